This design comes from an exercise in tuning for small area on the open sky130 flow, not from production work. Where RTL was checked, it was by simulation tests only, not by an equivalence proof against the original. Order is by start time. A run may have started before the one above it ended, and the first run may already hold edits. Not every run is shown, and edits may drop behaviour that the tests do not exercise. For runs 7 to 11, only the layout was checked, not whether the RTL still works. Power figures rest on the tool's default switching activity, not on a simulated workload. The flow treats the clock pin as an ideal source, which a real chip does not have.

--- design.v ---
`default_nettype none
module hub75 #(
    parameter FIFO_WIDTH = 64,
    parameter OUT_REG = 6,
    parameter CLK_SPEED = 40_000_000
) (
    input wire clk,
    input wire s_axi_valid,
    output logic s_axi_ready,
    input wire reset_n,
    input wire [FIFO_WIDTH - 1 : 0] r0_in,
    input wire [FIFO_WIDTH - 1 : 0] g0_in,
    input wire [FIFO_WIDTH - 1 : 0] b0_in,
    input wire [FIFO_WIDTH - 1 : 0] r1_in,
    input wire [FIFO_WIDTH - 1 : 0] g1_in,
    input wire [FIFO_WIDTH - 1 : 0] b1_in,
    output logic r0_out,
    output logic g0_out,
    output logic b0_out,
    output logic r1_out,
    output logic g1_out,
    output logic b1_out,
    output logic [5 - 1 : 0] addr_out,
    output logic blank,
    output logic latch_out,
    output logic clk_out
);
  logic [FIFO_WIDTH - 1 : 0] piso [6];  
  logic [2 : 0 ] addr_cnt;
  int shift_cnt; 
  int timer;
  logic valid_data;
  int bcm_val;  
  typedef enum {
    S0,  
    S1,  
    S2,  
    S3,  
    S4,  
    S5,  
    S6,  
    S7,
    RST
  } state_t;
  state_t c_state, n_state;
  always_comb begin
    case (addr_cnt)
      3'b000 : bcm_val = 10418;
      3'b001 : bcm_val = 5210;
      3'b010 : bcm_val = 2604;
      3'b011 : bcm_val = 1302;
      3'b100 : bcm_val = 651;
      3'b101 : bcm_val = 325;
      3'b110 : bcm_val = 163;
      default : bcm_val = 82;
    endcase
  end
  always_comb begin
    case (c_state)
      S0: begin
        if (s_axi_valid == 1'b1) begin
          n_state = S1;
        end else begin
          n_state = S0;
        end
      end
      S1: n_state = S2;
      S2: begin
        if (shift_cnt < 63) begin
          n_state = S1;
        end else begin
          n_state = S3;
        end
      end
      S3: begin
        if (timer > 0) begin
          n_state = S3;
        end else begin
          n_state = S4;
        end
      end
      S4: n_state = S5;
      S5: n_state = S6;
      S6: n_state = S0;
      RST: begin
        if (reset_n == 1'b0) begin
          n_state = RST;
        end else begin
          n_state = S0;
        end
      end
      default: n_state = RST;
    endcase
  end
  always_ff @(posedge clk) begin
    if (reset_n == 0) begin
      c_state <= RST;
      clk_out <= 1'b0;
      latch_out <= 1'b0;
      blank <= 1'b1;
      s_axi_ready <= 1'b0;
      addr_cnt <= '0;
      addr_out <= '0;
      valid_data <= 1'b0;
      shift_cnt <= 0;
      timer <= 0;
    end else begin
      c_state <= n_state;
      clk_out <= 1'b0;
      latch_out <= 1'b0;
      blank <= 1'b1;
      s_axi_ready <= (n_state == S0);
      if (timer > 0) begin
        timer <= timer - 1;
      end
      if (c_state == S0) begin
        if (valid_data) begin
          blank <= 1'b0; 
        end
        if (s_axi_valid == 1'b1) begin
          shift_cnt <= 0;
        end
      end
      if (c_state == S1) begin
        clk_out <= 1'b1;
        if (valid_data) begin
          blank <= 1'b0;
        end
      end
      if (c_state == S2) begin
        if (valid_data) begin
          blank <= 1'b0;
        end
        shift_cnt <= shift_cnt + 1;
      end
      if (c_state == S3) begin
        if (valid_data) begin
          blank <= 1'b0;
        end
      end
      if (c_state == S5) begin
        if (valid_data && (addr_cnt == 0)) begin
          addr_out <= addr_out + 1;
        end
      end
      if (c_state == S6) begin
        latch_out <= 1'b1;
        valid_data <= 1'b1;
        addr_cnt <= addr_cnt + 1;
        timer <= bcm_val;
      end
    end
  end
  always_ff @(posedge clk) begin
    if (c_state == S0) begin
      if (s_axi_valid == 1'b1) begin
        piso[0] <= r0_in;
        piso[1] <= g0_in;
        piso[2] <= b0_in;
        piso[3] <= r1_in;
        piso[4] <= g1_in;
        piso[5] <= b1_in;
      end
    end
    if (c_state == S2) begin
      for (int i = 0; i < 6; i++) begin
        for (int k = 0; k < 63; k++) begin
          piso[i][k] <= piso[i][k + 1];
        end
        piso[i][63] <= 1'b0;
      end
    end
  end
  always_comb begin
    r0_out = piso[0][0];
    g0_out = piso[1][0];
    b0_out = piso[2][0];
    r1_out = piso[3][0];
    g1_out = piso[4][0];
    b1_out = piso[5][0];
  end
endmodule
--- run.sh ---
#!/bin/bash
# synth_recipe.tcl (not shown) runs the flow's synth.tcl, then flattens the netlist and writes it again
# the make line also repeats each setting of config.mk as NAME=value (left out here)
make -C /OpenROAD-flow-scripts/flow DESIGN_CONFIG=/design/flow/config.mk WORK_HOME=/design/flow/orfs CLKGATE_MAP_FILE= SYNTH_SCRIPT=/design/flow/synth_recipe.tcl finish
--- config.mk ---
export PLATFORM = sky130hd
export DESIGN_NAME = hub75
export DESIGN_NICKNAME = hub75
export VERILOG_FILES = /design/flow/design.v
export SDC_FILE = /design/flow/constraint.sdc
export NUM_CORES = 4
export LEC_CHECK = 0
export CAP_MARGIN = 20
export CORE_MARGIN = 2
export CORE_UTILIZATION = 40
export SLEW_MARGIN = 20
--- constraint.sdc ---
create_clock -name core_clock -period 10.0 [get_ports {clk}]
set_input_delay 2.0000 -clock core_clock [delete_from_list [all_inputs] [get_ports {clk}]]
set_output_delay 2.0000 -clock core_clock [all_outputs]
set_load 0.01 [all_outputs]
==> results.yml, run 1 <==
global_routing:
  groute.layer.met2.usage: 0.309
  gr-total-overflow: 0
  met1_usage: 0.271
  grt_max_degree: 235
  grt_util_all_layers: 0.197
  grt_pass1_vias: 15327
  grt_antenna_before_repair: 11
  grt.met3_usage: 0.0570
  grt_pass1_wl_um: 83400
  grt-busiest-layer: "met2"
clock_network:
  htreeDepth: 2
  root_buffer: "clkbuf_16"
  cts_hold_buf: 0
  cts_tree: "built"
  clk_latency_ns: 0.59
  cts_sinks: 465
  cts.clk_slew.worst_paths_ns: 0.06
  cts_buffers: 51
  cts_resized: 0
  cts_setup_buffers: 0
  cts_buffer_depth: 3
synthesis:
  yosysWarningCount: 2
  ys_ff_latch: 465
  synthDistinctLibCells: 65
  syn_inst: 2154
  synth-seq-area-share: 0.639
  synth_edf_count: 378
  avgSynthCellArea_sq_um: 9.51
  ys.flop_type: "edfxtp_1"
  syn_area_sq_mm: 0.0205
  async_reset_ff_frac: 0
  synth_nets: 2550
placement:
  place_ws_ns: 4.51
  place.detailed.hpwl_um: 34600
  place_inst: 3125
  place.gp.congestion: 0.817
  io_buffers: 401
sta:
  finalWorstSetupSlack_ns: 5.02
  setup_viol: 0
  fmax_mhz: 201
  tns_ns: 0
  fin_crit_ns: 4.98
  rsz0062_at_grt: "no"
  max_slew_margin: 0.258
  slew_violations: 0
  worstMarginPinSlew_ns: 1.11
  fin_crit_sh: 0.498
  hold_viol: 0
  timing.hold.ws_ns: 0.431
  skew_ns: 0.0181
setup_path:
  path_max_fanout: 165
  start_kind: "primary input"
  arrival_ns: 5.19
  crit_type: "in2reg"
  worstSetupEndpointType: "flop"
  critPathRequiredTime_ns: 10.20
power:
  p_per_area_mw_per_mm2: 188
  leakage_nw: 10.7
  vdd_drop_max_v: 0.000136
finish:
  fillCellCount: 4616
  final_common_cell: "nand2_1"
  layout_common_cells: "1,185 x nand2_1, 401 x clkdlybuf4s50_1, 378 x edfxtp_1, 87 x dfxtp_1, 53 x clkbuf_16"
  nets: 2903
  final_util: 0.529
  syn_to_final_growth_pct: 30.1
  instances_no_fill: 3219
  layout-drive-gt1-share: 0.0425
outcome:
  status: "no timing/DRC/antenna violations"
floorplanning:
  pin_count: 402
  initial_core_util: 0.407
  chipHeight_um: 230
  dieArea_sq_mm: 0.0530
  fp.coreArea_sq_mm: 0.0504
  rows: 82
  chipWidth_um: 230
detailed_routing:
  viasPerCell: 4.93
  wire_per_inst_um: 16.6
  drtIter0Drc: 1256
  via_count: 15870
  ant_nets: 0
  routed_wl_um: 53300
  drc: 0
  dr.pass1.iters: 6
worst_hold_path:
  hold_path_class: "reg2reg"
job:
  cap_violations: 0
-- synth_stat cells (2+ instances only) --
cell	count	area [sq um]
nor3_1	15	75.1
or2_2	7	43.8
a21oi_1	47	235
inv_1	11	41.3
and2_1	6	37.5
nand2_1	1186	4450
a31o_2	2	17.5
nand2b_1	5	31.3
mux2_2	4	45.0
dfxtp_1	87	1740
nand4_1	19	119
and4_1	3	26.3
o21a_1	3	22.5
a211oi_1	4	30.0
and3_1	13	81.3
nor4_1	15	93.8
xor2_1	6	52.6
mux2i_1	4	40.0
a31oi_1	4	25.0
o21ai_0	19	95.1
buf_2	4	20.0
nor2_1	48	180
nand3b_1	6	45.0
o311ai_0	7	61.3
nor3b_1	3	22.5
or3_4	2	22.5
xnor2_1	5	43.8
o211ai_1	11	82.6
buf_1	2	7.51
ha_1	9	113
o221ai_1	2	17.5
or3_1	23	144
o31ai_1	8	60.1
edfxtp_1	378	11400
o211a_1	3	30.0
o2111a_1	2	22.5
or4_1	14	105
clkbuf_1	106	398
nand3_1	30	150
nor2b_1	5	31.3
or4_4	2	22.5
-- logic make-up after synthesis --
family,after synthesis,share of synthesized area
compound gates,123,0.0398
xor+xnor,11,0.00470
fa+ha+maj,9,0.00550
buf+inv,126,0.0239
flops,465,0.639
mux,8,0.00415
simple gates,1412,0.283
-- per-layer routing --
metal	part of all wire	wire, um
met1	0.45	24100
met3	0.076	4030
met5	0.0014	74
met2	0.45	24200
met4	0.016	864
-- worst paths after layout --
| check | startpoint | endpoint | slack, ns | depth (start not counted) |
|---|---|---|---|---|
| worst max-delay path | s_axi_valid | piso[4][42] | 5.02 | 7 |
| worst min-delay path | valid_data | blank | 0.43 | 1 |
| worst max register to register | c_state[1] | piso[4][42] | 5.82 | 7 |
| worst min register to register | valid_data | blank | 0.43 | 1 |
-- final cells by class --
class,instances,area (sq um),share of cell area
Antenna cell,5,12.5,0.000469
Clock buffer,71,1440,0.0539
Clock inverter,17,116,0.00437
Inverter,12,48.8,0.00183
Multi-Input combinational cell,1563,6930,0.260
Sequential cell,465,13100,0.491
Tap cell,672,841,0.0315
Timing Repair Buffer,414,4170,0.156
-- per-stage QoR --
stage	instance area (sq um)	power, mW
2_1_floorplan	20500	2.98
3_3_place_gp	25000	3.23
3_5_place_dp	25100	3.26
4_1_cts	26600	5.06
5_1_grt	26600	5.25
6_report	26700	5.00
-- sequential cells by signal, indices dropped and copies added (netlist names) --
signal / count
piso: 384
shift_cnt: 32
timer: 32
addr_out: 5
c_state: 4
addr_cnt: 3
blank: 1
clk_out: 1
latch_out: 1
s_axi_ready: 1
valid_data: 1
-- report_power, final --
| group | internal (mW) | switching, mW | leakage (nW) | total (mW) |
|---|---|---|---|---|
| clock network | 1.02 | 0.758 | 0.757 | 1.78 |
| logic | 0.371 | 0.460 | 5.69 | 0.831 |
| registers | 2.30 | 0.0911 | 4.24 | 2.39 |
-- critical path, stage by stage --
cell and delay, ns:
clkdlybuf4s50_1 0.53, and2_1 0.44, nor2_1 0.22, clkinvlp_4 0.17, buf_12 0.32, buf_16 0.51, buf_12 0.62
==> inputs of run 2 (changes only) <==
==> design.v (replaced) <==
`default_nettype none
module hub75 #(
    parameter FIFO_WIDTH = 64,
    parameter OUT_REG = 6,
    parameter CLK_SPEED = 40_000_000
) (
    input wire clk,
    input wire s_axi_valid,
    output logic s_axi_ready,
    input wire reset_n,
    input wire [FIFO_WIDTH - 1 : 0] r0_in,
    input wire [FIFO_WIDTH - 1 : 0] g0_in,
    input wire [FIFO_WIDTH - 1 : 0] b0_in,
    input wire [FIFO_WIDTH - 1 : 0] r1_in,
    input wire [FIFO_WIDTH - 1 : 0] g1_in,
    input wire [FIFO_WIDTH - 1 : 0] b1_in,
    output logic r0_out,
    output logic g0_out,
    output logic b0_out,
    output logic r1_out,
    output logic g1_out,
    output logic b1_out,
    output logic [5 - 1 : 0] addr_out,
    output logic blank,
    output logic latch_out,
    output logic clk_out
);
  logic ld_n;             
  logic sh, s3, s4, s5, s6, vd;
  logic [2:0] addr_cnt;
  logic [13:0] tmr;      
  logic tz;               
  logic [6:0] cnt;      
  logic [13:0] tload;
  logic done, rst_st, tterm, ldv;
  logic [5:0] head, col_q;
  logic [62:0] ring [6];
  logic [63:0] din [6];
  assign din[0] = r0_in;
  assign din[1] = g0_in;
  assign din[2] = b0_in;
  assign din[3] = r1_in;
  assign din[4] = g1_in;
  assign din[5] = b1_in;
  always_comb begin
    case (addr_cnt)
      3'd0: tload = 14'd0;
      3'd1: tload = 14'd13990;
      3'd2: tload = 14'd3472;
      3'd3: tload = 14'd10367;
      3'd4: tload = 14'd640;
      3'd5: tload = 14'd14945;
      3'd6: tload = 14'd851;
      3'd7: tload = 14'd10089;
      default: tload = 'x;
    endcase
  end
  assign done = (cnt == 7'd0);
  assign tterm = (tmr == 14'd5077);
  assign rst_st = ~(s_axi_ready | sh | s3 | s4 | s5 | s6);
  assign ldv = s_axi_ready & s_axi_valid;
  always_ff @(posedge clk) begin
    if (reset_n == 1'b0) begin
      s_axi_ready <= 1'b0;
      ld_n <= 1'b1;
      sh <= 1'b0;
      clk_out <= 1'b0;
      s3 <= 1'b0;
      s4 <= 1'b0;
      s5 <= 1'b0;
      s6 <= 1'b0;
      latch_out <= 1'b0;
      blank <= 1'b1;
      vd <= 1'b0;
      addr_cnt <= '0;
      addr_out <= '0;
      tz <= 1'b1;
    end else begin
      s_axi_ready <= s6 | rst_st | (s_axi_ready & ~s_axi_valid);
      ld_n <= ~(s6 | rst_st | (s_axi_ready & ~s_axi_valid));
      sh <= ldv | (sh & ~(clk_out & done));
      clk_out <= sh & ~clk_out;
      s3 <= (clk_out & done) | (s3 & ~tz);
      s4 <= s3 & tz;
      s5 <= s4;
      s6 <= s5;
      latch_out <= s6;
      blank <= ~(vd & (s_axi_ready | sh | s3));
      if (s6) vd <= 1'b1;
      if (s6) addr_cnt <= addr_cnt + 3'd1;
      if (s5 && vd && addr_cnt == 3'd0) addr_out <= addr_out + 5'd1;
      tz <= ~s6 & (tz | tterm);
    end
  end
  always_ff @(posedge clk) begin
    if (s6) tmr <= tload;
    else tmr <= {tmr[12:0], ~(^{tmr[13], tmr[12], tmr[11], tmr[1]})};
    if (s_axi_ready) cnt <= 7'd0;
    else cnt <= {cnt[5:0], ~(^{cnt[6], cnt[5]})};
  end
  always_ff @(posedge clk) begin
    ring[0][1] <= ~((ld_n | din[0][1]) & (s_axi_ready | ring[0][2]));
    ring[0][3] <= ~((ld_n | din[0][2]) & (s_axi_ready | ring[0][4]));
    ring[0][5] <= ~((ld_n | din[0][3]) & (s_axi_ready | ring[0][6]));
    ring[0][7] <= ~((ld_n | din[0][4]) & (s_axi_ready | ring[0][8]));
    ring[0][9] <= ~((ld_n | din[0][5]) & (s_axi_ready | ring[0][10]));
    ring[0][11] <= ~((ld_n | din[0][6]) & (s_axi_ready | ring[0][12]));
    ring[0][13] <= ~((ld_n | din[0][7]) & (s_axi_ready | ring[0][14]));
    ring[0][15] <= ~((ld_n | din[0][8]) & (s_axi_ready | ring[0][16]));
    ring[0][17] <= ~((ld_n | din[0][9]) & (s_axi_ready | ring[0][18]));
    ring[0][19] <= ~((ld_n | din[0][10]) & (s_axi_ready | ring[0][20]));
    ring[0][21] <= ~((ld_n | din[0][11]) & (s_axi_ready | ring[0][22]));
    ring[0][23] <= ~((ld_n | din[0][12]) & (s_axi_ready | ring[0][24]));
    ring[0][25] <= ~((ld_n | din[0][13]) & (s_axi_ready | ring[0][26]));
    ring[0][27] <= ~((ld_n | din[0][14]) & (s_axi_ready | ring[0][28]));
    ring[0][29] <= ~((ld_n | din[0][15]) & (s_axi_ready | ring[0][30]));
    ring[0][31] <= ~((ld_n | din[0][16]) & (s_axi_ready | ring[0][32]));
    ring[0][33] <= ~((ld_n | din[0][17]) & (s_axi_ready | ring[0][34]));
    ring[0][35] <= ~((ld_n | din[0][18]) & (s_axi_ready | ring[0][36]));
    ring[0][37] <= ~((ld_n | din[0][19]) & (s_axi_ready | ring[0][38]));
    ring[0][39] <= ~((ld_n | din[0][20]) & (s_axi_ready | ring[0][40]));
    ring[0][41] <= ~((ld_n | din[0][21]) & (s_axi_ready | ring[0][42]));
    ring[0][43] <= ~((ld_n | din[0][22]) & (s_axi_ready | ring[0][44]));
    ring[0][45] <= ~((ld_n | din[0][23]) & (s_axi_ready | ring[0][46]));
    ring[0][47] <= ~((ld_n | din[0][24]) & (s_axi_ready | ring[0][48]));
    ring[0][49] <= ~((ld_n | din[0][25]) & (s_axi_ready | ring[0][50]));
    ring[0][51] <= ~((ld_n | din[0][26]) & (s_axi_ready | ring[0][52]));
    ring[0][53] <= ~((ld_n | din[0][27]) & (s_axi_ready | ring[0][54]));
    ring[0][55] <= ~((ld_n | din[0][28]) & (s_axi_ready | ring[0][56]));
    ring[0][57] <= ~((ld_n | din[0][29]) & (s_axi_ready | ring[0][58]));
    ring[0][59] <= ~((ld_n | din[0][30]) & (s_axi_ready | ring[0][60]));
    ring[0][61] <= ~((ld_n | din[0][31]) & (s_axi_ready | ring[0][62]));
    ring[0][0] <= ~((ld_n | din[0][32]) & (s_axi_ready | ring[0][1]));
    ring[0][2] <= ~((ld_n | din[0][33]) & (s_axi_ready | ring[0][3]));
    ring[0][4] <= ~((ld_n | din[0][34]) & (s_axi_ready | ring[0][5]));
    ring[0][6] <= ~((ld_n | din[0][35]) & (s_axi_ready | ring[0][7]));
    ring[0][8] <= ~((ld_n | din[0][36]) & (s_axi_ready | ring[0][9]));
    ring[0][10] <= ~((ld_n | din[0][37]) & (s_axi_ready | ring[0][11]));
    ring[0][12] <= ~((ld_n | din[0][38]) & (s_axi_ready | ring[0][13]));
    ring[0][14] <= ~((ld_n | din[0][39]) & (s_axi_ready | ring[0][15]));
    ring[0][16] <= ~((ld_n | din[0][40]) & (s_axi_ready | ring[0][17]));
    ring[0][18] <= ~((ld_n | din[0][41]) & (s_axi_ready | ring[0][19]));
    ring[0][20] <= ~((ld_n | din[0][42]) & (s_axi_ready | ring[0][21]));
    ring[0][22] <= ~((ld_n | din[0][43]) & (s_axi_ready | ring[0][23]));
    ring[0][24] <= ~((ld_n | din[0][44]) & (s_axi_ready | ring[0][25]));
    ring[0][26] <= ~((ld_n | din[0][45]) & (s_axi_ready | ring[0][27]));
    ring[0][28] <= ~((ld_n | din[0][46]) & (s_axi_ready | ring[0][29]));
    ring[0][30] <= ~((ld_n | din[0][47]) & (s_axi_ready | ring[0][31]));
    ring[0][32] <= ~((ld_n | din[0][48]) & (s_axi_ready | ring[0][33]));
    ring[0][34] <= ~((ld_n | din[0][49]) & (s_axi_ready | ring[0][35]));
    ring[0][36] <= ~((ld_n | din[0][50]) & (s_axi_ready | ring[0][37]));
    ring[0][38] <= ~((ld_n | din[0][51]) & (s_axi_ready | ring[0][39]));
    ring[0][40] <= ~((ld_n | din[0][52]) & (s_axi_ready | ring[0][41]));
    ring[0][42] <= ~((ld_n | din[0][53]) & (s_axi_ready | ring[0][43]));
    ring[0][44] <= ~((ld_n | din[0][54]) & (s_axi_ready | ring[0][45]));
    ring[0][46] <= ~((ld_n | din[0][55]) & (s_axi_ready | ring[0][47]));
    ring[0][48] <= ~((ld_n | din[0][56]) & (s_axi_ready | ring[0][49]));
    ring[0][50] <= ~((ld_n | din[0][57]) & (s_axi_ready | ring[0][51]));
    ring[0][52] <= ~((ld_n | din[0][58]) & (s_axi_ready | ring[0][53]));
    ring[0][54] <= ~((ld_n | din[0][59]) & (s_axi_ready | ring[0][55]));
    ring[0][56] <= ~((ld_n | din[0][60]) & (s_axi_ready | ring[0][57]));
    ring[0][58] <= ~((ld_n | din[0][61]) & (s_axi_ready | ring[0][59]));
    ring[0][60] <= ~((ld_n | din[0][62]) & (s_axi_ready | ring[0][61]));
    ring[0][62] <= ~((ld_n | din[0][63]) & (s_axi_ready | ring[0][0]));
    ring[1][1] <= ~((ld_n | din[1][1]) & (s_axi_ready | ring[1][2]));
    ring[1][3] <= ~((ld_n | din[1][2]) & (s_axi_ready | ring[1][4]));
    ring[1][5] <= ~((ld_n | din[1][3]) & (s_axi_ready | ring[1][6]));
    ring[1][7] <= ~((ld_n | din[1][4]) & (s_axi_ready | ring[1][8]));
    ring[1][9] <= ~((ld_n | din[1][5]) & (s_axi_ready | ring[1][10]));
    ring[1][11] <= ~((ld_n | din[1][6]) & (s_axi_ready | ring[1][12]));
    ring[1][13] <= ~((ld_n | din[1][7]) & (s_axi_ready | ring[1][14]));
    ring[1][15] <= ~((ld_n | din[1][8]) & (s_axi_ready | ring[1][16]));
    ring[1][17] <= ~((ld_n | din[1][9]) & (s_axi_ready | ring[1][18]));
    ring[1][19] <= ~((ld_n | din[1][10]) & (s_axi_ready | ring[1][20]));
    ring[1][21] <= ~((ld_n | din[1][11]) & (s_axi_ready | ring[1][22]));
    ring[1][23] <= ~((ld_n | din[1][12]) & (s_axi_ready | ring[1][24]));
    ring[1][25] <= ~((ld_n | din[1][13]) & (s_axi_ready | ring[1][26]));
    ring[1][27] <= ~((ld_n | din[1][14]) & (s_axi_ready | ring[1][28]));
    ring[1][29] <= ~((ld_n | din[1][15]) & (s_axi_ready | ring[1][30]));
    ring[1][31] <= ~((ld_n | din[1][16]) & (s_axi_ready | ring[1][32]));
    ring[1][33] <= ~((ld_n | din[1][17]) & (s_axi_ready | ring[1][34]));
    ring[1][35] <= ~((ld_n | din[1][18]) & (s_axi_ready | ring[1][36]));
    ring[1][37] <= ~((ld_n | din[1][19]) & (s_axi_ready | ring[1][38]));
    ring[1][39] <= ~((ld_n | din[1][20]) & (s_axi_ready | ring[1][40]));
    ring[1][41] <= ~((ld_n | din[1][21]) & (s_axi_ready | ring[1][42]));
    ring[1][43] <= ~((ld_n | din[1][22]) & (s_axi_ready | ring[1][44]));
    ring[1][45] <= ~((ld_n | din[1][23]) & (s_axi_ready | ring[1][46]));
    ring[1][47] <= ~((ld_n | din[1][24]) & (s_axi_ready | ring[1][48]));
    ring[1][49] <= ~((ld_n | din[1][25]) & (s_axi_ready | ring[1][50]));
    ring[1][51] <= ~((ld_n | din[1][26]) & (s_axi_ready | ring[1][52]));
    ring[1][53] <= ~((ld_n | din[1][27]) & (s_axi_ready | ring[1][54]));
    ring[1][55] <= ~((ld_n | din[1][28]) & (s_axi_ready | ring[1][56]));
    ring[1][57] <= ~((ld_n | din[1][29]) & (s_axi_ready | ring[1][58]));
    ring[1][59] <= ~((ld_n | din[1][30]) & (s_axi_ready | ring[1][60]));
    ring[1][61] <= ~((ld_n | din[1][31]) & (s_axi_ready | ring[1][62]));
    ring[1][0] <= ~((ld_n | din[1][32]) & (s_axi_ready | ring[1][1]));
    ring[1][2] <= ~((ld_n | din[1][33]) & (s_axi_ready | ring[1][3]));
    ring[1][4] <= ~((ld_n | din[1][34]) & (s_axi_ready | ring[1][5]));
    ring[1][6] <= ~((ld_n | din[1][35]) & (s_axi_ready | ring[1][7]));
    ring[1][8] <= ~((ld_n | din[1][36]) & (s_axi_ready | ring[1][9]));
    ring[1][10] <= ~((ld_n | din[1][37]) & (s_axi_ready | ring[1][11]));
    ring[1][12] <= ~((ld_n | din[1][38]) & (s_axi_ready | ring[1][13]));
    ring[1][14] <= ~((ld_n | din[1][39]) & (s_axi_ready | ring[1][15]));
    ring[1][16] <= ~((ld_n | din[1][40]) & (s_axi_ready | ring[1][17]));
    ring[1][18] <= ~((ld_n | din[1][41]) & (s_axi_ready | ring[1][19]));
    ring[1][20] <= ~((ld_n | din[1][42]) & (s_axi_ready | ring[1][21]));
    ring[1][22] <= ~((ld_n | din[1][43]) & (s_axi_ready | ring[1][23]));
    ring[1][24] <= ~((ld_n | din[1][44]) & (s_axi_ready | ring[1][25]));
    ring[1][26] <= ~((ld_n | din[1][45]) & (s_axi_ready | ring[1][27]));
    ring[1][28] <= ~((ld_n | din[1][46]) & (s_axi_ready | ring[1][29]));
    ring[1][30] <= ~((ld_n | din[1][47]) & (s_axi_ready | ring[1][31]));
    ring[1][32] <= ~((ld_n | din[1][48]) & (s_axi_ready | ring[1][33]));
    ring[1][34] <= ~((ld_n | din[1][49]) & (s_axi_ready | ring[1][35]));
    ring[1][36] <= ~((ld_n | din[1][50]) & (s_axi_ready | ring[1][37]));
    ring[1][38] <= ~((ld_n | din[1][51]) & (s_axi_ready | ring[1][39]));
    ring[1][40] <= ~((ld_n | din[1][52]) & (s_axi_ready | ring[1][41]));
    ring[1][42] <= ~((ld_n | din[1][53]) & (s_axi_ready | ring[1][43]));
    ring[1][44] <= ~((ld_n | din[1][54]) & (s_axi_ready | ring[1][45]));
    ring[1][46] <= ~((ld_n | din[1][55]) & (s_axi_ready | ring[1][47]));
    ring[1][48] <= ~((ld_n | din[1][56]) & (s_axi_ready | ring[1][49]));
    ring[1][50] <= ~((ld_n | din[1][57]) & (s_axi_ready | ring[1][51]));
    ring[1][52] <= ~((ld_n | din[1][58]) & (s_axi_ready | ring[1][53]));
    ring[1][54] <= ~((ld_n | din[1][59]) & (s_axi_ready | ring[1][55]));
    ring[1][56] <= ~((ld_n | din[1][60]) & (s_axi_ready | ring[1][57]));
    ring[1][58] <= ~((ld_n | din[1][61]) & (s_axi_ready | ring[1][59]));
    ring[1][60] <= ~((ld_n | din[1][62]) & (s_axi_ready | ring[1][61]));
    ring[1][62] <= ~((ld_n | din[1][63]) & (s_axi_ready | ring[1][0]));
    ring[2][1] <= ~((ld_n | din[2][1]) & (s_axi_ready | ring[2][2]));
    ring[2][3] <= ~((ld_n | din[2][2]) & (s_axi_ready | ring[2][4]));
    ring[2][5] <= ~((ld_n | din[2][3]) & (s_axi_ready | ring[2][6]));
    ring[2][7] <= ~((ld_n | din[2][4]) & (s_axi_ready | ring[2][8]));
    ring[2][9] <= ~((ld_n | din[2][5]) & (s_axi_ready | ring[2][10]));
    ring[2][11] <= ~((ld_n | din[2][6]) & (s_axi_ready | ring[2][12]));
    ring[2][13] <= ~((ld_n | din[2][7]) & (s_axi_ready | ring[2][14]));
    ring[2][15] <= ~((ld_n | din[2][8]) & (s_axi_ready | ring[2][16]));
    ring[2][17] <= ~((ld_n | din[2][9]) & (s_axi_ready | ring[2][18]));
    ring[2][19] <= ~((ld_n | din[2][10]) & (s_axi_ready | ring[2][20]));
    ring[2][21] <= ~((ld_n | din[2][11]) & (s_axi_ready | ring[2][22]));
    ring[2][23] <= ~((ld_n | din[2][12]) & (s_axi_ready | ring[2][24]));
    ring[2][25] <= ~((ld_n | din[2][13]) & (s_axi_ready | ring[2][26]));
    ring[2][27] <= ~((ld_n | din[2][14]) & (s_axi_ready | ring[2][28]));
    ring[2][29] <= ~((ld_n | din[2][15]) & (s_axi_ready | ring[2][30]));
    ring[2][31] <= ~((ld_n | din[2][16]) & (s_axi_ready | ring[2][32]));
    ring[2][33] <= ~((ld_n | din[2][17]) & (s_axi_ready | ring[2][34]));
    ring[2][35] <= ~((ld_n | din[2][18]) & (s_axi_ready | ring[2][36]));
    ring[2][37] <= ~((ld_n | din[2][19]) & (s_axi_ready | ring[2][38]));
    ring[2][39] <= ~((ld_n | din[2][20]) & (s_axi_ready | ring[2][40]));
    ring[2][41] <= ~((ld_n | din[2][21]) & (s_axi_ready | ring[2][42]));
    ring[2][43] <= ~((ld_n | din[2][22]) & (s_axi_ready | ring[2][44]));
    ring[2][45] <= ~((ld_n | din[2][23]) & (s_axi_ready | ring[2][46]));
    ring[2][47] <= ~((ld_n | din[2][24]) & (s_axi_ready | ring[2][48]));
    ring[2][49] <= ~((ld_n | din[2][25]) & (s_axi_ready | ring[2][50]));
    ring[2][51] <= ~((ld_n | din[2][26]) & (s_axi_ready | ring[2][52]));
    ring[2][53] <= ~((ld_n | din[2][27]) & (s_axi_ready | ring[2][54]));
    ring[2][55] <= ~((ld_n | din[2][28]) & (s_axi_ready | ring[2][56]));
    ring[2][57] <= ~((ld_n | din[2][29]) & (s_axi_ready | ring[2][58]));
    ring[2][59] <= ~((ld_n | din[2][30]) & (s_axi_ready | ring[2][60]));
    ring[2][61] <= ~((ld_n | din[2][31]) & (s_axi_ready | ring[2][62]));
    ring[2][0] <= ~((ld_n | din[2][32]) & (s_axi_ready | ring[2][1]));
    ring[2][2] <= ~((ld_n | din[2][33]) & (s_axi_ready | ring[2][3]));
    ring[2][4] <= ~((ld_n | din[2][34]) & (s_axi_ready | ring[2][5]));
    ring[2][6] <= ~((ld_n | din[2][35]) & (s_axi_ready | ring[2][7]));
    ring[2][8] <= ~((ld_n | din[2][36]) & (s_axi_ready | ring[2][9]));
    ring[2][10] <= ~((ld_n | din[2][37]) & (s_axi_ready | ring[2][11]));
    ring[2][12] <= ~((ld_n | din[2][38]) & (s_axi_ready | ring[2][13]));
    ring[2][14] <= ~((ld_n | din[2][39]) & (s_axi_ready | ring[2][15]));
    ring[2][16] <= ~((ld_n | din[2][40]) & (s_axi_ready | ring[2][17]));
    ring[2][18] <= ~((ld_n | din[2][41]) & (s_axi_ready | ring[2][19]));
    ring[2][20] <= ~((ld_n | din[2][42]) & (s_axi_ready | ring[2][21]));
    ring[2][22] <= ~((ld_n | din[2][43]) & (s_axi_ready | ring[2][23]));
    ring[2][24] <= ~((ld_n | din[2][44]) & (s_axi_ready | ring[2][25]));
    ring[2][26] <= ~((ld_n | din[2][45]) & (s_axi_ready | ring[2][27]));
    ring[2][28] <= ~((ld_n | din[2][46]) & (s_axi_ready | ring[2][29]));
    ring[2][30] <= ~((ld_n | din[2][47]) & (s_axi_ready | ring[2][31]));
    ring[2][32] <= ~((ld_n | din[2][48]) & (s_axi_ready | ring[2][33]));
    ring[2][34] <= ~((ld_n | din[2][49]) & (s_axi_ready | ring[2][35]));
    ring[2][36] <= ~((ld_n | din[2][50]) & (s_axi_ready | ring[2][37]));
    ring[2][38] <= ~((ld_n | din[2][51]) & (s_axi_ready | ring[2][39]));
    ring[2][40] <= ~((ld_n | din[2][52]) & (s_axi_ready | ring[2][41]));
    ring[2][42] <= ~((ld_n | din[2][53]) & (s_axi_ready | ring[2][43]));
    ring[2][44] <= ~((ld_n | din[2][54]) & (s_axi_ready | ring[2][45]));
    ring[2][46] <= ~((ld_n | din[2][55]) & (s_axi_ready | ring[2][47]));
    ring[2][48] <= ~((ld_n | din[2][56]) & (s_axi_ready | ring[2][49]));
    ring[2][50] <= ~((ld_n | din[2][57]) & (s_axi_ready | ring[2][51]));
    ring[2][52] <= ~((ld_n | din[2][58]) & (s_axi_ready | ring[2][53]));
    ring[2][54] <= ~((ld_n | din[2][59]) & (s_axi_ready | ring[2][55]));
    ring[2][56] <= ~((ld_n | din[2][60]) & (s_axi_ready | ring[2][57]));
    ring[2][58] <= ~((ld_n | din[2][61]) & (s_axi_ready | ring[2][59]));
    ring[2][60] <= ~((ld_n | din[2][62]) & (s_axi_ready | ring[2][61]));
    ring[2][62] <= ~((ld_n | din[2][63]) & (s_axi_ready | ring[2][0]));
    ring[3][1] <= ~((ld_n | din[3][1]) & (s_axi_ready | ring[3][2]));
    ring[3][3] <= ~((ld_n | din[3][2]) & (s_axi_ready | ring[3][4]));
    ring[3][5] <= ~((ld_n | din[3][3]) & (s_axi_ready | ring[3][6]));
    ring[3][7] <= ~((ld_n | din[3][4]) & (s_axi_ready | ring[3][8]));
    ring[3][9] <= ~((ld_n | din[3][5]) & (s_axi_ready | ring[3][10]));
    ring[3][11] <= ~((ld_n | din[3][6]) & (s_axi_ready | ring[3][12]));
    ring[3][13] <= ~((ld_n | din[3][7]) & (s_axi_ready | ring[3][14]));
    ring[3][15] <= ~((ld_n | din[3][8]) & (s_axi_ready | ring[3][16]));
    ring[3][17] <= ~((ld_n | din[3][9]) & (s_axi_ready | ring[3][18]));
    ring[3][19] <= ~((ld_n | din[3][10]) & (s_axi_ready | ring[3][20]));
    ring[3][21] <= ~((ld_n | din[3][11]) & (s_axi_ready | ring[3][22]));
    ring[3][23] <= ~((ld_n | din[3][12]) & (s_axi_ready | ring[3][24]));
    ring[3][25] <= ~((ld_n | din[3][13]) & (s_axi_ready | ring[3][26]));
    ring[3][27] <= ~((ld_n | din[3][14]) & (s_axi_ready | ring[3][28]));
    ring[3][29] <= ~((ld_n | din[3][15]) & (s_axi_ready | ring[3][30]));
    ring[3][31] <= ~((ld_n | din[3][16]) & (s_axi_ready | ring[3][32]));
    ring[3][33] <= ~((ld_n | din[3][17]) & (s_axi_ready | ring[3][34]));
    ring[3][35] <= ~((ld_n | din[3][18]) & (s_axi_ready | ring[3][36]));
    ring[3][37] <= ~((ld_n | din[3][19]) & (s_axi_ready | ring[3][38]));
    ring[3][39] <= ~((ld_n | din[3][20]) & (s_axi_ready | ring[3][40]));
    ring[3][41] <= ~((ld_n | din[3][21]) & (s_axi_ready | ring[3][42]));
    ring[3][43] <= ~((ld_n | din[3][22]) & (s_axi_ready | ring[3][44]));
    ring[3][45] <= ~((ld_n | din[3][23]) & (s_axi_ready | ring[3][46]));
    ring[3][47] <= ~((ld_n | din[3][24]) & (s_axi_ready | ring[3][48]));
    ring[3][49] <= ~((ld_n | din[3][25]) & (s_axi_ready | ring[3][50]));
    ring[3][51] <= ~((ld_n | din[3][26]) & (s_axi_ready | ring[3][52]));
    ring[3][53] <= ~((ld_n | din[3][27]) & (s_axi_ready | ring[3][54]));
    ring[3][55] <= ~((ld_n | din[3][28]) & (s_axi_ready | ring[3][56]));
    ring[3][57] <= ~((ld_n | din[3][29]) & (s_axi_ready | ring[3][58]));
    ring[3][59] <= ~((ld_n | din[3][30]) & (s_axi_ready | ring[3][60]));
    ring[3][61] <= ~((ld_n | din[3][31]) & (s_axi_ready | ring[3][62]));
    ring[3][0] <= ~((ld_n | din[3][32]) & (s_axi_ready | ring[3][1]));
    ring[3][2] <= ~((ld_n | din[3][33]) & (s_axi_ready | ring[3][3]));
    ring[3][4] <= ~((ld_n | din[3][34]) & (s_axi_ready | ring[3][5]));
    ring[3][6] <= ~((ld_n | din[3][35]) & (s_axi_ready | ring[3][7]));
    ring[3][8] <= ~((ld_n | din[3][36]) & (s_axi_ready | ring[3][9]));
    ring[3][10] <= ~((ld_n | din[3][37]) & (s_axi_ready | ring[3][11]));
    ring[3][12] <= ~((ld_n | din[3][38]) & (s_axi_ready | ring[3][13]));
    ring[3][14] <= ~((ld_n | din[3][39]) & (s_axi_ready | ring[3][15]));
    ring[3][16] <= ~((ld_n | din[3][40]) & (s_axi_ready | ring[3][17]));
    ring[3][18] <= ~((ld_n | din[3][41]) & (s_axi_ready | ring[3][19]));
    ring[3][20] <= ~((ld_n | din[3][42]) & (s_axi_ready | ring[3][21]));
    ring[3][22] <= ~((ld_n | din[3][43]) & (s_axi_ready | ring[3][23]));
    ring[3][24] <= ~((ld_n | din[3][44]) & (s_axi_ready | ring[3][25]));
    ring[3][26] <= ~((ld_n | din[3][45]) & (s_axi_ready | ring[3][27]));
    ring[3][28] <= ~((ld_n | din[3][46]) & (s_axi_ready | ring[3][29]));
    ring[3][30] <= ~((ld_n | din[3][47]) & (s_axi_ready | ring[3][31]));
    ring[3][32] <= ~((ld_n | din[3][48]) & (s_axi_ready | ring[3][33]));
    ring[3][34] <= ~((ld_n | din[3][49]) & (s_axi_ready | ring[3][35]));
    ring[3][36] <= ~((ld_n | din[3][50]) & (s_axi_ready | ring[3][37]));
    ring[3][38] <= ~((ld_n | din[3][51]) & (s_axi_ready | ring[3][39]));
    ring[3][40] <= ~((ld_n | din[3][52]) & (s_axi_ready | ring[3][41]));
    ring[3][42] <= ~((ld_n | din[3][53]) & (s_axi_ready | ring[3][43]));
    ring[3][44] <= ~((ld_n | din[3][54]) & (s_axi_ready | ring[3][45]));
    ring[3][46] <= ~((ld_n | din[3][55]) & (s_axi_ready | ring[3][47]));
    ring[3][48] <= ~((ld_n | din[3][56]) & (s_axi_ready | ring[3][49]));
    ring[3][50] <= ~((ld_n | din[3][57]) & (s_axi_ready | ring[3][51]));
    ring[3][52] <= ~((ld_n | din[3][58]) & (s_axi_ready | ring[3][53]));
    ring[3][54] <= ~((ld_n | din[3][59]) & (s_axi_ready | ring[3][55]));
    ring[3][56] <= ~((ld_n | din[3][60]) & (s_axi_ready | ring[3][57]));
    ring[3][58] <= ~((ld_n | din[3][61]) & (s_axi_ready | ring[3][59]));
    ring[3][60] <= ~((ld_n | din[3][62]) & (s_axi_ready | ring[3][61]));
    ring[3][62] <= ~((ld_n | din[3][63]) & (s_axi_ready | ring[3][0]));
    ring[4][1] <= ~((ld_n | din[4][1]) & (s_axi_ready | ring[4][2]));
    ring[4][3] <= ~((ld_n | din[4][2]) & (s_axi_ready | ring[4][4]));
    ring[4][5] <= ~((ld_n | din[4][3]) & (s_axi_ready | ring[4][6]));
    ring[4][7] <= ~((ld_n | din[4][4]) & (s_axi_ready | ring[4][8]));
    ring[4][9] <= ~((ld_n | din[4][5]) & (s_axi_ready | ring[4][10]));
    ring[4][11] <= ~((ld_n | din[4][6]) & (s_axi_ready | ring[4][12]));
    ring[4][13] <= ~((ld_n | din[4][7]) & (s_axi_ready | ring[4][14]));
    ring[4][15] <= ~((ld_n | din[4][8]) & (s_axi_ready | ring[4][16]));
    ring[4][17] <= ~((ld_n | din[4][9]) & (s_axi_ready | ring[4][18]));
    ring[4][19] <= ~((ld_n | din[4][10]) & (s_axi_ready | ring[4][20]));
    ring[4][21] <= ~((ld_n | din[4][11]) & (s_axi_ready | ring[4][22]));
    ring[4][23] <= ~((ld_n | din[4][12]) & (s_axi_ready | ring[4][24]));
    ring[4][25] <= ~((ld_n | din[4][13]) & (s_axi_ready | ring[4][26]));
    ring[4][27] <= ~((ld_n | din[4][14]) & (s_axi_ready | ring[4][28]));
    ring[4][29] <= ~((ld_n | din[4][15]) & (s_axi_ready | ring[4][30]));
    ring[4][31] <= ~((ld_n | din[4][16]) & (s_axi_ready | ring[4][32]));
    ring[4][33] <= ~((ld_n | din[4][17]) & (s_axi_ready | ring[4][34]));
    ring[4][35] <= ~((ld_n | din[4][18]) & (s_axi_ready | ring[4][36]));
    ring[4][37] <= ~((ld_n | din[4][19]) & (s_axi_ready | ring[4][38]));
    ring[4][39] <= ~((ld_n | din[4][20]) & (s_axi_ready | ring[4][40]));
    ring[4][41] <= ~((ld_n | din[4][21]) & (s_axi_ready | ring[4][42]));
    ring[4][43] <= ~((ld_n | din[4][22]) & (s_axi_ready | ring[4][44]));
    ring[4][45] <= ~((ld_n | din[4][23]) & (s_axi_ready | ring[4][46]));
    ring[4][47] <= ~((ld_n | din[4][24]) & (s_axi_ready | ring[4][48]));
    ring[4][49] <= ~((ld_n | din[4][25]) & (s_axi_ready | ring[4][50]));
    ring[4][51] <= ~((ld_n | din[4][26]) & (s_axi_ready | ring[4][52]));
    ring[4][53] <= ~((ld_n | din[4][27]) & (s_axi_ready | ring[4][54]));
    ring[4][55] <= ~((ld_n | din[4][28]) & (s_axi_ready | ring[4][56]));
    ring[4][57] <= ~((ld_n | din[4][29]) & (s_axi_ready | ring[4][58]));
    ring[4][59] <= ~((ld_n | din[4][30]) & (s_axi_ready | ring[4][60]));
    ring[4][61] <= ~((ld_n | din[4][31]) & (s_axi_ready | ring[4][62]));
    ring[4][0] <= ~((ld_n | din[4][32]) & (s_axi_ready | ring[4][1]));
    ring[4][2] <= ~((ld_n | din[4][33]) & (s_axi_ready | ring[4][3]));
    ring[4][4] <= ~((ld_n | din[4][34]) & (s_axi_ready | ring[4][5]));
    ring[4][6] <= ~((ld_n | din[4][35]) & (s_axi_ready | ring[4][7]));
    ring[4][8] <= ~((ld_n | din[4][36]) & (s_axi_ready | ring[4][9]));
    ring[4][10] <= ~((ld_n | din[4][37]) & (s_axi_ready | ring[4][11]));
    ring[4][12] <= ~((ld_n | din[4][38]) & (s_axi_ready | ring[4][13]));
    ring[4][14] <= ~((ld_n | din[4][39]) & (s_axi_ready | ring[4][15]));
    ring[4][16] <= ~((ld_n | din[4][40]) & (s_axi_ready | ring[4][17]));
    ring[4][18] <= ~((ld_n | din[4][41]) & (s_axi_ready | ring[4][19]));
    ring[4][20] <= ~((ld_n | din[4][42]) & (s_axi_ready | ring[4][21]));
    ring[4][22] <= ~((ld_n | din[4][43]) & (s_axi_ready | ring[4][23]));
    ring[4][24] <= ~((ld_n | din[4][44]) & (s_axi_ready | ring[4][25]));
    ring[4][26] <= ~((ld_n | din[4][45]) & (s_axi_ready | ring[4][27]));
    ring[4][28] <= ~((ld_n | din[4][46]) & (s_axi_ready | ring[4][29]));
    ring[4][30] <= ~((ld_n | din[4][47]) & (s_axi_ready | ring[4][31]));
    ring[4][32] <= ~((ld_n | din[4][48]) & (s_axi_ready | ring[4][33]));
    ring[4][34] <= ~((ld_n | din[4][49]) & (s_axi_ready | ring[4][35]));
    ring[4][36] <= ~((ld_n | din[4][50]) & (s_axi_ready | ring[4][37]));
    ring[4][38] <= ~((ld_n | din[4][51]) & (s_axi_ready | ring[4][39]));
    ring[4][40] <= ~((ld_n | din[4][52]) & (s_axi_ready | ring[4][41]));
    ring[4][42] <= ~((ld_n | din[4][53]) & (s_axi_ready | ring[4][43]));
    ring[4][44] <= ~((ld_n | din[4][54]) & (s_axi_ready | ring[4][45]));
    ring[4][46] <= ~((ld_n | din[4][55]) & (s_axi_ready | ring[4][47]));
    ring[4][48] <= ~((ld_n | din[4][56]) & (s_axi_ready | ring[4][49]));
    ring[4][50] <= ~((ld_n | din[4][57]) & (s_axi_ready | ring[4][51]));
    ring[4][52] <= ~((ld_n | din[4][58]) & (s_axi_ready | ring[4][53]));
    ring[4][54] <= ~((ld_n | din[4][59]) & (s_axi_ready | ring[4][55]));
    ring[4][56] <= ~((ld_n | din[4][60]) & (s_axi_ready | ring[4][57]));
    ring[4][58] <= ~((ld_n | din[4][61]) & (s_axi_ready | ring[4][59]));
    ring[4][60] <= ~((ld_n | din[4][62]) & (s_axi_ready | ring[4][61]));
    ring[4][62] <= ~((ld_n | din[4][63]) & (s_axi_ready | ring[4][0]));
    ring[5][1] <= ~((ld_n | din[5][1]) & (s_axi_ready | ring[5][2]));
    ring[5][3] <= ~((ld_n | din[5][2]) & (s_axi_ready | ring[5][4]));
    ring[5][5] <= ~((ld_n | din[5][3]) & (s_axi_ready | ring[5][6]));
    ring[5][7] <= ~((ld_n | din[5][4]) & (s_axi_ready | ring[5][8]));
    ring[5][9] <= ~((ld_n | din[5][5]) & (s_axi_ready | ring[5][10]));
    ring[5][11] <= ~((ld_n | din[5][6]) & (s_axi_ready | ring[5][12]));
    ring[5][13] <= ~((ld_n | din[5][7]) & (s_axi_ready | ring[5][14]));
    ring[5][15] <= ~((ld_n | din[5][8]) & (s_axi_ready | ring[5][16]));
    ring[5][17] <= ~((ld_n | din[5][9]) & (s_axi_ready | ring[5][18]));
    ring[5][19] <= ~((ld_n | din[5][10]) & (s_axi_ready | ring[5][20]));
    ring[5][21] <= ~((ld_n | din[5][11]) & (s_axi_ready | ring[5][22]));
    ring[5][23] <= ~((ld_n | din[5][12]) & (s_axi_ready | ring[5][24]));
    ring[5][25] <= ~((ld_n | din[5][13]) & (s_axi_ready | ring[5][26]));
    ring[5][27] <= ~((ld_n | din[5][14]) & (s_axi_ready | ring[5][28]));
    ring[5][29] <= ~((ld_n | din[5][15]) & (s_axi_ready | ring[5][30]));
    ring[5][31] <= ~((ld_n | din[5][16]) & (s_axi_ready | ring[5][32]));
    ring[5][33] <= ~((ld_n | din[5][17]) & (s_axi_ready | ring[5][34]));
    ring[5][35] <= ~((ld_n | din[5][18]) & (s_axi_ready | ring[5][36]));
    ring[5][37] <= ~((ld_n | din[5][19]) & (s_axi_ready | ring[5][38]));
    ring[5][39] <= ~((ld_n | din[5][20]) & (s_axi_ready | ring[5][40]));
    ring[5][41] <= ~((ld_n | din[5][21]) & (s_axi_ready | ring[5][42]));
    ring[5][43] <= ~((ld_n | din[5][22]) & (s_axi_ready | ring[5][44]));
    ring[5][45] <= ~((ld_n | din[5][23]) & (s_axi_ready | ring[5][46]));
    ring[5][47] <= ~((ld_n | din[5][24]) & (s_axi_ready | ring[5][48]));
    ring[5][49] <= ~((ld_n | din[5][25]) & (s_axi_ready | ring[5][50]));
    ring[5][51] <= ~((ld_n | din[5][26]) & (s_axi_ready | ring[5][52]));
    ring[5][53] <= ~((ld_n | din[5][27]) & (s_axi_ready | ring[5][54]));
    ring[5][55] <= ~((ld_n | din[5][28]) & (s_axi_ready | ring[5][56]));
    ring[5][57] <= ~((ld_n | din[5][29]) & (s_axi_ready | ring[5][58]));
    ring[5][59] <= ~((ld_n | din[5][30]) & (s_axi_ready | ring[5][60]));
    ring[5][61] <= ~((ld_n | din[5][31]) & (s_axi_ready | ring[5][62]));
    ring[5][0] <= ~((ld_n | din[5][32]) & (s_axi_ready | ring[5][1]));
    ring[5][2] <= ~((ld_n | din[5][33]) & (s_axi_ready | ring[5][3]));
    ring[5][4] <= ~((ld_n | din[5][34]) & (s_axi_ready | ring[5][5]));
    ring[5][6] <= ~((ld_n | din[5][35]) & (s_axi_ready | ring[5][7]));
    ring[5][8] <= ~((ld_n | din[5][36]) & (s_axi_ready | ring[5][9]));
    ring[5][10] <= ~((ld_n | din[5][37]) & (s_axi_ready | ring[5][11]));
    ring[5][12] <= ~((ld_n | din[5][38]) & (s_axi_ready | ring[5][13]));
    ring[5][14] <= ~((ld_n | din[5][39]) & (s_axi_ready | ring[5][15]));
    ring[5][16] <= ~((ld_n | din[5][40]) & (s_axi_ready | ring[5][17]));
    ring[5][18] <= ~((ld_n | din[5][41]) & (s_axi_ready | ring[5][19]));
    ring[5][20] <= ~((ld_n | din[5][42]) & (s_axi_ready | ring[5][21]));
    ring[5][22] <= ~((ld_n | din[5][43]) & (s_axi_ready | ring[5][23]));
    ring[5][24] <= ~((ld_n | din[5][44]) & (s_axi_ready | ring[5][25]));
    ring[5][26] <= ~((ld_n | din[5][45]) & (s_axi_ready | ring[5][27]));
    ring[5][28] <= ~((ld_n | din[5][46]) & (s_axi_ready | ring[5][29]));
    ring[5][30] <= ~((ld_n | din[5][47]) & (s_axi_ready | ring[5][31]));
    ring[5][32] <= ~((ld_n | din[5][48]) & (s_axi_ready | ring[5][33]));
    ring[5][34] <= ~((ld_n | din[5][49]) & (s_axi_ready | ring[5][35]));
    ring[5][36] <= ~((ld_n | din[5][50]) & (s_axi_ready | ring[5][37]));
    ring[5][38] <= ~((ld_n | din[5][51]) & (s_axi_ready | ring[5][39]));
    ring[5][40] <= ~((ld_n | din[5][52]) & (s_axi_ready | ring[5][41]));
    ring[5][42] <= ~((ld_n | din[5][53]) & (s_axi_ready | ring[5][43]));
    ring[5][44] <= ~((ld_n | din[5][54]) & (s_axi_ready | ring[5][45]));
    ring[5][46] <= ~((ld_n | din[5][55]) & (s_axi_ready | ring[5][47]));
    ring[5][48] <= ~((ld_n | din[5][56]) & (s_axi_ready | ring[5][49]));
    ring[5][50] <= ~((ld_n | din[5][57]) & (s_axi_ready | ring[5][51]));
    ring[5][52] <= ~((ld_n | din[5][58]) & (s_axi_ready | ring[5][53]));
    ring[5][54] <= ~((ld_n | din[5][59]) & (s_axi_ready | ring[5][55]));
    ring[5][56] <= ~((ld_n | din[5][60]) & (s_axi_ready | ring[5][57]));
    ring[5][58] <= ~((ld_n | din[5][61]) & (s_axi_ready | ring[5][59]));
    ring[5][60] <= ~((ld_n | din[5][62]) & (s_axi_ready | ring[5][61]));
    ring[5][62] <= ~((ld_n | din[5][63]) & (s_axi_ready | ring[5][0]));
  end
  always_ff @(posedge clk) begin
    for (int c = 0; c < 6; c++) begin
      if (s_axi_ready) col_q[c] <= din[c][0];
      else if (clk_out) col_q[c] <= ring[c][0];
    end
  end
  always_comb begin
    r0_out = col_q[0];
    g0_out = col_q[1];
    b0_out = col_q[2];
    r1_out = col_q[3];
    g1_out = col_q[4];
    b1_out = col_q[5];
  end
endmodule
==> run 2 against run 1 <==
  * Sequential cell count decreased by 28
  * Clock power decreased by 9.6%
  * Design area decreased by 32%
  * Fmax increased by 26%
  * Still clean on timing, DRC and antenna
  * Global-route usage increased by 0.14 points
  * Critical endpoint is now s_axi_ready
  * Highest routed layer is now met4
  * Sequential power decreased by 3%
  * Register-to-register slack improved by 0.99 ns
  * Clock skew decreased by 0.0029 ns
==> results.yml, run 2 <==
outcome:
  status: "no timing/DRC/antenna violations"
setup_path:
  crit_buf_inv: 1
  crit_type: "reg2out"
  path_max_fanout: 61
  r2r_setup_slack_ns: 6.81
  slowest_stage: "dfxtp_4"
  path_cells: "clkdlybuf4s50_1"
  worstSetupEndpointType: "output port"
  start_kind: "flop"
  crit_path_max_incr_delay_ns: 0.75
  arrival_ns: 1.95
  cp_top_family: "flip-flops"
  critPathRequiredTime_ns: 8.00
clock_network:
  clk_latency_ns: 0.53
  cts_resized: 0
  cts_sinks: 437
  cts_tree: "built"
  cts_hold_buf: 0
  cts_buffers: 45
  root_buffer: "clkbuf_16"
  cts_buffer_depth: 3
  cts.clk_slew.worst_paths_ns: 0.06
  cts_setup_buffers: 0
  htreeDepth: 2
sta:
  max_slew_margin: 0.312
  slew_violations: 0
  fmax_mhz: 253
  hold_viol: 0
  setup_viol: 0
  fin_crit_ns: 3.95
  finalWorstSetupSlack_ns: 6.05
  skew_ns: 0.0152
  fin_crit_sh: 0.395
  rsz0062_at_grt: "no"
  worstMarginPinSlew_ns: 1.03
  tns_ns: 0
detailed_routing:
  viasPerCell: 5.07
  drc: 0
  routed_wl_um: 33900
  drtIter0Drc: 495
  dr_wl_met2_um: 15700
  wl_met3_um: 2590
  dr.pass1.iters: 4
  met1_length_um: 14700
  top_layer: "met4"
  ant_nets: 0
  wire_per_inst_um: 18.7
  via_count: 9195
synthesis:
  yosys-top-cells-area: "dfxtp_1 69%, o22ai_1 19%, mux2_2 2.0%"
  yosysWarningCount: 3
  async_reset_ff_frac: 0
  syn_inst: 1019
  avgSynthCellArea_sq_um: 12.2
  synth_edf_count: 6
  synth_area_leader_cell: "dfxtp_1"
  ys.flop_type: "dfxtp_1"
  synth_nets: 1415
  synth_common_cells: "431 x dfxtp_1, 378 x o22ai_1, 40 x buf_2, 32 x clkbuf_1, 22 x mux2_2"
  synth-seq-area-share: 0.707
  synth_top_area_share: 0.693
  yosysMostFrequentCell: "dfxtp_1"
  syn_area_sq_mm: 0.0125
  synthDistinctLibCells: 40
  ys_ff_latch: 437
finish:
  final_common_cell: "dfxtp_1"
  syn_to_final_growth_pct: 45.2
  layout_common_cells: "429 x dfxtp_1, 401 x clkdlybuf4s50_1, 378 x o22ai_1, 47 x clkbuf_16, 22 x mux2_2"
  top_register: "ring"
  nets: 1778
  fillCellCount: 2575
  largest_reg_flops: 378
  layout-drive-gt1-share: 0.0742
power:
  p_per_area_mw_per_mm2: 250
  power_mw: 4.52
  leakage_nw: 6.92
  vdd_drop_max_v: 0.000162
floorplanning:
  rows: 64
  dieArea_sq_mm: 0.0326
  fp.coreArea_sq_mm: 0.0306
  chipWidth_um: 180
  pin_count: 402
  initial_core_util: 0.407
  chipHeight_um: 180
global_routing:
  grt_util_all_layers: 0.198
  grt_max_degree: 231
  grt_antenna_before_repair: 3
  gr-total-overflow: 0
  grt_pass1_vias: 9238
  grt_pass1_wl_um: 51700
placement:
  io_buffers: 401
  place.detailed.hpwl_um: 22800
  place.gp.congestion: 0.756
  place_ws_ns: 5.82
job:
  cap_violations: 0
worst_hold_path:
  hold_path_class: "reg2reg"
## run 2: routing by layer
layer / vias up / global-route usage
met3: 54 / 0.0643
met5: - / 0
met1: 4245 / 0.249
met2: 319 / 0.325
met4: 0 / 0.0623
li1: 4577 / -
## run 2: area by class of cell
class	instances	area, sq um	area share
Inverter	12	45.0	0.00249
Sequential cell	437	8820	0.487
Clock buffer	69	1370	0.0757
Tap cell	396	495	0.0274
Multi-Input combinational cell	479	3200	0.177
Clock inverter	11	83.8	0.00463
Antenna cell	3	7.51	0.000415
Timing Repair Buffer	407	4070	0.225
## run 2: worst paths after layout
path / cells past startpoint / startpoint / to
worst max-delay path: 1 / s_axi_ready / s_axi_ready
worst min-delay path: 1 / ring[1][60] / ring[1][59]
worst max register to register: 3 / s_axi_ready / col_q[3]
worst min register to register: 1 / ring[1][60] / ring[1][59]
## run 2: metrics by stage
stage / hold slack (ns) / utilization / instances / cell area (sq um)
after global placement: 0.400 / 0.544 / 1731 / 16600
final: 0.397 / 0.591 / 1814 / 18100
after floorplan: 0.393 / - / 1019 / 12500
after detailed placement: 0.404 / 0.544 / 1731 / 16600
after CTS: 0.398 / 0.591 / 1811 / 18100
after global routing: 0.419 / 0.591 / 1814 / 18100
## run 2: cell families (layout without fill, tap and decap cells)
kind of cell / count (synthesis) / count (layout) / share of synthesized area
AO/OA/AOI/OAI: 395 / 395 / 0.199
XOR/XNOR: 5 / 5 / 0.00352
adder cells (fa/ha/maj): 9 / 9 / 0.00904
buffers and inverters: 103 / 499 / 0.0357
flip-flops: 437 / 437 / 0.707
multiplexers: 26 / 26 / 0.0241
other: 0 / 3 / 0
AND/OR/NAND/NOR: 44 / 44 / 0.0217
## run 2: power by group
group / switching [mW] / internal, mW / leakage (nW)
clock: 0.647 / 0.965 / 0.725
combinational: 0.237 / 0.347 / 2.51
sequential: 0.147 / 2.17 / 3.68
==> inputs of run 3 (changes only) <==
==> flow/run.sh (new file) <==
#!/bin/bash
# Standard layout, but with the smallest buffer on the ports.
set -euo pipefail
bash standard.sh "BUFFER_PORTS_ARGS=-buffer_cell sky130_fd_sc_hd__buf_1" finish > standard_flow.log 2>&1
==> standard.sh (new file) <==
#!/bin/bash
# synth_recipe.tcl (not shown) runs the flow's synth.tcl, then flattens the netlist and writes it again
# the make line also repeats each setting of config.mk as NAME=value (left out here)
make -C /OpenROAD-flow-scripts/flow DESIGN_CONFIG=/design/flow/config.mk WORK_HOME=/design/flow/orfs CLKGATE_MAP_FILE= SYNTH_SCRIPT=/design/flow/synth_recipe.tcl "${@:-finish}"
--- a/config.mk
+++ b/config.mk
@@ -8,4 +8,6 @@
 export CAP_MARGIN = 20
 export CORE_MARGIN = 2
 export CORE_UTILIZATION = 40
+export CTS_BUF_LIST = sky130_fd_sc_hd__clkbuf_4
+export CTS_CLUSTER_SIZE = 20
 export SLEW_MARGIN = 20
removed: run.sh
==> run 3 against run 2 <==
  * Highest routed layer unchanged
  * Worst hold slack worse by 0.011 ns
  * Clock power is 16% lower
  * Critical endpoint unchanged
  * First-iteration DRC count fell by 19%
  * Still clean
  * Sequential cell count unchanged
  * Fmax grew 2.8%
  * Via count rose by 3.0%
  * Synthesized cell count unchanged
  * Sequential power about the same
  * Combinational power decreased by 18%
  * Core utilization fell by 8.8 points
==> results.yml, run 3 <==
outcome:
  status: "no timing/DRC/antenna violations"
clock_network:
  cts_tree: "built"
  cts_setup_buffers: 0
  cts_buffers: 107
  root_buffer: "clkbuf_4"
  cts_hold_buf: 0
  cts_resized: 0
  cts.clk_slew.worst_paths_ns: 0.07
  clk_latency_ns: 0.71
  cts_sinks: 437
  htreeDepth: 3
  cts_buffer_depth: 3
floorplanning:
  chipWidth_um: 180
  dieArea_sq_mm: 0.0326
  rows: 64
  fp.coreArea_sq_mm: 0.0306
  chipHeight_um: 180
  pin_count: 402
  initial_core_util: 0.407
synthesis:
  synth_area_leader_cell: "dfxtp_1"
  synth-seq-area-share: 0.707
  async_reset_ff_frac: 0
  ys_ff_latch: 437
  yosys-top-cells-area: "dfxtp_1 69%, o22ai_1 19%, mux2_2 2.0%"
  yosysMostFrequentCell: "dfxtp_1"
  synth_edf_count: 6
  synth_nets: 1415
  avgSynthCellArea_sq_um: 12.2
  synth_top_area_share: 0.693
  synthDistinctLibCells: 40
  syn_inst: 1019
  yosysWarningCount: 3
  synth_common_cells: "431 x dfxtp_1, 378 x o22ai_1, 40 x buf_2, 32 x clkbuf_1, 22 x mux2_2"
  ys.flop_type: "dfxtp_1"
  syn_area_sq_mm: 0.0125
placement:
  place.gp.congestion: 0.792
  place.detailed.hpwl_um: 20500
  dpl_cell_area_sq_mm: 0.0141
  io_buffers: 401
  place_inst: 1729
  place_ws_ns: 6.13
finish:
  layout-drive-gt1-share: 0.126
  top_register: "ring"
  final_common_cell: "dfxtp_1"
  nets: 1838
  final_util: 0.503
  instances_no_fill: 1910
  layout_common_cells: "429 x dfxtp_1, 401 x buf_1, 378 x o22ai_1, 151 x clkbuf_4"
  largest_reg_flops: 378
  syn_to_final_growth_pct: 23.6
  final_area_sq_mm: 0.0154
setup_path:
  path_max_fanout: 83
  crit_path_max_incr_delay_ns: 0.89
  worstSetupEndpointType: "output port"
  arrival_ns: 1.84
  start_kind: "flop"
  slowest_stage: "dfxtp_4"
  crit_type: "reg2out"
  cp_top_family: "flip-flops"
  path_cells: "buf_1"
  crit_buf_inv: 1
  critPathRequiredTime_ns: 8.00
detailed_routing:
  viasPerCell: 4.96
  drtIter0Drc: 399
  wire_per_inst_um: 16.4
  via_count: 9472
  dr.pass1.iters: 4
  drc: 0
  routed_wl_um: 31400
  ant_nets: 0
sta:
  finalWorstSetupSlack_ns: 6.16
  worstMarginPinSlew_ns: 1.15
  rsz0062_at_grt: "no"
  fmax_mhz: 260
  setup_viol: 0
  fin_crit_sh: 0.384
  slew_violations: 0
  skew_ns: 0.0326
  hold_viol: 0
  max_slew_margin: 0.235
  tns_ns: 0
  fin_crit_ns: 3.84
  timing.hold.ws_ns: 0.386
job:
  cap_violations: 0
worst_hold_path:
  hold_path_class: "reg2reg"
global_routing:
  gr-total-overflow: 0
  grt_util_all_layers: 0.185
  grt_antenna_before_repair: 1
  grt_pass1_wl_um: 48900
  grt_max_degree: 232
  grt_pass1_vias: 9530
power:
  vdd_drop_max_v: 0.000140
  p_per_area_mw_per_mm2: 271
  power_mw: 4.17
  leakage_nw: 5.85
## run 3: cell count changes in the layout (fill, tap and decap cells not counted), sizes merged
| cell | previous run | this run |
|---|---|---|
| clkinv | 9 | 23 |
| buf | 6 | 405 |
| clkinvlp | 0 | 2 |
| clkdlybuf4s50 | 401 | 0 |
| clkbuf | 69 | 151 |
## run 3: layout make-up
type | count | area (sq um)
clock inverter | 27 | 136
clock buffer | 151 | 1130
sequential | 437 | 8820
multi-input combinational | 479 | 3200
fill | 2909 | 15200
antenna | 3 | 7.51
tap | 396 | 495
timing repair buffer | 405 | 1560
inverter | 12 | 45.0
## run 3: power by group
part	total [mW]	switching, mW	internal (mW)
Combinational	0.478	0.232	0.245
Clock	1.36	0.650	0.714
Sequential	2.33	0.155	2.17
## run 3: cell families (layout without fill, tap and decap cells)
family                   after synthesis  in the layout  share of synthesized area
adder cells (fa/ha/maj)                9              9                    0.00904
AND/OR/NAND/NOR                       44             44                     0.0217
AO/OA/AOI/OAI                        395            395                      0.199
buffers and inverters                103            595                     0.0357
XOR/XNOR                               5              5                    0.00352
flip-flops                           437            437                      0.707
other                                  0              3                          0
multiplexers                          26             26                     0.0241
## run 3: final timing paths
kind	start	endpoint	slack, ns	depth (start not counted)
setup / recovery	s_axi_ready	s_axi_ready	6.16	1
hold / removal	ring[2][2]	ring[2][1]	0.39	1
setup reg to reg	s_axi_ready	col_q[3]	7.44	2
hold reg to reg	ring[2][2]	ring[2][1]	0.39	1
## run 3: metal layers
metal,vias to the layer above,global-route usage,wire (um)
met2,372,0.290,14500
met4,0,0.0913,865
met5,-,0,0
li1,4753,-,-
met1,4286,0.225,13400
met3,61,0.0697,2610
==> inputs of run 4 (changes only) <==
==> run.sh (new file) <==
#!/bin/bash
# synth_recipe.tcl (not shown) runs the flow's synth.tcl, then flattens the netlist and writes it again
# the make line also repeats each setting of config.mk as NAME=value (left out here)
make -C /OpenROAD-flow-scripts/flow DESIGN_CONFIG=/design/flow/config.mk WORK_HOME=/design/flow/orfs CLKGATE_MAP_FILE= SYNTH_SCRIPT=/design/flow/synth_recipe.tcl finish
removed: flow/run.sh
removed: standard.sh
==> run 4 against run 3 <==
  * Still clean
  * Final cell count grew 0.26%
  * Routed wire length grew 9.4%
  * Critical path depth is the same
  * Via count grew 1.0%
  * Register-to-register slack lost 0.58 ns
  * Critical endpoint unchanged
  * Highest routed layer unchanged
==> results.yml, run 4 <==
outcome:
  status: "no timing/DRC/antenna violations"
synthesis:
  synth_nets: 1415
  syn_inst: 1019
  synth-seq-area-share: 0.707
  ys.flop_type: "dfxtp_1"
  avgSynthCellArea_sq_um: 12.2
  yosys-top-cells-area: "dfxtp_1 69%, o22ai_1 19%, mux2_2 2.0%"
  async_reset_ff_frac: 0
  yosysMostFrequentCell: "dfxtp_1"
  synthDistinctLibCells: 40
  synth_top_area_share: 0.693
  syn_area_sq_mm: 0.0125
  synth_edf_count: 6
  ys_ff_latch: 437
  synth_common_cells: "431 x dfxtp_1, 378 x o22ai_1, 40 x buf_2, 32 x clkbuf_1, 22 x mux2_2"
  yosysWarningCount: 3
  synth_area_leader_cell: "dfxtp_1"
power:
  p_per_area_mw_per_mm2: 239
  power_frac_comb: 0.136
  power_mw: 4.29
  power.switching_fraction: 0.245
  leakage_nw: 6.97
  p_int_mw: 3.24
  pwr-share-seq: 0.541
  p_clk_frac: 0.323
  vdd_drop_max_v: 0.000138
  p_sw_mw: 1.05
floorplanning:
  chipWidth_um: 180
  chipHeight_um: 180
  pin_count: 402
  dieArea_sq_mm: 0.0326
  initial_core_util: 0.407
  fp.coreArea_sq_mm: 0.0306
  rows: 64
sta:
  tns_ns: 0
  skew_ns: 0.0472
  fmax_mhz: 244
  fin_crit_ns: 4.11
  slew_violations: 0
  hold_viol: 0
  fin_crit_sh: 0.411
  worstMarginPinSlew_ns: 1.09
  setup_viol: 0
  max_slew_margin: 0.276
  rsz0062_at_grt: "no"
  timing.hold.ws_ns: 0.380
finish:
  top_register: "ring"
  layout-drive-gt1-share: 0.133
  fillCellCount: 2642
  layout_common_cells: "429 x dfxtp_1, 401 x clkdlybuf4s50_1, 378 x o22ai_1, 158 x clkbuf_4, 22 x mux2_2"
  largest_reg_flops: 378
  final_common_cell: "dfxtp_1"
  instances_no_fill: 1915
  nets: 1841
  syn_to_final_growth_pct: 44.0
detailed_routing:
  routed_wl_um: 34400
  dr.pass1.iters: 5
  ant_nets: 0
  drtIter0Drc: 484
  via_count: 9568
  viasPerCell: 5.00
  wire_per_inst_um: 17.9
  drc: 0
clock_network:
  htreeDepth: 3
  cts_sinks: 437
  cts_hold_buf: 0
  root_buffer: "clkbuf_4"
  cts_buffer_depth: 3
  cts.clk_slew.worst_paths_ns: 0.06
  clk_latency_ns: 0.72
  cts_tree: "built"
  cts_setup_buffers: 0
  cts_resized: 0
  cts_buffers: 108
setup_path:
  crit_buf_inv: 1
  crit_path_max_incr_delay_ns: 0.76
  startpoint: "s_axi_ready"
  arrival_ns: 2.11
  path_max_fanout: 61
  path_cells: "clkdlybuf4s50_1"
  start_kind: "flop"
  critPathRequiredTime_ns: 8.00
  cp_top_family: "flip-flops"
  r2r-start: "s_axi_ready"
  slowest_stage: "dfxtp_4"
  crit_type: "reg2out"
  worstSetupEndpointType: "output port"
global_routing:
  grt_pass1_wl_um: 52700
  grt_antenna_before_repair: 4
  grt_util_all_layers: 0.202
  gr-total-overflow: 0
  grt_pass1_vias: 9701
  grt_max_degree: 231
placement:
  place_inst: 1731
  place.gp.congestion: 0.756
  place.detailed.hpwl_um: 22800
  io_buffers: 401
worst_hold_path:
  hold_path_class: "reg2reg"
  holdCritStartpoint: "ring[4][51]"
job:
  cap_violations: 0
run 4: cell counts after synthesis:
No cell type changed its count.
run 4: logic make-up (layout without fill, tap and decap cells):
family	count (synthesis)	in the layout	share of synthesized area
compound gates	395	395	0.199
simple gates	44	44	0.0217
flops	437	437	0.707
mux	26	26	0.0241
other cells	0	4	0
fa+ha+maj	9	9	0.00904
xor+xnor	5	5	0.00352
buf+inv	103	599	0.0357
run 4: layer usage:
metal / GRT usage / share of wire / up-vias
li1: - / - / 4766
met1: 0.246 / 0.43 / 4386
met2: 0.326 / 0.47 / 358
met3: 0.0762 / 0.080 / 58
met4: 0.0765 / 0.022 / 0
met5: 0 / 0 / -
run 4: layout make-up:
cell class,instances,area (sq um),area share
Tap cell,396,495,0.0276
Multi-Input combinational cell,479,3200,0.179
Clock inverter,22,104,0.00579
Antenna cell,4,10.0,0.000558
Clock buffer,158,1190,0.0662
Inverter,12,45.0,0.00251
Timing Repair Buffer,407,4070,0.227
Sequential cell,437,8820,0.492
run 4: power groups by stage:
| stage | clock network (mW) | logic, mW | registers (mW) |
|---|---|---|---|
| final | 1.38 | 0.585 | 2.32 |
| after global routing | 1.53 | 0.646 | 2.36 |
| after detailed placement | 0 | 0.586 | 2.35 |
| after global placement | 0 | 0.572 | 2.35 |
| after floorplan | 0 | 0.370 | 2.30 |
| after CTS | 1.44 | 0.589 | 2.32 |
run 4: worst paths after layout:
check | end | slack [ns] | cells after the start
worst max-delay path | s_axi_ready | 5.89 | 1
worst min-delay path | ring[4][50] | 0.38 | 1
worst max register to register | col_q[3] | 6.86 | 3
worst min register to register | ring[4][50] | 0.38 | 1
run 4: through the flow:
step | area, sq um | setup WS, ns | util
3_3_place_gp | 16600 | 5.87 | 0.544
3_5_place_dp | 16600 | 5.82 | 0.544
2_1_floorplan | 12500 | 6.81 | -
4_1_cts | 17900 | 5.84 | 0.586
5_1_grt | 17900 | 5.78 | 0.586
6_report | 17900 | 5.89 | 0.586
==> inputs of run 5 (changes only) <==
--- a/design.v
+++ b/design.v
@@ -42,19 +42,20 @@
   assign din[3] = r1_in;
   assign din[4] = g1_in;
   assign din[5] = b1_in;
-  always_comb begin
-    case (addr_cnt)
-      3'd0: tload = 14'd0;
-      3'd1: tload = 14'd13990;
-      3'd2: tload = 14'd3472;
-      3'd3: tload = 14'd10367;
-      3'd4: tload = 14'd640;
-      3'd5: tload = 14'd14945;
-      3'd6: tload = 14'd851;
-      3'd7: tload = 14'd10089;
-      default: tload = 'x;
-    endcase
-  end
+  assign tload[0] = 8'b11101000 >> addr_cnt;
+  assign tload[1] = 8'b01001010 >> addr_cnt;
+  assign tload[2] = 8'b00001010 >> addr_cnt;
+  assign tload[3] = 8'b10001000 >> addr_cnt;
+  assign tload[4] = 8'b01001100 >> addr_cnt;
+  assign tload[5] = 8'b10101010 >> addr_cnt;
+  assign tload[6] = 8'b11101000 >> addr_cnt;
+  assign tload[7] = 8'b00010110 >> addr_cnt;
+  assign tload[8] = 8'b11000100 >> addr_cnt;
+  assign tload[9] = 8'b11110010 >> addr_cnt;
+  assign tload[10] = 8'b10000110 >> addr_cnt;
+  assign tload[11] = 8'b00101100 >> addr_cnt;
+  assign tload[12] = 8'b00100010 >> addr_cnt;
+  assign tload[13] = 8'b10101010 >> addr_cnt;
   assign done = (cnt == 7'd0);
   assign tterm = (tmr == 14'd5077);
   assign rst_st = ~(s_axi_ready | sh | s3 | s4 | s5 | s6);
==> flow/run.sh (new file) <==
#!/bin/bash
# Standard layout, with the smallest buffer on the ports and a leaner clock tree.
set -euo pipefail
bash standard.sh "BUFFER_PORTS_ARGS=-buffer_cell sky130_fd_sc_hd__buf_1" \
  "CTS_ARGS=-sink_clustering_enable -repair_clock_nets -buf_list {sky130_fd_sc_hd__clkbuf_8 sky130_fd_sc_hd__clkbuf_16} -sink_clustering_size 30 -sink_clustering_max_diameter 100 -dont_use_dummy_load" \
  finish > standard_flow.log 2>&1
==> standard.sh (new file) <==
#!/bin/bash
# synth_recipe.tcl (not shown) runs the flow's synth.tcl, then flattens the netlist and writes it again
# the make line also repeats each setting of config.mk as NAME=value (left out here)
make -C /OpenROAD-flow-scripts/flow DESIGN_CONFIG=/design/flow/config.mk WORK_HOME=/design/flow/orfs CLKGATE_MAP_FILE= SYNTH_SCRIPT=/design/flow/synth_recipe.tcl "${@:-finish}"
--- a/config.mk
+++ b/config.mk
@@ -7,7 +7,6 @@
 export LEC_CHECK = 0
 export CAP_MARGIN = 20
 export CORE_MARGIN = 2
-export CORE_UTILIZATION = 40
-export CTS_BUF_LIST = sky130_fd_sc_hd__clkbuf_4
-export CTS_CLUSTER_SIZE = 20
+export CORE_UTILIZATION = 65
+export PLACE_DENSITY = 0.75
 export SLEW_MARGIN = 20
removed: run.sh
==> run 5 against run 4 <==
  * Still clean
  * Die area shrank 39%
  * Synthesized area shrank 2.0%
  * Routed wire length shrank 12%
  * Total power shrank 17%
  * Core utilization grew 17 points
  * Critical path type unchanged
==> results.yml, run 5 <==
detailed_routing:
  drc: 0
  drtIter0Drc: 575
  wire_per_inst_um: 19.0
  ant_nets: 0
  dr.pass1.iters: 4
  viasPerCell: 5.59
  via_count: 8870
  routed_wl_um: 30100
floorplanning:
  initial_core_util: 0.657
  rows: 50
  dieArea_sq_mm: 0.0199
  chipHeight_um: 141
  pin_count: 402
  chipWidth_um: 141
  fp.coreArea_sq_mm: 0.0186
power:
  leakage_nw: 5.17
  vdd_drop_max_v: 0.000152
  p_sw_uw: 868
  pwr-share-seq: 0.641
  power.switching_fraction: 0.244
  power_frac_comb: 0.133
  p_int_mw: 2.69
  p_per_area_mw_per_mm2: 252
  p_clk_frac: 0.226
synthesis:
  yosysWarningCount: 3
  synth_common_cells: "419 x dfxtp_1, 378 x o22ai_1, 76 x buf_2, 17 x clkbuf_1, 15 x a21oi_1"
  synth-seq-area-share: 0.702
  synth_area_leader_cell: "dfxtp_1"
  yosysMostFrequentCell: "dfxtp_1"
  avgSynthCellArea_sq_um: 12.1
  ys.flop_type: "dfxtp_1"
  synth_edf_count: 6
  async_reset_ff_frac: 0
  yosys-top-cells-area: "dfxtp_1 69%, o22ai_1 19%, buf_2 3.1%"
  syn_inst: 1013
  syn_area_sq_mm: 0.0122
  synth_nets: 1409
  ys_ff_latch: 425
  synthDistinctLibCells: 38
  synth_top_area_share: 0.687
clock_network:
  htreeDepth: 1
  cts_hold_buf: 0
  cts_setup_buffers: 0
  cts_buffer_depth: 3
  cts_buffers: 18
  cts.clk_slew.worst_paths_ns: 0.11
  cts_resized: 0
  cts_tree: "built"
  root_buffer: "clkbuf_16"
  cts_sinks: 425
  clk_latency_ns: 0.52
worst_hold_path:
  hold_path_class: "reg2reg"
  holdCritStartpoint: "ring[0][39]"
setup_path:
  worstSetupEndpointType: "output port"
  crit_buf_inv: 1
  r2r-start: "s_axi_ready"
  cp_top_family: "flip-flops"
  path_max_fanout: 51
  start_kind: "flop"
  crit_type: "reg2out"
  arrival_ns: 1.45
  slowest_stage: "dfxtp_4"
  startpoint: "s_axi_ready"
  critPathRequiredTime_ns: 8.00
  crit_path_max_incr_delay_ns: 0.68
  path_cells: "buf_1"
placement:
  place_inst: 1562
  place.detailed.hpwl_um: 21200
  io_buffers: 401
  dpl_cell_area_sq_mm: 0.0136
  place.gp.congestion: 0.835
sta:
  hold_viol: 0
  fin_crit_ns: 3.45
  worstMarginPinSlew_ns: 1.10
  timing.hold.ws_ns: 0.355
  slew_violations: 0
  tns_ns: 0
  rsz0062_at_grt: "no"
  max_slew_margin: 0.269
  fin_crit_sh: 0.345
  skew_ns: 0.0603
  setup_viol: 0
  fmax_mhz: 290
finish:
  layout_common_cells: "416 x dfxtp_1, 401 x buf_1, 378 x o22ai_1, 18 x clkbuf_16, 15 x a21oi_1"
  nets: 1744
  final_area_sq_mm: 0.0141
  final_common_cell: "dfxtp_1"
  final_util: 0.758
  top_register: "ring"
  layout-drive-gt1-share: 0.0305
  syn_to_final_growth_pct: 15.4
  largest_reg_flops: 378
  instances_no_fill: 1586
global_routing:
  grt_antenna_before_repair: 4
  grt_pass1_wl_um: 44200
  grt_pass1_vias: 8295
  gr-total-overflow: 0
  grt_util_all_layers: 0.282
  grt_max_degree: 113
job:
  cap_violations: 0
outcome:
  status: "no timing/DRC/antenna violations"
## run 5: cell types whose count changed in the layout (fill, tap and decap cells not counted), moves of 9 or more
| cell | delta |
|---|---|
| a21oi_1 | +14 |
| buf_1 | +401 |
| clkbuf_16 | +18 |
| clkbuf_4 | -158 |
| clkdlybuf4s50_1 | -401 |
| clkinv_1 | -15 |
| dfxtp_1 | -13 |
| mux2_2 | -14 |
| nor2_1 | +9 |
## run 5: stage by stage
stage,total power [mW],setup WS [ns]
2_1_floorplan,2.62,7.50
3_3_place_gp,2.76,6.87
3_5_place_dp,2.78,6.85
4_1_cts,3.57,6.53
5_1_grt,3.71,6.46
6_report,3.55,6.55
## run 5: layout make-up
cell class	instances	area, sq um
Multi-Input combinational cell	488	3170
Clock buffer	18	450
Inverter	7	26.3
Sequential cell	425	8580
Timing Repair Buffer	408	1560
Tap cell	234	293
Antenna cell	6	15.0
Fill cell	1382	4490
## run 5: cell families after synthesis
logic type	after synthesis	synth area share
xor gates and xnor gates	5	0.00359
buffers and inverters	100	0.0385
DFF	425	0.702
AOI/OAI and AO/OA	406	0.207
muxes	14	0.0123
adders and majority gates	9	0.00923
and+or+nand+nor	54	0.0272
## run 5: layer usage
layer	routed length (um)	global-route usage
met5	0	0
met2	14200	0.460
met4	1080	0.112
met3	2280	0.0761
met1	12500	0.360
## run 5: path summary, 6_finish.rpt
kind | end | cells past startpoint | slack, ns
max | s_axi_ready | 1 | 6.55
min | ring[0][38] | 1 | 0.36
max reg2reg | col_q[4] | 3 | 6.79
min reg2reg | ring[0][38] | 1 | 0.36
## run 5: power groups by stage
| stage | logic [mW] | clock network (mW) | registers [mW] |
|---|---|---|---|
| finish | 0.473 | 0.804 | 2.28 |
| global placement | 0.449 | 0 | 2.31 |
| floorplan | 0.374 | 0 | 2.25 |
| CTS | 0.473 | 0.814 | 2.28 |
| detailed placement | 0.471 | 0 | 2.31 |
| global route | 0.527 | 0.868 | 2.32 |
==> inputs of run 6 (changes only) <==
--- a/config.mk
+++ b/config.mk
@@ -7,6 +7,5 @@
 export LEC_CHECK = 0
 export CAP_MARGIN = 20
 export CORE_MARGIN = 2
-export CORE_UTILIZATION = 65
-export PLACE_DENSITY = 0.75
+export CORE_UTILIZATION = 40
 export SLEW_MARGIN = 20
==> run 6 against run 5 <==
  * Clock skew decreased by 0.0090 ns
  * Via count decreased by 0.74%
  * Sequential power about the same
  * Sequential cell count unchanged
  * Worst hold slack improved by 0.040 ns
  * Global-route usage decreased by 11 points
  * Synthesized cell count unchanged
  * Setup slack got worse by 0.31 ns
  * Non-clock buffer count decreased by 2
  * Total power increased by 0.32%
  * Register-to-register slack improved by 0.25 ns
  * Final cell count increased by 9.4%
  * Critical endpoint unchanged
==> results.yml, run 6 <==
outcome:
  status: "no timing/DRC/antenna violations"
synthesis:
  syn_area_sq_mm: 0.0122
  synth_nets: 1409
  avgSynthCellArea_sq_um: 12.1
  syn_inst: 1013
  yosysWarningCount: 3
  yosys-top-cells-area: "dfxtp_1 69%, o22ai_1 19%, buf_2 3.1%"
  async_reset_ff_frac: 0
  ys_ff_latch: 425
  synth-seq-area-share: 0.702
  yosysMostFrequentCell: "dfxtp_1"
  synthDistinctLibCells: 38
  synth_area_leader_cell: "dfxtp_1"
  synth_edf_count: 6
  synth_common_cells: "419 x dfxtp_1, 378 x o22ai_1, 76 x buf_2, 17 x clkbuf_1, 15 x a21oi_1"
  synth_top_area_share: 0.687
  ys.flop_type: "dfxtp_1"
setup_path:
  startpoint: "s_axi_ready"
  worstSetupEndpointType: "output port"
  crit_path_max_incr_delay_ns: 1.01
  r2r_setup_slack_ns: 7.04
  start_kind: "flop"
  cp_top_family: "flip-flops"
  critPathRequiredTime_ns: 8.00
  r2r-start: "ld_n"
  endpoint: "s_axi_ready"
  cp.depth: 1
  path_max_fanout: 96
  r2r_cells: 3
  slowest_stage: "dfxtp_4"
  arrival_ns: 1.76
  crit_buf_inv: 1
  path_cells: "buf_1"
  regToRegEndpoint: "ring[3][33]"
  crit_type: "reg2out"
detailed_routing:
  via_count: 8804
  viasPerCell: 5.07
  drtIter0Drc: 594
  dr.pass1.iters: 4
  wire_per_inst_um: 17.4
  drc: 0
  routed_wl_um: 30100
  ant_nets: 0
finish:
  largest_reg_flops: 378
  layout-drive-gt1-share: 0.0290
  nets: 1742
  fillCellCount: 2849
  top_register: "ring"
  layout_common_cells: "416 x dfxtp_1, 401 x buf_1, 378 x o22ai_1, 18 x clkbuf_16, 15 x a21oi_1"
  instances_no_fill: 1735
  final_common_cell: "dfxtp_1"
  syn_to_final_growth_pct: 16.9
  final_util: 0.478
placement:
  place_inst: 1716
  io_buffers: 401
  place.gp.congestion: 0.796
  place.detailed.hpwl_um: 20300
power:
  p_int_mw: 2.69
  power_frac_comb: 0.131
  p_sw_uw: 878
  pwr-share-seq: 0.639
  p_clk_frac: 0.229
  p_per_area_mw_per_mm2: 250
  vdd_drop_max_v: 0.000183
  leakage_nw: 5.16
  power_mw: 3.57
  power.switching_fraction: 0.246
global_routing:
  grt-busiest-layer: "met2"
  grt_antenna_before_repair: 1
  grt_util_all_layers: 0.172
  met1_usage: 0.225
  grt.met3_usage: 0.0536
  grt_pass1_vias: 8283
  grt_pass1_wl_um: 43500
  grt_max_degree: 201
  gr-total-overflow: 0
  groute.layer.met2.usage: 0.276
floorplanning:
  rows: 63
  chipWidth_um: 179
  initial_core_util: 0.409
  fp.coreArea_sq_mm: 0.0299
  dieArea_sq_mm: 0.0319
  chipHeight_um: 179
  pin_count: 402
clock_network:
  cts_buffer_depth: 3
  cts_setup_buffers: 0
  clk_latency_ns: 0.52
  cts_buffers: 18
  htreeDepth: 1
  cts_resized: 0
  cts.clk_slew.worst_paths_ns: 0.11
  root_buffer: "clkbuf_16"
  cts_tree: "built"
  cts_sinks: 425
  cts_hold_buf: 0
sta:
  slew_violations: 0
  skew_ns: 0.0513
  setup_viol: 0
  worstMarginPinSlew_ns: 1.04
  tns_ns: 0
  fin_crit_sh: 0.376
  max_slew_margin: 0.308
  fmax_mhz: 266
  rsz0062_at_grt: "no"
  fin_crit_ns: 3.76
  hold_viol: 0
worst_hold_path:
  hold_path_class: "reg2reg"
job:
  cap_violations: 0
==> run 6: per-layer routing <==
| metal | vias up | routed length [um] |
|---|---|---|
| li1 | 4458 | - |
| met1 | 4027 | 12900 |
| met2 | 282 | 13700 |
| met3 | 37 | 2740 |
| met4 | 0 | 799 |
| met5 | - | 0 |
==> run 6: area by class of cell <==
class                      instances  area, sq um  share of cell area
clock buffer                      18          450              0.0316
multi-input combinational        488         3170               0.222
tap                              390          488              0.0342
sequential                       425         8580               0.601
timing repair buffer             406         1560               0.109
inverter                           7         26.3             0.00184
antenna                            1         2.50            0.000175
==> run 6: worst min-delay path by stage <==
| stage | from | endpoint | slack (ns) | cells past startpoint |
|---|---|---|---|---|
| after floorplan | ring[0][1] | ring[0][0] | 0.40 | 1 |
| after global placement | ring[3][50] | ring[3][49] | 0.40 | 1 |
| after detailed placement | ring[1][11] | ring[1][10] | 0.40 | 1 |
| after CTS | tmr[4] | tmr[5] | 0.40 | 2 |
| after global routing | ring[0][22] | ring[0][21] | 0.42 | 1 |
| final | tmr[4] | tmr[5] | 0.40 | 2 |
==> run 6: kinds of logic after synthesis <==
family                   count (synthesis)  share of synthesized area
AND/OR/NAND/NOR                         54                     0.0272
buffers and inverters                  100                     0.0385
flip-flops                             425                      0.702
XOR/XNOR                                 5                    0.00359
AO/OA/AOI/OAI                          406                      0.207
multiplexers                            14                     0.0123
adder cells (fa/ha/maj)                  9                    0.00923
==> run 6: power by group through the flow <==
| stage | Clock, mW | Sequential [mW] | Combinational, mW |
|---|---|---|---|
| 2_1_floorplan | 0 | 2.25 | 0.374 |
| 3_3_place_gp | 0 | 2.32 | 0.451 |
| 3_5_place_dp | 0 | 2.31 | 0.469 |
| 4_1_cts | 0.849 | 2.28 | 0.471 |
| 5_1_grt | 0.904 | 2.32 | 0.528 |
| 6_report | 0.818 | 2.28 | 0.468 |
==> run 6: per-stage QoR <==
| stage | instance area [sq um] | setup slack, ns | hold WS, ns |
|---|---|---|---|
| after CTS | 14300 | 6.22 | 0.397 |
| after global routing | 14300 | 6.13 | 0.425 |
| after global placement | 13800 | 6.81 | 0.400 |
| after floorplan | 12200 | 7.50 | 0.399 |
| final | 14300 | 6.24 | 0.395 |
| after detailed placement | 13800 | 6.80 | 0.405 |
==> inputs of run 7 (changes only) <==
--- a/design.v
+++ b/design.v
@@ -42,22 +42,22 @@
   assign din[3] = r1_in;
   assign din[4] = g1_in;
   assign din[5] = b1_in;
-  assign tload[0] = 8'b11101000 >> addr_cnt;
-  assign tload[1] = 8'b01001010 >> addr_cnt;
-  assign tload[2] = 8'b00001010 >> addr_cnt;
-  assign tload[3] = 8'b10001000 >> addr_cnt;
-  assign tload[4] = 8'b01001100 >> addr_cnt;
-  assign tload[5] = 8'b10101010 >> addr_cnt;
-  assign tload[6] = 8'b11101000 >> addr_cnt;
-  assign tload[7] = 8'b00010110 >> addr_cnt;
-  assign tload[8] = 8'b11000100 >> addr_cnt;
-  assign tload[9] = 8'b11110010 >> addr_cnt;
-  assign tload[10] = 8'b10000110 >> addr_cnt;
-  assign tload[11] = 8'b00101100 >> addr_cnt;
-  assign tload[12] = 8'b00100010 >> addr_cnt;
-  assign tload[13] = 8'b10101010 >> addr_cnt;
+  assign tload[0] = 8'b00011111 >> addr_cnt;
+  assign tload[1] = 8'b10010010 >> addr_cnt;
+  assign tload[2] = 8'b10100001 >> addr_cnt;
+  assign tload[3] = 8'b11011000 >> addr_cnt;
+  assign tload[4] = 8'b10111110 >> addr_cnt;
+  assign tload[5] = 8'b10110110 >> addr_cnt;
+  assign tload[6] = 8'b01101100 >> addr_cnt;
+  assign tload[7] = 8'b01101001 >> addr_cnt;
+  assign tload[8] = 8'b10001101 >> addr_cnt;
+  assign tload[9] = 8'b01011010 >> addr_cnt;
+  assign tload[10] = 8'b10101001 >> addr_cnt;
+  assign tload[11] = 8'b01011110 >> addr_cnt;
+  assign tload[12] = 8'b11111011 >> addr_cnt;
+  assign tload[13] = 8'b01000100 >> addr_cnt;
   assign done = (cnt == 7'd0);
-  assign tterm = (tmr == 14'd5077);
+  assign tterm = (tmr == 14'd9714);
   assign rst_st = ~(s_axi_ready | sh | s3 | s4 | s5 | s6);
   assign ldv = s_axi_ready & s_axi_valid;
   always_ff @(posedge clk) begin
==> run 7 against run 6 <==
  * Still clean
  * Critical path type unchanged
  * First-iteration DRC count decreased by 3.5%
  * Worst hold slack got worse by 0.021 ns
  * Largest cell class unchanged
  * Core utilization increased by 0.19 points
  * Sequential power about the same
  * Die area decreased by 0.89%
  * Highest routed layer is now met5
==> results.yml, run 7 <==
outcome:
  status: "no timing/DRC/antenna violations"
finish:
  fillCellCount: 2816
  final_common_cell: "dfxtp_1"
  largest_reg_flops: 378
  nets: 1745
  top_register: "ring"
  syn_to_final_growth_pct: 17.8
  layout-drive-gt1-share: 0.0282
  layout_common_cells: "417 x dfxtp_1, 401 x buf_1, 379 x o22ai_1, 18 x nor2_1, 18 x clkbuf_16"
  diodes: 0
floorplanning:
  rows: 63
  pin_count: 402
  chipHeight_um: 178
  chipWidth_um: 178
  fp.coreArea_sq_mm: 0.0297
  dieArea_sq_mm: 0.0316
  initial_core_util: 0.407
synthesis:
  synthDistinctLibCells: 37
  yosysMostFrequentCell: "dfxtp_1"
  synth_nets: 1412
  ys_ff_latch: 425
  syn_inst: 1018
  synth_edf_count: 6
  yosys-top-cells-area: "dfxtp_1 69%, o22ai_1 20%, clkbuf_1 2.5%"
  ys.flop_type: "dfxtp_1"
  synth_top_area_share: 0.693
  avgSynthCellArea_sq_um: 11.9
  syn_area_sq_mm: 0.0121
  synth_common_cells: "419 x dfxtp_1, 379 x o22ai_1, 82 x clkbuf_1, 18 x nor2_1, 13 x a21oi_1"
  synth_area_leader_cell: "dfxtp_1"
  async_reset_ff_frac: 0
  synth-seq-area-share: 0.708
  yosysWarningCount: 3
setup_path:
  r2r-start: "ld_n"
  crit_buf_inv: 1
  regToRegEndpoint: "ring[3][39]"
  start_kind: "flop"
  cp_top_family: "flip-flops"
  worstSetupEndpointType: "output port"
  path_max_fanout: 87
  crit_type: "reg2out"
  r2r_cells: 3
  slowest_stage: "dfxtp_4"
  crit_path_max_incr_delay_ns: 0.94
  path_cells: "buf_1"
  arrival_ns: 1.70
  critPathRequiredTime_ns: 8.00
  r2r_setup_slack_ns: 6.99
detailed_routing:
  drc: 0
  via_count: 8823
  dr.pass1.iters: 4
  wire_per_inst_um: 17.3
  viasPerCell: 5.07
  routed_wl_um: 30200
  drtIter0Drc: 573
  ant_nets: 0
sta:
  fin_crit_ns: 3.70
  rsz0062_at_grt: "no"
  setup_viol: 0
  worstMarginPinSlew_ns: 1.08
  hold_viol: 0
  tns_ns: 0
  max_slew_margin: 0.282
  skew_ns: 0.0442
  fin_crit_sh: 0.370
  fmax_mhz: 270
  slew_violations: 0
placement:
  place.gp.congestion: 0.787
  io_buffers: 401
  place.detailed.hpwl_um: 20400
power:
  p_per_area_mw_per_mm2: 251
  leakage_nw: 5.13
  p_int_mw: 2.69
  pwr-share-seq: 0.637
  p_sw_uw: 888
  vdd_drop_max_v: 0.000157
  power_frac_comb: 0.135
  power.switching_fraction: 0.248
  p_clk_frac: 0.228
  power_mw: 3.58
global_routing:
  grt_antenna_before_repair: 1
  grt_pass1_vias: 8341
  gr-total-overflow: 0
  grt_max_degree: 229
  grt_util_all_layers: 0.175
  grt_pass1_wl_um: 44400
worst_hold_path:
  min_to: "ring[0][22]"
  hold_depth: 1
  hold_path_class: "reg2reg"
  holdCritStartpoint: "ring[0][23]"
clock_network:
  cts_hold_buf: 0
  cts.clk_slew.worst_paths_ns: 0.11
  cts_buffer_depth: 3
  htreeDepth: 1
  cts_tree: "built"
  clk_latency_ns: 0.53
  cts_sinks: 425
  root_buffer: "clkbuf_16"
  cts_resized: 0
  cts_setup_buffers: 0
  cts_buffers: 18
job:
  cap_violations: 0
## run 7: cell count changes after synthesis, sizes merged, moves of 3 or more
cell,change
a21boi,-3
nor2b,-5
buf,-65
nor2,+6
xnor2,+3
and2,-3
nand2,+4
clkbuf,+65
## run 7: power groups by stage
stage          Combinational [mW]  Clock (mW)  Sequential (mW)
6_report                    0.483       0.818             2.28
5_1_grt                     0.540       0.909             2.32
4_1_cts                     0.485       0.850             2.28
3_5_place_dp                0.484           0             2.31
3_3_place_gp                0.464           0             2.32
2_1_floorplan               0.369           0             2.25
## run 7: cells by family after synthesis
| logic type | synth area share |
|---|---|
| and+or+nand+nor | 0.0241 |
| AOI/OAI and AO/OA | 0.210 |
| muxes | 0.0133 |
| xor gates and xnor gates | 0.00507 |
| buffers and inverters | 0.0321 |
| adders and majority gates | 0.00724 |
| DFF | 0.708 |
## run 7: worst max path at each step
stage	from	endpoint	slack [ns]	cells past startpoint
final	s_axi_ready	s_axi_ready	6.30	1
after global routing	s_axi_ready	s_axi_ready	6.19	1
after CTS	s_axi_ready	s_axi_ready	6.28	1
after detailed placement	s_axi_ready	s_axi_ready	6.86	1
after global placement	s_axi_ready	s_axi_ready	6.87	1
after floorplan	reset_n	addr_cnt[0]	7.28	4
## run 7: stage by stage
step | hold WS [ns] | cells | instance area, sq um | utilization | setup WS, ns
2_1_floorplan | 0.381 | 1018 | 12100 | - | 7.28
3_3_place_gp | 0.400 | 1721 | 13800 | 0.464 | 6.87
3_5_place_dp | 0.404 | 1721 | 13800 | 0.464 | 6.86
4_1_cts | 0.376 | 1739 | 14200 | 0.479 | 6.28
5_1_grt | 0.376 | 1739 | 14300 | 0.480 | 6.19
6_report | 0.374 | 1739 | 14300 | 0.480 | 6.30
## run 7: layout make-up
class                           instances  area (sq um)  area share
Inverter                               10          38.8     0.00272
Tap cell                              390           488      0.0342
Clock buffer                           18           450      0.0316
Multi-Input combinational cell        490          3140       0.220
Sequential cell                       425          8580       0.602
Timing Repair Buffer                  406          1560       0.109
## run 7: layer usage
layer	vias up	share of wire	routed length [um]	track usage
li1	4474	-	-	-
met1	4007	0.44	13200	0.226
met2	306	0.45	13500	0.281
met3	34	0.099	2980	0.0617
met4	2	0.018	541	0.0417
met5	-	0.00043	13	0
==> inputs of run 8 (changes only) <==
==> flow/run.sh (replaced) <==
#!/bin/bash
# Standard layout, with the smallest buffer on the ports and a leaner clock tree.
set -euo pipefail
bash standard.sh "BUFFER_PORTS_ARGS=-buffer_cell sky130_fd_sc_hd__buf_1" \
  "CTS_ARGS=-sink_clustering_enable -repair_clock_nets -buf_list {sky130_fd_sc_hd__clkbuf_8} -sink_clustering_size 18 -sink_clustering_max_diameter 100 -dont_use_dummy_load" \
  finish > standard_flow.log 2>&1
--- a/config.mk
+++ b/config.mk
@@ -7,5 +7,6 @@
 export LEC_CHECK = 0
 export CAP_MARGIN = 20
 export CORE_MARGIN = 2
-export CORE_UTILIZATION = 40
+export CORE_UTILIZATION = 65
+export PLACE_DENSITY = 0.75
 export SLEW_MARGIN = 20
==> run 8 against run 7 <==
  * Combinational power is 2% higher
  * Largest cell class unchanged
  * Largest power group unchanged
  * Non-clock buffer count is 1 higher
  * Clock power is 12% lower
  * Critical endpoint unchanged
  * Sequential share of layout area is 0.93 points higher
==> results.yml, run 8 <==
outcome:
  status: "no timing/DRC/antenna violations"
sta:
  slew_violations: 0
  tns_ns: 0
  fin_crit_sh: 0.385
  skew_ns: 0.0279
  rsz0062_at_grt: "no"
  max_slew_margin: 0.298
  fin_crit_ns: 3.85
  setup_viol: 0
  finalWorstSetupSlack_ns: 6.15
  fmax_mhz: 260
  worstMarginPinSlew_ns: 1.05
  hold_viol: 0
power:
  vdd_drop_max_v: 0.000185
  p_sw_uw: 877
  p_clk_frac: 0.207
  leakage_nw: 5.12
  power_frac_comb: 0.142
  p_int_mw: 2.61
  power.switching_fraction: 0.251
  power_mw: 3.49
  p_per_area_mw_per_mm2: 249
  pwr-share-seq: 0.652
setup_path:
  path_max_fanout: 62
  worstSetupEndpointType: "output port"
  r2r_setup_slack_ns: 7.09
  regToRegEndpoint: "ring[2][5]"
  crit_type: "reg2out"
  start_kind: "flop"
  startpoint: "s_axi_ready"
  critPathRequiredTime_ns: 8.00
  endpoint: "s_axi_ready"
  arrival_ns: 1.85
  slowest_stage: "dfxtp_4"
  crit_path_max_incr_delay_ns: 0.72
  r2r_cells: 3
  path_cells: "buf_12 > buf_1"
  r2r-start: "ld_n"
global_routing:
  grt_pass1_vias: 8565
  grt_pass1_wl_um: 44900
  grt_max_degree: 284
  grt_antenna_before_repair: 7
  gr-total-overflow: 0
  grt_util_all_layers: 0.291
finish:
  fillCellCount: 1268
  final_area_sq_mm: 0.0140
  layout_common_cells: "417 x dfxtp_1, 401 x buf_1, 379 x o22ai_1, 27 x clkbuf_8, 18 x nor2_1"
  syn_to_final_growth_pct: 16.0
  nets: 1755
  largest_reg_flops: 378
  layout-drive-gt1-share: 0.0353
  top_register: "ring"
  final_common_cell: "dfxtp_1"
synthesis:
  synthDistinctLibCells: 37
  syn_inst: 1018
  yosysWarningCount: 3
  synth_top_area_share: 0.693
  synth_area_leader_cell: "dfxtp_1"
  synth_edf_count: 6
  synth_nets: 1412
  ys_ff_latch: 425
  yosys-top-cells-area: "dfxtp_1 69%, o22ai_1 20%, clkbuf_1 2.5%"
  avgSynthCellArea_sq_um: 11.9
  synth-seq-area-share: 0.708
  yosysMostFrequentCell: "dfxtp_1"
  syn_area_sq_mm: 0.0121
  ys.flop_type: "dfxtp_1"
  async_reset_ff_frac: 0
  synth_common_cells: "419 x dfxtp_1, 379 x o22ai_1, 82 x clkbuf_1, 18 x nor2_1, 13 x a21oi_1"
detailed_routing:
  drc: 0
  drtIter0Drc: 489
  routed_wl_um: 30900
  ant_nets: 0
  via_count: 9064
  dr.pass1.iters: 5
  wire_per_inst_um: 19.3
  viasPerCell: 5.68
floorplanning:
  dieArea_sq_mm: 0.0197
  fp.coreArea_sq_mm: 0.0181
  chipHeight_um: 140
  pin_count: 402
  rows: 49
  initial_core_util: 0.669
  chipWidth_um: 140
placement:
  place_ws_ns: 6.69
  dpl_cell_area_sq_mm: 0.0136
  place.gp.congestion: 0.859
  place.detailed.hpwl_um: 21500
  io_buffers: 401
clock_network:
  cts_tree: "built"
  cts_resized: 0
  clk_latency_ns: 0.58
  cts_buffers: 27
  cts_setup_buffers: 0
  root_buffer: "clkbuf_8"
  cts_hold_buf: 0
  cts_sinks: 425
  cts_buffer_depth: 3
  cts.clk_slew.worst_paths_ns: 0.10
  htreeDepth: 1
worst_hold_path:
  holdCritStartpoint: "ring[0][17]"
  hold_path_class: "reg2reg"
job:
  cap_violations: 0
[run 8: cell counts after synthesis]
No cell type changed its count.
[run 8: cell families (layout without fill, tap and decap cells)]
group | Yosys count | count (layout) | synth area share
flip-flops | 425 | 425 | 0.708
buffers and inverters | 103 | 444 | 0.0321
AND/OR/NAND/NOR | 55 | 55 | 0.0241
other | 0 | 9 | 0
XOR/XNOR | 7 | 7 | 0.00507
AO/OA/AOI/OAI | 406 | 406 | 0.210
multiplexers | 15 | 15 | 0.0133
adder cells (fa/ha/maj) | 7 | 7 | 0.00724
[run 8: critical path: cells and delay by family, from the launching register on]
family	cells	cell delay [ns]
flip-flops	1	0.72
buffers and inverters	2	0.52
[run 8: per-stage QoR]
| stage | hold slack [ns] | util | instances |
|---|---|---|---|
| 5_1_grt | 0.409 | 0.776 | 1594 |
| 4_1_cts | 0.403 | 0.772 | 1586 |
| 2_1_floorplan | 0.381 | - | 1018 |
| 3_3_place_gp | 0.399 | 0.751 | 1559 |
| 6_report | 0.402 | 0.776 | 1597 |
| 3_5_place_dp | 0.403 | 0.751 | 1559 |
[run 8: final cells by class]
cell class,instances,area [sq um],share of cell area
Sequential cell,425,8580,0.611
Multi-Input combinational cell,490,3140,0.224
Timing Repair Buffer,407,1600,0.114
Clock buffer,27,372,0.0265
Tap cell,229,287,0.0204
Inverter,10,38.8,0.00276
Antenna cell,9,22.5,0.00160
[run 8: how the worst min path moves through the flow]
stage | end | slack [ns] | cells after the start
detailed placement | blank | 0.40 | 1
global placement | ring[3][59] | 0.40 | 1
global route | ring[0][16] | 0.41 | 1
CTS | ring[0][5] | 0.40 | 1
finish | ring[0][16] | 0.40 | 1
floorplan | blank | 0.38 | 1
[run 8: metal layers]
metal  global-route usage  wire, um  up-vias  part of all wire
met1                0.364     12600     4128              0.41
met2                0.462     14200      338              0.46
li1                     -         -     4502                 -
met5                    0        10        -           0.00032
met4                0.148      1610        2             0.052
met3               0.0831      2470       94             0.080
[run 8: power groups by stage]
stage | Sequential (mW) | Clock (mW) | Combinational (mW)
floorplan | 2.25 | 0 | 0.369
global placement | 2.31 | 0 | 0.456
detailed placement | 2.31 | 0 | 0.480
CTS | 2.28 | 0.731 | 0.481
global route | 2.31 | 0.783 | 0.552
finish | 2.27 | 0.721 | 0.495
==> inputs of run 9 (changes only) <==
==> flow/run.sh (replaced) <==
#!/bin/bash
# Standard layout, with the smallest buffer on the ports and a leaner clock tree.
set -euo pipefail
bash standard.sh "BUFFER_PORTS_ARGS=-buffer_cell sky130_fd_sc_hd__buf_1" \
  "CTS_ARGS=-sink_clustering_enable -repair_clock_nets -buf_list {sky130_fd_sc_hd__clkbuf_8} -sink_clustering_size 17 -sink_clustering_max_diameter 60 -dont_use_dummy_load" \
  finish > standard_flow.log 2>&1
--- a/config.mk
+++ b/config.mk
@@ -7,6 +7,5 @@
 export LEC_CHECK = 0
 export CAP_MARGIN = 20
 export CORE_MARGIN = 2
-export CORE_UTILIZATION = 65
-export PLACE_DENSITY = 0.75
+export CORE_UTILIZATION = 40
 export SLEW_MARGIN = 20
==> run 9 against run 8 <==
  * Critical path depth shrank 1
  * Clock power is 6.9% higher
  * Sequential cell count is the same
  * Register-to-register slack got worse by 0.07 ns
  * Fmax up 2.8%
  * Clock skew is 0.019 ns higher
  * Combinational power fell by 3%
  * Sequential share of layout area shrank 0.83 points
  * Clock-buffer cell count rose by 4
  * Final cell count rose by 9.7%
  * Largest cell class unchanged
  * Highest routed layer unchanged
==> results.yml, run 9 <==
outcome:
  status: "no timing/DRC/antenna violations"
floorplanning:
  chipWidth_um: 178
  rows: 63
  chipHeight_um: 178
  dieArea_sq_mm: 0.0316
  initial_core_util: 0.407
  fp.coreArea_sq_mm: 0.0297
  pin_count: 402
finish:
  nets: 1758
  final_util: 0.479
  final_area_sq_mm: 0.0142
  multi_input_area_sq_mm: 0.00314
  instances_no_fill: 1752
  final_common_cell: "dfxtp_1"
  diodes: 0
  layout-drive-gt1-share: 0.0374
  layout_common_cells: "417 x dfxtp_1, 401 x buf_1, 379 x o22ai_1, 31 x clkbuf_8, 18 x nor2_1"
  top_register: "ring"
  fillCellCount: 2826
  syn_to_final_growth_pct: 17.6
  seqCellArea_sq_mm: 0.00858
  largest_reg_flops: 378
power:
  p_clk_frac: 0.218
  leakage_nw: 5.13
  power_mw: 3.53
  vdd_drop_max_v: 0.000126
  p_sw_uw: 890
  power.switching_fraction: 0.252
  power_frac_comb: 0.136
  pwr-share-seq: 0.645
  p_per_area_mw_per_mm2: 248
  p_int_mw: 2.64
setup_path:
  crit_type: "reg2out"
  cp.depth: 1
  crit_buf_inv: 1
  path_cells: "buf_1"
  crit_path_max_incr_delay_ns: 0.93
  path_max_fanout: 87
  cp_top_family: "flip-flops"
  critPathRequiredTime_ns: 8.00
  worstSetupEndpointType: "output port"
  start_kind: "flop"
  slowest_stage: "dfxtp_4"
  r2r-start: "ld_n"
  startpoint: "s_axi_ready"
  r2r_cells: 3
  arrival_ns: 1.74
synthesis:
  synth_area_leader_cell: "dfxtp_1"
  synth-seq-area-share: 0.708
  yosys-top-cells-area: "dfxtp_1 69%, o22ai_1 20%, clkbuf_1 2.5%"
  synth_common_cells: "419 x dfxtp_1, 379 x o22ai_1, 82 x clkbuf_1, 18 x nor2_1, 13 x a21oi_1"
  avgSynthCellArea_sq_um: 11.9
  synthDistinctLibCells: 37
  syn_inst: 1018
  yosysWarningCount: 3
  ys.flop_type: "dfxtp_1"
  synth_nets: 1412
  yosysMostFrequentCell: "dfxtp_1"
  synth_top_area_share: 0.693
  async_reset_ff_frac: 0
  syn_area_sq_mm: 0.0121
  ys_ff_latch: 425
  synth_edf_count: 6
job:
  cap_violations: 0
clock_network:
  cts_tree: "built"
  cts.clk_slew.worst_paths_ns: 0.10
  htreeDepth: 1
  cts_resized: 0
  cts_buffer_depth: 3
  cts_buffers: 31
  root_buffer: "clkbuf_8"
  clk_latency_ns: 0.61
  cts_setup_buffers: 0
  cts_hold_buf: 0
  cts_sinks: 425
sta:
  skew_ns: 0.0466
  fin_crit_ns: 3.74
  worstMarginPinSlew_ns: 1.08
  timing.hold.ws_ns: 0.387
  fin_crit_sh: 0.374
  max_slew_margin: 0.281
  finalWorstSetupSlack_ns: 6.26
  setup_viol: 0
  tns_ns: 0
  fmax_mhz: 267
  rsz0062_at_grt: "no"
  slew_violations: 0
  hold_viol: 0
global_routing:
  grt_util_all_layers: 0.176
  grt_antenna_before_repair: 1
  gr-total-overflow: 0
  grt_pass1_vias: 8391
  grt_max_degree: 229
  grt_pass1_wl_um: 44500
worst_hold_path:
  holdCritStartpoint: "ring[4][48]"
  hold_path_class: "reg2reg"
  hold_depth: 1
placement:
  io_buffers: 401
  place_inst: 1721
  place.detailed.hpwl_um: 20400
  dpl_cell_area_sq_mm: 0.0138
  place_ws_ns: 6.86
  place.gp.congestion: 0.787
detailed_routing:
  drtIter0Drc: 511
  drc: 0
  routed_wl_um: 30200
  wire_per_inst_um: 17.2
  dr.pass1.iters: 4
  viasPerCell: 5.05
  via_count: 8845
  ant_nets: 0
[run 9: layout make-up]
type	instances	area share
Sequential cell	425	0.603
Multi-Input combinational cell	490	0.221
Timing Repair Buffer	406	0.110
Tap cell	390	0.0343
Clock buffer	31	0.0300
Inverter	10	0.00273
[run 9: kinds of logic after synthesis]
logic type | share of synthesized area
buffers and inverters | 0.0321
DFF | 0.708
and+or+nand+nor | 0.0241
xor gates and xnor gates | 0.00507
AOI/OAI and AO/OA | 0.210
adders and majority gates | 0.00724
muxes | 0.0133
[run 9: power groups by stage]
stage	clock network, mW	logic [mW]	registers, mW
2_1_floorplan	0	0.369	2.25
3_3_place_gp	0	0.464	2.32
3_5_place_dp	0	0.484	2.31
4_1_cts	0.808	0.484	2.28
5_1_grt	0.864	0.540	2.32
6_report	0.771	0.482	2.28
[run 9: per-layer routing]
layer  vias up  wire length (um)  GRT usage  share of wire
met3        53              2850     0.0632          0.094
met1      3988             13100      0.225           0.43
met2       309             13300      0.278           0.44
met5         -                13          0        0.00043
met4         2               901     0.0546          0.030
li1       4493                 -          -              -
[run 9: worst paths after layout]
path	endpoint	slack, ns
setup / recovery	s_axi_ready	6.26
hold / removal	ring[4][47]	0.39
setup reg to reg	ring[4][10]	7.02
hold reg to reg	ring[4][47]	0.39
==> inputs of run 10 (changes only) <==
==> flow/run.sh (replaced) <==
#!/bin/bash
# Standard layout, with the smallest buffer on the ports and a leaner clock tree.
set -euo pipefail
bash standard.sh "BUFFER_PORTS_ARGS=-buffer_cell sky130_fd_sc_hd__buf_1" \
  "CTS_ARGS=-sink_clustering_enable -repair_clock_nets -buf_list {sky130_fd_sc_hd__clkbuf_16} -sink_clustering_size 34 -sink_clustering_max_diameter 100 -dont_use_dummy_load" \
  finish > standard_flow.log 2>&1
--- a/config.mk
+++ b/config.mk
@@ -7,5 +7,6 @@
 export LEC_CHECK = 0
 export CAP_MARGIN = 20
 export CORE_MARGIN = 2
-export CORE_UTILIZATION = 40
+export CORE_UTILIZATION = 65
+export PLACE_DENSITY = 0.75
 export SLEW_MARGIN = 20
==> run 10 against run 9 <==
  * Sequential power about the same
  * Via count is 2.0% higher
  * Clock-buffer cell count shrank 15
  * Critical endpoint unchanged
==> results.yml, run 10 <==
detailed_routing:
  met1_length_um: 12200
  dr.pass1.iters: 5
  ant_nets: 0
  wire_per_inst_um: 19.4
  routed_wl_um: 30700
  drc: 0
  wl_met3_um: 2680
  drtIter0Drc: 592
  viasPerCell: 5.70
  top_layer: "met5"
  via_count: 9022
  dr_wl_met2_um: 14300
outcome:
  status: "no timing/DRC/antenna violations"
synthesis:
  yosysWarningCount: 3
  synth_top_area_share: 0.693
  syn_area_sq_mm: 0.0121
  synth_common_cells: "419 x dfxtp_1, 379 x o22ai_1, 82 x clkbuf_1, 18 x nor2_1, 13 x a21oi_1"
  ys_ff_latch: 425
  synth_nets: 1412
  synth_edf_count: 6
  yosysMostFrequentCell: "dfxtp_1"
  syn_inst: 1018
  async_reset_ff_frac: 0
  synth_area_leader_cell: "dfxtp_1"
  yosys-top-cells-area: "dfxtp_1 69%, o22ai_1 20%, clkbuf_1 2.5%"
  avgSynthCellArea_sq_um: 11.9
  ys.flop_type: "dfxtp_1"
  synthDistinctLibCells: 37
  synth-seq-area-share: 0.708
setup_path:
  crit_type: "reg2out"
  critPathRequiredTime_ns: 8.00
  regToRegEndpoint: "ring[2][26]"
  r2r-start: "ld_n"
  r2r_cells: 3
  arrival_ns: 1.68
  start_kind: "flop"
  worstSetupEndpointType: "output port"
  r2r_setup_slack_ns: 7.02
  path_max_fanout: 80
sta:
  slew_violations: 0
  skew_ns: 0.0508
  fmax_mhz: 271
  fin_crit_sh: 0.368
  finalWorstSetupSlack_ns: 6.32
  max_slew_margin: 0.282
  rsz0062_at_grt: "no"
  worstMarginPinSlew_ns: 1.08
  setup_viol: 0
  hold_viol: 0
  fin_crit_ns: 3.68
  tns_ns: 0
global_routing:
  grt_pass1_vias: 8443
  grt_antenna_before_repair: 9
  gr-total-overflow: 0
  grt_max_degree: 284
  grt_pass1_wl_um: 44400
  grt_util_all_layers: 0.289
clock_network:
  cts_sinks: 425
  cts_tree: "built"
  cts_hold_buf: 0
  cts_setup_buffers: 0
  cts_resized: 0
  htreeDepth: 1
  cts.clk_slew.worst_paths_ns: 0.12
  root_buffer: "clkbuf_16"
  cts_buffer_depth: 3
  clk_latency_ns: 0.51
  cts_buffers: 16
power:
  vdd_drop_max_v: 0.000212
  power_mw: 3.53
  leakage_nw: 5.12
  p_per_area_mw_per_mm2: 251
floorplanning:
  pin_count: 402
  chipHeight_um: 140
  initial_core_util: 0.669
  chipWidth_um: 140
  fp.coreArea_sq_mm: 0.0181
  rows: 49
  dieArea_sq_mm: 0.0197
finish:
  top_register: "ring"
  syn_to_final_growth_pct: 16.3
  layout-drive-gt1-share: 0.0274
  instances_no_fill: 1584
  final_common_cell: "dfxtp_1"
  largest_reg_flops: 378
  nets: 1744
  layout_common_cells: "417 x dfxtp_1, 401 x buf_1, 379 x o22ai_1, 18 x nor2_1, 16 x clkbuf_16"
placement:
  place.gp.congestion: 0.859
  io_buffers: 401
  place_inst: 1559
  place_ws_ns: 6.69
  place.detailed.hpwl_um: 21500
worst_hold_path:
  hold_depth: 1
  min_to: "ring[0][28]"
  hold_path_class: "reg2reg"
  holdCritStartpoint: "ring[0][29]"
job:
  cap_violations: 0
-- run 10: worst max-delay path by stage --
stage,start,end,slack (ns),depth (start not counted)
floorplan,reset_n,addr_cnt[0],7.28,4
global route,s_axi_ready,s_axi_ready,6.23,2
finish,s_axi_ready,s_axi_ready,6.32,2
detailed placement,s_axi_ready,s_axi_ready,6.69,1
global placement,s_axi_ready,s_axi_ready,6.70,1
CTS,s_axi_ready,s_axi_ready,6.13,1
-- run 10: report_power, final --
part           switching, mW  internal [mW]
combinational          0.250          0.248
clock                  0.467          0.292
sequential             0.149           2.12
total                  0.866           2.66
-- run 10: logic make-up (layout without fill, tap and decap cells) --
kind of cell / after synthesis / count (layout) / synth area share
mux: 15 / 15 / 0.0133
compound gates: 406 / 406 / 0.210
xor+xnor: 7 / 7 / 0.00507
simple gates: 55 / 55 / 0.0241
flops: 425 / 425 / 0.708
buf+inv: 103 / 433 / 0.0321
fa+ha+maj: 7 / 7 / 0.00724
other cells: 0 / 7 / 0
-- run 10: area by class of cell --
type                       count  area, sq um
sequential                   425         8580
fill                        1269         4020
multi-input combinational    490         3140
timing repair buffer         407         1610
clock buffer                  16          400
tap                          229          287
inverter                      10         38.8
antenna                        7         17.5
-- run 10: per-stage QoR --
step,utilization,hold WS (ns),area [sq um]
floorplan,-,0.381,12100
global placement,0.751,0.399,13600
detailed placement,0.751,0.403,13600
CTS,0.773,0.373,14000
global route,0.777,0.378,14100
finish,0.778,0.369,14100
-- run 10: worst max-delay path, stage by stage, from the launching register on --
cell and delay (ns):
dfxtp_4 0.62, buf_16 0.33, buf_1 0.19
-- run 10: layer usage --
| layer | up-vias | global-route usage |
|---|---|---|
| met5 | - | 0 |
| met3 | 87 | 0.0909 |
| li1 | 4482 | - |
| met4 | 2 | 0.147 |
| met2 | 308 | 0.457 |
| met1 | 4143 | 0.358 |
==> inputs of run 11 (changes only) <==
==> flow/run.sh (replaced) <==
#!/bin/bash
# Standard layout, with the smallest buffer on the ports and a leaner clock tree.
set -euo pipefail
bash standard.sh "BUFFER_PORTS_ARGS=-buffer_cell sky130_fd_sc_hd__buf_1" \
  "CTS_ARGS=-sink_clustering_enable -repair_clock_nets -buf_list {sky130_fd_sc_hd__clkbuf_8} -sink_clustering_size 20 -sink_clustering_max_diameter 100 -dont_use_dummy_load" \
  finish > standard_flow.log 2>&1
==> run 11 against run 10 <==
  * Still clean
  * Via count grew 0.74%
  * Sequential cell count is the same
  * Sequential share of layout area grew 0.22 points
  * Core utilization shrank 0.28 points
  * Worst hold slack lost 0.016 ns
  * First-iteration DRC count shrank 7.4%
  * Fmax shrank 2.9%
  * Combinational power shrank 0.8%
  * Synthesized cell count is the same
==> results.yml, run 11 <==
floorplanning:
  rows: 49
  chipHeight_um: 140
  pin_count: 402
  initial_core_util: 0.669
  dieArea_sq_mm: 0.0197
  chipWidth_um: 140
  fp.coreArea_sq_mm: 0.0181
synthesis:
  yosys-top-cells-area: "dfxtp_1 69%, o22ai_1 20%, clkbuf_1 2.5%"
  synth_top_area_share: 0.693
  synthDistinctLibCells: 37
  synth_area_leader_cell: "dfxtp_1"
  synth_edf_count: 6
  synth_common_cells: "419 x dfxtp_1, 379 x o22ai_1, 82 x clkbuf_1, 18 x nor2_1, 13 x a21oi_1"
  avgSynthCellArea_sq_um: 11.9
  async_reset_ff_frac: 0
  synth-seq-area-share: 0.708
  yosysMostFrequentCell: "dfxtp_1"
  synth_nets: 1412
  yosysWarningCount: 3
  syn_area_sq_mm: 0.0121
  ys.flop_type: "dfxtp_1"
  syn_inst: 1018
  ys_ff_latch: 425
worst_hold_path:
  hold_depth: 1
  min_to: "ring[0][24]"
  hold_path_class: "reg2reg"
  holdCritStartpoint: "ring[0][25]"
clock_network:
  cts_setup_buffers: 0
  cts_buffers: 25
  cts_hold_buf: 0
  cts_buffer_depth: 3
  cts_sinks: 425
  clk_latency_ns: 0.54
  cts_resized: 0
  root_buffer: "clkbuf_8"
  cts_tree: "built"
  cts.clk_slew.worst_paths_ns: 0.11
  htreeDepth: 1
setup_path:
  arrival_ns: 1.79
  r2r_cells: 3
  crit_type: "reg2out"
  start_kind: "flop"
  worstSetupEndpointType: "output port"
  r2r_setup_slack_ns: 7.09
  critPathRequiredTime_ns: 8.00
  path_max_fanout: 69
  regToRegEndpoint: "ring[2][26]"
  r2r-start: "ld_n"
  startpoint: "s_axi_ready"
placement:
  dpl_cell_area_sq_mm: 0.0136
  place.gp.congestion: 0.859
  place_inst: 1559
  io_buffers: 401
  place.detailed.hpwl_um: 21500
detailed_routing:
  via_count: 9089
  drtIter0Drc: 548
  routed_wl_um: 30800
  ant_nets: 0
  drc: 0
  dr.pass1.iters: 5
  viasPerCell: 5.70
  wire_per_inst_um: 19.3
sta:
  setup_viol: 0
  fin_crit_sh: 0.379
  skew_ns: 0.0579
  worstMarginPinSlew_ns: 1.04
  slew_violations: 0
  fin_crit_ns: 3.79
  tns_ns: 0
  hold_viol: 0
  max_slew_margin: 0.303
  rsz0062_at_grt: "no"
  fmax_mhz: 264
job:
  cap_violations: 0
global_routing:
  grt_util_all_layers: 0.290
  gr-total-overflow: 0
  grt_pass1_wl_um: 44700
  grt_pass1_vias: 8492
  grt_max_degree: 284
  grt_antenna_before_repair: 8
finish:
  layout-drive-gt1-share: 0.0339
  final_common_cell: "dfxtp_1"
  instances_no_fill: 1595
  syn_to_final_growth_pct: 15.9
  fillCellCount: 1274
  nets: 1753
  top_register: "ring"
  largest_reg_flops: 378
  final_area_sq_mm: 0.0140
  layout_common_cells: "417 x dfxtp_1, 401 x buf_1, 379 x o22ai_1, 25 x clkbuf_8, 18 x nor2_1"
power:
  leakage_nw: 5.11
  vdd_drop_max_v: 0.000167
  p_per_area_mw_per_mm2: 247
outcome:
  status: "no timing/DRC/antenna violations"
[run 11: logic make-up after synthesis]
logic type / Yosys count / synth area share
and+or+nand+nor: 55 / 0.0241
adders and majority gates: 7 / 0.00724
AOI/OAI and AO/OA: 406 / 0.210
xor gates and xnor gates: 7 / 0.00507
buffers and inverters: 103 / 0.0321
DFF: 425 / 0.708
muxes: 15 / 0.0133
[run 11: worst max-delay path, cell delays in order, from the launching register on]
cell	delay [ns]
dfxtp_4	0.70
buf_16	0.32
buf_1	0.19
[run 11: metrics by stage]
step | hold WS (ns) | setup WS [ns] | utilization | total power, mW
after floorplan | 0.381 | 7.28 | - | 2.62
after global placement | 0.399 | 6.70 | 0.751 | 2.76
after detailed placement | 0.403 | 6.69 | 0.751 | 2.79
after CTS | 0.353 | 6.07 | 0.770 | 3.46
after global routing | 0.363 | 6.13 | 0.774 | 3.61
final | 0.353 | 6.21 | 0.775 | 3.46
[run 11: power breakdown]
part	leakage, nW	internal, mW	switching [mW]	total (mW)
clock	0.180	0.226	0.470	0.696
sequential	3.59	2.12	0.151	2.27
combinational	1.34	0.248	0.247	0.495
total	5.11	2.60	0.868	3.46
[run 11: worst max path at each step]
stage	endpoint	depth (start not counted)	slack (ns)
finish	s_axi_ready	2	6.21
global route	s_axi_ready	2	6.13
CTS	s_axi_ready	1	6.07
detailed placement	s_axi_ready	1	6.69
global placement	s_axi_ready	1	6.70
floorplan	addr_cnt[0]	4	7.28
[run 11: cell type report]
cell class	instances	area, sq um	share of cell area
Sequential cell	425	8580	0.612
Tap cell	229	287	0.0204
Timing Repair Buffer	407	1610	0.115
Multi-Input combinational cell	490	3140	0.224
Inverter	10	38.8	0.00277
Clock buffer	25	344	0.0246
Antenna cell	9	22.5	0.00161
[run 11: metal layers]
metal / routed length [um] / track usage / part of all wire
met4: 1630 / 0.147 / 0.053
met2: 14200 / 0.466 / 0.46
met5: 13 / 0 / 0.00042
met1: 12600 / 0.359 / 0.41
met3: 2390 / 0.0831 / 0.077
==> inputs of run 12 (changes only) <==
==> design.v (replaced) <==
`default_nettype none
module hub75 #(
    parameter FIFO_WIDTH = 64,
    parameter OUT_REG = 6,
    parameter CLK_SPEED = 40_000_000
) (
    input wire clk,
    input wire s_axi_valid,
    output logic s_axi_ready,
    input wire reset_n,
    input wire [FIFO_WIDTH - 1 : 0] r0_in,
    input wire [FIFO_WIDTH - 1 : 0] g0_in,
    input wire [FIFO_WIDTH - 1 : 0] b0_in,
    input wire [FIFO_WIDTH - 1 : 0] r1_in,
    input wire [FIFO_WIDTH - 1 : 0] g1_in,
    input wire [FIFO_WIDTH - 1 : 0] b1_in,
    output logic r0_out,
    output logic g0_out,
    output logic b0_out,
    output logic r1_out,
    output logic g1_out,
    output logic b1_out,
    output logic [5 - 1 : 0] addr_out,
    output logic blank,
    output logic latch_out,
    output logic clk_out
);
  logic sh, s3, s4, s5, s6, vd;
  logic [2:0] addr_cnt;
  logic [13:0] tmr;      
  logic tz;               
  logic [6:0] cnt;      
  logic [13:0] tload;
  logic done, rst_st, tterm, ldv;
  logic [5:0] head, col_q;
  logic [62:0] ring [6];
  logic [63:0] din [6];
  assign din[0] = r0_in;
  assign din[1] = g0_in;
  assign din[2] = b0_in;
  assign din[3] = r1_in;
  assign din[4] = g1_in;
  assign din[5] = b1_in;
  assign tload[0] = 8'b00011111 >> addr_cnt;
  assign tload[1] = 8'b10010010 >> addr_cnt;
  assign tload[2] = 8'b10100001 >> addr_cnt;
  assign tload[3] = 8'b11011000 >> addr_cnt;
  assign tload[4] = 8'b10111110 >> addr_cnt;
  assign tload[5] = 8'b10110110 >> addr_cnt;
  assign tload[6] = 8'b01101100 >> addr_cnt;
  assign tload[7] = 8'b01101001 >> addr_cnt;
  assign tload[8] = 8'b10001101 >> addr_cnt;
  assign tload[9] = 8'b01011010 >> addr_cnt;
  assign tload[10] = 8'b10101001 >> addr_cnt;
  assign tload[11] = 8'b01011110 >> addr_cnt;
  assign tload[12] = 8'b11111011 >> addr_cnt;
  assign tload[13] = 8'b01000100 >> addr_cnt;
  assign done = (cnt == 7'd0);
  assign tterm = (tmr == 14'd9714);
  assign rst_st = ~(s_axi_ready | sh | s3 | s4 | s5 | s6);
  assign ldv = s_axi_ready & s_axi_valid;
  always_ff @(posedge clk) begin
    if (reset_n == 1'b0) begin
      s_axi_ready <= 1'b0;
      sh <= 1'b0;
      clk_out <= 1'b0;
      s3 <= 1'b0;
      s4 <= 1'b0;
      s5 <= 1'b0;
      s6 <= 1'b0;
      latch_out <= 1'b0;
      blank <= 1'b1;
      vd <= 1'b0;
      addr_cnt <= '0;
      addr_out <= '0;
      tz <= 1'b1;
    end else begin
      s_axi_ready <= s6 | rst_st | (s_axi_ready & ~s_axi_valid);
      sh <= ldv | (sh & ~(clk_out & done));
      clk_out <= sh & ~clk_out;
      s3 <= (clk_out & done) | (s3 & ~tz);
      s4 <= s3 & tz;
      s5 <= s4;
      s6 <= s5;
      latch_out <= s6;
      blank <= ~(vd & (s_axi_ready | sh | s3));
      if (s6) vd <= 1'b1;
      if (s6) addr_cnt <= addr_cnt + 3'd1;
      if (s5 && vd && addr_cnt == 3'd0) addr_out <= addr_out + 5'd1;
      tz <= ~s6 & (tz | tterm);
    end
  end
  always_ff @(posedge clk) begin
    if (s6) tmr <= tload;
    else tmr <= {tmr[12:0], ~(^{tmr[13], tmr[12], tmr[11], tmr[1]})};
    if (s_axi_ready) cnt <= 7'd0;
    else cnt <= {cnt[5:0], ~(^{cnt[6], cnt[5]})};
  end
  always_ff @(posedge clk) begin
    ring[0][1] <= ~((sh | din[0][1]) & (s_axi_ready | ring[0][2]));
    ring[0][3] <= ~((sh | din[0][2]) & (s_axi_ready | ring[0][4]));
    ring[0][5] <= ~((sh | din[0][3]) & (s_axi_ready | ring[0][6]));
    ring[0][7] <= ~((sh | din[0][4]) & (s_axi_ready | ring[0][8]));
    ring[0][9] <= ~((sh | din[0][5]) & (s_axi_ready | ring[0][10]));
    ring[0][11] <= ~((sh | din[0][6]) & (s_axi_ready | ring[0][12]));
    ring[0][13] <= ~((sh | din[0][7]) & (s_axi_ready | ring[0][14]));
    ring[0][15] <= ~((sh | din[0][8]) & (s_axi_ready | ring[0][16]));
    ring[0][17] <= ~((sh | din[0][9]) & (s_axi_ready | ring[0][18]));
    ring[0][19] <= ~((sh | din[0][10]) & (s_axi_ready | ring[0][20]));
    ring[0][21] <= ~((sh | din[0][11]) & (s_axi_ready | ring[0][22]));
    ring[0][23] <= ~((sh | din[0][12]) & (s_axi_ready | ring[0][24]));
    ring[0][25] <= ~((sh | din[0][13]) & (s_axi_ready | ring[0][26]));
    ring[0][27] <= ~((sh | din[0][14]) & (s_axi_ready | ring[0][28]));
    ring[0][29] <= ~((sh | din[0][15]) & (s_axi_ready | ring[0][30]));
    ring[0][31] <= ~((sh | din[0][16]) & (s_axi_ready | ring[0][32]));
    ring[0][33] <= ~((sh | din[0][17]) & (s_axi_ready | ring[0][34]));
    ring[0][35] <= ~((sh | din[0][18]) & (s_axi_ready | ring[0][36]));
    ring[0][37] <= ~((sh | din[0][19]) & (s_axi_ready | ring[0][38]));
    ring[0][39] <= ~((sh | din[0][20]) & (s_axi_ready | ring[0][40]));
    ring[0][41] <= ~((sh | din[0][21]) & (s_axi_ready | ring[0][42]));
    ring[0][43] <= ~((sh | din[0][22]) & (s_axi_ready | ring[0][44]));
    ring[0][45] <= ~((sh | din[0][23]) & (s_axi_ready | ring[0][46]));
    ring[0][47] <= ~((sh | din[0][24]) & (s_axi_ready | ring[0][48]));
    ring[0][49] <= ~((sh | din[0][25]) & (s_axi_ready | ring[0][50]));
    ring[0][51] <= ~((sh | din[0][26]) & (s_axi_ready | ring[0][52]));
    ring[0][53] <= ~((sh | din[0][27]) & (s_axi_ready | ring[0][54]));
    ring[0][55] <= ~((sh | din[0][28]) & (s_axi_ready | ring[0][56]));
    ring[0][57] <= ~((sh | din[0][29]) & (s_axi_ready | ring[0][58]));
    ring[0][59] <= ~((sh | din[0][30]) & (s_axi_ready | ring[0][60]));
    ring[0][61] <= ~((sh | din[0][31]) & (s_axi_ready | ring[0][62]));
    ring[0][0] <= ~((sh | din[0][32]) & (s_axi_ready | ring[0][1]));
    ring[0][2] <= ~((sh | din[0][33]) & (s_axi_ready | ring[0][3]));
    ring[0][4] <= ~((sh | din[0][34]) & (s_axi_ready | ring[0][5]));
    ring[0][6] <= ~((sh | din[0][35]) & (s_axi_ready | ring[0][7]));
    ring[0][8] <= ~((sh | din[0][36]) & (s_axi_ready | ring[0][9]));
    ring[0][10] <= ~((sh | din[0][37]) & (s_axi_ready | ring[0][11]));
    ring[0][12] <= ~((sh | din[0][38]) & (s_axi_ready | ring[0][13]));
    ring[0][14] <= ~((sh | din[0][39]) & (s_axi_ready | ring[0][15]));
    ring[0][16] <= ~((sh | din[0][40]) & (s_axi_ready | ring[0][17]));
    ring[0][18] <= ~((sh | din[0][41]) & (s_axi_ready | ring[0][19]));
    ring[0][20] <= ~((sh | din[0][42]) & (s_axi_ready | ring[0][21]));
    ring[0][22] <= ~((sh | din[0][43]) & (s_axi_ready | ring[0][23]));
    ring[0][24] <= ~((sh | din[0][44]) & (s_axi_ready | ring[0][25]));
    ring[0][26] <= ~((sh | din[0][45]) & (s_axi_ready | ring[0][27]));
    ring[0][28] <= ~((sh | din[0][46]) & (s_axi_ready | ring[0][29]));
    ring[0][30] <= ~((sh | din[0][47]) & (s_axi_ready | ring[0][31]));
    ring[0][32] <= ~((sh | din[0][48]) & (s_axi_ready | ring[0][33]));
    ring[0][34] <= ~((sh | din[0][49]) & (s_axi_ready | ring[0][35]));
    ring[0][36] <= ~((sh | din[0][50]) & (s_axi_ready | ring[0][37]));
    ring[0][38] <= ~((sh | din[0][51]) & (s_axi_ready | ring[0][39]));
    ring[0][40] <= ~((sh | din[0][52]) & (s_axi_ready | ring[0][41]));
    ring[0][42] <= ~((sh | din[0][53]) & (s_axi_ready | ring[0][43]));
    ring[0][44] <= ~((sh | din[0][54]) & (s_axi_ready | ring[0][45]));
    ring[0][46] <= ~((sh | din[0][55]) & (s_axi_ready | ring[0][47]));
    ring[0][48] <= ~((sh | din[0][56]) & (s_axi_ready | ring[0][49]));
    ring[0][50] <= ~((sh | din[0][57]) & (s_axi_ready | ring[0][51]));
    ring[0][52] <= ~((sh | din[0][58]) & (s_axi_ready | ring[0][53]));
    ring[0][54] <= ~((sh | din[0][59]) & (s_axi_ready | ring[0][55]));
    ring[0][56] <= ~((sh | din[0][60]) & (s_axi_ready | ring[0][57]));
    ring[0][58] <= ~((sh | din[0][61]) & (s_axi_ready | ring[0][59]));
    ring[0][60] <= ~((sh | din[0][62]) & (s_axi_ready | ring[0][61]));
    ring[0][62] <= ~((sh | din[0][63]) & (s_axi_ready | ring[0][0]));
    ring[1][1] <= ~((sh | din[1][1]) & (s_axi_ready | ring[1][2]));
    ring[1][3] <= ~((sh | din[1][2]) & (s_axi_ready | ring[1][4]));
    ring[1][5] <= ~((sh | din[1][3]) & (s_axi_ready | ring[1][6]));
    ring[1][7] <= ~((sh | din[1][4]) & (s_axi_ready | ring[1][8]));
    ring[1][9] <= ~((sh | din[1][5]) & (s_axi_ready | ring[1][10]));
    ring[1][11] <= ~((sh | din[1][6]) & (s_axi_ready | ring[1][12]));
    ring[1][13] <= ~((sh | din[1][7]) & (s_axi_ready | ring[1][14]));
    ring[1][15] <= ~((sh | din[1][8]) & (s_axi_ready | ring[1][16]));
    ring[1][17] <= ~((sh | din[1][9]) & (s_axi_ready | ring[1][18]));
    ring[1][19] <= ~((sh | din[1][10]) & (s_axi_ready | ring[1][20]));
    ring[1][21] <= ~((sh | din[1][11]) & (s_axi_ready | ring[1][22]));
    ring[1][23] <= ~((sh | din[1][12]) & (s_axi_ready | ring[1][24]));
    ring[1][25] <= ~((sh | din[1][13]) & (s_axi_ready | ring[1][26]));
    ring[1][27] <= ~((sh | din[1][14]) & (s_axi_ready | ring[1][28]));
    ring[1][29] <= ~((sh | din[1][15]) & (s_axi_ready | ring[1][30]));
    ring[1][31] <= ~((sh | din[1][16]) & (s_axi_ready | ring[1][32]));
    ring[1][33] <= ~((sh | din[1][17]) & (s_axi_ready | ring[1][34]));
    ring[1][35] <= ~((sh | din[1][18]) & (s_axi_ready | ring[1][36]));
    ring[1][37] <= ~((sh | din[1][19]) & (s_axi_ready | ring[1][38]));
    ring[1][39] <= ~((sh | din[1][20]) & (s_axi_ready | ring[1][40]));
    ring[1][41] <= ~((sh | din[1][21]) & (s_axi_ready | ring[1][42]));
    ring[1][43] <= ~((sh | din[1][22]) & (s_axi_ready | ring[1][44]));
    ring[1][45] <= ~((sh | din[1][23]) & (s_axi_ready | ring[1][46]));
    ring[1][47] <= ~((sh | din[1][24]) & (s_axi_ready | ring[1][48]));
    ring[1][49] <= ~((sh | din[1][25]) & (s_axi_ready | ring[1][50]));
    ring[1][51] <= ~((sh | din[1][26]) & (s_axi_ready | ring[1][52]));
    ring[1][53] <= ~((sh | din[1][27]) & (s_axi_ready | ring[1][54]));
    ring[1][55] <= ~((sh | din[1][28]) & (s_axi_ready | ring[1][56]));
    ring[1][57] <= ~((sh | din[1][29]) & (s_axi_ready | ring[1][58]));
    ring[1][59] <= ~((sh | din[1][30]) & (s_axi_ready | ring[1][60]));
    ring[1][61] <= ~((sh | din[1][31]) & (s_axi_ready | ring[1][62]));
    ring[1][0] <= ~((sh | din[1][32]) & (s_axi_ready | ring[1][1]));
    ring[1][2] <= ~((sh | din[1][33]) & (s_axi_ready | ring[1][3]));
    ring[1][4] <= ~((sh | din[1][34]) & (s_axi_ready | ring[1][5]));
    ring[1][6] <= ~((sh | din[1][35]) & (s_axi_ready | ring[1][7]));
    ring[1][8] <= ~((sh | din[1][36]) & (s_axi_ready | ring[1][9]));
    ring[1][10] <= ~((sh | din[1][37]) & (s_axi_ready | ring[1][11]));
    ring[1][12] <= ~((sh | din[1][38]) & (s_axi_ready | ring[1][13]));
    ring[1][14] <= ~((sh | din[1][39]) & (s_axi_ready | ring[1][15]));
    ring[1][16] <= ~((sh | din[1][40]) & (s_axi_ready | ring[1][17]));
    ring[1][18] <= ~((sh | din[1][41]) & (s_axi_ready | ring[1][19]));
    ring[1][20] <= ~((sh | din[1][42]) & (s_axi_ready | ring[1][21]));
    ring[1][22] <= ~((sh | din[1][43]) & (s_axi_ready | ring[1][23]));
    ring[1][24] <= ~((sh | din[1][44]) & (s_axi_ready | ring[1][25]));
    ring[1][26] <= ~((sh | din[1][45]) & (s_axi_ready | ring[1][27]));
    ring[1][28] <= ~((sh | din[1][46]) & (s_axi_ready | ring[1][29]));
    ring[1][30] <= ~((sh | din[1][47]) & (s_axi_ready | ring[1][31]));
    ring[1][32] <= ~((sh | din[1][48]) & (s_axi_ready | ring[1][33]));
    ring[1][34] <= ~((sh | din[1][49]) & (s_axi_ready | ring[1][35]));
    ring[1][36] <= ~((sh | din[1][50]) & (s_axi_ready | ring[1][37]));
    ring[1][38] <= ~((sh | din[1][51]) & (s_axi_ready | ring[1][39]));
    ring[1][40] <= ~((sh | din[1][52]) & (s_axi_ready | ring[1][41]));
    ring[1][42] <= ~((sh | din[1][53]) & (s_axi_ready | ring[1][43]));
    ring[1][44] <= ~((sh | din[1][54]) & (s_axi_ready | ring[1][45]));
    ring[1][46] <= ~((sh | din[1][55]) & (s_axi_ready | ring[1][47]));
    ring[1][48] <= ~((sh | din[1][56]) & (s_axi_ready | ring[1][49]));
    ring[1][50] <= ~((sh | din[1][57]) & (s_axi_ready | ring[1][51]));
    ring[1][52] <= ~((sh | din[1][58]) & (s_axi_ready | ring[1][53]));
    ring[1][54] <= ~((sh | din[1][59]) & (s_axi_ready | ring[1][55]));
    ring[1][56] <= ~((sh | din[1][60]) & (s_axi_ready | ring[1][57]));
    ring[1][58] <= ~((sh | din[1][61]) & (s_axi_ready | ring[1][59]));
    ring[1][60] <= ~((sh | din[1][62]) & (s_axi_ready | ring[1][61]));
    ring[1][62] <= ~((sh | din[1][63]) & (s_axi_ready | ring[1][0]));
    ring[2][1] <= ~((sh | din[2][1]) & (s_axi_ready | ring[2][2]));
    ring[2][3] <= ~((sh | din[2][2]) & (s_axi_ready | ring[2][4]));
    ring[2][5] <= ~((sh | din[2][3]) & (s_axi_ready | ring[2][6]));
    ring[2][7] <= ~((sh | din[2][4]) & (s_axi_ready | ring[2][8]));
    ring[2][9] <= ~((sh | din[2][5]) & (s_axi_ready | ring[2][10]));
    ring[2][11] <= ~((sh | din[2][6]) & (s_axi_ready | ring[2][12]));
    ring[2][13] <= ~((sh | din[2][7]) & (s_axi_ready | ring[2][14]));
    ring[2][15] <= ~((sh | din[2][8]) & (s_axi_ready | ring[2][16]));
    ring[2][17] <= ~((sh | din[2][9]) & (s_axi_ready | ring[2][18]));
    ring[2][19] <= ~((sh | din[2][10]) & (s_axi_ready | ring[2][20]));
    ring[2][21] <= ~((sh | din[2][11]) & (s_axi_ready | ring[2][22]));
    ring[2][23] <= ~((sh | din[2][12]) & (s_axi_ready | ring[2][24]));
    ring[2][25] <= ~((sh | din[2][13]) & (s_axi_ready | ring[2][26]));
    ring[2][27] <= ~((sh | din[2][14]) & (s_axi_ready | ring[2][28]));
    ring[2][29] <= ~((sh | din[2][15]) & (s_axi_ready | ring[2][30]));
    ring[2][31] <= ~((sh | din[2][16]) & (s_axi_ready | ring[2][32]));
    ring[2][33] <= ~((sh | din[2][17]) & (s_axi_ready | ring[2][34]));
    ring[2][35] <= ~((sh | din[2][18]) & (s_axi_ready | ring[2][36]));
    ring[2][37] <= ~((sh | din[2][19]) & (s_axi_ready | ring[2][38]));
    ring[2][39] <= ~((sh | din[2][20]) & (s_axi_ready | ring[2][40]));
    ring[2][41] <= ~((sh | din[2][21]) & (s_axi_ready | ring[2][42]));
    ring[2][43] <= ~((sh | din[2][22]) & (s_axi_ready | ring[2][44]));
    ring[2][45] <= ~((sh | din[2][23]) & (s_axi_ready | ring[2][46]));
    ring[2][47] <= ~((sh | din[2][24]) & (s_axi_ready | ring[2][48]));
    ring[2][49] <= ~((sh | din[2][25]) & (s_axi_ready | ring[2][50]));
    ring[2][51] <= ~((sh | din[2][26]) & (s_axi_ready | ring[2][52]));
    ring[2][53] <= ~((sh | din[2][27]) & (s_axi_ready | ring[2][54]));
    ring[2][55] <= ~((sh | din[2][28]) & (s_axi_ready | ring[2][56]));
    ring[2][57] <= ~((sh | din[2][29]) & (s_axi_ready | ring[2][58]));
    ring[2][59] <= ~((sh | din[2][30]) & (s_axi_ready | ring[2][60]));
    ring[2][61] <= ~((sh | din[2][31]) & (s_axi_ready | ring[2][62]));
    ring[2][0] <= ~((sh | din[2][32]) & (s_axi_ready | ring[2][1]));
    ring[2][2] <= ~((sh | din[2][33]) & (s_axi_ready | ring[2][3]));
    ring[2][4] <= ~((sh | din[2][34]) & (s_axi_ready | ring[2][5]));
    ring[2][6] <= ~((sh | din[2][35]) & (s_axi_ready | ring[2][7]));
    ring[2][8] <= ~((sh | din[2][36]) & (s_axi_ready | ring[2][9]));
    ring[2][10] <= ~((sh | din[2][37]) & (s_axi_ready | ring[2][11]));
    ring[2][12] <= ~((sh | din[2][38]) & (s_axi_ready | ring[2][13]));
    ring[2][14] <= ~((sh | din[2][39]) & (s_axi_ready | ring[2][15]));
    ring[2][16] <= ~((sh | din[2][40]) & (s_axi_ready | ring[2][17]));
    ring[2][18] <= ~((sh | din[2][41]) & (s_axi_ready | ring[2][19]));
    ring[2][20] <= ~((sh | din[2][42]) & (s_axi_ready | ring[2][21]));
    ring[2][22] <= ~((sh | din[2][43]) & (s_axi_ready | ring[2][23]));
    ring[2][24] <= ~((sh | din[2][44]) & (s_axi_ready | ring[2][25]));
    ring[2][26] <= ~((sh | din[2][45]) & (s_axi_ready | ring[2][27]));
    ring[2][28] <= ~((sh | din[2][46]) & (s_axi_ready | ring[2][29]));
    ring[2][30] <= ~((sh | din[2][47]) & (s_axi_ready | ring[2][31]));
    ring[2][32] <= ~((sh | din[2][48]) & (s_axi_ready | ring[2][33]));
    ring[2][34] <= ~((sh | din[2][49]) & (s_axi_ready | ring[2][35]));
    ring[2][36] <= ~((sh | din[2][50]) & (s_axi_ready | ring[2][37]));
    ring[2][38] <= ~((sh | din[2][51]) & (s_axi_ready | ring[2][39]));
    ring[2][40] <= ~((sh | din[2][52]) & (s_axi_ready | ring[2][41]));
    ring[2][42] <= ~((sh | din[2][53]) & (s_axi_ready | ring[2][43]));
    ring[2][44] <= ~((sh | din[2][54]) & (s_axi_ready | ring[2][45]));
    ring[2][46] <= ~((sh | din[2][55]) & (s_axi_ready | ring[2][47]));
    ring[2][48] <= ~((sh | din[2][56]) & (s_axi_ready | ring[2][49]));
    ring[2][50] <= ~((sh | din[2][57]) & (s_axi_ready | ring[2][51]));
    ring[2][52] <= ~((sh | din[2][58]) & (s_axi_ready | ring[2][53]));
    ring[2][54] <= ~((sh | din[2][59]) & (s_axi_ready | ring[2][55]));
    ring[2][56] <= ~((sh | din[2][60]) & (s_axi_ready | ring[2][57]));
    ring[2][58] <= ~((sh | din[2][61]) & (s_axi_ready | ring[2][59]));
    ring[2][60] <= ~((sh | din[2][62]) & (s_axi_ready | ring[2][61]));
    ring[2][62] <= ~((sh | din[2][63]) & (s_axi_ready | ring[2][0]));
    ring[3][1] <= ~((sh | din[3][1]) & (s_axi_ready | ring[3][2]));
    ring[3][3] <= ~((sh | din[3][2]) & (s_axi_ready | ring[3][4]));
    ring[3][5] <= ~((sh | din[3][3]) & (s_axi_ready | ring[3][6]));
    ring[3][7] <= ~((sh | din[3][4]) & (s_axi_ready | ring[3][8]));
    ring[3][9] <= ~((sh | din[3][5]) & (s_axi_ready | ring[3][10]));
    ring[3][11] <= ~((sh | din[3][6]) & (s_axi_ready | ring[3][12]));
    ring[3][13] <= ~((sh | din[3][7]) & (s_axi_ready | ring[3][14]));
    ring[3][15] <= ~((sh | din[3][8]) & (s_axi_ready | ring[3][16]));
    ring[3][17] <= ~((sh | din[3][9]) & (s_axi_ready | ring[3][18]));
    ring[3][19] <= ~((sh | din[3][10]) & (s_axi_ready | ring[3][20]));
    ring[3][21] <= ~((sh | din[3][11]) & (s_axi_ready | ring[3][22]));
    ring[3][23] <= ~((sh | din[3][12]) & (s_axi_ready | ring[3][24]));
    ring[3][25] <= ~((sh | din[3][13]) & (s_axi_ready | ring[3][26]));
    ring[3][27] <= ~((sh | din[3][14]) & (s_axi_ready | ring[3][28]));
    ring[3][29] <= ~((sh | din[3][15]) & (s_axi_ready | ring[3][30]));
    ring[3][31] <= ~((sh | din[3][16]) & (s_axi_ready | ring[3][32]));
    ring[3][33] <= ~((sh | din[3][17]) & (s_axi_ready | ring[3][34]));
    ring[3][35] <= ~((sh | din[3][18]) & (s_axi_ready | ring[3][36]));
    ring[3][37] <= ~((sh | din[3][19]) & (s_axi_ready | ring[3][38]));
    ring[3][39] <= ~((sh | din[3][20]) & (s_axi_ready | ring[3][40]));
    ring[3][41] <= ~((sh | din[3][21]) & (s_axi_ready | ring[3][42]));
    ring[3][43] <= ~((sh | din[3][22]) & (s_axi_ready | ring[3][44]));
    ring[3][45] <= ~((sh | din[3][23]) & (s_axi_ready | ring[3][46]));
    ring[3][47] <= ~((sh | din[3][24]) & (s_axi_ready | ring[3][48]));
    ring[3][49] <= ~((sh | din[3][25]) & (s_axi_ready | ring[3][50]));
    ring[3][51] <= ~((sh | din[3][26]) & (s_axi_ready | ring[3][52]));
    ring[3][53] <= ~((sh | din[3][27]) & (s_axi_ready | ring[3][54]));
    ring[3][55] <= ~((sh | din[3][28]) & (s_axi_ready | ring[3][56]));
    ring[3][57] <= ~((sh | din[3][29]) & (s_axi_ready | ring[3][58]));
    ring[3][59] <= ~((sh | din[3][30]) & (s_axi_ready | ring[3][60]));
    ring[3][61] <= ~((sh | din[3][31]) & (s_axi_ready | ring[3][62]));
    ring[3][0] <= ~((sh | din[3][32]) & (s_axi_ready | ring[3][1]));
    ring[3][2] <= ~((sh | din[3][33]) & (s_axi_ready | ring[3][3]));
    ring[3][4] <= ~((sh | din[3][34]) & (s_axi_ready | ring[3][5]));
    ring[3][6] <= ~((sh | din[3][35]) & (s_axi_ready | ring[3][7]));
    ring[3][8] <= ~((sh | din[3][36]) & (s_axi_ready | ring[3][9]));
    ring[3][10] <= ~((sh | din[3][37]) & (s_axi_ready | ring[3][11]));
    ring[3][12] <= ~((sh | din[3][38]) & (s_axi_ready | ring[3][13]));
    ring[3][14] <= ~((sh | din[3][39]) & (s_axi_ready | ring[3][15]));
    ring[3][16] <= ~((sh | din[3][40]) & (s_axi_ready | ring[3][17]));
    ring[3][18] <= ~((sh | din[3][41]) & (s_axi_ready | ring[3][19]));
    ring[3][20] <= ~((sh | din[3][42]) & (s_axi_ready | ring[3][21]));
    ring[3][22] <= ~((sh | din[3][43]) & (s_axi_ready | ring[3][23]));
    ring[3][24] <= ~((sh | din[3][44]) & (s_axi_ready | ring[3][25]));
    ring[3][26] <= ~((sh | din[3][45]) & (s_axi_ready | ring[3][27]));
    ring[3][28] <= ~((sh | din[3][46]) & (s_axi_ready | ring[3][29]));
    ring[3][30] <= ~((sh | din[3][47]) & (s_axi_ready | ring[3][31]));
    ring[3][32] <= ~((sh | din[3][48]) & (s_axi_ready | ring[3][33]));
    ring[3][34] <= ~((sh | din[3][49]) & (s_axi_ready | ring[3][35]));
    ring[3][36] <= ~((sh | din[3][50]) & (s_axi_ready | ring[3][37]));
    ring[3][38] <= ~((sh | din[3][51]) & (s_axi_ready | ring[3][39]));
    ring[3][40] <= ~((sh | din[3][52]) & (s_axi_ready | ring[3][41]));
    ring[3][42] <= ~((sh | din[3][53]) & (s_axi_ready | ring[3][43]));
    ring[3][44] <= ~((sh | din[3][54]) & (s_axi_ready | ring[3][45]));
    ring[3][46] <= ~((sh | din[3][55]) & (s_axi_ready | ring[3][47]));
    ring[3][48] <= ~((sh | din[3][56]) & (s_axi_ready | ring[3][49]));
    ring[3][50] <= ~((sh | din[3][57]) & (s_axi_ready | ring[3][51]));
    ring[3][52] <= ~((sh | din[3][58]) & (s_axi_ready | ring[3][53]));
    ring[3][54] <= ~((sh | din[3][59]) & (s_axi_ready | ring[3][55]));
    ring[3][56] <= ~((sh | din[3][60]) & (s_axi_ready | ring[3][57]));
    ring[3][58] <= ~((sh | din[3][61]) & (s_axi_ready | ring[3][59]));
    ring[3][60] <= ~((sh | din[3][62]) & (s_axi_ready | ring[3][61]));
    ring[3][62] <= ~((sh | din[3][63]) & (s_axi_ready | ring[3][0]));
    ring[4][1] <= ~((sh | din[4][1]) & (s_axi_ready | ring[4][2]));
    ring[4][3] <= ~((sh | din[4][2]) & (s_axi_ready | ring[4][4]));
    ring[4][5] <= ~((sh | din[4][3]) & (s_axi_ready | ring[4][6]));
    ring[4][7] <= ~((sh | din[4][4]) & (s_axi_ready | ring[4][8]));
    ring[4][9] <= ~((sh | din[4][5]) & (s_axi_ready | ring[4][10]));
    ring[4][11] <= ~((sh | din[4][6]) & (s_axi_ready | ring[4][12]));
    ring[4][13] <= ~((sh | din[4][7]) & (s_axi_ready | ring[4][14]));
    ring[4][15] <= ~((sh | din[4][8]) & (s_axi_ready | ring[4][16]));
    ring[4][17] <= ~((sh | din[4][9]) & (s_axi_ready | ring[4][18]));
    ring[4][19] <= ~((sh | din[4][10]) & (s_axi_ready | ring[4][20]));
    ring[4][21] <= ~((sh | din[4][11]) & (s_axi_ready | ring[4][22]));
    ring[4][23] <= ~((sh | din[4][12]) & (s_axi_ready | ring[4][24]));
    ring[4][25] <= ~((sh | din[4][13]) & (s_axi_ready | ring[4][26]));
    ring[4][27] <= ~((sh | din[4][14]) & (s_axi_ready | ring[4][28]));
    ring[4][29] <= ~((sh | din[4][15]) & (s_axi_ready | ring[4][30]));
    ring[4][31] <= ~((sh | din[4][16]) & (s_axi_ready | ring[4][32]));
    ring[4][33] <= ~((sh | din[4][17]) & (s_axi_ready | ring[4][34]));
    ring[4][35] <= ~((sh | din[4][18]) & (s_axi_ready | ring[4][36]));
    ring[4][37] <= ~((sh | din[4][19]) & (s_axi_ready | ring[4][38]));
    ring[4][39] <= ~((sh | din[4][20]) & (s_axi_ready | ring[4][40]));
    ring[4][41] <= ~((sh | din[4][21]) & (s_axi_ready | ring[4][42]));
    ring[4][43] <= ~((sh | din[4][22]) & (s_axi_ready | ring[4][44]));
    ring[4][45] <= ~((sh | din[4][23]) & (s_axi_ready | ring[4][46]));
    ring[4][47] <= ~((sh | din[4][24]) & (s_axi_ready | ring[4][48]));
    ring[4][49] <= ~((sh | din[4][25]) & (s_axi_ready | ring[4][50]));
    ring[4][51] <= ~((sh | din[4][26]) & (s_axi_ready | ring[4][52]));
    ring[4][53] <= ~((sh | din[4][27]) & (s_axi_ready | ring[4][54]));
    ring[4][55] <= ~((sh | din[4][28]) & (s_axi_ready | ring[4][56]));
    ring[4][57] <= ~((sh | din[4][29]) & (s_axi_ready | ring[4][58]));
    ring[4][59] <= ~((sh | din[4][30]) & (s_axi_ready | ring[4][60]));
    ring[4][61] <= ~((sh | din[4][31]) & (s_axi_ready | ring[4][62]));
    ring[4][0] <= ~((sh | din[4][32]) & (s_axi_ready | ring[4][1]));
    ring[4][2] <= ~((sh | din[4][33]) & (s_axi_ready | ring[4][3]));
    ring[4][4] <= ~((sh | din[4][34]) & (s_axi_ready | ring[4][5]));
    ring[4][6] <= ~((sh | din[4][35]) & (s_axi_ready | ring[4][7]));
    ring[4][8] <= ~((sh | din[4][36]) & (s_axi_ready | ring[4][9]));
    ring[4][10] <= ~((sh | din[4][37]) & (s_axi_ready | ring[4][11]));
    ring[4][12] <= ~((sh | din[4][38]) & (s_axi_ready | ring[4][13]));
    ring[4][14] <= ~((sh | din[4][39]) & (s_axi_ready | ring[4][15]));
    ring[4][16] <= ~((sh | din[4][40]) & (s_axi_ready | ring[4][17]));
    ring[4][18] <= ~((sh | din[4][41]) & (s_axi_ready | ring[4][19]));
    ring[4][20] <= ~((sh | din[4][42]) & (s_axi_ready | ring[4][21]));
    ring[4][22] <= ~((sh | din[4][43]) & (s_axi_ready | ring[4][23]));
    ring[4][24] <= ~((sh | din[4][44]) & (s_axi_ready | ring[4][25]));
    ring[4][26] <= ~((sh | din[4][45]) & (s_axi_ready | ring[4][27]));
    ring[4][28] <= ~((sh | din[4][46]) & (s_axi_ready | ring[4][29]));
    ring[4][30] <= ~((sh | din[4][47]) & (s_axi_ready | ring[4][31]));
    ring[4][32] <= ~((sh | din[4][48]) & (s_axi_ready | ring[4][33]));
    ring[4][34] <= ~((sh | din[4][49]) & (s_axi_ready | ring[4][35]));
    ring[4][36] <= ~((sh | din[4][50]) & (s_axi_ready | ring[4][37]));
    ring[4][38] <= ~((sh | din[4][51]) & (s_axi_ready | ring[4][39]));
    ring[4][40] <= ~((sh | din[4][52]) & (s_axi_ready | ring[4][41]));
    ring[4][42] <= ~((sh | din[4][53]) & (s_axi_ready | ring[4][43]));
    ring[4][44] <= ~((sh | din[4][54]) & (s_axi_ready | ring[4][45]));
    ring[4][46] <= ~((sh | din[4][55]) & (s_axi_ready | ring[4][47]));
    ring[4][48] <= ~((sh | din[4][56]) & (s_axi_ready | ring[4][49]));
    ring[4][50] <= ~((sh | din[4][57]) & (s_axi_ready | ring[4][51]));
    ring[4][52] <= ~((sh | din[4][58]) & (s_axi_ready | ring[4][53]));
    ring[4][54] <= ~((sh | din[4][59]) & (s_axi_ready | ring[4][55]));
    ring[4][56] <= ~((sh | din[4][60]) & (s_axi_ready | ring[4][57]));
    ring[4][58] <= ~((sh | din[4][61]) & (s_axi_ready | ring[4][59]));
    ring[4][60] <= ~((sh | din[4][62]) & (s_axi_ready | ring[4][61]));
    ring[4][62] <= ~((sh | din[4][63]) & (s_axi_ready | ring[4][0]));
    ring[5][1] <= ~((sh | din[5][1]) & (s_axi_ready | ring[5][2]));
    ring[5][3] <= ~((sh | din[5][2]) & (s_axi_ready | ring[5][4]));
    ring[5][5] <= ~((sh | din[5][3]) & (s_axi_ready | ring[5][6]));
    ring[5][7] <= ~((sh | din[5][4]) & (s_axi_ready | ring[5][8]));
    ring[5][9] <= ~((sh | din[5][5]) & (s_axi_ready | ring[5][10]));
    ring[5][11] <= ~((sh | din[5][6]) & (s_axi_ready | ring[5][12]));
    ring[5][13] <= ~((sh | din[5][7]) & (s_axi_ready | ring[5][14]));
    ring[5][15] <= ~((sh | din[5][8]) & (s_axi_ready | ring[5][16]));
    ring[5][17] <= ~((sh | din[5][9]) & (s_axi_ready | ring[5][18]));
    ring[5][19] <= ~((sh | din[5][10]) & (s_axi_ready | ring[5][20]));
    ring[5][21] <= ~((sh | din[5][11]) & (s_axi_ready | ring[5][22]));
    ring[5][23] <= ~((sh | din[5][12]) & (s_axi_ready | ring[5][24]));
    ring[5][25] <= ~((sh | din[5][13]) & (s_axi_ready | ring[5][26]));
    ring[5][27] <= ~((sh | din[5][14]) & (s_axi_ready | ring[5][28]));
    ring[5][29] <= ~((sh | din[5][15]) & (s_axi_ready | ring[5][30]));
    ring[5][31] <= ~((sh | din[5][16]) & (s_axi_ready | ring[5][32]));
    ring[5][33] <= ~((sh | din[5][17]) & (s_axi_ready | ring[5][34]));
    ring[5][35] <= ~((sh | din[5][18]) & (s_axi_ready | ring[5][36]));
    ring[5][37] <= ~((sh | din[5][19]) & (s_axi_ready | ring[5][38]));
    ring[5][39] <= ~((sh | din[5][20]) & (s_axi_ready | ring[5][40]));
    ring[5][41] <= ~((sh | din[5][21]) & (s_axi_ready | ring[5][42]));
    ring[5][43] <= ~((sh | din[5][22]) & (s_axi_ready | ring[5][44]));
    ring[5][45] <= ~((sh | din[5][23]) & (s_axi_ready | ring[5][46]));
    ring[5][47] <= ~((sh | din[5][24]) & (s_axi_ready | ring[5][48]));
    ring[5][49] <= ~((sh | din[5][25]) & (s_axi_ready | ring[5][50]));
    ring[5][51] <= ~((sh | din[5][26]) & (s_axi_ready | ring[5][52]));
    ring[5][53] <= ~((sh | din[5][27]) & (s_axi_ready | ring[5][54]));
    ring[5][55] <= ~((sh | din[5][28]) & (s_axi_ready | ring[5][56]));
    ring[5][57] <= ~((sh | din[5][29]) & (s_axi_ready | ring[5][58]));
    ring[5][59] <= ~((sh | din[5][30]) & (s_axi_ready | ring[5][60]));
    ring[5][61] <= ~((sh | din[5][31]) & (s_axi_ready | ring[5][62]));
    ring[5][0] <= ~((sh | din[5][32]) & (s_axi_ready | ring[5][1]));
    ring[5][2] <= ~((sh | din[5][33]) & (s_axi_ready | ring[5][3]));
    ring[5][4] <= ~((sh | din[5][34]) & (s_axi_ready | ring[5][5]));
    ring[5][6] <= ~((sh | din[5][35]) & (s_axi_ready | ring[5][7]));
    ring[5][8] <= ~((sh | din[5][36]) & (s_axi_ready | ring[5][9]));
    ring[5][10] <= ~((sh | din[5][37]) & (s_axi_ready | ring[5][11]));
    ring[5][12] <= ~((sh | din[5][38]) & (s_axi_ready | ring[5][13]));
    ring[5][14] <= ~((sh | din[5][39]) & (s_axi_ready | ring[5][15]));
    ring[5][16] <= ~((sh | din[5][40]) & (s_axi_ready | ring[5][17]));
    ring[5][18] <= ~((sh | din[5][41]) & (s_axi_ready | ring[5][19]));
    ring[5][20] <= ~((sh | din[5][42]) & (s_axi_ready | ring[5][21]));
    ring[5][22] <= ~((sh | din[5][43]) & (s_axi_ready | ring[5][23]));
    ring[5][24] <= ~((sh | din[5][44]) & (s_axi_ready | ring[5][25]));
    ring[5][26] <= ~((sh | din[5][45]) & (s_axi_ready | ring[5][27]));
    ring[5][28] <= ~((sh | din[5][46]) & (s_axi_ready | ring[5][29]));
    ring[5][30] <= ~((sh | din[5][47]) & (s_axi_ready | ring[5][31]));
    ring[5][32] <= ~((sh | din[5][48]) & (s_axi_ready | ring[5][33]));
    ring[5][34] <= ~((sh | din[5][49]) & (s_axi_ready | ring[5][35]));
    ring[5][36] <= ~((sh | din[5][50]) & (s_axi_ready | ring[5][37]));
    ring[5][38] <= ~((sh | din[5][51]) & (s_axi_ready | ring[5][39]));
    ring[5][40] <= ~((sh | din[5][52]) & (s_axi_ready | ring[5][41]));
    ring[5][42] <= ~((sh | din[5][53]) & (s_axi_ready | ring[5][43]));
    ring[5][44] <= ~((sh | din[5][54]) & (s_axi_ready | ring[5][45]));
    ring[5][46] <= ~((sh | din[5][55]) & (s_axi_ready | ring[5][47]));
    ring[5][48] <= ~((sh | din[5][56]) & (s_axi_ready | ring[5][49]));
    ring[5][50] <= ~((sh | din[5][57]) & (s_axi_ready | ring[5][51]));
    ring[5][52] <= ~((sh | din[5][58]) & (s_axi_ready | ring[5][53]));
    ring[5][54] <= ~((sh | din[5][59]) & (s_axi_ready | ring[5][55]));
    ring[5][56] <= ~((sh | din[5][60]) & (s_axi_ready | ring[5][57]));
    ring[5][58] <= ~((sh | din[5][61]) & (s_axi_ready | ring[5][59]));
    ring[5][60] <= ~((sh | din[5][62]) & (s_axi_ready | ring[5][61]));
    ring[5][62] <= ~((sh | din[5][63]) & (s_axi_ready | ring[5][0]));
  end
  always_ff @(posedge clk) begin
    for (int c = 0; c < 6; c++) begin
      if (s_axi_ready) col_q[c] <= din[c][0];
      else if (clk_out) col_q[c] <= ring[c][0];
    end
  end
  always_comb begin
    r0_out = col_q[0];
    g0_out = col_q[1];
    b0_out = col_q[2];
    r1_out = col_q[3];
    g1_out = col_q[4];
    b1_out = col_q[5];
  end
endmodule
==> run 12 against run 11 <==
  * Total power fell by 8.5%
  * Clock skew rose by 0.0061 ns
  * Fmax rose by 7.8%
  * Sequential cell count fell by 1
  * Via count fell by 0.13%
  * Clock power fell by 1%
  * Critical endpoint unchanged
  * Largest cell class unchanged
  * Highest routed layer is now met4
==> results.yml, run 12 <==
finish:
  fillCellCount: 1273
  nets: 1752
  layout-drive-gt1-share: 0.0347
  layout_common_cells: "416 x dfxtp_1, 401 x buf_1, 379 x o22ai_1, 25 x clkbuf_8, 18 x nor2_1"
  syn_to_final_growth_pct: 15.4
  final_common_cell: "dfxtp_1"
  multi_input_area_sq_mm: 0.00313
  final_area_sq_mm: 0.0139
  seqCellArea_sq_mm: 0.00856
  top_register: "ring"
  largest_reg_flops: 378
floorplanning:
  chipHeight_um: 140
  rows: 49
  dieArea_sq_mm: 0.0197
  pin_count: 402
  fp.coreArea_sq_mm: 0.0181
  chipWidth_um: 140
  initial_core_util: 0.667
placement:
  io_buffers: 401
  place.detailed.hpwl_um: 20700
  place.gp.congestion: 0.850
  place_ws_ns: 6.84
  dpl_cell_area_sq_mm: 0.0136
detailed_routing:
  routed_wl_um: 29700
  ant_nets: 0
  drc: 0
  dr.pass1.iters: 5
  viasPerCell: 5.72
  via_count: 9077
  wire_per_inst_um: 18.7
  drtIter0Drc: 521
setup_path:
  worstSetupEndpointType: "output port"
  r2r_cells: 3
  path_cells: "buf_1"
  r2r_setup_slack_ns: 6.81
  slowest_stage: "dfxtp_4"
  path_max_fanout: 62
  critPathRequiredTime_ns: 8.00
  regToRegEndpoint: "col_q[2]"
  crit_path_max_incr_delay_ns: 0.76
  start_kind: "flop"
  startpoint: "s_axi_ready"
  cp_top_family: "flip-flops"
  arrival_ns: 1.52
  crit_type: "reg2out"
  r2r-start: "s_axi_ready"
  crit_buf_inv: 1
  cp.depth: 1
  endpoint: "s_axi_ready"
sta:
  setup_viol: 0
  fin_crit_sh: 0.352
  skew_ns: 0.0639
  rsz0062_at_grt: "no"
  max_slew_margin: 0.313
  slew_violations: 0
  hold_viol: 0
  finalWorstSetupSlack_ns: 6.48
  tns_ns: 0
  worstMarginPinSlew_ns: 1.03
  fmax_mhz: 284
  fin_crit_ns: 3.52
clock_network:
  root_buffer: "clkbuf_8"
  cts_tree: "built"
  clk_latency_ns: 0.57
  cts_buffer_depth: 3
  htreeDepth: 1
  cts.clk_slew.worst_paths_ns: 0.12
  cts_buffers: 25
  cts_setup_buffers: 0
  cts_sinks: 424
  cts_hold_buf: 0
  cts_resized: 0
synthesis:
  avgSynthCellArea_sq_um: 11.9
  synthDistinctLibCells: 35
  synth_common_cells: "418 x dfxtp_1, 379 x o22ai_1, 81 x clkbuf_1, 18 x nor2_1, 13 x a21oi_1"
  syn_area_sq_mm: 0.0121
  ys.flop_type: "dfxtp_1"
  synth-simple-area-share: 0.0243
  yosysMostFrequentCell: "dfxtp_1"
  syn_inst: 1015
  synth-adder-area-share: 0.00726
  synth_compound_area_frac: 0.210
  synth_top_family_by_area: "compound AO/OA/AOI/OAI gates"
  synth-xor-area-share: 0.00508
  synth_nets: 1409
  ys_ff_latch: 424
  synth_area_leader_cell: "dfxtp_1"
  yosys-top-cells-area: "dfxtp_1 69%, o22ai_1 20%, clkbuf_1 2.5%"
  synthMuxAreaShare: 0.0134
  synth-seq-area-share: 0.709
  async_reset_ff_frac: 0
  synth_top_area_share: 0.694
  yosysWarningCount: 3
  synth_edf_count: 6
global_routing:
  grt_pass1_wl_um: 44400
  grt_max_degree: 118
  gr-total-overflow: 0
  grt_pass1_vias: 8661
  grt_util_all_layers: 0.286
  grt_antenna_before_repair: 2
job:
  cap_violations: 0
power:
  leakage_nw: 5.01
  p_per_area_mw_per_mm2: 228
  vdd_drop_max_v: 0.000170
  power_mw: 3.17
worst_hold_path:
  hold_path_class: "reg2reg"
  holdCritStartpoint: "ring[1][26]"
outcome:
  status: "no timing/DRC/antenna violations"
## run 12: kinds of logic (layout without fill, tap and decap cells)
kind of cell / after synthesis / in the layout
compound gates: 405 / 405
xor+xnor: 7 / 7
fa+ha+maj: 7 / 7
buf+inv: 102 / 443
flops: 424 / 424
mux: 15 / 15
other cells: 0 / 2
simple gates: 55 / 55
## run 12: how the worst min path moves through the flow
stage | endpoint | slack [ns] | depth (start not counted)
after floorplan | blank | 0.38 | 1
after global placement | ring[5][43] | 0.40 | 1
after detailed placement | ring[3][35] | 0.40 | 1
after CTS | ring[1][25] | 0.35 | 1
after global routing | ring[1][16] | 0.35 | 1
final | ring[1][25] | 0.34 | 1
## run 12: layer usage
layer	share of wire	routed length, um	vias up	track usage
met2	0.48	14300	343	0.467
met1	0.41	12100	4201	0.365
met4	0.032	959	0	0.108
li1	-	-	4477	-
met3	0.078	2320	56	0.0790
met5	0	0	-	0
## run 12: where the power goes
part           internal [mW]  total (mW)  switching (mW)
combinational          0.196       0.391           0.195
sequential              1.98        2.09           0.113
clock                  0.226       0.688           0.462
total                   2.40        3.17           0.770
## run 12: per-stage QoR
stage          cells  hold slack, ns  utilization
5_1_grt         1587           0.352        0.770
6_report        1587           0.343        0.770
2_1_floorplan   1015           0.381            -
3_3_place_gp    1560           0.400        0.750
3_5_place_dp    1560           0.404        0.750
4_1_cts         1585           0.347        0.769
## run 12: layout make-up
| type | instances | share of cell area |
|---|---|---|
| Sequential cell | 424 | 0.615 |
| Multi-Input combinational cell | 489 | 0.225 |
| Timing Repair Buffer | 408 | 0.112 |
| Clock buffer | 25 | 0.0247 |
| Tap cell | 229 | 0.0206 |
| Inverter | 10 | 0.00279 |
| Antenna cell | 2 | 0.000359 |
==> inputs of run 13 (changes only) <==
--- a/design.v
+++ b/design.v
@@ -25,14 +25,14 @@
     output logic latch_out,
     output logic clk_out
 );
-  logic sh, s3, s4, s5, s6, vd;
+  logic sh, s3, post, s5, s6, vd;
   logic [2:0] addr_cnt;
   logic [13:0] tmr;      
   logic tz;               
   logic [6:0] cnt;      
   logic [13:0] tload;
-  logic done, rst_st, tterm, ldv;
-  logic [5:0] head, col_q;
+  logic done, rst_st, tfb, ldv;
+  logic [5:0] col_q;
   logic [62:0] ring [6];
   logic [63:0] din [6];
   assign din[0] = r0_in;
@@ -41,23 +41,26 @@
   assign din[3] = r1_in;
   assign din[4] = g1_in;
   assign din[5] = b1_in;
-  assign tload[0] = 8'b00011111 >> addr_cnt;
-  assign tload[1] = 8'b10010010 >> addr_cnt;
-  assign tload[2] = 8'b10100001 >> addr_cnt;
-  assign tload[3] = 8'b11011000 >> addr_cnt;
-  assign tload[4] = 8'b10111110 >> addr_cnt;
-  assign tload[5] = 8'b10110110 >> addr_cnt;
-  assign tload[6] = 8'b01101100 >> addr_cnt;
-  assign tload[7] = 8'b01101001 >> addr_cnt;
-  assign tload[8] = 8'b10001101 >> addr_cnt;
-  assign tload[9] = 8'b01011010 >> addr_cnt;
-  assign tload[10] = 8'b10101001 >> addr_cnt;
-  assign tload[11] = 8'b01011110 >> addr_cnt;
-  assign tload[12] = 8'b11111011 >> addr_cnt;
-  assign tload[13] = 8'b01000100 >> addr_cnt;
-  assign done = (cnt == 7'd0);
-  assign tterm = (tmr == 14'd9714);
-  assign rst_st = ~(s_axi_ready | sh | s3 | s4 | s5 | s6);
+  assign tload[0] = 8'b10111111 >> addr_cnt;
+  assign tload[1] = 8'b01011100 >> addr_cnt;
+  assign tload[2] = 8'b01101111 >> addr_cnt;
+  assign tload[3] = 8'b11100101 >> addr_cnt;
+  assign tload[4] = 8'b11111011 >> addr_cnt;
+  assign tload[5] = 8'b10010110 >> addr_cnt;
+  assign tload[6] = 8'b01011100 >> addr_cnt;
+  assign tload[7] = 8'b11111010 >> addr_cnt;
+  assign tload[8] = 8'b11001000 >> addr_cnt;
+  assign tload[9] = 8'b10101000 >> addr_cnt;
+  assign tload[10] = 8'b10110101 >> addr_cnt;
+  assign tload[11] = 8'b01010100 >> addr_cnt;
+  assign tload[12] = 8'b11101000 >> addr_cnt;
+  assign tload[13] = 8'b10000010 >> addr_cnt;
+  assign done = (cnt == 7'd66);
+  assign tz = ~vd | (&tmr);
+  assign tfb = ~(^{tmr[13], tmr[12], tmr[11], tmr[1]}) | (&tmr[12:0]);
+  assign s5 = post & cnt[2];
+  assign s6 = post & cnt[0];
+  assign rst_st = ~(s_axi_ready | sh | s3 | post);
   assign ldv = s_axi_ready & s_axi_valid;
   always_ff @(posedge clk) begin
     if (reset_n == 1'b0) begin
@@ -65,35 +68,29 @@
       sh <= 1'b0;
       clk_out <= 1'b0;
       s3 <= 1'b0;
-      s4 <= 1'b0;
-      s5 <= 1'b0;
-      s6 <= 1'b0;
+      post <= 1'b0;
       latch_out <= 1'b0;
       blank <= 1'b1;
       vd <= 1'b0;
       addr_cnt <= '0;
       addr_out <= '0;
-      tz <= 1'b1;
     end else begin
       s_axi_ready <= s6 | rst_st | (s_axi_ready & ~s_axi_valid);
       sh <= ldv | (sh & ~(clk_out & done));
       clk_out <= sh & ~clk_out;
       s3 <= (clk_out & done) | (s3 & ~tz);
-      s4 <= s3 & tz;
-      s5 <= s4;
-      s6 <= s5;
+      post <= (s3 & tz) | (post & ~cnt[0]);
       latch_out <= s6;
       blank <= ~(vd & (s_axi_ready | sh | s3));
       if (s6) vd <= 1'b1;
       if (s6) addr_cnt <= addr_cnt + 3'd1;
       if (s5 && vd && addr_cnt == 3'd0) addr_out <= addr_out + 5'd1;
-      tz <= ~s6 & (tz | tterm);
     end
   end
   always_ff @(posedge clk) begin
     if (s6) tmr <= tload;
-    else tmr <= {tmr[12:0], ~(^{tmr[13], tmr[12], tmr[11], tmr[1]})};
-    if (s_axi_ready) cnt <= 7'd0;
+    else tmr <= {tmr[12:0], tfb};
+    if (s_axi_ready | s3) cnt <= 7'd66;
     else cnt <= {cnt[5:0], ~(^{cnt[6], cnt[5]})};
   end
   always_ff @(posedge clk) begin
==> run 13 against run 12 <==
  * Setup slack worse by 0.23 ns
  * Core utilization decreased by 0.090 points
  * Sequential power about the same
  * Fmax decreased by 6.1%
  * Critical path type unchanged
  * Critical endpoint unchanged
  * Highest routed layer unchanged
==> results.yml, run 13 <==
detailed_routing:
  ant_nets: 0
  drtIter0Drc: 591
  routed_wl_um: 30000
  via_count: 9113
  wire_per_inst_um: 18.8
  viasPerCell: 5.72
  dr.pass1.iters: 5
  drc: 0
worst_hold_path:
  hold_depth: 1
  holdCritStartpoint: "ring[4][55]"
  min_to: "ring[4][54]"
  hold_path_class: "reg2reg"
setup_path:
  path_max_fanout: 65
  path_cells: "buf_12 > buf_1"
  slowest_stage: "dfxtp_4"
  critPathRequiredTime_ns: 8.00
  arrival_ns: 1.75
  r2r_cells: 4
  crit_path_max_incr_delay_ns: 0.68
  start_kind: "flop"
  worstSetupEndpointType: "output port"
  r2r-start: "s_axi_ready"
  crit_type: "reg2out"
  cp_top_family: "flip-flops"
  regToRegEndpoint: "col_q[4]"
  crit_buf_inv: 2
  r2r_setup_slack_ns: 6.85
synthesis:
  yosysMostFrequentCell: "dfxtp_1"
  async_reset_ff_frac: 0
  synth_nets: 1412
  synth-simple-area-share: 0.0269
  synth_common_cells: "415 x dfxtp_1, 378 x o22ai_1, 60 x clkbuf_1, 22 x buf_2, 16 x nand2_1"
  synth_edf_count: 6
  synth-xor-area-share: 0.00488
  syn_inst: 1018
  avgSynthCellArea_sq_um: 11.8
  ys_ff_latch: 421
  synth-seq-area-share: 0.704
  synth_top_area_share: 0.689
  synth-adder-area-share: 0.00726
  ys.flop_type: "dfxtp_1"
  synthMuxAreaShare: 0.00726
  synth_area_leader_cell: "dfxtp_1"
  synth_top_family_by_area: "compound AO/OA/AOI/OAI gates"
  synthDistinctLibCells: 44
  syn_area_sq_mm: 0.0121
  synth_compound_area_frac: 0.215
  yosys-top-cells-area: "dfxtp_1 69%, o22ai_1 20%, clkbuf_1 1.9%"
  yosysWarningCount: 3
floorplanning:
  pin_count: 402
  chipWidth_um: 140
  initial_core_util: 0.667
  chipHeight_um: 140
  dieArea_sq_mm: 0.0197
  fp.coreArea_sq_mm: 0.0181
  rows: 49
clock_network:
  cts_setup_buffers: 0
  cts_buffers: 25
  cts_tree: "built"
  cts_resized: 0
  root_buffer: "clkbuf_8"
  htreeDepth: 1
  cts_buffer_depth: 3
  clk_latency_ns: 0.56
  cts_hold_buf: 0
  cts.clk_slew.worst_paths_ns: 0.11
  cts_sinks: 421
finish:
  top_register: "ring"
  layout-drive-gt1-share: 0.0310
  syn_to_final_growth_pct: 15.3
  final_area_sq_mm: 0.0139
  largest_reg_flops: 378
  layout_common_cells: "413 x dfxtp_1, 401 x buf_1, 378 x o22ai_1, 25 x clkbuf_8, 16 x nand2_1"
  final_common_cell: "dfxtp_1"
  final_util: 0.769
  nets: 1752
sta:
  hold_viol: 0
  worstMarginPinSlew_ns: 0.991
  slew_violations: 0
  fmax_mhz: 267
  rsz0062_at_grt: "no"
  setup_viol: 0
  max_slew_margin: 0.339
  fin_crit_sh: 0.375
  timing.hold.ws_ns: 0.353
  fin_crit_ns: 3.75
  skew_ns: 0.0671
  tns_ns: 0
power:
  leakage_nw: 5.00
  power_frac_comb: 0.121
  p_sw_uw: 758
  pwr-share-seq: 0.659
  power.switching_fraction: 0.242
  p_per_area_mw_per_mm2: 225
  vdd_drop_max_v: 0.000157
  p_int_mw: 2.37
  power_mw: 3.13
  p_clk_frac: 0.220
placement:
  place.detailed.hpwl_um: 20400
  dpl_cell_area_sq_mm: 0.0135
  io_buffers: 401
  place.gp.congestion: 0.858
job:
  cap_violations: 0
global_routing:
  grt_pass1_wl_um: 44900
  grt_antenna_before_repair: 6
  grt_pass1_vias: 8725
  gr-total-overflow: 0
  grt_max_degree: 125
  grt_util_all_layers: 0.288
outcome:
  status: "no timing/DRC/antenna violations"
## run 13: cell families after synthesis
| group | count (synthesis) |
|---|---|
| mux | 8 |
| simple gates | 61 |
| compound gates | 414 |
| buf+inv | 102 |
| fa+ha+maj | 7 |
| flops | 421 |
| xor+xnor | 5 |
## run 13: routing by layer
metal	up-vias	wire, um	GRT usage
met4	0	1380	0.135
met2	324	14000	0.450
met5	-	0	0
met1	4192	12300	0.376
li1	4513	-	-
met3	84	2320	0.0776
## run 13: how the worst max path moves through the flow
| stage | slack (ns) | startpoint | depth (start not counted) | to |
|---|---|---|---|---|
| 6_report | 6.25 | s_axi_ready | 2 | s_axi_ready |
| 5_1_grt | 6.15 | s_axi_ready | 2 | s_axi_ready |
| 4_1_cts | 6.10 | s_axi_ready | 1 | s_axi_ready |
| 3_5_place_dp | 6.72 | s_axi_ready | 3 | col_q[4] |
| 2_1_floorplan | 7.27 | reset_n | 4 | addr_cnt[0] |
| 3_3_place_gp | 6.72 | s_axi_ready | 3 | col_q[4] |
## run 13: cell type report
class,count,area (sq um)
fill,1289,4180
multi-input combinational,495,3160
inverter,7,26.3
clock buffer,25,344
tap,229,287
sequential,421,8500
antenna,8,20.0
timing repair buffer,408,1580
## run 13: through the flow
stage / instances / setup slack (ns)
after floorplan: 1018 / 7.27
after global placement: 1559 / 6.72
after detailed placement: 1559 / 6.72
after CTS: 1584 / 6.10
after global routing: 1590 / 6.15
final: 1593 / 6.25
## run 13: worst reg2reg max path, cell delays in order, from the launching register on
cell,delay (ns)
dfxtp_4,0.68
buf_12,0.33
buf_4,0.58
buf_4,0.90
mux2_2,0.44
## run 13: power by group through the flow
stage                     Sequential, mW  Clock [mW]  Combinational, mW
after floorplan                     2.05           0              0.283
after global placement              2.10           0              0.354
after detailed placement            2.10           0              0.369
after CTS                           2.07       0.703              0.369
after global routing                2.09       0.753              0.427
final                               2.06       0.689              0.379
==> inputs of run 14 (changes only) <==
--- a/config.mk
+++ b/config.mk
@@ -5,8 +5,8 @@
 export SDC_FILE = /design/flow/constraint.sdc
 export NUM_CORES = 4
 export LEC_CHECK = 0
-export CAP_MARGIN = 20
+export CAP_MARGIN = 5
 export CORE_MARGIN = 2
 export CORE_UTILIZATION = 65
 export PLACE_DENSITY = 0.75
-export SLEW_MARGIN = 20
+export SLEW_MARGIN = 5
==> run 14 against run 13 <==
  * Routed wire length fell by 0.18%
  * Design area fell by 0.22%
  * Clock skew barely moved
  * Register-to-register slack got worse by 0.18 ns
  * Worst hold slack got worse by 0.0016 ns
  * First-iteration DRC count fell by 3.4%
  * Critical path depth fell by 1
  * Final cell count fell by 0.13%
  * Combinational power fell by 3%
  * Sequential power barely moved
  * Critical path type unchanged
  * Largest cell class unchanged
  * Largest power group unchanged
==> results.yml, run 14 <==
setup_path:
  slowest_stage: "dfxtp_4"
  arrival_ns: 1.88
  worstSetupEndpointType: "output port"
  path_cells: "buf_1"
  r2r_cells: 3
  cp_top_family: "flip-flops"
  start_kind: "flop"
  crit_buf_inv: 1
  crit_type: "reg2out"
  path_max_fanout: 110
  cp.depth: 1
  crit_path_max_incr_delay_ns: 1.09
  critPathRequiredTime_ns: 8.00
floorplanning:
  chipHeight_um: 140
  chipWidth_um: 140
  rows: 49
  fp.coreArea_sq_mm: 0.0181
  pin_count: 402
  dieArea_sq_mm: 0.0197
  initial_core_util: 0.667
global_routing:
  grt_antenna_before_repair: 6
  gr-total-overflow: 0
  grt_pass1_wl_um: 44900
  grt_max_degree: 125
  grt_util_all_layers: 0.288
  grt_pass1_vias: 8725
detailed_routing:
  viasPerCell: 5.73
  dr.pass1.iters: 7
  via_count: 9119
  ant_nets: 0
  drc: 0
  wire_per_inst_um: 18.8
  drtIter0Drc: 571
  routed_wl_um: 29900
placement:
  place.gp.congestion: 0.858
  io_buffers: 401
  place.detailed.hpwl_um: 20400
  place_ws_ns: 6.72
power:
  leakage_nw: 4.98
  p_per_area_mw_per_mm2: 225
  vdd_drop_max_v: 0.000157
finish:
  syn_to_final_growth_pct: 15.1
  final_util: 0.767
  nets: 1751
  layout-drive-gt1-share: 0.0303
  fillCellCount: 1296
  layout_common_cells: "413 x dfxtp_1, 401 x buf_1, 378 x o22ai_1, 25 x clkbuf_8, 16 x nand2_1"
  largest_reg_flops: 378
  final_common_cell: "dfxtp_1"
  top_register: "ring"
sta:
  setup_viol: 0
  max_slew_margin: 0.219
  tns_ns: 0
  fin_crit_sh: 0.388
  skew_ns: 0.0674
  hold_viol: 0
  slew_violations: 0
  rsz0062_at_grt: "no"
  finalWorstSetupSlack_ns: 6.12
  worstMarginPinSlew_ns: 1.17
  fmax_mhz: 257
  fin_crit_ns: 3.88
worst_hold_path:
  hold_depth: 1
  hold_path_class: "reg2reg"
synthesis:
  synth_edf_count: 6
  synth_top_area_share: 0.689
  synth_nets: 1412
  syn_area_sq_mm: 0.0121
  yosysMostFrequentCell: "dfxtp_1"
  synth_common_cells: "415 x dfxtp_1, 378 x o22ai_1, 60 x clkbuf_1, 22 x buf_2, 16 x nand2_1"
  yosys-top-cells-area: "dfxtp_1 69%, o22ai_1 20%, clkbuf_1 1.9%"
  avgSynthCellArea_sq_um: 11.8
  synthDistinctLibCells: 44
  ys_ff_latch: 421
  ys.flop_type: "dfxtp_1"
  yosysWarningCount: 3
  synth_area_leader_cell: "dfxtp_1"
  async_reset_ff_frac: 0
  synth-seq-area-share: 0.704
  syn_inst: 1018
clock_network:
  cts_resized: 0
  cts_sinks: 421
  cts.clk_slew.worst_paths_ns: 0.11
  root_buffer: "clkbuf_8"
  clk_latency_ns: 0.56
  cts_buffer_depth: 3
  cts_buffers: 25
  cts_hold_buf: 0
  cts_setup_buffers: 0
  htreeDepth: 1
  cts_tree: "built"
outcome:
  status: "no timing/DRC/antenna violations"
job:
  cap_violations: 0
==> run 14: layout make-up <==
cell class	instances	area [sq um]	area share
Antenna cell	7	17.5	0.00126
Tap cell	229	287	0.0206
Inverter	7	26.3	0.00189
Sequential cell	421	8500	0.612
Clock buffer	25	344	0.0248
Multi-Input combinational cell	495	3160	0.227
Timing Repair Buffer	407	1550	0.112
==> run 14: power by group <==
part | leakage (nW) | internal, mW | switching, mW | total [mW]
clock network | 0.180 | 0.226 | 0.462 | 0.688
logic | 1.25 | 0.193 | 0.176 | 0.369
registers | 3.55 | 1.95 | 0.118 | 2.07
total | 4.98 | 2.37 | 0.756 | 3.13
==> run 14: layer usage <==
metal | global-route usage | vias to the layer above | part of all wire
li1 | - | 4511 | -
met1 | 0.376 | 4188 | 0.41
met2 | 0.450 | 332 | 0.47
met3 | 0.0776 | 88 | 0.078
met4 | 0.135 | 0 | 0.048
met5 | 0 | - | 0
==> run 14: worst reg2reg max path, delay by kind of cell (launching register included) <==
family | cells | cell delay (ns)
buf+inv | 2 | 1.56
flops | 1 | 1.09
mux | 1 | 0.45
==> run 14: cells by family (layout without fill, tap and decap cells) <==
family | Yosys count | after routing | synth area share
DFF | 421 | 421 | 0.704
AOI/OAI and AO/OA | 414 | 414 | 0.215
buffers and inverters | 102 | 439 | 0.0343
adders and majority gates | 7 | 7 | 0.00726
muxes | 8 | 8 | 0.00726
and+or+nand+nor | 61 | 61 | 0.0269
other | 0 | 7 | 0
xor gates and xnor gates | 5 | 5 | 0.00488
==> run 14: path summary, 6_finish.rpt <==
path | from | to | slack (ns)
min reg2reg | ring[4][55] | ring[4][54] | 0.35
max | s_axi_ready | s_axi_ready | 6.12
max reg2reg | s_axi_ready | col_q[4] | 6.67
min | ring[4][55] | ring[4][54] | 0.35
==> run 14: per-stage QoR <==
stage                     std cells  power (mW)  cell area, sq um  hold slack [ns]
after global placement         1559        2.45             13500            0.400
after global routing           1589        3.26             13900            0.378
after CTS                      1584        3.14             13900            0.348
after floorplan                1018        2.33             12100            0.399
final                          1591        3.13             13900            0.351
after detailed placement       1559        2.47             13500            0.404
==> inputs of run 15 (changes only) <==
--- a/design.v
+++ b/design.v
@@ -72,7 +72,7 @@
       latch_out <= 1'b0;
       blank <= 1'b1;
       vd <= 1'b0;
-      addr_cnt <= '0;
+      addr_cnt <= 3'd0;
       addr_out <= '0;
     end else begin
       s_axi_ready <= s6 | rst_st | (s_axi_ready & ~s_axi_valid);
@@ -83,8 +83,8 @@
       latch_out <= s6;
       blank <= ~(vd & (s_axi_ready | sh | s3));
       if (s6) vd <= 1'b1;
-      if (s6) addr_cnt <= addr_cnt + 3'd1;
-      if (s5 && vd && addr_cnt == 3'd0) addr_out <= addr_out + 5'd1;
+      if (s6) addr_cnt <= {addr_cnt[2] ^ (addr_cnt[1] & addr_cnt[0]), addr_cnt[1] ^ addr_cnt[0], ~addr_cnt[0]};
+      if (s5 && vd && addr_cnt == 3'd0) addr_out <= addr_out ^ {&addr_out[3:0], &addr_out[2:0], &addr_out[1:0], addr_out[0], 1'b1};
     end
   end
   always_ff @(posedge clk) begin
==> flow/run.sh (replaced) <==
#!/bin/bash
# The standard layout (standard.sh), with three changes:
#  - no half/full-adder cells from Yosys's extract_fa (plain gates for abc instead);
#  - the smallest buffer on the ports;
#  - a clock tree of clkbuf_8 leaves, about 20 flip-flops each, without dummy loads.
set -euo pipefail
bash standard.sh "ADDER_MAP_FILE=" \
  "BUFFER_PORTS_ARGS=-buffer_cell sky130_fd_sc_hd__buf_1" \
  "CTS_ARGS=-sink_clustering_enable -repair_clock_nets -buf_list {sky130_fd_sc_hd__clkbuf_8} -sink_clustering_size 20 -sink_clustering_max_diameter 100 -dont_use_dummy_load" \
  finish > standard_flow.log 2>&1
==> run 15 against run 14 <==
  * Via count is 0.25% lower
  * Critical path depth unchanged
  * Critical endpoint unchanged
  * Final cell count down 0.38%
  * Total power shrank 0.41%
  * Clock-buffer cell count unchanged
  * Register-to-register slack got worse by 0.15 ns
  * Synthesized cell count shrank 0.39%
  * Largest power group unchanged
  * Highest routed layer unchanged
  * Routed wire length fell by 0.18%
  * Sequential share of layout area increased by 0.24 points
  * Design area is 0.40% lower
==> results.yml, run 15 <==
synthesis:
  synthDistinctLibCells: 46
  yosysMostFrequentCell: "dfxtp_1"
  syn_inst: 1014
  yosys-top-cells-area: "dfxtp_1 69%, o22ai_1 20%, clkbuf_1 2.4%"
  synth_top_area_share: 0.693
  yosysWarningCount: 3
  syn_area_sq_mm: 0.0120
  synth_nets: 1401
  async_reset_ff_frac: 0
  synth_area_leader_cell: "dfxtp_1"
  ys.flop_type: "dfxtp_1"
  synth_common_cells: "415 x dfxtp_1, 378 x o22ai_1, 77 x clkbuf_1, 16 x nor2_1, 13 x nand2_1"
  ys_ff_latch: 421
  synth-seq-area-share: 0.708
  synth_edf_count: 6
  avgSynthCellArea_sq_um: 11.8
finish:
  final_util: 0.767
  nets: 1740
  final_common_cell: "dfxtp_1"
  top_register: "ring"
  largest_reg_flops: 378
  fillCellCount: 1332
  layout_common_cells: "413 x dfxtp_1, 401 x buf_1, 378 x o22ai_1, 25 x clkbuf_8, 16 x nor2_1"
  syn_to_final_growth_pct: 15.2
  layout-drive-gt1-share: 0.0311
sta:
  fmax_mhz: 264
  setup_viol: 0
  max_slew_margin: 0.264
  tns_ns: 0
  worstMarginPinSlew_ns: 1.10
  finalWorstSetupSlack_ns: 6.21
  skew_ns: 0.0701
  hold_viol: 0
  fin_crit_ns: 3.79
  rsz0062_at_grt: "no"
  fin_crit_sh: 0.379
  slew_violations: 0
detailed_routing:
  via_count: 9096
  wire_per_inst_um: 18.8
  ant_nets: 0
  viasPerCell: 5.74
  drtIter0Drc: 621
  routed_wl_um: 29800
  drc: 0
  dr.pass1.iters: 6
clock_network:
  clk_latency_ns: 0.58
  cts_buffers: 25
  cts_buffer_depth: 3
  cts_hold_buf: 0
  cts_tree: "built"
  cts_sinks: 421
  cts_resized: 0
  htreeDepth: 1
  cts_setup_buffers: 0
  cts.clk_slew.worst_paths_ns: 0.11
  root_buffer: "clkbuf_8"
outcome:
  status: "no timing/DRC/antenna violations"
power:
  p_per_area_mw_per_mm2: 225
  vdd_drop_max_v: 0.000177
  leakage_nw: 4.95
setup_path:
  r2r_setup_slack_ns: 6.52
  start_kind: "flop"
  path_cells: "buf_1"
  crit_type: "reg2out"
  crit_path_max_incr_delay_ns: 0.93
  slowest_stage: "dfxtp_4"
  worstSetupEndpointType: "output port"
  critPathRequiredTime_ns: 8.00
  path_max_fanout: 89
  cp_top_family: "flip-flops"
  arrival_ns: 1.79
  crit_buf_inv: 1
floorplanning:
  rows: 49
  dieArea_sq_mm: 0.0196
  chipWidth_um: 140
  pin_count: 402
  initial_core_util: 0.665
  chipHeight_um: 140
  fp.coreArea_sq_mm: 0.0180
global_routing:
  grt_max_degree: 118
  gr-total-overflow: 0
  grt_pass1_wl_um: 44600
  grt_antenna_before_repair: 4
  grt_util_all_layers: 0.287
  grt_pass1_vias: 8528
placement:
  place.gp.congestion: 0.864
  place.detailed.hpwl_um: 20700
  place_ws_ns: 6.61
  io_buffers: 401
worst_hold_path:
  hold_path_class: "reg2reg"
job:
  cap_violations: 0
run 15: changes by cell type in the layout (fill, tap and decap cells not counted), moves of 3 or more:
cell	previous run	this run
ha_1	7	0
nand2_1	16	13
nand3_1	6	3
nor2_1	11	16
nor3_1	4	1
o21ai_0	12	7
o31ai_1	1	4
or4_1	0	4
xor2_1	1	4
run 15: report_power, final:
group          internal, mW  switching (mW)
clock network         0.226           0.464
logic                 0.185           0.172
registers              1.95           0.121
run 15: stage by stage:
stage	area [sq um]	hold slack, ns	total power [mW]	std cells
detailed placement	13500	0.404	2.45	1555
global placement	13500	0.400	2.44	1555
global route	13800	0.347	3.25	1582
CTS	13800	0.355	3.13	1580
finish	13800	0.356	3.11	1585
floorplan	12000	0.399	2.32	1014
run 15: final timing paths:
check | from | endpoint | cells after the start
setup reg to reg | s_axi_ready | col_q[2] | 3
hold reg to reg | ring[0][9] | ring[0][8] | 1
setup / recovery | s_axi_ready | s_axi_ready | 1
hold / removal | ring[0][9] | ring[0][8] | 1
run 15: cell families (layout without fill, tap and decap cells):
| kind of cell | after synthesis | in the layout | share of synthesized area |
|---|---|---|---|
| DFF | 421 | 421 | 0.708 |
| and+or+nand+nor | 65 | 65 | 0.0297 |
| muxes | 9 | 9 | 0.00824 |
| AOI/OAI and AO/OA | 411 | 411 | 0.216 |
| xor gates and xnor gates | 8 | 8 | 0.00584 |
| other | 0 | 5 | 0 |
| buffers and inverters | 100 | 437 | 0.0328 |
run 15: area by class of cell:
cell class / instances / area [sq um] / area share
sequential: 421 / 8500 / 0.615
multi-input combinational: 493 / 3110 / 0.225
timing repair buffer: 407 / 1550 / 0.112
clock buffer: 25 / 344 / 0.0249
tap: 229 / 287 / 0.0207
inverter: 5 / 18.8 / 0.00136
antenna: 5 / 12.5 / 0.000905
run 15: layer usage:
layer	track usage	vias up	routed length [um]
li1	-	4507	-
met1	0.372	4143	12100
met2	0.438	364	13600
met3	0.103	82	2970
met4	0.123	0	1220
met5	0	-	0
==> inputs of run 16 (changes only) <==
==> flow/run.sh (replaced) <==
#!/bin/bash
# The standard layout (standard.sh), with these changes:
#  - synthesis: no half/full-adder cells from Yosys's extract_fa, and an area-oriented abc
#    script (flow/area.abc) through flow/synth.tcl, a copy of synth_recipe.tcl;
#  - the smallest buffer on the ports;
#  - a clock tree of clkbuf_8 leaves, about 20 flip-flops each, without dummy loads.
set -euo pipefail
here=$(pwd)
FLOW_ABC_SCRIPT=$here/flow/area.abc bash standard.sh \
  "SYNTH_SCRIPT=$here/flow/synth.tcl" \
  "ADDER_MAP_FILE=" \
  "BUFFER_PORTS_ARGS=-buffer_cell sky130_fd_sc_hd__buf_1" \
  "CTS_ARGS=-sink_clustering_enable -repair_clock_nets -buf_list {sky130_fd_sc_hd__clkbuf_8} -sink_clustering_size 20 -sink_clustering_max_diameter 100 -dont_use_dummy_load" \
  finish > standard_flow.log 2>&1
==> flow/area.abc (new file) <==
&get -n
&st
&syn2
&dch -f
&nf -a -R 1000
&put
==> flow/synth.tcl (new file) <==
# The standard flow's synthesis script (synth_recipe.tcl), with abc's mapping script replaced by
# FLOW_ABC_SCRIPT when that is set: an area-oriented script instead of ORFS's speed one.
# Only abc's combinational mapping changes; the registers come from the same passes.
proc synth {args} { yosys synth -nofsm -noshare {*}$args }
proc abc {args} {
  set i [lsearch -exact $args -script]
  if { $i >= 0 && [info exists ::env(FLOW_ABC_SCRIPT)] } {
    lset args [expr {$i + 1}] $::env(FLOW_ABC_SCRIPT)
  }
  yosys abc {*}$args
}
source $::env(SCRIPTS_DIR)/synth.tcl
# left out here: clear keep_hierarchy, flatten, clean up, hide names made inside functions, write 1_2_yosys.v
==> run 16 against run 15 <==
  * Design area is 0.82% lower
  * Still clean on timing, DRC and antenna
  * Worst hold slack worse by 0.025 ns
  * Fmax rose by 9.5%
  * Clock-buffer cell count is the same
  * Core utilization grew 2.6 points
  * Synthesized area decreased by 4.1%
  * Non-clock buffer count is 1 lower
  * Sequential power about the same
==> results.yml, run 16 <==
floorplanning:
  pin_count: 402
  chipHeight_um: 137
  fp.coreArea_sq_mm: 0.0173
  initial_core_util: 0.665
  rows: 48
  chipWidth_um: 137
  dieArea_sq_mm: 0.0188
synthesis:
  ys_ff_latch: 421
  yosysMostFrequentCell: "dfxtp_1"
  synth_common_cells: "415 x dfxtp_1, 378 x o22ai_1, 19 x nand2_1, 13 x nor2_1, 12 x o21ai_0"
  yosysWarningCount: 3
  synthDistinctLibCells: 34
  synth_nets: 1297
  ys.flop_type: "dfxtp_1"
  synth_top_area_share: 0.722
  synth_area_leader_cell: "dfxtp_1"
  yosys-top-cells-area: "dfxtp_1 72%, o22ai_1 21%, edfxtp_1 1.6%"
  syn_area_sq_mm: 0.0115
  avgSynthCellArea_sq_um: 12.6
  syn_inst: 910
  async_reset_ff_frac: 0
  synth_edf_count: 6
  synth-seq-area-share: 0.738
global_routing:
  grt_pass1_vias: 8462
  grt-busiest-layer: "met2"
  grt.met3_usage: 0.0867
  grt_util_all_layers: 0.304
  gr-total-overflow: 0
  groute.layer.met2.usage: 0.489
  grt_pass1_wl_um: 43900
  grt_antenna_before_repair: 8
  met1_usage: 0.379
  grt_max_degree: 256
finish:
  final_util: 0.792
  layout_common_cells: "413 x dfxtp_1, 401 x buf_1, 378 x o22ai_1, 25 x clkbuf_8, 19 x nand2_1"
  largest_reg_flops: 378
  layout-drive-gt1-share: 0.0239
  nets: 1730
  final_common_cell: "dfxtp_1"
  top_register: "ring"
  syn_to_final_growth_pct: 19.2
setup_path:
  crit_buf_inv: 1
  r2r_setup_slack_ns: 6.80
  r2r_cells: 3
  worstSetupEndpointType: "output port"
  cp_top_family: "flip-flops"
  path_cells: "buf_1"
  start_kind: "flop"
  critPathRequiredTime_ns: 8.00
  regToRegEndpoint: "col_q[3]"
  arrival_ns: 1.46
  crit_type: "reg2out"
  path_max_fanout: 49
  slowest_stage: "dfxtp_4"
  r2r-start: "s_axi_ready"
  crit_path_max_incr_delay_ns: 0.68
power:
  pwr-share-seq: 0.662
  leakage_nw: 4.91
  p_int_mw: 2.35
  power.switching_fraction: 0.242
  vdd_drop_max_v: 0.000169
  p_sw_uw: 748
  p_per_area_mw_per_mm2: 226
  p_clk_frac: 0.223
  power_frac_comb: 0.115
clock_network:
  htreeDepth: 1
  root_buffer: "clkbuf_8"
  cts.clk_slew.worst_paths_ns: 0.12
  cts_sinks: 421
  cts_buffers: 25
  clk_latency_ns: 0.57
  cts_setup_buffers: 0
  cts_resized: 0
  cts_hold_buf: 0
  cts_buffer_depth: 3
  cts_tree: "built"
detailed_routing:
  ant_nets: 0
  via_count: 9137
  drtIter0Drc: 675
  dr.pass1.iters: 5
  viasPerCell: 5.81
  drc: 0
  routed_wl_um: 30500
  wire_per_inst_um: 19.4
sta:
  setup_viol: 0
  rsz0062_at_grt: "no"
  max_slew_margin: 0.130
  tns_ns: 0
  fin_crit_sh: 0.346
  fin_crit_ns: 3.46
  skew_ns: 0.0741
  hold_viol: 0
  worstMarginPinSlew_ns: 1.31
  fmax_mhz: 289
  finalWorstSetupSlack_ns: 6.54
  slew_violations: 0
placement:
  place_ws_ns: 6.97
  io_buffers: 401
  place.gp.congestion: 0.814
  place.detailed.hpwl_um: 21000
worst_hold_path:
  hold_depth: 1
  holdCritStartpoint: "ring[5][51]"
  min_to: "ring[5][50]"
  hold_path_class: "reg2reg"
job:
  cap_violations: 0
outcome:
  status: "no timing/DRC/antenna violations"
## run 16: changes by cell type in the layout (fill, tap and decap cells not counted), moves of 4 or more
cell and delta:
inv_1 -5, and2_0 +9, mux2_1 +6, or4_1 -4, o21ai_0 +5, nand2_1 +6, mux2_2 -7, and2_1 -5
## run 16: cell type report
type	count	area, sq um
multi-input combinational	487	3010
timing repair buffer	406	1560
fill	1160	3590
sequential	421	8500
clock buffer	25	344
tap	225	282
inverter	2	7.51
antenna	7	17.5
## run 16: worst max path at each step
stage               cells after the start  slack [ns]     endpoint   startpoint
finish                                  1        6.54  s_axi_ready  s_axi_ready
global route                            1        6.45  s_axi_ready  s_axi_ready
CTS                                     1        6.51  s_axi_ready  s_axi_ready
detailed placement                      3        6.97  ring[4][25]           sh
global placement                        3        7.02   ring[5][5]           sh
floorplan                               0        1.39  s_axi_ready  s_axi_ready
## run 16: power groups by stage
stage	clock network (mW)	registers [mW]	logic [mW]
2_1_floorplan	0	2.10	0.217
3_3_place_gp	0	2.08	0.335
3_5_place_dp	0	2.08	0.353
4_1_cts	0.699	2.05	0.354
5_1_grt	0.756	2.07	0.395
6_report	0.690	2.05	0.355
## run 16: logic make-up after synthesis
family / after synthesis / share of synthesized area
and+or+nand+nor: 64 / 0.0282
xor gates and xnor gates: 5 / 0.00381
buffers and inverters: 2 / 0.000653
AOI/OAI and AO/OA: 412 / 0.223
DFF: 421 / 0.738
muxes: 6 / 0.00587
## run 16: metrics by stage
step           total power [mW]  hold slack [ns]  area [sq um]  std cells
5_1_grt                    3.22            0.349         13700       1573
6_report                   3.09            0.331         13700       1573
3_3_place_gp               2.42            0.400         13300       1541
3_5_place_dp               2.43            0.404         13300       1541
2_1_floorplan              2.32            0.399         11500        910
4_1_cts                    3.10            0.338         13700       1566
## run 16: routing by layer
| layer | wire length, um | vias up | share of wire |
|---|---|---|---|
| met2 | 14700 | 370 | 0.48 |
| met5 | 11 | - | 0.00036 |
| met4 | 1210 | 2 | 0.040 |
| met1 | 11900 | 4246 | 0.39 |
| li1 | - | 4442 | - |
| met3 | 2710 | 77 | 0.089 |
==> inputs of run 17 (changes only) <==
--- a/config.mk
+++ b/config.mk
@@ -7,6 +7,6 @@
 export LEC_CHECK = 0
 export CAP_MARGIN = 5
 export CORE_MARGIN = 2
-export CORE_UTILIZATION = 65
-export PLACE_DENSITY = 0.75
+export CORE_UTILIZATION = 72
+export PLACE_DENSITY = 0.8
 export SLEW_MARGIN = 5
==> run 17 against run 16 <==
  * Still clean
  * Register-to-register slack got worse by 0.33 ns
  * Sequential cell count is the same
  * First-iteration DRC count down 6.4%
  * Final cell count is 0.70% lower
  * Synthesized cell count unchanged
  * Routed wire length grew 3.2%
  * Combinational power barely moved
  * Non-clock buffer count rose by 1
  * Sequential power is essentially flat
  * Critical endpoint unchanged
  * Largest power group unchanged
==> results.yml, run 17 <==
job:
  cap_violations: 0
detailed_routing:
  drtIter0Drc: 632
  ant_nets: 0
  wire_per_inst_um: 20.2
  routed_wl_um: 31500
  drc: 0
  dr.pass1.iters: 5
  via_count: 9159
  viasPerCell: 5.86
clock_network:
  cts_setup_buffers: 0
  root_buffer: "clkbuf_8"
  cts_sinks: 421
  cts_buffers: 25
  clk_latency_ns: 0.56
  cts_resized: 0
  cts.clk_slew.worst_paths_ns: 0.11
  cts_hold_buf: 0
  cts_tree: "built"
  cts_buffer_depth: 3
  htreeDepth: 1
finish:
  nets: 1731
  largest_reg_flops: 378
  layout_common_cells: "413 x dfxtp_1, 401 x buf_1, 378 x o22ai_1, 25 x clkbuf_8, 19 x nand2_1"
  instances_no_fill: 1562
  top_register: "ring"
  syn_to_final_growth_pct: 19.0
  fillCellCount: 874
  layout-drive-gt1-share: 0.0246
  final_common_cell: "dfxtp_1"
  final_area_sq_mm: 0.0137
synthesis:
  synth_nets: 1297
  avgSynthCellArea_sq_um: 12.6
  synthDistinctLibCells: 34
  synth-seq-area-share: 0.738
  yosysWarningCount: 3
  ys_ff_latch: 421
  yosys-top-cells-area: "dfxtp_1 72%, o22ai_1 21%, edfxtp_1 1.6%"
  ys.flop_type: "dfxtp_1"
  syn_inst: 910
  async_reset_ff_frac: 0
  synth_area_leader_cell: "dfxtp_1"
  syn_area_sq_mm: 0.0115
  synth_top_area_share: 0.722
  synth_edf_count: 6
  synth_common_cells: "415 x dfxtp_1, 378 x o22ai_1, 19 x nand2_1, 13 x nor2_1, 12 x o21ai_0"
  yosysMostFrequentCell: "dfxtp_1"
sta:
  fmax_mhz: 258
  skew_ns: 0.0662
  max_slew_margin: 0.244
  slew_violations: 0
  hold_viol: 0
  worstMarginPinSlew_ns: 1.13
  setup_viol: 0
  rsz0062_at_grt: "no"
  finalWorstSetupSlack_ns: 6.13
  fin_crit_ns: 3.87
  fin_crit_sh: 0.387
  tns_ns: 0
global_routing:
  grt_pass1_vias: 8599
  grt_pass1_wl_um: 45200
  grt_max_degree: 118
  grt_antenna_before_repair: 1
  grt_util_all_layers: 0.343
  gr-total-overflow: 0
outcome:
  status: "no timing/DRC/antenna violations"
floorplanning:
  initial_core_util: 0.729
  pin_count: 402
  dieArea_sq_mm: 0.0170
  chipHeight_um: 130
  chipWidth_um: 130
  fp.coreArea_sq_mm: 0.0158
  rows: 46
worst_hold_path:
  hold_depth: 1
  hold_path_class: "reg2reg"
  holdCritStartpoint: "ring[5][39]"
  min_to: "ring[5][38]"
placement:
  place_inst: 1533
  place.detailed.hpwl_um: 21300
  place.gp.congestion: 0.840
  place_ws_ns: 6.57
  io_buffers: 401
  dpl_cell_area_sq_mm: 0.0133
setup_path:
  worstSetupEndpointType: "output port"
  r2r_cells: 3
  r2r-start: "s_axi_ready"
  crit_path_max_incr_delay_ns: 1.00
  regToRegEndpoint: "col_q[4]"
  path_max_fanout: 97
  r2r_setup_slack_ns: 6.47
  arrival_ns: 1.87
  path_cells: "buf_1"
  crit_type: "reg2out"
  start_kind: "flop"
  crit_buf_inv: 1
  cp_top_family: "flip-flops"
  slowest_stage: "dfxtp_4"
  critPathRequiredTime_ns: 8.00
power:
  power_mw: 3.11
  p_per_area_mw_per_mm2: 227
  vdd_drop_max_v: 0.000183
  leakage_nw: 4.91
-- run 17: metrics by stage --
step,hold WS [ns],util
after global routing,0.386,0.867
after floorplan,0.399,-
after detailed placement,0.404,0.845
final,0.375,0.868
after global placement,0.400,0.845
after CTS,0.374,0.867
-- run 17: cells by family (layout without fill, tap and decap cells) --
logic type | count (synthesis) | in the layout | share of synthesized area
AO/OA/AOI/OAI | 412 | 412 | 0.223
buffers and inverters | 2 | 434 | 0.000653
AND/OR/NAND/NOR | 64 | 64 | 0.0282
other | 0 | 4 | 0
multiplexers | 6 | 6 | 0.00587
flip-flops | 421 | 421 | 0.738
XOR/XNOR | 5 | 5 | 0.00381
-- run 17: routing by layer --
layer | share of wire | GRT usage | routed length, um
met4 | 0.046 | 0.156 | 1460
met1 | 0.39 | 0.418 | 12200
met3 | 0.086 | 0.107 | 2700
met2 | 0.48 | 0.567 | 15200
met5 | 0 | 0 | 0
-- run 17: worst max path at each step --
stage | start | to | cells past startpoint
floorplan | s_axi_ready | s_axi_ready | 0
global placement | s_axi_ready | col_q[5] | 3
detailed placement | s_axi_ready | col_q[4] | 3
CTS | s_axi_ready | s_axi_ready | 1
global route | s_axi_ready | s_axi_ready | 1
finish | s_axi_ready | s_axi_ready | 1
-- run 17: area by class of cell --
class | count | area (sq um) | area share
timing repair buffer | 407 | 1550 | 0.113
tap | 216 | 270 | 0.0198
antenna | 4 | 10.0 | 0.000732
sequential | 421 | 8500 | 0.621
multi-input combinational | 487 | 3010 | 0.220
clock buffer | 25 | 344 | 0.0251
inverter | 2 | 7.51 | 0.000549
-- run 17: power breakdown --
part           total, mW  leakage [nW]  switching [mW]  internal (mW)
clock network      0.690         0.180           0.464          0.226
registers           2.06          3.55           0.117           1.94
logic              0.355          1.18           0.178          0.178
==> inputs of run 18 (changes only) <==
==> flow/area.abc (replaced) <==
&get -n
&st
&dc2
&dch -f
&nf -a -R 1000
&put
--- a/config.mk
+++ b/config.mk
@@ -7,6 +7,6 @@
 export LEC_CHECK = 0
 export CAP_MARGIN = 5
 export CORE_MARGIN = 2
-export CORE_UTILIZATION = 72
-export PLACE_DENSITY = 0.8
+export CORE_UTILIZATION = 65
+export PLACE_DENSITY = 0.75
 export SLEW_MARGIN = 5
==> run 18 against run 17 <==
  * Still clean
  * Die area up 10%
  * Fmax rose by 5.8%
  * Combinational power up 4%
  * Design area is essentially flat
  * Clock power increased by 0.6%
  * Routed wire length shrank 5.5%
  * Largest power group unchanged
==> results.yml, run 18 <==
outcome:
  status: "no timing/DRC/antenna violations"
finish:
  nets: 1728
  syn_to_final_growth_pct: 19.1
  layout_common_cells: "413 x dfxtp_1, 401 x buf_1, 378 x o22ai_1, 25 x clkbuf_8, 17 x nand2_1"
  final_area_sq_mm: 0.0137
  instances_no_fill: 1567
  multi_input_area_sq_mm: 0.00299
  largest_reg_flops: 378
  layout-drive-gt1-share: 0.0246
  fillCellCount: 1163
  seqCellArea_sq_mm: 0.00850
  final_common_cell: "dfxtp_1"
  top_register: "ring"
global_routing:
  grt_antenna_before_repair: 4
  grt_max_degree: 114
  grt_pass1_wl_um: 43300
  grt_pass1_vias: 8506
  grt_util_all_layers: 0.300
  gr-total-overflow: 0
synthesis:
  synth_common_cells: "415 x dfxtp_1, 378 x o22ai_1, 17 x nand2_1, 15 x o21ai_0, 12 x a21oi_1"
  avgSynthCellArea_sq_um: 12.7
  synth_top_area_share: 0.723
  yosysWarningCount: 3
  ys.flop_type: "dfxtp_1"
  ys_ff_latch: 421
  yosysMostFrequentCell: "dfxtp_1"
  synthDistinctLibCells: 30
  yosys-top-cells-area: "dfxtp_1 72%, o22ai_1 21%, edfxtp_1 1.6%"
  synth_area_leader_cell: "dfxtp_1"
  syn_area_sq_mm: 0.0115
  synth-seq-area-share: 0.739
  async_reset_ff_frac: 0
  synth_nets: 1294
  syn_inst: 907
  synth_edf_count: 6
detailed_routing:
  ant_nets: 0
  via_count: 8947
  dr.pass1.iters: 4
  drtIter0Drc: 428
  viasPerCell: 5.71
  routed_wl_um: 29800
  wire_per_inst_um: 19.0
  drc: 0
setup_path:
  slowest_stage: "dfxtp_4"
  arrival_ns: 1.66
  crit_path_max_incr_delay_ns: 0.86
  path_cells: "buf_1"
  cp_top_family: "flip-flops"
  crit_type: "reg2out"
  start_kind: "flop"
  r2r_setup_slack_ns: 6.82
  worstSetupEndpointType: "output port"
  critPathRequiredTime_ns: 8.00
  path_max_fanout: 79
  crit_buf_inv: 1
sta:
  rsz0062_at_grt: "no"
  worstMarginPinSlew_ns: 1.07
  hold_viol: 0
  fin_crit_ns: 3.66
  timing.hold.ws_ns: 0.338
  fmax_mhz: 274
  slew_violations: 0
  setup_viol: 0
  finalWorstSetupSlack_ns: 6.34
  skew_ns: 0.0650
  fin_crit_sh: 0.366
  max_slew_margin: 0.287
  tns_ns: 0
clock_network:
  cts_resized: 0
  cts_hold_buf: 0
  cts.clk_slew.worst_paths_ns: 0.11
  root_buffer: "clkbuf_8"
  cts_tree: "built"
  clk_latency_ns: 0.57
  cts_sinks: 421
  htreeDepth: 1
  cts_setup_buffers: 0
  cts_buffer_depth: 3
  cts_buffers: 25
placement:
  io_buffers: 401
  place.gp.congestion: 0.864
  place_ws_ns: 6.93
  place_inst: 1539
  dpl_cell_area_sq_mm: 0.0133
  place.detailed.hpwl_um: 20600
power:
  power.switching_fraction: 0.245
  p_clk_frac: 0.221
  p_per_area_mw_per_mm2: 230
  p_int_mw: 2.37
  pwr-share-seq: 0.662
  leakage_nw: 4.92
  vdd_drop_max_v: 0.000197
  p_sw_uw: 770
  power_frac_comb: 0.117
floorplanning:
  rows: 48
  fp.coreArea_sq_mm: 0.0173
  chipHeight_um: 137
  dieArea_sq_mm: 0.0187
  initial_core_util: 0.664
  pin_count: 402
  chipWidth_um: 137
job:
  cap_violations: 0
worst_hold_path:
  hold_path_class: "reg2reg"
[run 18: cell types whose count changed in the layout (fill, tap and decap cells not counted), sizes merged, moves of 2 or more]
cell and delta:
xnor2 +3, o31ai -2, xor2 -3, o21ai +3, a21oi +3, nand2 -2
a21o +2, nor2 -4, and2 -2, nand3 +2
[run 18: layer usage]
metal / track usage / up-vias / routed length (um)
met5: 0 / - / 29
met4: 0.148 / 4 / 1490
met3: 0.0989 / 91 / 2520
met2: 0.478 / 326 / 13900
met1: 0.367 / 4084 / 11900
li1: - / 4442 / -
[run 18: power by group through the flow]
stage / clock [mW] / sequential, mW / combinational, mW
after floorplan: 0 / 2.13 / 0.231
after global placement: 0 / 2.11 / 0.353
after detailed placement: 0 / 2.11 / 0.368
after CTS: 0.705 / 2.08 / 0.369
after global routing: 0.756 / 2.10 / 0.413
final: 0.694 / 2.08 / 0.369
[run 18: worst register-to-register path: stages (launching register included)]
cell	delay (ns)
dfxtp_4	0.86
buf_4	0.88
buf_4	1.03
o22ai_1	0.18
[run 18: metrics by stage]
stage	power, mW	utilization
after global routing	3.27	0.791
after CTS	3.15	0.790
after floorplan	2.36	-
final	3.14	0.791
after global placement	2.46	0.770
after detailed placement	2.48	0.770
[run 18: cells by family after synthesis]
family,share of synthesized area
and+or+nand+nor,0.0255
AOI/OAI and AO/OA,0.225
muxes,0.00588
buffers and inverters,0.000654
xor gates and xnor gates,0.00381
DFF,0.739
[run 18: path summary, 6_finish.rpt]
path | from | endpoint | cells past startpoint
max | s_axi_ready | s_axi_ready | 1
min | ring[5][29] | ring[5][28] | 1
max reg2reg | s_axi_ready | ring[5][30] | 3
min reg2reg | ring[5][29] | ring[5][28] | 1
[run 18: layout make-up]
class,instances,share of cell area
multi-input cells,484,0.219
diodes,3,0.000549
well taps,225,0.0206
clock buffers,25,0.0252
repair buffers,407,0.113
inverters,2,0.000549
flip-flops and latches,421,0.621

==> separate check: timing with driven ports <==
In the flow no input, the clock included, has a driving cell. The finished layouts below were timed again as built, in two steps. Step 1 assumes that a clkbuf_16 drives the clock port and a buf_2 every other input. Step 2, shift: input delay + t, output delay - t, t = (earliest + latest rising clock arrival at the registers) / 2. This alone moves slack from input paths to output paths. Three values: ideal, step 1, step 2; two values: the first two.
run | t (ns) | slack for setup (ns) | worst setup path at the end | latest minus earliest clock arrival (ns) | worst data-port slew with drivers (ns)
run 1 | 0.643 | 5.017 / 5.044 / 4.400 | input to register | 0.021 / 0.021 | 0.11
run 2 | 0.567 | 6.053 / 6.007 / 5.798 | input to register | 0.020 / 0.021 | 0.13
run 3 | 0.738 | 6.161 / 6.120 / 6.114 | input to register | 0.041 / 0.041 | 0.08
run 4 | 0.736 | 5.895 / 5.857 / 5.810 | input to register | 0.048 / 0.048 | 0.13
run 5 | 0.534 | 6.552 / 6.506 / 6.790 | register to register | 0.061 / 0.061 | 0.10
run 6 | 0.543 | 6.243 / 6.194 / 6.737 | register to output | 0.059 / 0.059 | 0.09
run 7 | 0.552 | 6.303 / 6.253 / 6.806 | register to output | 0.055 / 0.055 | 0.09
run 8 | 0.604 | 6.154 / 6.115 / 6.719 | register to output | 0.033 / 0.034 | 0.12
run 9 | 0.629 | 6.259 / 6.211 / 6.840 | register to output | 0.057 / 0.057 | 0.10
run 10 | 0.536 | 6.317 / 6.268 / 6.805 | register to output | 0.057 / 0.057 | 0.12
run 11 | 0.577 | 6.208 / 6.168 / 6.745 | register to output | 0.100 / 0.100 | 0.13
run 12 | 0.580 | 6.481 / 6.436 / 6.811 | register to register | 0.064 / 0.064 | 0.09
run 13 | 0.573 | 6.251 / 6.210 / 6.783 | register to output | 0.073 / 0.073 | 0.09
run 14 | 0.571 | 6.116 / 6.076 / 6.647 | register to output | 0.072 / 0.072 | 0.09
run 15 | 0.589 | 6.212 / 6.171 / 6.517 | register to register | 0.071 / 0.072 | 0.12
run 16 | 0.572 | 6.540 / 6.498 / 6.798 | register to register | 0.074 / 0.074 | 0.11
run 17 | 0.569 | 6.131 / 6.092 / 6.467 | register to register | 0.072 / 0.072 | 0.11
run 18 | 0.582 | 6.344 / 6.303 / 6.819 | register to register | 0.077 / 0.077 | 0.09
After both steps every run listed still meets setup and hold. The setup slack of run 1, which loses most, moves by +0.027 ns with the drivers and by -0.617 ns with both steps.
